Source: an optimization exercise on an open RTL-to-GDS flow (aim: small area and a short achievable clock period). Production flows keep margins and buffers that such runs may drop. At most, simulation tests tie the RTL to the original design; equivalence was not proved. The runs stand in the order in which they began. Some may have run side by side, so a run need not build on the results above it, and the first need not be the original design. Some runs may be left out. An edit can pass the tests and still lose a function that they never use. Function not checked in runs 2 to 5: the RTL went through the layout flow alone. No driver is modelled on the clock port, so clocking that relies on it looks cheaper here than on a real chip. Power and IR drop assume default switching activity.

File: constraint.sdc
create_clock -name core_clock -period 8.5 [get_ports {clk}]
set_input_delay 1.7000 -clock core_clock [delete_from_list [all_inputs] [get_ports {clk}]]
set_output_delay 1.7000 -clock core_clock [all_outputs]
set_load 0.01 [all_outputs]
File: run.sh
#!/bin/bash
# synth_recipe.tcl (not shown) runs the flow's synth.tcl, then flattens the netlist and writes it again
# the make line also repeats each setting of config.mk as NAME=value (left out here)
make -C /OpenROAD-flow-scripts/flow DESIGN_CONFIG=/design/flow/config.mk WORK_HOME=/design/flow/orfs CLKGATE_MAP_FILE= SYNTH_SCRIPT=/design/flow/synth_recipe.tcl finish
File: config.mk
export PLATFORM = sky130hd
export DESIGN_NAME = booth_recoded_multiplier
export DESIGN_NICKNAME = booth_recoded_multiplier
export VERILOG_FILES = /design/flow/design.v
export SDC_FILE = /design/flow/constraint.sdc
export NUM_CORES = 4
export LEC_CHECK = 0
export CAP_MARGIN = 20
export CORE_MARGIN = 2
export CORE_UTILIZATION = 40
export SLEW_MARGIN = 20
File: design.v
module reg_N #(
	parameter NUMBER_OF_BITS = 12
)(
	reset, clk, D, Q
);
	input clk, reset;
	input [NUMBER_OF_BITS-1:0] D; 
	output [NUMBER_OF_BITS-1:0] Q;
	reg [NUMBER_OF_BITS-1:0] Q;
	always @ (posedge clk or posedge reset)
	if (reset==1)
	Q <= 0;
	else
	Q <= D;
endmodule 
module bin2comp #(
	parameter NUMBER_OF_BITS = 12
)(
	bin, inv_add
);
	input [NUMBER_OF_BITS-1:0]bin;
	output [NUMBER_OF_BITS-1:0]inv_add;
	assign	inv_add = bin[NUMBER_OF_BITS-1]?(~ bin +1'b1):bin;
endmodule
module boothEn (
    _y, _x, _2x, _neg
);
    input[2:0] _y;
    output _x, _2x, _neg;
    assign _x = _y[0] ^ _y[1];
    assign _2x = _y[2]?~(_y[1]|_y[0]):(_y[1]&_y[0]);
    assign _neg = _y[2];
endmodule
module boothEnNBits #(
    parameter NUMBER_OF_BITS = 12
)(
    _x, _y
);
    input [NUMBER_OF_BITS-1:0] _x;
    output [(NUMBER_OF_BITS/2)*3-1:0] _y;
    genvar i;
    generate 
        for(i=0;i<NUMBER_OF_BITS/2;i = i+1) begin
            if(i==0) 
                boothEn boothEncoder({_x[1:0],1'b0}, _y[2], _y[1], _y[0]);
            else 
                boothEn boothEncoder(_x[(i*2+1):(i*2-1)], _y[i*3+2], _y[i*3+1], _y[i*3]);
        end  
    endgenerate
endmodule
module ppGenNBits #(
    parameter NUMBER_OF_BITS = 12
)(
    _boothEn, _xin, _pp, _corBits
);
    input[(NUMBER_OF_BITS/2)*3-1:0] _boothEn;
    input[NUMBER_OF_BITS-1:0] _xin;
    output[(NUMBER_OF_BITS/2)*(NUMBER_OF_BITS+2):0] _pp;
    output[NUMBER_OF_BITS/2-1:0] _corBits;
    wire[(NUMBER_OF_BITS/2)*(NUMBER_OF_BITS+1)-1:0] _ppBuff;
    genvar i;
    generate
        for(i=0;i<NUMBER_OF_BITS/2;i=i+1) begin
            ppLineGenNBits #(NUMBER_OF_BITS) ppLine(_boothEn[(i+1)*3-1:i*3],_xin,_ppBuff[(i+1)*(NUMBER_OF_BITS+1)-1:i*(NUMBER_OF_BITS+1)]);
            if(i==0) begin
                assign _pp[NUMBER_OF_BITS+2:0] = {~_ppBuff[NUMBER_OF_BITS],_ppBuff[NUMBER_OF_BITS],_ppBuff[NUMBER_OF_BITS:0]};
            end
            else begin
                assign _pp[(i+1)*(NUMBER_OF_BITS+2):i*(NUMBER_OF_BITS+2)+1] = {1'b1,~_ppBuff[(i+1)*(NUMBER_OF_BITS+1)-1],_ppBuff[(i+1)*(NUMBER_OF_BITS+1)-2:i*(NUMBER_OF_BITS+1)]};
            end
            assign _corBits[i] = _boothEn[i*3];
        end
    endgenerate
endmodule
module ppLineGenNBits #(
    parameter NUMBER_OF_BITS = 12
)(
    _boothEn, _xin, _pp
);
    input[2:0] _boothEn;
    input[NUMBER_OF_BITS-1:0] _xin;
    output[NUMBER_OF_BITS:0] _pp;
    genvar i;
    generate
        for (i=0;i<=NUMBER_OF_BITS;i=i+1) begin
            if(i==NUMBER_OF_BITS)
                ppGenerator ppGen({2{_xin[i-1]}},_boothEn,_pp[i]);
            else begin
                if(i==0)
                    ppGenerator ppGen({_xin[i],1'b0},_boothEn,_pp[i]);
                else
                    ppGenerator ppGen(_xin[i:i-1],_boothEn,_pp[i]);
            end
        end
    endgenerate
endmodule
module ppGenerator(
    _xin, _be, _pp
);
    input[1:0] _xin;
    input[2:0] _be;
    output _pp;
    assign temp1 = _be[2] & _xin[1];
    assign temp2 = _be[1] & _xin[0];
    assign temp = temp1 | temp2;
    assign _pp = temp ^ _be[0];
endmodule
module full_adder(a, b, cin, cout, sum);
    input a, b, cin;
    output cout, sum;
    wire cout, sum;
    assign {cout, sum} = a + b + cin;
endmodule
module half_adder(a, b, c, s);
    input a, b;
    output c, s;
    wire c, s;
    assign {c, s} = a + b;
endmodule
module CSA_fa #(
    parameter bits = 4
)(
    a,b,cin,sum,cout
);
    input [bits-1:0] a, b, cin;
    output [bits-1:0] sum, cout;
    genvar i;
    generate
        for(i=0;i<bits;i=i+1) begin
            full_adder fa(a[i],b[i],cin[i],cout[i],sum[i]);
        end
    endgenerate
endmodule
module CSA_ha #(
    parameter bits = 4
)(
    a,b,sum,cout
);
    input [bits-1:0] a, b;
    output [bits-1:0] sum, cout;
    genvar i;
    generate
        for(i=0;i<bits;i=i+1) begin
            half_adder ha(a[i],b[i],cout[i],sum[i]);
        end
    endgenerate
endmodule
module ppCompressor_12(
    _PP, _Cor, _C, _S
);
    input[84:0] _PP;
    input[5:0] _Cor;
    output[23:0] _C, _S;
    wire[14:0] _pp0;
    wire[13:0] _pp1, _pp2, _pp3, _pp4, _pp5;
    assign _pp0 = _PP[14:0];
    assign _pp1 = _PP[28:15];
    assign _pp2 = _PP[42:29];
    assign _pp3 = _PP[56:43];
    assign _pp4 = _PP[70:57];
    assign _pp5 = _PP[84:71];
    wire[23:0] _r0, _r1, _r2, _r3, _r4, _r5, _rc;
    assign _r0 = {9'b0, _pp0};
    assign _r1 = {8'b0, _pp1, 2'b0};
    assign _r2 = {6'b0, _pp2, 4'b0};
    assign _r3 = {4'b0, _pp3, 6'b0};
    assign _r4 = {2'b0, _pp4, 8'b0};
    assign _r5 = {_pp5, 10'b0};
    assign _rc = {13'b0, _Cor[5], 1'b0, _Cor[4], 1'b0, _Cor[3], 1'b0, _Cor[2], 1'b0, _Cor[1], 1'b0, _Cor[0]};
    wire[23:0] _S11, _C11, _S12, _C12, _S21, _C21, _S31, _C31, _S41, _C41;
    CSA_fa #(24)   CSA_11(_r0, _r1, _r2, _S11, _C11);
    CSA_fa #(24)   CSA_12(_r3, _r4, _r5, _S12, _C12);
    CSA_fa #(24)   CSA_21(_S11, {_C11[22:0],1'b0}, _S12, _S21, _C21);
    CSA_fa #(24)   CSA_31(_S21, {_C21[22:0],1'b0}, {_C12[22:0],1'b0}, _S31, _C31);
    CSA_fa #(24)   CSA_41(_S31, {_C31[22:0],1'b0}, _rc, _S41, _C41);
    assign _C = {_C41[22:0],1'b0};
    assign _S = _S41;
endmodule
module cla_4bit(x, y , cin, sum, cout);
	input [3:0] x, y; 
	input cin;
	output [3:0] sum;
	output cout;
	wire [4:0] s;
	wire [3:0] p;   
	wire [3:0] g;   
	wire [4:0] c;   
	assign p[3:0] = x[3:0] ^ y[3:0];
	assign g[3:0] = x[3:0] & y[3:0];
	assign c[0] = cin;
	assign c[1] = g[0] | (p[0] & c[0]);
	assign c[2] = g[1] | (p[1] & g[0]) | (p[1] & p[0] & c[0]);
	assign c[3] = g[2] | (p[2] & g[1]) | (p[2] & p[1] & g[0])| (p[2] & p[1] & p[0] & c[0]);
	assign c[4] = g[3] | (p[3] & g[2]) | (p[3] & p[2] & g[1])| (p[3] & p[2] & p[1] & g[0])| (p[3] & p[2] & p[1] & p[0] & c[0]);
	assign s[4:0] = {1'b0, p[3:0]} ^ c[4:0];
	assign sum = s[3:0];
	assign cout = c[4];
endmodule
module cla_24bit(
    a, b , cin, sum, cout
);
    input[23:0] a,b;
    input cin;
    output[23:0] sum;
    output cout;
    wire [4:0] c;
    cla_4bit cla1(a[3:0],b[3:0],cin,sum[3:0],c[0]);
    cla_4bit cla2(a[7:4],b[7:4],c[0],sum[7:4],c[1]);
    cla_4bit cla3(a[11:8],b[11:8],c[1],sum[11:8],c[2]);
    cla_4bit cla4(a[15:12],b[15:12],c[2],sum[15:12],c[3]);
    cla_4bit cla5(a[19:16],b[19:16],c[3],sum[19:16],c[4]);
    cla_4bit cla6(a[23:20],b[23:20],c[4],sum[23:20],cout);
endmodule
module booth_recoded_multiplier(
    clk, reset, multiplicand, multiplier, prod
);
    input clk;       
    input reset;     
	input [11:0] multiplicand, multiplier;
	output [23:0] prod;
	wire [11:0] A, B, A_2comp, B_2comp;
	wire [17:0] enc_op;
	wire [5:0] cor_bit;
	wire [84:0] pp;
	wire [23:0] out_x, out_y, sum,sumBuf;
	wire sign;
	wire cout;
	reg_N #(12) reg12_00(reset, clk, multiplicand, A);
	reg_N #(12) reg12_01(reset, clk, multiplier, B);
	reg_N #(24) reg24_00(reset, clk, sum, prod);
	bin2comp #(12) bin00 (A, A_2comp);
	bin2comp #(12) bin01 (B, B_2comp);
	assign sign = A[11]^B[11]^A_2comp[11]^B_2comp[11];
	assign sum = sign ? (~sumBuf + 1'b1) : sumBuf;
    boothEnNBits #(12) booth_enc00(B_2comp, enc_op);
    ppGenNBits #(12) pp_gen00( enc_op, A_2comp, pp, cor_bit);
    ppCompressor_12 pp_comp( pp, cor_bit, out_x, out_y);
	cla_24bit cla00(out_x, out_y , 1'b0, sumBuf, cout);
endmodule
==> impl_metrics.env, run 1 <==
export IMPL_synth_top_cell_area_share=0.183
export IMPL_dieArea_mm2=0.0174
export IMPL_relSlewSlack=0.449
export IMPL_routed_via_density=5.60
export IMPL_fill_cells=1525
export IMPL_cp_end_kind="flop"
export IMPL_fmax_mhz=125
export IMPL_fp_dieH_um=132
export IMPL_tns_ps=0
export IMPL_routedWlPerCell_um=17.5
export IMPL_place_port_buffers=49
export IMPL_async_reset_ff_frac=1.00
export IMPL_cts_root_buf="clkbuf_16"
export IMPL_grt_usage=0.205
export IMPL_place_congestion=0.953
export IMPL_synth_top_area_cell="dfrtp_1"
export IMPL_syn_inst=733
export IMPL_clock_sinks=48
export IMPL_grt_max_degree=49
export IMPL_whs_path_depth=2
export IMPL_setup_viol_count_final=0
export IMPL_dp_hpwl_um=13900
export IMPL_maxCapViolations=0
export IMPL_hp_class="flop to flop"
export IMPL_cp_start_kind="flop"
export IMPL_grt_pass1_wl_um=28700
export IMPL_post_cts_resize_count=0
export IMPL_dp_cells=988
export IMPL_dr_first_iter_drc_count=459
export IMPL_ys_ff_latch=48
export IMPL_fin_util=0.480
export IMPL_rows=46
export IMPL_routed_wl_um=17400
export IMPL_rsz0062_at_grt="false"
export IMPL_required_ps=8690
export IMPL_synth_edff_count=0
export IMPL_outcome="no timing/DRC/antenna violations"
export IMPL_finalHoldViolations=0
export IMPL_grt_overflow=0
export IMPL_antenna_found_initial=0
export IMPL_synthToLayoutAreaGrowth_pct=16.6
export IMPL_postRouteAntennaNets=0
export IMPL_diodes=0
export IMPL_yosysSeqAreaShare=0.183
export IMPL_route_detailed_drc=0
export IMPL_r2r_cells=26
export IMPL_clk_path_buf_depth=2
export IMPL_final_cells=996
export IMPL_grt_pass1_vias=5555
export IMPL_core_mm2=0.0159
export IMPL_place_ws_ps=409
export IMPL_insertion_delay_ps=310
export IMPL_slew_viol_final=0
export IMPL_clk_pin_slew_ps=70
export IMPL_tritoncts="yes"
export IMPL_ys_top_cells_by_area="dfrtp_1 (18%), fa_1 (15%), xnor2_1 (13%)"
export IMPL_syn_area_per_cell_um2=8.95
export IMPL_tightest_slew_ps=825
export IMPL_htree_levels=2
export IMPL_setup_ws_ps=526
export IMPL_cts_buffers=5
export IMPL_post_cts_buffers=0
export IMPL_arrival_ps=8160
export IMPL_syn_area_mm2=0.00656
export IMPL_routed_via_count=5580
export IMPL_cp_max_fo=17
export IMPL_ys_flop_type="dfrtp_1"
export IMPL_fp_dieW_um=132
export IMPL_critPathKind="flop to flop"
export IMPL_skew_ps=12.3
export IMPL_synth_fp_nets=871
export IMPL_drive_above_1_share=0.0782
export IMPL_yosysWarnings=5
export IMPL_cts_hold_buffers=0
export IMPL_period_needed_ps=7970
export IMPL_ys_types=65
export IMPL_boundaryPins=50
export IMPL_drt_pass1_iterations=6
export IMPL_fin_crit_sh=0.938
export IMPL_start_util=0.412
export IMPL_nNetsFinal=917
-- logic make-up (layout without fill, tap and decap cells) --
group,after synthesis,count (layout),synth area share
and+or+nand+nor,150,150,0.115
DFF,48,48,0.183
xor gates and xnor gates,120,120,0.161
AOI/OAI and AO/OA,177,177,0.187
muxes,4,4,0.00629
adders and majority gates,118,118,0.279
buffers and inverters,116,163,0.0681
-- cells in the mapped netlist, drive strengths merged (6+ instances only) --
cell / number
fa: 49
nand2b: 10
inv: 72
a22oi: 50
o31ai: 12
maj3: 6
xor2: 21
o21ai: 33
or3: 6
buf: 8
a21oi: 28
or4: 6
nand2: 41
xnor2: 99
dfrtp: 48
nor3: 12
nor2: 39
clkbuf: 34
nand3: 11
ha: 63
o22ai: 8
-- metal layers --
metal / GRT usage / routed length (um) / vias up
met2: 0.337 / 8480 / 156
met5: 0 / 0 / -
met3: 0.0250 / 776 / 31
li1: - / - / 2641
met4: 0.0688 / 478 / 0
met1: 0.279 / 7650 / 2752
-- critical path: stages (launching register included) --
cell	delay (ps)
dfrtp_1	420
or4_1	580
or3_1	400
o21ai_1	250
xor2_2	210
buf_4	290
nand2_1	80
nand2_1	190
a22oi_1	120
xnor2_1	220
fa_1	480
fa_1	550
inv_1	50
fa_1	500
inv_1	50
fa_1	500
inv_1	40
ha_1	220
a21oi_1	230
nand2_1	100
o31a_1	280
fa_1	490
or4b_1	520
or4_4	460
nor4_4	320
a31oi_1	160
xnor2_1	160
-- per-stage QoR --
step	instance area (um2)	hold slack (ps)
after floorplan	6560	588
after global placement	7430	816
after detailed placement	7430	816
after CTS	7650	832
after global routing	7650	867
final	7650	850
-- layout by cell type (no fill, tap or decap), types with 5 or more instances in the layout --
master	n
or3_1	6
o31ai_1	9
clkdlybuf4s50_1	49
a21oi_1	28
nor3_1	12
a21o_1	5
ha_1	63
nand2b_1	10
or4_1	5
clkbuf_16	5
inv_1	70
and2_1	5
fa_1	49
nand2_1	41
xor2_1	20
a22oi_1	50
o22ai_1	8
nand3_1	11
dfrtp_1	48
nor2_1	39
buf_4	32
xnor2_1	95
o21ai_0	29
maj3_1	6
-- sequential cells by signal (all words and copies together) (netlist names) --
signal and cells:
reg12_01.Q 12, reg12_00.Q 12, reg24_00.Q 24
-- path summary, 6_finish.rpt --
kind	startpoint	slack, ps	to
min in group asynchronous	reset	1860	reg24_00.Q[23]
max	reg12_01.Q[3]	530	reg24_00.Q[23]
min reg2reg	reg12_01.Q[0]	850	reg24_00.Q[0]
max reg2reg	reg12_01.Q[3]	530	reg24_00.Q[23]
min	reg12_01.Q[0]	850	reg24_00.Q[0]
max in group asynchronous	reset	6150	reg12_01.Q[10]
-- layout make-up --
type / count / area [um2] / share of cell area
multi-input cells: 569 / 4960 / 0.648
clock buffers: 5 / 125 / 0.0163
repair buffers: 81 / 731 / 0.0955
inverters: 74 / 279 / 0.0365
flip-flops and latches: 48 / 1200 / 0.157
well taps: 216 / 270 / 0.0353
clock inverters: 3 / 90.1 / 0.0118
Power of run 1 is left out: the tool's default activity adds up to more than one toggle a clock period on the data nets, which glitch-free logic cannot reach.
==> inputs of run 2 (changes only) <==
==> design.v (replaced) <==
module booth_recoded_multiplier(clk, reset, multiplicand, multiplier, prod);
  input clk, reset;
  input [11:0] multiplicand, multiplier;
  output reg [23:0] prod;
  reg [11:0] A, B;
  wire [23:0] X, Y, P;
  wire hs1;
  wire hc2;
  wire fs3;
  wire fc4;
  wire hs5;
  wire hc6;
  wire fs7;
  wire fc8;
  wire fs9;
  wire fc10;
  wire hs11;
  wire hc12;
  wire fs13;
  wire fc14;
  wire fs15;
  wire fc16;
  wire fs17;
  wire fc18;
  wire hs19;
  wire hc20;
  wire fs21;
  wire fc22;
  wire fs23;
  wire fc24;
  wire fs25;
  wire fc26;
  wire fs27;
  wire fc28;
  wire hs29;
  wire hc30;
  wire fs31;
  wire fc32;
  wire fs33;
  wire fc34;
  wire fs35;
  wire fc36;
  wire fs37;
  wire fc38;
  wire fs39;
  wire fc40;
  wire fs41;
  wire fc42;
  wire fs43;
  wire fc44;
  wire fs45;
  wire fc46;
  wire fs47;
  wire fc48;
  wire fs49;
  wire fc50;
  wire hs51;
  wire hc52;
  wire fs53;
  wire fc54;
  wire fs55;
  wire fc56;
  wire fs57;
  wire fc58;
  wire fs59;
  wire fc60;
  wire fs61;
  wire fc62;
  wire fs63;
  wire fc64;
  wire hs65;
  wire hc66;
  wire fs67;
  wire fc68;
  wire fs69;
  wire fc70;
  wire fs71;
  wire fc72;
  wire fs73;
  wire fc74;
  wire fs75;
  wire fc76;
  wire fs77;
  wire fc78;
  wire fs79;
  wire fc80;
  wire hs81;
  wire hc82;
  wire fs83;
  wire fc84;
  wire fs85;
  wire fc86;
  wire fs87;
  wire fc88;
  wire fs89;
  wire fc90;
  wire fs91;
  wire fc92;
  wire fs93;
  wire fc94;
  wire fs95;
  wire fc96;
  wire fs97;
  wire fc98;
  wire hs99;
  wire hc100;
  wire fs101;
  wire fc102;
  wire fs103;
  wire fc104;
  wire fs105;
  wire fc106;
  wire fs107;
  wire fc108;
  wire fs109;
  wire fc110;
  wire fs111;
  wire fc112;
  wire fs113;
  wire fc114;
  wire fs115;
  wire fc116;
  wire fs117;
  wire fc118;
  wire hs119;
  wire hc120;
  wire fs121;
  wire fc122;
  wire fs123;
  wire fc124;
  wire fs125;
  wire fc126;
  wire fs127;
  wire fc128;
  wire fs129;
  wire fc130;
  wire fs131;
  wire fc132;
  wire fs133;
  wire fc134;
  wire fs135;
  wire fc136;
  wire fs137;
  wire fc138;
  wire fs139;
  wire fc140;
  wire fs141;
  wire fc142;
  wire fs143;
  wire fc144;
  wire fs145;
  wire fc146;
  wire fs147;
  wire fc148;
  wire fs149;
  wire fc150;
  wire fs151;
  wire fc152;
  wire fs153;
  wire fc154;
  wire fs155;
  wire fc156;
  wire fs157;
  wire fc158;
  wire fs159;
  wire fc160;
  wire fs161;
  wire fc162;
  wire fs163;
  wire fc164;
  wire fs165;
  wire fc166;
  wire fs167;
  wire fc168;
  wire fs169;
  wire fc170;
  wire fs171;
  wire fc172;
  wire fs173;
  wire fc174;
  wire fs175;
  wire fc176;
  wire fs177;
  wire fc178;
  wire fs179;
  wire fc180;
  wire fs181;
  wire fc182;
  wire fs183;
  wire fc184;
  wire fs185;
  wire fc186;
  wire fs187;
  wire fc188;
  wire fs189;
  wire fc190;
  wire fs191;
  wire fc192;
  wire fs193;
  wire fc194;
  wire fs195;
  wire fc196;
  wire fs197;
  wire fc198;
  wire fs199;
  wire fc200;
  wire fs201;
  wire fc202;
  wire fs203;
  wire fc204;
  wire fs205;
  wire fc206;
  wire fs207;
  wire fc208;
  wire fs209;
  wire fc210;
  wire fs211;
  wire fc212;
  wire fs213;
  wire fc214;
  wire fs215;
  wire fc216;
  wire fs217;
  wire fc218;
  wire fs219;
  wire fc220;
  wire fs221;
  wire fc222;
  wire fs223;
  wire fc224;
  wire fs225;
  wire fc226;
  wire fs227;
  wire fc228;
  wire fs229;
  wire fc230;
  ha uhs1 (.a((A[0] & B[1])), .b((A[1] & B[0])), .s(hs1), .c(hc2));
  fa ufs3 (.a((A[0] & B[2])), .b((A[1] & B[1])), .ci((A[2] & B[0])), .s(fs3), .co(fc4));
  ha uhs5 (.a(hc2), .b(fs3), .s(hs5), .c(hc6));
  fa ufs7 (.a((A[0] & B[3])), .b((A[1] & B[2])), .ci((A[2] & B[1])), .s(fs7), .co(fc8));
  fa ufs9 (.a((A[3] & B[0])), .b(fc4), .ci(fs7), .s(fs9), .co(fc10));
  ha uhs11 (.a(hc6), .b(fs9), .s(hs11), .c(hc12));
  fa ufs13 (.a((A[0] & B[4])), .b((A[1] & B[3])), .ci((A[2] & B[2])), .s(fs13), .co(fc14));
  fa ufs15 (.a((A[3] & B[1])), .b((A[4] & B[0])), .ci(fc8), .s(fs15), .co(fc16));
  fa ufs17 (.a(fs13), .b(fc10), .ci(fs15), .s(fs17), .co(fc18));
  ha uhs19 (.a(hc12), .b(fs17), .s(hs19), .c(hc20));
  fa ufs21 (.a((A[0] & B[5])), .b((A[1] & B[4])), .ci((A[2] & B[3])), .s(fs21), .co(fc22));
  fa ufs23 (.a((A[3] & B[2])), .b((A[4] & B[1])), .ci((A[5] & B[0])), .s(fs23), .co(fc24));
  fa ufs25 (.a(fc14), .b(fs21), .ci(fs23), .s(fs25), .co(fc26));
  fa ufs27 (.a(fc16), .b(fs25), .ci(fc18), .s(fs27), .co(fc28));
  ha uhs29 (.a(hc20), .b(fs27), .s(hs29), .c(hc30));
  fa ufs31 (.a((A[0] & B[6])), .b((A[1] & B[5])), .ci((A[2] & B[4])), .s(fs31), .co(fc32));
  fa ufs33 (.a((A[3] & B[3])), .b((A[4] & B[2])), .ci((A[5] & B[1])), .s(fs33), .co(fc34));
  fa ufs35 (.a((A[6] & B[0])), .b(fc22), .ci(fc24), .s(fs35), .co(fc36));
  fa ufs37 (.a(fs31), .b(fs33), .ci(fc26), .s(fs37), .co(fc38));
  fa ufs39 (.a(fs35), .b(fs37), .ci(fc28), .s(fs39), .co(fc40));
  fa ufs41 (.a((A[0] & B[7])), .b((A[1] & B[6])), .ci((A[2] & B[5])), .s(fs41), .co(fc42));
  fa ufs43 (.a((A[3] & B[4])), .b((A[4] & B[3])), .ci((A[5] & B[2])), .s(fs43), .co(fc44));
  fa ufs45 (.a((A[6] & B[1])), .b((A[7] & B[0])), .ci(fc32), .s(fs45), .co(fc46));
  fa ufs47 (.a(fc34), .b(fs41), .ci(fs43), .s(fs47), .co(fc48));
  fa ufs49 (.a(fc36), .b(fs45), .ci(fs47), .s(fs49), .co(fc50));
  ha uhs51 (.a(fc38), .b(fs49), .s(hs51), .c(hc52));
  fa ufs53 (.a((A[0] & B[8])), .b((A[1] & B[7])), .ci((A[2] & B[6])), .s(fs53), .co(fc54));
  fa ufs55 (.a((A[3] & B[5])), .b((A[4] & B[4])), .ci((A[5] & B[3])), .s(fs55), .co(fc56));
  fa ufs57 (.a((A[6] & B[2])), .b((A[7] & B[1])), .ci((A[8] & B[0])), .s(fs57), .co(fc58));
  fa ufs59 (.a(fc42), .b(fc44), .ci(fs53), .s(fs59), .co(fc60));
  fa ufs61 (.a(fs55), .b(fs57), .ci(fc46), .s(fs61), .co(fc62));
  fa ufs63 (.a(fc48), .b(fs59), .ci(fs61), .s(fs63), .co(fc64));
  ha uhs65 (.a(fc50), .b(hc52), .s(hs65), .c(hc66));
  fa ufs67 (.a((A[0] & B[9])), .b((A[1] & B[8])), .ci((A[2] & B[7])), .s(fs67), .co(fc68));
  fa ufs69 (.a((A[3] & B[6])), .b((A[4] & B[5])), .ci((A[5] & B[4])), .s(fs69), .co(fc70));
  fa ufs71 (.a((A[6] & B[3])), .b((A[7] & B[2])), .ci((A[8] & B[1])), .s(fs71), .co(fc72));
  fa ufs73 (.a((A[9] & B[0])), .b(fc54), .ci(fc56), .s(fs73), .co(fc74));
  fa ufs75 (.a(fc58), .b(fs67), .ci(fs69), .s(fs75), .co(fc76));
  fa ufs77 (.a(fs71), .b(fc60), .ci(fs73), .s(fs77), .co(fc78));
  fa ufs79 (.a(fs75), .b(fc62), .ci(fs77), .s(fs79), .co(fc80));
  ha uhs81 (.a(fc64), .b(fs79), .s(hs81), .c(hc82));
  fa ufs83 (.a((A[0] & B[10])), .b((A[1] & B[9])), .ci((A[2] & B[8])), .s(fs83), .co(fc84));
  fa ufs85 (.a((A[3] & B[7])), .b((A[4] & B[6])), .ci((A[5] & B[5])), .s(fs85), .co(fc86));
  fa ufs87 (.a((A[6] & B[4])), .b((A[7] & B[3])), .ci((A[8] & B[2])), .s(fs87), .co(fc88));
  fa ufs89 (.a((A[9] & B[1])), .b((A[10] & B[0])), .ci(fc68), .s(fs89), .co(fc90));
  fa ufs91 (.a(fc70), .b(fc72), .ci(fs83), .s(fs91), .co(fc92));
  fa ufs93 (.a(fs85), .b(fs87), .ci(fc74), .s(fs93), .co(fc94));
  fa ufs95 (.a(fc76), .b(fs89), .ci(fs91), .s(fs95), .co(fc96));
  fa ufs97 (.a(fs93), .b(fc78), .ci(fs95), .s(fs97), .co(fc98));
  ha uhs99 (.a(fc80), .b(fs97), .s(hs99), .c(hc100));
  fa ufs101 (.a(~(A[0] & B[11])), .b((A[1] & B[10])), .ci((A[2] & B[9])), .s(fs101), .co(fc102));
  fa ufs103 (.a((A[3] & B[8])), .b((A[4] & B[7])), .ci((A[5] & B[6])), .s(fs103), .co(fc104));
  fa ufs105 (.a((A[6] & B[5])), .b((A[7] & B[4])), .ci((A[8] & B[3])), .s(fs105), .co(fc106));
  fa ufs107 (.a((A[9] & B[2])), .b((A[10] & B[1])), .ci(~(A[11] & B[0])), .s(fs107), .co(fc108));
  fa ufs109 (.a(fc84), .b(fc86), .ci(fc88), .s(fs109), .co(fc110));
  fa ufs111 (.a(fs101), .b(fs103), .ci(fs105), .s(fs111), .co(fc112));
  fa ufs113 (.a(fs107), .b(fc90), .ci(fc92), .s(fs113), .co(fc114));
  fa ufs115 (.a(fs109), .b(fs111), .ci(fc94), .s(fs115), .co(fc116));
  fa ufs117 (.a(fs113), .b(fc96), .ci(fs115), .s(fs117), .co(fc118));
  ha uhs119 (.a(fc98), .b(hc100), .s(hs119), .c(hc120));
  fa ufs121 (.a(1'b1), .b(~(A[1] & B[11])), .ci((A[2] & B[10])), .s(fs121), .co(fc122));
  fa ufs123 (.a((A[3] & B[9])), .b((A[4] & B[8])), .ci((A[5] & B[7])), .s(fs123), .co(fc124));
  fa ufs125 (.a((A[6] & B[6])), .b((A[7] & B[5])), .ci((A[8] & B[4])), .s(fs125), .co(fc126));
  fa ufs127 (.a((A[9] & B[3])), .b((A[10] & B[2])), .ci(~(A[11] & B[1])), .s(fs127), .co(fc128));
  fa ufs129 (.a(fc102), .b(fc104), .ci(fc106), .s(fs129), .co(fc130));
  fa ufs131 (.a(fc108), .b(fs121), .ci(fs123), .s(fs131), .co(fc132));
  fa ufs133 (.a(fs125), .b(fs127), .ci(fc110), .s(fs133), .co(fc134));
  fa ufs135 (.a(fc112), .b(fs129), .ci(fs131), .s(fs135), .co(fc136));
  fa ufs137 (.a(fc114), .b(fs133), .ci(fs135), .s(fs137), .co(fc138));
  fa ufs139 (.a(fc116), .b(fs137), .ci(fc118), .s(fs139), .co(fc140));
  fa ufs141 (.a(~(A[2] & B[11])), .b((A[3] & B[10])), .ci((A[4] & B[9])), .s(fs141), .co(fc142));
  fa ufs143 (.a((A[5] & B[8])), .b((A[6] & B[7])), .ci((A[7] & B[6])), .s(fs143), .co(fc144));
  fa ufs145 (.a((A[8] & B[5])), .b((A[9] & B[4])), .ci((A[10] & B[3])), .s(fs145), .co(fc146));
  fa ufs147 (.a(~(A[11] & B[2])), .b(fc122), .ci(fc124), .s(fs147), .co(fc148));
  fa ufs149 (.a(fc126), .b(fc128), .ci(fs141), .s(fs149), .co(fc150));
  fa ufs151 (.a(fs143), .b(fs145), .ci(fc130), .s(fs151), .co(fc152));
  fa ufs153 (.a(fc132), .b(fs147), .ci(fs149), .s(fs153), .co(fc154));
  fa ufs155 (.a(fc134), .b(fs151), .ci(fc136), .s(fs155), .co(fc156));
  fa ufs157 (.a(fs153), .b(fc138), .ci(fs155), .s(fs157), .co(fc158));
  fa ufs159 (.a(~(A[3] & B[11])), .b((A[4] & B[10])), .ci((A[5] & B[9])), .s(fs159), .co(fc160));
  fa ufs161 (.a((A[6] & B[8])), .b((A[7] & B[7])), .ci((A[8] & B[6])), .s(fs161), .co(fc162));
  fa ufs163 (.a((A[9] & B[5])), .b((A[10] & B[4])), .ci(~(A[11] & B[3])), .s(fs163), .co(fc164));
  fa ufs165 (.a(fc142), .b(fc144), .ci(fc146), .s(fs165), .co(fc166));
  fa ufs167 (.a(fs159), .b(fs161), .ci(fs163), .s(fs167), .co(fc168));
  fa ufs169 (.a(fc148), .b(fc150), .ci(fs165), .s(fs169), .co(fc170));
  fa ufs171 (.a(fs167), .b(fc152), .ci(fc154), .s(fs171), .co(fc172));
  fa ufs173 (.a(fs169), .b(fc156), .ci(fs171), .s(fs173), .co(fc174));
  fa ufs175 (.a(~(A[4] & B[11])), .b((A[5] & B[10])), .ci((A[6] & B[9])), .s(fs175), .co(fc176));
  fa ufs177 (.a((A[7] & B[8])), .b((A[8] & B[7])), .ci((A[9] & B[6])), .s(fs177), .co(fc178));
  fa ufs179 (.a((A[10] & B[5])), .b(~(A[11] & B[4])), .ci(fc160), .s(fs179), .co(fc180));
  fa ufs181 (.a(fc162), .b(fc164), .ci(fs175), .s(fs181), .co(fc182));
  fa ufs183 (.a(fs177), .b(fc166), .ci(fc168), .s(fs183), .co(fc184));
  fa ufs185 (.a(fs179), .b(fs181), .ci(fc170), .s(fs185), .co(fc186));
  fa ufs187 (.a(fs183), .b(fc172), .ci(fs185), .s(fs187), .co(fc188));
  fa ufs189 (.a(~(A[5] & B[11])), .b((A[6] & B[10])), .ci((A[7] & B[9])), .s(fs189), .co(fc190));
  fa ufs191 (.a((A[8] & B[8])), .b((A[9] & B[7])), .ci((A[10] & B[6])), .s(fs191), .co(fc192));
  fa ufs193 (.a(~(A[11] & B[5])), .b(fc176), .ci(fc178), .s(fs193), .co(fc194));
  fa ufs195 (.a(fs189), .b(fs191), .ci(fc180), .s(fs195), .co(fc196));
  fa ufs197 (.a(fc182), .b(fs193), .ci(fc184), .s(fs197), .co(fc198));
  fa ufs199 (.a(fs195), .b(fc186), .ci(fs197), .s(fs199), .co(fc200));
  fa ufs201 (.a(~(A[6] & B[11])), .b((A[7] & B[10])), .ci((A[8] & B[9])), .s(fs201), .co(fc202));
  fa ufs203 (.a((A[9] & B[8])), .b((A[10] & B[7])), .ci(~(A[11] & B[6])), .s(fs203), .co(fc204));
  fa ufs205 (.a(fc190), .b(fc192), .ci(fs201), .s(fs205), .co(fc206));
  fa ufs207 (.a(fs203), .b(fc194), .ci(fs205), .s(fs207), .co(fc208));
  fa ufs209 (.a(fc196), .b(fs207), .ci(fc198), .s(fs209), .co(fc210));
  fa ufs211 (.a(~(A[7] & B[11])), .b((A[8] & B[10])), .ci((A[9] & B[9])), .s(fs211), .co(fc212));
  fa ufs213 (.a((A[10] & B[8])), .b(~(A[11] & B[7])), .ci(fc202), .s(fs213), .co(fc214));
  fa ufs215 (.a(fc204), .b(fs211), .ci(fc206), .s(fs215), .co(fc216));
  fa ufs217 (.a(fs213), .b(fs215), .ci(fc208), .s(fs217), .co(fc218));
  fa ufs219 (.a(~(A[8] & B[11])), .b((A[9] & B[10])), .ci((A[10] & B[9])), .s(fs219), .co(fc220));
  fa ufs221 (.a(~(A[11] & B[8])), .b(fc212), .ci(fs219), .s(fs221), .co(fc222));
  fa ufs223 (.a(fc214), .b(fs221), .ci(fc216), .s(fs223), .co(fc224));
  fa ufs225 (.a(~(A[9] & B[11])), .b((A[10] & B[10])), .ci(~(A[11] & B[9])), .s(fs225), .co(fc226));
  fa ufs227 (.a(fc220), .b(fs225), .ci(fc222), .s(fs227), .co(fc228));
  fa ufs229 (.a(~(A[10] & B[11])), .b(~(A[11] & B[10])), .ci(fc226), .s(fs229), .co(fc230));
  assign X = {1'b1, (A[11] & B[11]), fc228, fc224, fc218, fc210, fc200, fc188, fc174, fc158, fc140, hc120, fs117, hc82, hc66, fs63, fc40, hc30, hs29, hs19, hs11, hs5, hs1, (A[0] & B[0])};
  assign Y = {1'b0, fc230, fs229, fs227, fs223, fs217, fs209, fs199, fs187, fs173, fs157, fs139, hs119, hs99, hs81, hs65, hs51, fs39, 1'b0, 1'b0, 1'b0, 1'b0, 1'b0, 1'b0};
  assign P = X + Y;
  always @(posedge clk or posedge reset)
    if (reset) begin A <= 12'd0; B <= 12'd0; prod <= 24'd0; end
    else begin A <= multiplicand; B <= multiplier; prod <= P; end
endmodule
module fa(input a, input b, input ci, output s, output co);
  assign s = a ^ b ^ ci;
  assign co = (a & b) | (ci & (a ^ b));
endmodule
module ha(input a, input b, output s, output c);
  assign s = a ^ b;
  assign c = a & b;
endmodule
--- a/config.mk
+++ b/config.mk
@@ -11 +11,3 @@
 export SLEW_MARGIN = 20
+export SYNTH_HIERARCHICAL = 1
+export SYNTH_MINIMUM_KEEP_SIZE = 0
==> run 2 against run 1 <==
Against the previous run:
- critical endpoint is now prod[18]
- highest routed layer unchanged
- sequential share of layout area rose by 4.3 points
- routed wire length shrank 34%
- utilization is 0.76 points lower
- critical path depth is 12 lower
- clock skew shrank 3.0 ps
- hold slack worse by 81 ps
- via count down 39%
- critical path type unchanged
==> impl_metrics.env, run 2 <==
export IMPL_outcome="no timing/DRC/antenna violations"
export IMPL_fp_dieH_um=119
export IMPL_place_port_buffers=49
export IMPL_required_ps=8720
export IMPL_syn_area_per_cell_um2=11.5
export IMPL_worstHoldStart="A[0]"
export IMPL_fin_crit_sh=0.569
export IMPL_rows=41
export IMPL_cpPeakStageDelay_ps=530
export IMPL_timing_rr_start="B[3]"
export IMPL_fp_dieW_um=119
export IMPL_grt_overflow=0
export IMPL_yosysMostFrequentCell="and2_1"
export IMPL_drive_above_1_share=0.0287
export IMPL_finalHoldViolations=0
export IMPL_core_mm2=0.0127
export IMPL_syn_inst=456
export IMPL_tns_ps=0
export IMPL_start_util=0.413
export IMPL_synth_top_cell_area_share=0.404
export IMPL_post_cts_buffers=0
export IMPL_largest_reg_flops=24
export IMPL_routed_via_density=5.12
export IMPL_postRouteAntennaNets=0
export IMPL_ys_flop_type="dfrtp_1"
export IMPL_r2r_slack_ps=3660
export IMPL_path_delay_family="adder cells"
export IMPL_place_congestion=0.866
export IMPL_whs_path_depth=1
export IMPL_tightest_slew_ps=844
export IMPL_cts_root_buf="clkbuf_16"
export IMPL_syn_area_mm2=0.00525
export IMPL_yosysSeqAreaShare=0.229
export IMPL_r2r_cells=14
export IMPL_hp_class="flop to flop"
export IMPL_synthTopCellsByCount="and2_1 (126), fa_1 (106), dfrtp_1 (48)"
export IMPL_wl_met3_um=537
export IMPL_diodes=0
export IMPL_met1Wirelength_um=4750
export IMPL_slew_viol_final=0
export IMPL_fill_cells=1187
export IMPL_dp_hpwl_um=8930
export IMPL_top_register="prod"
export IMPL_power_density_mw_per_mm2=354
export IMPL_yosysWarnings=7
export IMPL_routed_via_count=3377
export IMPL_htree_levels=2
export IMPL_period_needed_ps=4840
export IMPL_synth_fp_nets=615
export IMPL_fmax_mhz=207
export IMPL_critPathKind="flop to flop"
export IMPL_worst_path_buf_inv=1
export IMPL_cts_buffers=5
export IMPL_reg2reg_to="prod[18]"
export IMPL_antenna_found_initial=0
export IMPL_nNetsFinal=646
export IMPL_ys_ff_latch=48
export IMPL_rsz0062_at_grt="false"
export IMPL_fin_hold_ws_ps=769
export IMPL_boundaryPins=50
export IMPL_synth_edff_count=0
export IMPL_grt_max_degree=49
export IMPL_top_regs="prod x24, A x12, B x12"
export IMPL_routedWlPerCell_um=17.5
export IMPL_final_common_cell="and2_1"
export IMPL_routed_wl_um=11500
export IMPL_whs_endpoint="prod[0]"
export IMPL_cp_start_kind="flop"
export IMPL_peakVddDrop_mv=0.249
export IMPL_dieArea_mm2=0.0141
export IMPL_insertion_delay_ps=300
export IMPL_cp_end_kind="flop"
export IMPL_ys_types=38
export IMPL_maxUsedRoutingLayer="met4"
export IMPL_skew_ps=9.31
export IMPL_arrival_ps=5060
export IMPL_route_detailed_drc=0
export IMPL_synthToLayoutAreaGrowth_pct=14.5
export IMPL_maxCapViolations=0
export IMPL_critical_path_slowest_cell="dfrtp_1"
export IMPL_synth_top_area_cell="fa_1"
export IMPL_post_cts_resize_count=0
export IMPL_grt_usage=0.176
export IMPL_relSlewSlack=0.437
export IMPL_ys_top_cells_by_area="fa_1 (40%), dfrtp_1 (23%), and2_1 (15%)"
export IMPL_grt_pass1_wl_um=19300
export IMPL_clk_pin_slew_ps=70
export IMPL_crit_chain="and2_1 > fa_1 > fa_1 > fa_1 > fa_1 > fa_1 > ha_1 > inv_1 > fa_1 > nand2b_1 > a21oi_2 > o2111ai_1 > a31oi_1 > xor2_1"
export IMPL_dr_first_iter_drc_count=201
export IMPL_p_leak_uw=0.00258
export IMPL_cpMostUsedCell="fa_1"
export IMPL_grt_pass1_vias=3750
export IMPL_clock_sinks=48
export IMPL_drt_pass1_iterations=4
export IMPL_clk_path_buf_depth=2
export IMPL_most_common_layout_cells="and2_1 (126), fa_1 (106), clkdlybuf4s50_1 (49)"
export IMPL_setup_viol_count_final=0
export IMPL_async_reset_ff_frac=1.00
export IMPL_tritoncts="yes"
export IMPL_cp_max_fo=12
export IMPL_wl_met2_um=6020
export IMPL_cts_hold_buffers=0
-- run 2: cell count changes after synthesis, sizes merged, moves of 28 or more --
| cell | before | now |
|---|---|---|
| fa | 49 | 106 |
| and2 | 5 | 126 |
| o21ai | 33 | 5 |
| a22oi | 50 | 1 |
| nor2 | 39 | 8 |
| inv | 72 | 7 |
| xnor2 | 99 | 7 |
| ha | 63 | 27 |
-- run 2: per-stage QoR --
step	setup WS, ps	cells	util	power, uW	area (um2)
final	3660	660	0.472	2130	6010
after global routing	3430	660	0.472	2340	6010
after CTS	3660	660	0.472	2150	6010
after detailed placement	3690	652	0.460	1930	5860
after global placement	3740	652	0.460	1920	5860
after floorplan	4080	456	-	1520	5250
-- run 2: how the worst max path moves through the flow --
stage               from       end  slack (ps)  depth (start not counted)
floorplan           B[8]  prod[23]        4080                         14
global placement    B[3]  prod[20]        3740                         14
detailed placement  B[3]  prod[18]        3690                         14
CTS                 B[3]  prod[18]        3660                         14
global route        B[3]  prod[18]        3430                         14
finish              B[3]  prod[18]        3660                         14
-- run 2: cell type report --
type / count / area [um2] / area share
multi-input combinational: 376 / 3920 / 0.653
sequential: 48 / 1200 / 0.200
inverter: 7 / 27.5 / 0.00458
clock inverter: 2 / 13.8 / 0.00229
timing repair buffer: 49 / 490 / 0.0816
tap: 172 / 215 / 0.0358
clock buffer: 6 / 139 / 0.0231
-- run 2: per-layer routing --
layer,vias to the layer above,GRT usage
met5,-,0
met4,0,0.0558
li1,1509,-
met1,1743,0.226
met2,107,0.301
met3,18,0.0323
-- run 2: per-module statistics from Yosys (local to each module, per instance) --
module	times used	area, um2
booth_recoded_multiplier	1	3020
fa	105	20.0
ha	10	12.5
-- run 2: cells by family after synthesis --
kind of cell,Yosys count,share of synthesized area
AOI/OAI and AO/OA,40,0.0520
adders and majority gates,133,0.469
muxes,1,0.00215
other,1,0.000714
DFF,48,0.229
buffers and inverters,32,0.0236
xor gates and xnor gates,13,0.0217
and+or+nand+nor,188,0.202
-- run 2: report_power, final --
part	leakage [uW]	total, uW	internal, uW	switching (uW)
logic	0.00194	1570	717	856
clock network	0.0000772	208	118	90.3
registers	0.000561	345	310	34.8
total	0.00258	2130	1140	981
==> inputs of run 3 (changes only) <==
==> design.v (replaced) <==
module booth_recoded_multiplier(clk, reset, multiplicand, multiplier, prod);
  input clk, reset;
  input [11:0] multiplicand, multiplier;
  output reg [23:0] prod;
  reg [11:0] A, B;
  wire [23:0] X, Y, P;
  wire p1;
  wire p2;
  wire p3;
  wire p4;
  wire p5;
  wire p6;
  wire p7;
  wire p8;
  wire p9;
  wire p10;
  wire p11;
  wire p12;
  wire p13;
  wire p14;
  wire p15;
  wire p16;
  wire p17;
  wire p18;
  wire p19;
  wire p20;
  wire p21;
  wire p22;
  wire p23;
  wire p24;
  wire p25;
  wire p26;
  wire p27;
  wire p28;
  wire p29;
  wire p30;
  wire p31;
  wire p32;
  wire p33;
  wire p34;
  wire p35;
  wire p36;
  wire p37;
  wire p38;
  wire p39;
  wire p40;
  wire p41;
  wire p42;
  wire p43;
  wire p44;
  wire p45;
  wire p46;
  wire p47;
  wire p48;
  wire p49;
  wire p50;
  wire p51;
  wire p52;
  wire p53;
  wire p54;
  wire p55;
  wire p56;
  wire p57;
  wire p58;
  wire p59;
  wire p60;
  wire p61;
  wire p62;
  wire p63;
  wire p64;
  wire p65;
  wire p66;
  wire p67;
  wire p68;
  wire p69;
  wire p70;
  wire p71;
  wire p72;
  wire p73;
  wire p74;
  wire p75;
  wire p76;
  wire p77;
  wire p78;
  wire p79;
  wire p80;
  wire p81;
  wire p82;
  wire p83;
  wire p84;
  wire p85;
  wire p86;
  wire p87;
  wire p88;
  wire p89;
  wire p90;
  wire p91;
  wire p92;
  wire p93;
  wire p94;
  wire p95;
  wire p96;
  wire p97;
  wire p98;
  wire p99;
  wire p100;
  wire p101;
  wire p102;
  wire p103;
  wire p104;
  wire p105;
  wire p106;
  wire p107;
  wire p108;
  wire p109;
  wire p110;
  wire p111;
  wire p112;
  wire p113;
  wire p114;
  wire p115;
  wire p116;
  wire p117;
  wire p118;
  wire p119;
  wire p120;
  wire p121;
  wire p122;
  wire p123;
  wire p124;
  wire p125;
  wire p126;
  wire p127;
  wire p128;
  wire p129;
  wire p130;
  wire p131;
  wire p132;
  wire p133;
  wire p134;
  wire p135;
  wire p136;
  wire p137;
  wire p138;
  wire p139;
  wire p140;
  wire p141;
  wire p142;
  wire p143;
  wire p144;
  wire hs145;
  wire hc146;
  wire fs147;
  wire fc148;
  wire hs149;
  wire hc150;
  wire fs151;
  wire fc152;
  wire fs153;
  wire fc154;
  wire hs155;
  wire hc156;
  wire fs157;
  wire fc158;
  wire fs159;
  wire fc160;
  wire fs161;
  wire fc162;
  wire hs163;
  wire hc164;
  wire fs165;
  wire fc166;
  wire fs167;
  wire fc168;
  wire fs169;
  wire fc170;
  wire fs171;
  wire fc172;
  wire hs173;
  wire hc174;
  wire fs175;
  wire fc176;
  wire fs177;
  wire fc178;
  wire fs179;
  wire fc180;
  wire fs181;
  wire fc182;
  wire fs183;
  wire fc184;
  wire fs185;
  wire fc186;
  wire fs187;
  wire fc188;
  wire fs189;
  wire fc190;
  wire fs191;
  wire fc192;
  wire fs193;
  wire fc194;
  wire hs195;
  wire hc196;
  wire fs197;
  wire fc198;
  wire fs199;
  wire fc200;
  wire fs201;
  wire fc202;
  wire fs203;
  wire fc204;
  wire fs205;
  wire fc206;
  wire fs207;
  wire fc208;
  wire hs209;
  wire hc210;
  wire fs211;
  wire fc212;
  wire fs213;
  wire fc214;
  wire fs215;
  wire fc216;
  wire fs217;
  wire fc218;
  wire fs219;
  wire fc220;
  wire fs221;
  wire fc222;
  wire fs223;
  wire fc224;
  wire hs225;
  wire hc226;
  wire fs227;
  wire fc228;
  wire fs229;
  wire fc230;
  wire fs231;
  wire fc232;
  wire fs233;
  wire fc234;
  wire fs235;
  wire fc236;
  wire fs237;
  wire fc238;
  wire fs239;
  wire fc240;
  wire fs241;
  wire fc242;
  wire hs243;
  wire hc244;
  wire fs245;
  wire fc246;
  wire fs247;
  wire fc248;
  wire fs249;
  wire fc250;
  wire fs251;
  wire fc252;
  wire fs253;
  wire fc254;
  wire fs255;
  wire fc256;
  wire fs257;
  wire fc258;
  wire fs259;
  wire fc260;
  wire fs261;
  wire fc262;
  wire hs263;
  wire hc264;
  wire ks265;
  wire kc266;
  wire fs267;
  wire fc268;
  wire fs269;
  wire fc270;
  wire fs271;
  wire fc272;
  wire fs273;
  wire fc274;
  wire fs275;
  wire fc276;
  wire fs277;
  wire fc278;
  wire fs279;
  wire fc280;
  wire fs281;
  wire fc282;
  wire fs283;
  wire fc284;
  wire fs285;
  wire fc286;
  wire fs287;
  wire fc288;
  wire fs289;
  wire fc290;
  wire fs291;
  wire fc292;
  wire fs293;
  wire fc294;
  wire fs295;
  wire fc296;
  wire fs297;
  wire fc298;
  wire fs299;
  wire fc300;
  wire fs301;
  wire fc302;
  wire fs303;
  wire fc304;
  wire fs305;
  wire fc306;
  wire fs307;
  wire fc308;
  wire fs309;
  wire fc310;
  wire fs311;
  wire fc312;
  wire fs313;
  wire fc314;
  wire fs315;
  wire fc316;
  wire fs317;
  wire fc318;
  wire fs319;
  wire fc320;
  wire fs321;
  wire fc322;
  wire fs323;
  wire fc324;
  wire fs325;
  wire fc326;
  wire fs327;
  wire fc328;
  wire fs329;
  wire fc330;
  wire fs331;
  wire fc332;
  wire fs333;
  wire fc334;
  wire fs335;
  wire fc336;
  wire fs337;
  wire fc338;
  wire fs339;
  wire fc340;
  wire fs341;
  wire fc342;
  wire fs343;
  wire fc344;
  wire fs345;
  wire fc346;
  wire fs347;
  wire fc348;
  wire fs349;
  wire fc350;
  wire fs351;
  wire fc352;
  wire fs353;
  wire fc354;
  wire fs355;
  wire fc356;
  wire fs357;
  wire fc358;
  wire fs359;
  wire fc360;
  wire fs361;
  wire fc362;
  wire fs363;
  wire fc364;
  wire fs365;
  wire fc366;
  wire fs367;
  wire fc368;
  wire fs369;
  wire fc370;
  wire fs371;
  wire fc372;
  wire fs373;
  wire fc374;
  assign p1 = ~(A[0] & B[0]);
  assign p2 = ~(A[0] & B[1]);
  assign p3 = ~(A[0] & B[2]);
  assign p4 = ~(A[0] & B[3]);
  assign p5 = ~(A[0] & B[4]);
  assign p6 = ~(A[0] & B[5]);
  assign p7 = ~(A[0] & B[6]);
  assign p8 = ~(A[0] & B[7]);
  assign p9 = ~(A[0] & B[8]);
  assign p10 = ~(A[0] & B[9]);
  assign p11 = ~(A[0] & B[10]);
  assign p12 = (A[0] & B[11]);
  assign p13 = ~(A[1] & B[0]);
  assign p14 = ~(A[1] & B[1]);
  assign p15 = ~(A[1] & B[2]);
  assign p16 = ~(A[1] & B[3]);
  assign p17 = ~(A[1] & B[4]);
  assign p18 = ~(A[1] & B[5]);
  assign p19 = ~(A[1] & B[6]);
  assign p20 = ~(A[1] & B[7]);
  assign p21 = ~(A[1] & B[8]);
  assign p22 = ~(A[1] & B[9]);
  assign p23 = ~(A[1] & B[10]);
  assign p24 = (A[1] & B[11]);
  assign p25 = ~(A[2] & B[0]);
  assign p26 = ~(A[2] & B[1]);
  assign p27 = ~(A[2] & B[2]);
  assign p28 = ~(A[2] & B[3]);
  assign p29 = ~(A[2] & B[4]);
  assign p30 = ~(A[2] & B[5]);
  assign p31 = ~(A[2] & B[6]);
  assign p32 = ~(A[2] & B[7]);
  assign p33 = ~(A[2] & B[8]);
  assign p34 = ~(A[2] & B[9]);
  assign p35 = ~(A[2] & B[10]);
  assign p36 = (A[2] & B[11]);
  assign p37 = ~(A[3] & B[0]);
  assign p38 = ~(A[3] & B[1]);
  assign p39 = ~(A[3] & B[2]);
  assign p40 = ~(A[3] & B[3]);
  assign p41 = ~(A[3] & B[4]);
  assign p42 = ~(A[3] & B[5]);
  assign p43 = ~(A[3] & B[6]);
  assign p44 = ~(A[3] & B[7]);
  assign p45 = ~(A[3] & B[8]);
  assign p46 = ~(A[3] & B[9]);
  assign p47 = ~(A[3] & B[10]);
  assign p48 = (A[3] & B[11]);
  assign p49 = ~(A[4] & B[0]);
  assign p50 = ~(A[4] & B[1]);
  assign p51 = ~(A[4] & B[2]);
  assign p52 = ~(A[4] & B[3]);
  assign p53 = ~(A[4] & B[4]);
  assign p54 = ~(A[4] & B[5]);
  assign p55 = ~(A[4] & B[6]);
  assign p56 = ~(A[4] & B[7]);
  assign p57 = ~(A[4] & B[8]);
  assign p58 = ~(A[4] & B[9]);
  assign p59 = ~(A[4] & B[10]);
  assign p60 = (A[4] & B[11]);
  assign p61 = ~(A[5] & B[0]);
  assign p62 = ~(A[5] & B[1]);
  assign p63 = ~(A[5] & B[2]);
  assign p64 = ~(A[5] & B[3]);
  assign p65 = ~(A[5] & B[4]);
  assign p66 = ~(A[5] & B[5]);
  assign p67 = ~(A[5] & B[6]);
  assign p68 = ~(A[5] & B[7]);
  assign p69 = ~(A[5] & B[8]);
  assign p70 = ~(A[5] & B[9]);
  assign p71 = ~(A[5] & B[10]);
  assign p72 = (A[5] & B[11]);
  assign p73 = ~(A[6] & B[0]);
  assign p74 = ~(A[6] & B[1]);
  assign p75 = ~(A[6] & B[2]);
  assign p76 = ~(A[6] & B[3]);
  assign p77 = ~(A[6] & B[4]);
  assign p78 = ~(A[6] & B[5]);
  assign p79 = ~(A[6] & B[6]);
  assign p80 = ~(A[6] & B[7]);
  assign p81 = ~(A[6] & B[8]);
  assign p82 = ~(A[6] & B[9]);
  assign p83 = ~(A[6] & B[10]);
  assign p84 = (A[6] & B[11]);
  assign p85 = ~(A[7] & B[0]);
  assign p86 = ~(A[7] & B[1]);
  assign p87 = ~(A[7] & B[2]);
  assign p88 = ~(A[7] & B[3]);
  assign p89 = ~(A[7] & B[4]);
  assign p90 = ~(A[7] & B[5]);
  assign p91 = ~(A[7] & B[6]);
  assign p92 = ~(A[7] & B[7]);
  assign p93 = ~(A[7] & B[8]);
  assign p94 = ~(A[7] & B[9]);
  assign p95 = ~(A[7] & B[10]);
  assign p96 = (A[7] & B[11]);
  assign p97 = ~(A[8] & B[0]);
  assign p98 = ~(A[8] & B[1]);
  assign p99 = ~(A[8] & B[2]);
  assign p100 = ~(A[8] & B[3]);
  assign p101 = ~(A[8] & B[4]);
  assign p102 = ~(A[8] & B[5]);
  assign p103 = ~(A[8] & B[6]);
  assign p104 = ~(A[8] & B[7]);
  assign p105 = ~(A[8] & B[8]);
  assign p106 = ~(A[8] & B[9]);
  assign p107 = ~(A[8] & B[10]);
  assign p108 = (A[8] & B[11]);
  assign p109 = ~(A[9] & B[0]);
  assign p110 = ~(A[9] & B[1]);
  assign p111 = ~(A[9] & B[2]);
  assign p112 = ~(A[9] & B[3]);
  assign p113 = ~(A[9] & B[4]);
  assign p114 = ~(A[9] & B[5]);
  assign p115 = ~(A[9] & B[6]);
  assign p116 = ~(A[9] & B[7]);
  assign p117 = ~(A[9] & B[8]);
  assign p118 = ~(A[9] & B[9]);
  assign p119 = ~(A[9] & B[10]);
  assign p120 = (A[9] & B[11]);
  assign p121 = ~(A[10] & B[0]);
  assign p122 = ~(A[10] & B[1]);
  assign p123 = ~(A[10] & B[2]);
  assign p124 = ~(A[10] & B[3]);
  assign p125 = ~(A[10] & B[4]);
  assign p126 = ~(A[10] & B[5]);
  assign p127 = ~(A[10] & B[6]);
  assign p128 = ~(A[10] & B[7]);
  assign p129 = ~(A[10] & B[8]);
  assign p130 = ~(A[10] & B[9]);
  assign p131 = ~(A[10] & B[10]);
  assign p132 = (A[10] & B[11]);
  assign p133 = (A[11] & B[0]);
  assign p134 = (A[11] & B[1]);
  assign p135 = (A[11] & B[2]);
  assign p136 = (A[11] & B[3]);
  assign p137 = (A[11] & B[4]);
  assign p138 = (A[11] & B[5]);
  assign p139 = (A[11] & B[6]);
  assign p140 = (A[11] & B[7]);
  assign p141 = (A[11] & B[8]);
  assign p142 = (A[11] & B[9]);
  assign p143 = (A[11] & B[10]);
  assign p144 = ~(A[11] & B[11]);
  assign hs145 = ~(p2 ^ p13);
  assign hc146 = p2 | p13;
  fa ufs147 (.a(p3), .b(p14), .ci(p25), .s(fs147), .co(fc148));
  assign hs149 = ~(hc146 ^ fs147);
  assign hc150 = hc146 | fs147;
  fa ufs151 (.a(p4), .b(p15), .ci(p26), .s(fs151), .co(fc152));
  fa ufs153 (.a(p37), .b(fc148), .ci(fs151), .s(fs153), .co(fc154));
  assign hs155 = ~(hc150 ^ fs153);
  assign hc156 = hc150 | fs153;
  fa ufs157 (.a(p5), .b(p16), .ci(p27), .s(fs157), .co(fc158));
  fa ufs159 (.a(p38), .b(p49), .ci(fc152), .s(fs159), .co(fc160));
  fa ufs161 (.a(fs157), .b(fc154), .ci(fs159), .s(fs161), .co(fc162));
  assign hs163 = ~(hc156 ^ fs161);
  assign hc164 = hc156 | fs161;
  fa ufs165 (.a(p6), .b(p17), .ci(p28), .s(fs165), .co(fc166));
  fa ufs167 (.a(p39), .b(p50), .ci(p61), .s(fs167), .co(fc168));
  fa ufs169 (.a(fc158), .b(fs165), .ci(fs167), .s(fs169), .co(fc170));
  fa ufs171 (.a(fc160), .b(fs169), .ci(fc162), .s(fs171), .co(fc172));
  assign hs173 = ~(hc164 ^ fs171);
  assign hc174 = hc164 | fs171;
  fa ufs175 (.a(p7), .b(p18), .ci(p29), .s(fs175), .co(fc176));
  fa ufs177 (.a(p40), .b(p51), .ci(p62), .s(fs177), .co(fc178));
  fa ufs179 (.a(p73), .b(fc166), .ci(fc168), .s(fs179), .co(fc180));
  fa ufs181 (.a(fs175), .b(fs177), .ci(fc170), .s(fs181), .co(fc182));
  fa ufs183 (.a(fs179), .b(fs181), .ci(fc172), .s(fs183), .co(fc184));
  fa ufs185 (.a(p8), .b(p19), .ci(p30), .s(fs185), .co(fc186));
  fa ufs187 (.a(p41), .b(p52), .ci(p63), .s(fs187), .co(fc188));
  fa ufs189 (.a(p74), .b(p85), .ci(fc176), .s(fs189), .co(fc190));
  fa ufs191 (.a(fc178), .b(fs185), .ci(fs187), .s(fs191), .co(fc192));
  fa ufs193 (.a(fc180), .b(fs189), .ci(fs191), .s(fs193), .co(fc194));
  assign hs195 = ~(fc182 ^ fs193);
  assign hc196 = fc182 | fs193;
  fa ufs197 (.a(p9), .b(p20), .ci(p31), .s(fs197), .co(fc198));
  fa ufs199 (.a(p42), .b(p53), .ci(p64), .s(fs199), .co(fc200));
  fa ufs201 (.a(p75), .b(p86), .ci(p97), .s(fs201), .co(fc202));
  fa ufs203 (.a(fc186), .b(fc188), .ci(fs197), .s(fs203), .co(fc204));
  fa ufs205 (.a(fs199), .b(fs201), .ci(fc190), .s(fs205), .co(fc206));
  fa ufs207 (.a(fc192), .b(fs203), .ci(fs205), .s(fs207), .co(fc208));
  assign hs209 = ~(fc194 ^ hc196);
  assign hc210 = fc194 | hc196;
  fa ufs211 (.a(p10), .b(p21), .ci(p32), .s(fs211), .co(fc212));
  fa ufs213 (.a(p43), .b(p54), .ci(p65), .s(fs213), .co(fc214));
  fa ufs215 (.a(p76), .b(p87), .ci(p98), .s(fs215), .co(fc216));
  fa ufs217 (.a(p109), .b(fc198), .ci(fc200), .s(fs217), .co(fc218));
  fa ufs219 (.a(fc202), .b(fs211), .ci(fs213), .s(fs219), .co(fc220));
  fa ufs221 (.a(fs215), .b(fc204), .ci(fs217), .s(fs221), .co(fc222));
  fa ufs223 (.a(fs219), .b(fc206), .ci(fs221), .s(fs223), .co(fc224));
  assign hs225 = ~(fc208 ^ fs223);
  assign hc226 = fc208 | fs223;
  fa ufs227 (.a(p11), .b(p22), .ci(p33), .s(fs227), .co(fc228));
  fa ufs229 (.a(p44), .b(p55), .ci(p66), .s(fs229), .co(fc230));
  fa ufs231 (.a(p77), .b(p88), .ci(p99), .s(fs231), .co(fc232));
  fa ufs233 (.a(p110), .b(p121), .ci(fc212), .s(fs233), .co(fc234));
  fa ufs235 (.a(fc214), .b(fc216), .ci(fs227), .s(fs235), .co(fc236));
  fa ufs237 (.a(fs229), .b(fs231), .ci(fc218), .s(fs237), .co(fc238));
  fa ufs239 (.a(fc220), .b(fs233), .ci(fs235), .s(fs239), .co(fc240));
  fa ufs241 (.a(fs237), .b(fc222), .ci(fs239), .s(fs241), .co(fc242));
  assign hs243 = ~(fc224 ^ fs241);
  assign hc244 = fc224 | fs241;
  fa ufs245 (.a(p12), .b(p23), .ci(p34), .s(fs245), .co(fc246));
  fa ufs247 (.a(p45), .b(p56), .ci(p67), .s(fs247), .co(fc248));
  fa ufs249 (.a(p78), .b(p89), .ci(p100), .s(fs249), .co(fc250));
  fa ufs251 (.a(p111), .b(p122), .ci(p133), .s(fs251), .co(fc252));
  fa ufs253 (.a(fc228), .b(fc230), .ci(fc232), .s(fs253), .co(fc254));
  fa ufs255 (.a(fs245), .b(fs247), .ci(fs249), .s(fs255), .co(fc256));
  fa ufs257 (.a(fs251), .b(fc234), .ci(fc236), .s(fs257), .co(fc258));
  fa ufs259 (.a(fs253), .b(fs255), .ci(fc238), .s(fs259), .co(fc260));
  fa ufs261 (.a(fs257), .b(fc240), .ci(fs259), .s(fs261), .co(fc262));
  assign hs263 = ~(fc242 ^ hc244);
  assign hc264 = fc242 | hc244;
  ha uks265 (.a(p24), .b(p35), .s(ks265), .c(kc266));
  fa ufs267 (.a(p46), .b(p57), .ci(p68), .s(fs267), .co(fc268));
  fa ufs269 (.a(p79), .b(p90), .ci(p101), .s(fs269), .co(fc270));
  fa ufs271 (.a(p112), .b(p123), .ci(p134), .s(fs271), .co(fc272));
  fa ufs273 (.a(ks265), .b(fc246), .ci(fc248), .s(fs273), .co(fc274));
  fa ufs275 (.a(fc250), .b(fc252), .ci(fs267), .s(fs275), .co(fc276));
  fa ufs277 (.a(fs269), .b(fs271), .ci(fc254), .s(fs277), .co(fc278));
  fa ufs279 (.a(fc256), .b(fs273), .ci(fs275), .s(fs279), .co(fc280));
  fa ufs281 (.a(fc258), .b(fs277), .ci(fs279), .s(fs281), .co(fc282));
  fa ufs283 (.a(fc260), .b(fs281), .ci(fc262), .s(fs283), .co(fc284));
  fa ufs285 (.a(p36), .b(p47), .ci(p58), .s(fs285), .co(fc286));
  fa ufs287 (.a(p69), .b(p80), .ci(p91), .s(fs287), .co(fc288));
  fa ufs289 (.a(p102), .b(p113), .ci(p124), .s(fs289), .co(fc290));
  fa ufs291 (.a(p135), .b(kc266), .ci(fc268), .s(fs291), .co(fc292));
  fa ufs293 (.a(fc270), .b(fc272), .ci(fs285), .s(fs293), .co(fc294));
  fa ufs295 (.a(fs287), .b(fs289), .ci(fc274), .s(fs295), .co(fc296));
  fa ufs297 (.a(fc276), .b(fs291), .ci(fs293), .s(fs297), .co(fc298));
  fa ufs299 (.a(fc278), .b(fs295), .ci(fc280), .s(fs299), .co(fc300));
  fa ufs301 (.a(fs297), .b(fc282), .ci(fs299), .s(fs301), .co(fc302));
  fa ufs303 (.a(p48), .b(p59), .ci(p70), .s(fs303), .co(fc304));
  fa ufs305 (.a(p81), .b(p92), .ci(p103), .s(fs305), .co(fc306));
  fa ufs307 (.a(p114), .b(p125), .ci(p136), .s(fs307), .co(fc308));
  fa ufs309 (.a(fc286), .b(fc288), .ci(fc290), .s(fs309), .co(fc310));
  fa ufs311 (.a(fs303), .b(fs305), .ci(fs307), .s(fs311), .co(fc312));
  fa ufs313 (.a(fc292), .b(fc294), .ci(fs309), .s(fs313), .co(fc314));
  fa ufs315 (.a(fs311), .b(fc296), .ci(fc298), .s(fs315), .co(fc316));
  fa ufs317 (.a(fs313), .b(fc300), .ci(fs315), .s(fs317), .co(fc318));
  fa ufs319 (.a(p60), .b(p71), .ci(p82), .s(fs319), .co(fc320));
  fa ufs321 (.a(p93), .b(p104), .ci(p115), .s(fs321), .co(fc322));
  fa ufs323 (.a(p126), .b(p137), .ci(fc304), .s(fs323), .co(fc324));
  fa ufs325 (.a(fc306), .b(fc308), .ci(fs319), .s(fs325), .co(fc326));
  fa ufs327 (.a(fs321), .b(fc310), .ci(fc312), .s(fs327), .co(fc328));
  fa ufs329 (.a(fs323), .b(fs325), .ci(fc314), .s(fs329), .co(fc330));
  fa ufs331 (.a(fs327), .b(fc316), .ci(fs329), .s(fs331), .co(fc332));
  fa ufs333 (.a(p72), .b(p83), .ci(p94), .s(fs333), .co(fc334));
  fa ufs335 (.a(p105), .b(p116), .ci(p127), .s(fs335), .co(fc336));
  fa ufs337 (.a(p138), .b(fc320), .ci(fc322), .s(fs337), .co(fc338));
  fa ufs339 (.a(fs333), .b(fs335), .ci(fc324), .s(fs339), .co(fc340));
  fa ufs341 (.a(fc326), .b(fs337), .ci(fc328), .s(fs341), .co(fc342));
  fa ufs343 (.a(fs339), .b(fc330), .ci(fs341), .s(fs343), .co(fc344));
  fa ufs345 (.a(p84), .b(p95), .ci(p106), .s(fs345), .co(fc346));
  fa ufs347 (.a(p117), .b(p128), .ci(p139), .s(fs347), .co(fc348));
  fa ufs349 (.a(fc334), .b(fc336), .ci(fs345), .s(fs349), .co(fc350));
  fa ufs351 (.a(fs347), .b(fc338), .ci(fs349), .s(fs351), .co(fc352));
  fa ufs353 (.a(fc340), .b(fs351), .ci(fc342), .s(fs353), .co(fc354));
  fa ufs355 (.a(p96), .b(p107), .ci(p118), .s(fs355), .co(fc356));
  fa ufs357 (.a(p129), .b(p140), .ci(fc346), .s(fs357), .co(fc358));
  fa ufs359 (.a(fc348), .b(fs355), .ci(fc350), .s(fs359), .co(fc360));
  fa ufs361 (.a(fs357), .b(fs359), .ci(fc352), .s(fs361), .co(fc362));
  fa ufs363 (.a(p108), .b(p119), .ci(p130), .s(fs363), .co(fc364));
  fa ufs365 (.a(p141), .b(fc356), .ci(fs363), .s(fs365), .co(fc366));
  fa ufs367 (.a(fc358), .b(fs365), .ci(fc360), .s(fs367), .co(fc368));
  fa ufs369 (.a(p120), .b(p131), .ci(p142), .s(fs369), .co(fc370));
  fa ufs371 (.a(fc364), .b(fs369), .ci(fc366), .s(fs371), .co(fc372));
  fa ufs373 (.a(p132), .b(p143), .ci(fc370), .s(fs373), .co(fc374));
  assign X = {1'b1, p144, fc372, fc368, fc362, fc354, fc344, fc332, fc318, fc302, fc284, hc264, fs261, hc226, hc210, fs207, fc184, hc174, hs173, hs163, hs155, hs149, hs145, p1};
  assign Y = {1'b1, fc374, fs373, fs371, fs367, fs361, fs353, fs343, fs331, fs317, fs301, fs283, hs263, hs243, hs225, hs209, hs195, fs183, 1'b1, 1'b1, 1'b1, 1'b1, 1'b1, 1'b1};
  assign P = (~(X + Y + 24'd1)) ^ 24'h800000;
  always @(posedge clk or posedge reset)
    if (reset) begin A <= 12'd0; B <= 12'd0; prod <= 24'd0; end
    else begin A <= multiplicand; B <= multiplier; prod <= P; end
endmodule
module fa(input a, input b, input ci, output s, output co);
  assign s = a ^ b ^ ci;
  assign co = (a & b) | (ci & (a ^ b));
endmodule
module ha(input a, input b, output s, output c);
  assign s = a ^ b;
  assign c = a & b;
endmodule
==> run 3 against run 2 <==
Against the previous run:
- still clean on timing, DRC and antenna
- critical path depth rose by 1
- worst setup slack improved by 15 ps
- sequential share of layout area rose by 0.71 points
- fmax rose by 0.32%
- synthesized cell count rose by 2.2%
- sequential cell count did not move
- clock-buffer cell count fell by 1
- clock skew fell by 3.5 ps
- cell count rose by 1.7%
- register-to-register slack improved by 20 ps
- cell area fell by 3.4%
- largest cell class unchanged
==> impl_metrics.env, run 3 <==
export IMPL_finalHoldViolations=0
export IMPL_critical_path_slowest_cell="dfrtp_1"
export IMPL_tns_ps=0
export IMPL_tightest_slew_ps=851
export IMPL_clk_pin_slew_ps=70
export IMPL_yosysWarnings=7
export IMPL_required_ps=8690
export IMPL_synth_xor_area_frac=0.0243
export IMPL_synth_simple_area_share=0.151
export IMPL_yosysSeqAreaShare=0.238
export IMPL_grt_usage=0.171
export IMPL_rsz0062_at_grt="false"
export IMPL_cpMostUsedCell="fa_1"
export IMPL_grt_pass1_wl_um=17300
export IMPL_most_common_layout_cells="nand2_1 (129), fa_1 (105), clkdlybuf4s50_1 (49)"
export IMPL_cp_start_kind="flop"
export IMPL_cpPeakStageDelay_ps=620
export IMPL_clk_path_buf_depth=2
export IMPL_crit_chain="nand2_1 > fa_1 > fa_1 > fa_1 > fa_1 > fa_1 > inv_1 > ha_1 > fa_1 > nand2b_1 > a21oi_2 > o211ai_1 > o31ai_1 > a21oi_1 > xor2_1"
export IMPL_critPathKind="flop to flop"
export IMPL_routed_wl_um=10600
export IMPL_slew_viol_final=0
export IMPL_cp_end_kind="flop"
export IMPL_place_port_buffers=49
export IMPL_grt_overflow=0
export IMPL_fin_crit_sh=0.568
export IMPL_synth_adder_area_share=0.486
export IMPL_drt_pass1_iterations=4
export IMPL_final_common_cell="nand2_1"
export IMPL_synth_fp_nets=625
export IMPL_yosysMostFrequentCell="nand2_1"
export IMPL_synthMuxAreaShare=0
export IMPL_synth_compound_area_frac=0.0640
export IMPL_ys_top_cells_by_area="fa_1 (42%), dfrtp_1 (24%), nand2_1 (9.6%)"
export IMPL_routedWlPerCell_um=15.9
export IMPL_postRouteAntennaNets=0
export IMPL_place_congestion=0.877
export IMPL_synth_top_cell_area_share=0.417
export IMPL_top_regs="prod x24, A x12, B x12"
export IMPL_relSlewSlack=0.432
export IMPL_cts_root_buf="clkbuf_16"
export IMPL_synthToLayoutAreaGrowth_pct=15.2
export IMPL_grt_max_degree=49
export IMPL_outcome="no timing/DRC/antenna violations"
export IMPL_cts_hold_buffers=0
export IMPL_ys_types=34
export IMPL_whs_path_depth=1
export IMPL_r2r_cells=15
export IMPL_top_register="prod"
export IMPL_async_reset_ff_frac=1.00
export IMPL_nNetsFinal=657
export IMPL_routed_via_count=3359
export IMPL_synth_edff_count=0
export IMPL_largest_reg_flops=24
export IMPL_period_needed_ps=4820
export IMPL_setup_viol_count_final=0
export IMPL_cts_buffers=5
export IMPL_maxCapViolations=0
export IMPL_ys_flop_type="dfrtp_1"
export IMPL_dp_hpwl_um=8250
export IMPL_arrival_ps=5010
export IMPL_insertion_delay_ps=310
export IMPL_syn_inst=466
export IMPL_post_cts_resize_count=0
export IMPL_skew_ps=5.77
export IMPL_core_mm2=0.0125
export IMPL_htree_levels=2
export IMPL_antenna_found_initial=0
export IMPL_grt_pass1_vias=3483
export IMPL_synth_top_family_by_area="adder cells"
export IMPL_syn_area_per_cell_um2=10.8
export IMPL_dieArea_mm2=0.0135
export IMPL_route_detailed_drc=0
export IMPL_drive_above_1_share=0.0401
export IMPL_routed_via_density=5.01
export IMPL_syn_area_mm2=0.00504
export IMPL_synthTopCellsByCount="nand2_1 (129), fa_1 (105), dfrtp_1 (48)"
export IMPL_hp_class="flop to flop"
export IMPL_post_cts_buffers=0
export IMPL_tritoncts="yes"
export IMPL_start_util=0.404
export IMPL_rows=41
export IMPL_diodes=0
export IMPL_cp_max_fo=12
export IMPL_synth_top_area_cell="fa_1"
export IMPL_fmax_mhz=207
export IMPL_boundaryPins=50
export IMPL_clock_sinks=48
export IMPL_ys_ff_latch=48
export IMPL_dr_first_iter_drc_count=105
export IMPL_fp_dieW_um=116
export IMPL_fp_dieH_um=116
==> run 3: changes by cell type after synthesis, sizes merged, moves of 3 or more <==
cell and change:
and2 -101, nand2 +94, inv +17, a21o +5, o21ai +5, a21oi +4
a31oi -3, xor2 +3
==> run 3: path summary, 6_finish.rpt <==
kind / end / slack, ps / start
setup / recovery: prod[20] / 3680 / B[2]
hold / removal: prod[0] / 740 / A[0]
setup reg to reg: prod[20] / 3680 / B[2]
hold reg to reg: prod[0] / 740 / A[0]
max in group asynchronous: A[4] / 6130 / reset
min in group asynchronous: prod[6] / 1870 / reset
==> run 3: critical path, delay by kind of cell, from the launching register on <==
family	cells	cell delay, ps
compound gates	4	700
fa+ha+maj	7	2880
simple gates	2	330
buf+inv	1	40
xor+xnor	1	150
flops	1	620
==> run 3: area by class of cell <==
type | instances | area (um2)
Clock buffer | 5 | 125
Clock inverter | 3 | 22.5
Fill cell | 1152 | 6660
Tap cell | 172 | 215
Multi-Input combinational cell | 370 | 3660
Inverter | 24 | 91.3
Timing Repair Buffer | 49 | 490
Sequential cell | 48 | 1200
==> run 3: metrics by stage <==
| step | cells | hold slack [ps] | utilization | area, um2 | setup slack, ps |
|---|---|---|---|---|---|
| finish | 671 | 743 | 0.466 | 5810 | 3680 |
| global route | 671 | 791 | 0.466 | 5810 | 3410 |
| CTS | 671 | 752 | 0.466 | 5800 | 3670 |
| detailed placement | 663 | 742 | 0.454 | 5660 | 3690 |
| global placement | 663 | 738 | 0.454 | 5660 | 3720 |
| floorplan | 466 | 471 | - | 5040 | 3980 |
==> run 3: cell families (layout without fill, tap and decap cells) <==
kind of cell | Yosys count | count (layout)
adder cells (fa/ha/maj) | 133 | 133
flip-flops | 48 | 48
XOR/XNOR | 14 | 14
AND/OR/NAND/NOR | 177 | 177
AO/OA/AOI/OAI | 46 | 46
buffers and inverters | 48 | 81
==> run 3: metal layers <==
| metal | wire length (um) | track usage | vias to the layer above |
|---|---|---|---|
| met3 | 547 | 0.0368 | 17 |
| met5 | 0 | 0 | - |
| met2 | 5580 | 0.293 | 92 |
| met1 | 4310 | 0.215 | 1736 |
| li1 | - | - | 1514 |
| met4 | 208 | 0.0627 | 0 |
==> run 3: per-module statistics from Yosys (local to each module, per instance) <==
module | copies in the design | cells
booth_recoded_multiplier | 1 | 361
ha | 1 | 1
fa | 104 | 1
Power of run 3 is not shown: the default activity estimate is doubtful for this run.
==> inputs of run 4 (changes only) <==
--- a/config.mk
+++ b/config.mk
@@ -9,3 +9,4 @@
 export CORE_MARGIN = 2
-export CORE_UTILIZATION = 40
+export CORE_UTILIZATION = 60
+export SETUP_SLACK_MARGIN = 4.0
 export SLEW_MARGIN = 20
==> run 4 against run 3 <==
Against the previous run:
- critical path depth fell by 2
- area after synthesis did not move
- die area fell by 32%
- via count rose by 17%
- sequential share of layout area fell by 2.1 points
- synthesized cell count did not move
- critical path type unchanged
==> impl_metrics.env, run 4 <==
export IMPL_slew_viol_final=0
export IMPL_synthToLayoutAreaGrowth_pct=31.7
export IMPL_grt_max_degree=49
export IMPL_dr_first_iter_drc_count=223
export IMPL_syn_area_mm2=0.00504
export IMPL_grt_usage=0.281
export IMPL_dieArea_mm2=0.00915
export IMPL_fmax_mhz=223
export IMPL_required_ps=8670
export IMPL_insertion_delay_ps=300
export IMPL_cp_end_kind="flop"
export IMPL_routed_via_count=3916
export IMPL_cts_root_buf="clkbuf_8"
export IMPL_r2r_slack_ps=4010
export IMPL_grt_overflow=0
export IMPL_place_port_buffers=49
export IMPL_yosysWarnings=7
export IMPL_fin_crit_sh=0.528
export IMPL_cp_max_fo=6
export IMPL_place_ws_ps=3620
export IMPL_clk_path_buf_depth=2
export IMPL_htree_levels=2
export IMPL_postRouteAntennaNets=0
export IMPL_skew_ps=5.20
export IMPL_async_reset_ff_frac=1.00
export IMPL_antenna_found_initial=0
export IMPL_path_delay_family="adder cells"
export IMPL_fin_hold_ws_ps=602
export IMPL_drt_pass1_iterations=5
export IMPL_syn_area_per_cell_um2=10.8
export IMPL_top_register="prod"
export IMPL_cp_start_kind="flop"
export IMPL_worst_path_buf_inv=0
export IMPL_routedWlPerCell_um=19.1
export IMPL_critical_path_slowest_cell="fa_1"
export IMPL_cts_buffers=5
export IMPL_final_cell_area_mm2=0.00664
export IMPL_synth_top_cell_area_share=0.417
export IMPL_start_util=0.617
export IMPL_tns_ps=0
export IMPL_grt_pass1_wl_um=18700
export IMPL_nNetsFinal=737
export IMPL_rows=33
export IMPL_largest_reg_flops=24
export IMPL_cts_hold_buffers=0
export IMPL_tightest_slew_ps=884
export IMPL_top_regs="prod x24, A x12, B x12"
export IMPL_core_mm2=0.00818
export IMPL_ys_top_cells_by_area="fa_1 (42%), dfrtp_1 (24%), nand2_1 (9.6%)"
export IMPL_crit_chain="nand2_2 > fa_1 > fa_1 > fa_1 > fa_1 > fa_1 > ha_4 > a21o_1 > a21oi_2 > nand3b_1 > o21ai_4 > or3_1 > nand4_1"
export IMPL_maxCapViolations=0
export IMPL_synth_edff_count=0
export IMPL_fp_dieW_um=95.7
export IMPL_arrival_ps=4660
export IMPL_synthTopCellsByCount="nand2_1 (129), fa_1 (105), dfrtp_1 (48)"
export IMPL_drive_above_1_share=0.304
export IMPL_most_common_layout_cells="nand2_1 (120), fa_1 (84), buf_4 (66)"
export IMPL_rsz0062_at_grt="true"
export IMPL_setup_ws_ps=4010
export IMPL_synth_fp_nets=625
export IMPL_finalHoldViolations=0
export IMPL_cpPeakStageDelay_ps=610
export IMPL_setup_viol_count_final=0
export IMPL_hp_class="flop to flop"
export IMPL_period_needed_ps=4490
export IMPL_critPathKind="flop to flop"
export IMPL_syn_inst=466
export IMPL_clk_pin_slew_ps=90
export IMPL_fp_dieH_um=95.7
export IMPL_dp_hpwl_um=8140
export IMPL_clock_sinks=48
export IMPL_cpMostUsedCell="fa_1"
export IMPL_final_common_cell="nand2_1"
export IMPL_routed_wl_um=13100
export IMPL_ys_ff_latch=48
export IMPL_routed_via_density=5.73
export IMPL_post_dp_cell_area_mm2=0.00557
export IMPL_grt_pass1_vias=3946
export IMPL_route_detailed_drc=0
export IMPL_tritoncts="yes"
export IMPL_place_congestion=0.896
export IMPL_yosysMostFrequentCell="nand2_1"
export IMPL_yosysSeqAreaShare=0.238
export IMPL_diodes=0
export IMPL_ys_types=34
export IMPL_relSlewSlack=0.410
export IMPL_ys_flop_type="dfrtp_1"
export IMPL_outcome="no timing/DRC/antenna violations"
export IMPL_boundaryPins=50
export IMPL_synth_top_area_cell="fa_1"
==> run 4: stage by stage <==
stage	instances	utilization
finish	684	0.812
floorplan	466	-
global placement	596	0.682
detailed placement	596	0.682
CTS	654	0.756
global route	684	0.812
==> run 4: final cells by class <==
| type | instances | area, um2 |
|---|---|---|
| multi-input combinational | 370 | 3920 |
| tap | 105 | 131 |
| sequential | 48 | 1230 |
| clock buffer | 8 | 90.1 |
| inverter | 24 | 91.3 |
| fill | 476 | 1540 |
| timing repair buffer | 129 | 1180 |
==> run 4: worst register-to-register path: stages (launching register included) <==
cell,delay [ps]
dfrtp_2,500
nand2_2,100
fa_1,560
fa_1,450
fa_1,610
fa_1,450
fa_1,570
ha_4,230
a21o_1,170
a21oi_2,160
nand3b_1,140
o21ai_4,210
or3_1,140
nand4_1,80
==> run 4: repair_timing <==
| item | CTS | global route |
|---|---|---|
| gates resized for setup | 41 | 54 |
| setup buffers | 50 | 30 |
| pin swaps | 18 | 29 |
| endpoints found under the setup margin | 10 | 10 |
==> run 4: kinds of logic (layout without fill, tap and decap cells) <==
family,count (synthesis),count (layout),share of synthesized area
fa+ha+maj,133,133,0.486
xor+xnor,14,14,0.0243
compound gates,46,46,0.0640
simple gates,177,177,0.151
flops,48,48,0.238
buf+inv,48,161,0.0357
==> run 4: worst paths after layout <==
kind	from	to	cells after the start
max	B[9]	prod[21]	13
min	A[0]	prod[0]	1
max reg2reg	B[9]	prod[21]	13
min reg2reg	A[0]	prod[0]	1
max in group asynchronous	reset	B[8]	2
min in group asynchronous	reset	prod[8]	2
==> run 4: Yosys stat by module (local to each module, per instance) <==
module / cells inside / times used / flops+latches
fa: 1 / 104 / 0
ha: 1 / 1 / 0
booth_recoded_multiplier: 361 / 1 / 48
==> run 4: per-layer routing <==
layer | vias to the layer above | global-route usage | part of all wire
met5 | - | 0 | 0
met4 | 0 | 0.0952 | 0.036
met3 | 49 | 0.0498 | 0.065
met2 | 196 | 0.492 | 0.53
met1 | 1992 | 0.352 | 0.37
li1 | 1679 | - | -
Power of run 4 is not shown: the default activity estimate is doubtful for this run.
==> inputs of run 5 (changes only) <==
==> flow/run.sh (new file) <==
#!/bin/bash
# Standard layout, with each port buffered by the smallest buffer instead of the default.
set -euo pipefail
export BUFFER_PORTS_ARGS="-buffer_cell sky130_fd_sc_hd__buf_1"
bash standard.sh > flow_make.log 2>&1
==> standard.sh (new file) <==
#!/bin/bash
# synth_recipe.tcl (not shown) runs the flow's synth.tcl, then flattens the netlist and writes it again
# the make line also repeats each setting of config.mk as NAME=value (left out here)
make -C /OpenROAD-flow-scripts/flow DESIGN_CONFIG=/design/flow/config.mk WORK_HOME=/design/flow/orfs CLKGATE_MAP_FILE= SYNTH_SCRIPT=/design/flow/synth_recipe.tcl "${@:-finish}"
--- a/config.mk
+++ b/config.mk
@@ -9,4 +9,3 @@
 export CORE_MARGIN = 2
-export CORE_UTILIZATION = 60
-export SETUP_SLACK_MARGIN = 4.0
+export CORE_UTILIZATION = 70
 export SLEW_MARGIN = 20
removed: run.sh
==> run 5 against run 4 <==
Against the previous run:
- highest routed layer unchanged
- routed wire length decreased by 20%
- still clean
- utilization decreased by 3.1 points
- sequential cell count unchanged
- cell area decreased by 19%
- via count decreased by 11%
==> impl_metrics.env, run 5 <==
export IMPL_drive_above_1_share=0.0381
export IMPL_fin_crit_sh=0.573
export IMPL_synth_edff_count=0
export IMPL_rows=30
export IMPL_most_common_layout_cells="nand2_1 (129), fa_1 (105), buf_1 (49)"
export IMPL_fp_dieH_um=88.9
export IMPL_final_cell_area_mm2=0.00536
export IMPL_cp_end_kind="flop"
export IMPL_clk_pin_slew_ps=90
export IMPL_critPathKind="flop to flop"
export IMPL_dp_cells=587
export IMPL_postRouteAntennaNets=0
export IMPL_routed_via_density=5.87
export IMPL_yosysWarnings=7
export IMPL_syn_area_per_cell_um2=10.8
export IMPL_period_needed_ps=4870
export IMPL_top_register="prod"
export IMPL_slew_viol_final=0
export IMPL_post_cts_buffers=0
export IMPL_relSlewSlack=0.447
export IMPL_required_ps=8680
export IMPL_cts_hold_buffers=0
export IMPL_clk_path_buf_depth=2
export IMPL_fmax_mhz=205
export IMPL_cts_buffers=5
export IMPL_tns_ps=0
export IMPL_maxCapViolations=0
export IMPL_fp_dieW_um=88.9
export IMPL_timing_rr_start="B[5]"
export IMPL_antenna_found_initial=0
export IMPL_final_common_cell="nand2_1"
export IMPL_post_cts_resize_count=0
export IMPL_boundaryPins=50
export IMPL_syn_inst=466
export IMPL_diodes=0
export IMPL_finalHoldViolations=0
export IMPL_route_detailed_drc=0
export IMPL_clock_sinks=48
export IMPL_place_port_buffers=49
export IMPL_arrival_ps=5050
export IMPL_ys_types=34
export IMPL_synth_top_area_cell="fa_1"
export IMPL_routedWlPerCell_um=17.7
export IMPL_yosysMostFrequentCell="nand2_1"
export IMPL_routed_wl_um=10500
export IMPL_grt_usage=0.288
export IMPL_insertion_delay_ps=300
export IMPL_grt_pass1_vias=3643
export IMPL_dr_first_iter_drc_count=273
export IMPL_cpMostUsedCell="fa_1"
export IMPL_final_cells=595
export IMPL_async_reset_ff_frac=1.00
export IMPL_tightest_slew_ps=829
export IMPL_largest_reg_flops=24
export IMPL_nNetsFinal=657
export IMPL_cp_start_kind="flop"
export IMPL_tritoncts="yes"
export IMPL_ys_ff_latch=48
export IMPL_dp_hpwl_um=8130
export IMPL_reg2reg_to="prod[19]"
export IMPL_grt_pass1_wl_um=16900
export IMPL_crit_path_end="prod[19]"
export IMPL_skew_ps=7.57
export IMPL_crit_chain="nand2_1 > fa_1 > fa_1 > fa_1 > fa_1 > fa_1 > fa_1 > ha_1 > a21o_1 > a21oi_1 > nand3b_1 > o21ai_2 > o21ai_1 > xnor2_1"
export IMPL_top_regs="prod x24, A x12, B x12"
export IMPL_synthToLayoutAreaGrowth_pct=6.40
export IMPL_ys_flop_type="dfrtp_1"
export IMPL_setup_viol_count_final=0
export IMPL_fill_cells=463
export IMPL_grt_overflow=0
export IMPL_core_mm2=0.00687
export IMPL_ys_top_cells_by_area="fa_1 (42%), dfrtp_1 (24%), nand2_1 (9.6%)"
export IMPL_r2r_slack_ps=3630
export IMPL_dieArea_mm2=0.00790
export IMPL_synth_fp_nets=625
export IMPL_hp_class="flop to flop"
export IMPL_cpPeakStageDelay_ps=680
export IMPL_post_dp_cell_area_mm2=0.00526
export IMPL_grt_max_degree=49
export IMPL_drt_pass1_iterations=6
export IMPL_htree_levels=2
export IMPL_place_congestion=0.881
export IMPL_crit_start="B[5]"
export IMPL_start_util=0.734
export IMPL_cp_max_fo=12
export IMPL_yosysSeqAreaShare=0.238
export IMPL_synth_top_cell_area_share=0.417
export IMPL_synthTopCellsByCount="nand2_1 (129), fa_1 (105), dfrtp_1 (48)"
export IMPL_cts_root_buf="clkbuf_8"
export IMPL_routed_via_count=3491
export IMPL_r2r_cells=14
export IMPL_outcome="no timing/DRC/antenna violations"
export IMPL_syn_area_mm2=0.00504
export IMPL_rsz0062_at_grt="false"
export IMPL_critical_path_slowest_cell="dfrtp_1"
==> run 5: cell counts after synthesis <==
No cell type changed its count.
==> run 5: per-module statistics from Yosys (local to each module, per instance) <==
module	flops+latches	cell area (um2)	cells
ha	0	12.5	1
booth_recoded_multiplier	48	2950	361
fa	0	20.0	1
==> run 5: routing by layer <==
layer,wire (um),GRT usage,part of all wire,vias to the layer above
met5,0,0,0,-
met4,230,0.0813,0.022,0
met3,707,0.0448,0.067,29
met2,5580,0.499,0.53,179
met1,4000,0.381,0.38,1768
li1,-,-,-,1515
==> run 5: cells by family after synthesis <==
kind of cell | count (synthesis) | share of synthesized area
AOI/OAI and AO/OA | 46 | 0.0640
buffers and inverters | 48 | 0.0357
adders and majority gates | 133 | 0.486
xor gates and xnor gates | 14 | 0.0243
DFF | 48 | 0.238
and+or+nand+nor | 177 | 0.151
==> run 5: how the worst min path moves through the flow <==
stage / from / end / slack, ps / cells after the start
final: A[0] / prod[0] / 780 / 1
after global routing: A[0] / prod[0] / 800 / 1
after CTS: A[0] / prod[0] / 780 / 1
after detailed placement: A[0] / prod[0] / 770 / 1
after global placement: A[0] / prod[0] / 770 / 1
after floorplan: B[0] / prod[0] / 470 / 1
==> run 5: layout make-up <==
| cell class | instances | area, um2 | area share |
|---|---|---|---|
| multi-input combinational | 370 | 3660 | 0.682 |
| clock buffer | 6 | 72.6 | 0.0135 |
| clock inverter | 2 | 35.0 | 0.00653 |
| sequential | 48 | 1200 | 0.224 |
| tap | 96 | 120 | 0.0224 |
| inverter | 24 | 91.3 | 0.0170 |
| timing repair buffer | 49 | 184 | 0.0343 |
==> run 5: worst max-delay path, delay by kind of cell, from the launching register on <==
kind                       cells  cell delay (ps)
adders and majority gates      7             2920
and+or+nand+nor                2              290
xor gates and xnor gates       1              140
DFF                            1              680
AOI/OAI and AO/OA              4              700
==> run 5: per-stage QoR <==
step                hold slack, ps  worst slack [ps]   util
floorplan                      471              3980      -
global placement               769              3770  0.765
detailed placement             771              3670  0.765
CTS                            784              3660  0.781
global route                   798              3370  0.781
finish                         781              3630  0.781
Power of run 5 is not shown: the default activity estimate is doubtful for this run.
==> inputs of run 6 (changes only) <==
--- a/design.v
+++ b/design.v
@@ -653,4 +653,6 @@
   always @(posedge clk or posedge reset)
-    if (reset) begin A <= 12'd0; B <= 12'd0; prod <= 24'd0; end
-    else begin A <= multiplicand; B <= multiplier; prod <= P; end
+    if (reset) begin A <= 12'd0; prod <= 24'd0; end
+    else begin A <= multiplicand; prod <= P; end
+  always @(posedge clk)
+    B <= multiplier;
 endmodule
==> flow/run.sh (replaced) <==
#!/bin/bash
# Standard layout, with each port buffered by the smallest buffer, and no dummy clock loads.
set -euo pipefail
export BUFFER_PORTS_ARGS="-buffer_cell sky130_fd_sc_hd__buf_1"
export CTS_ARGS="-sink_clustering_enable -repair_clock_nets -dont_use_dummy_load"
bash standard.sh > flow_make.log 2>&1
==> run 6 against run 5 <==
Against the previous run:
- clock skew up 3.0 ps
- global-route usage up 2.0 points
- area after synthesis down 1.2%
- critical endpoint is now prod[21]
==> impl_metrics.env, run 6 <==
export IMPL_outcome="no timing/DRC/antenna violations"
export IMPL_core_mm2=0.00683
export IMPL_syn_inst=466
export IMPL_period_needed_ps=4930
export IMPL_critPathKind="flop to flop"
export IMPL_ys_flop_type="dfrtp_1"
export IMPL_nNetsFinal=658
export IMPL_cp_end_kind="flop"
export IMPL_yosysSeqAreaShare=0.229
export IMPL_place_port_buffers=49
export IMPL_cpPeakStageDelay_ps=700
export IMPL_grt_pass1_wl_um=17700
export IMPL_synthTopCellsByCount="nand2_1 (129), fa_1 (105), dfrtp_1 (36)"
export IMPL_yosysMostFrequentCell="nand2_1"
export IMPL_start_util=0.729
export IMPL_fill_cells=495
export IMPL_cpMostUsedCell="fa_1"
export IMPL_fmax_mhz=203
export IMPL_fp_dieW_um=88.4
export IMPL_fin_crit_sh=0.580
export IMPL_ys_ff_latch=48
export IMPL_route_detailed_drc=0
export IMPL_required_ps=8670
export IMPL_ys_top_cells_by_area="fa_1 (42%), dfrtp_1 (18%), nand2_1 (9.7%)"
export IMPL_grt_overflow=0
export IMPL_final_common_cell="nand2_1"
export IMPL_routedWlPerCell_um=18.0
export IMPL_async_reset_ff_frac=0.750
export IMPL_maxCapViolations=0
export IMPL_dieArea_mm2=0.00781
export IMPL_most_common_layout_cells="nand2_1 (129), fa_1 (105), buf_1 (49)"
export IMPL_cp_max_fo=12
export IMPL_diodes=0
export IMPL_crit_chain="nand2_1 > fa_1 > fa_1 > fa_1 > fa_1 > fa_1 > ha_1 > a21o_1 > a21oi_1 > nand3b_1 > o21ai_2 > or3_1 > nand4_1"
export IMPL_grt_max_degree=37
export IMPL_routed_via_density=5.87
export IMPL_syn_area_per_cell_um2=10.7
export IMPL_tritoncts="yes"
export IMPL_antenna_found_initial=0
export IMPL_synth_edff_count=0
export IMPL_cts_buffers=5
export IMPL_clk_path_buf_depth=2
export IMPL_syn_area_mm2=0.00498
export IMPL_place_congestion=0.851
export IMPL_synth_top_cell_area_share=0.422
export IMPL_yosysWarnings=7
export IMPL_timing_rr_start="B[7]"
export IMPL_slew_viol_final=0
export IMPL_largest_reg_flops=24
export IMPL_rsz0062_at_grt="false"
export IMPL_dr_first_iter_drc_count=207
export IMPL_drive_above_1_share=0.0342
export IMPL_arrival_ps=5100
export IMPL_routed_via_count=3480
export IMPL_cp_start_kind="flop"
export IMPL_worstHoldStart="B[0]"
export IMPL_routed_wl_um=10700
export IMPL_relSlewSlack=0.602
export IMPL_ys_types=35
export IMPL_worst_path_buf_inv=0
export IMPL_synth_top_area_cell="fa_1"
export IMPL_postRouteAntennaNets=0
export IMPL_path_delay_family="adder cells"
export IMPL_critical_path_slowest_cell="dfxtp_1"
export IMPL_synthToLayoutAreaGrowth_pct=5.83
export IMPL_crit_start="B[7]"
export IMPL_grt_pass1_vias=3882
export IMPL_setup_viol_count_final=0
export IMPL_clock_sinks=48
export IMPL_synth_fp_nets=625
export IMPL_hp_class="flop to flop"
export IMPL_boundaryPins=50
export IMPL_clk_pin_slew_ps=80
export IMPL_post_cts_buffers=0
export IMPL_tns_ps=0
export IMPL_insertion_delay_ps=300
export IMPL_cts_hold_buffers=0
export IMPL_cts_root_buf="clkbuf_8"
export IMPL_rows=30
export IMPL_htree_levels=2
export IMPL_drt_pass1_iterations=5
export IMPL_top_register="prod"
export IMPL_skew_ps=10.6
export IMPL_fp_dieH_um=88.4
export IMPL_dp_hpwl_um=8040
export IMPL_tightest_slew_ps=596
export IMPL_post_cts_resize_count=0
export IMPL_grt_usage=0.308
export IMPL_finalHoldViolations=0
export IMPL_top_regs="prod x24, A x12, B x12"
[run 6: worst paths after layout]
kind                            slack (ps)  cells after the start  endpoint
worst min-delay path                   700                      1   prod[0]
min in group asynchronous             1460                      3   prod[8]
worst max-delay path                  3570                     13  prod[21]
worst max register to register        3570                     13  prod[21]
max in group asynchronous             6700                      3     A[10]
worst min register to register         700                      1   prod[0]
[run 6: final cells by class]
class	count	area (um2)	share of cell area
clock buffer	5	68.8	0.0131
inverter	24	90.1	0.0171
timing repair buffer	50	191	0.0363
tap	96	120	0.0228
multi-input combinational	370	3660	0.694
sequential	48	1140	0.216
[run 6: kinds of logic after synthesis]
kind of cell	share of synthesized area
AO/OA/AOI/OAI	0.0648
AND/OR/NAND/NOR	0.153
adder cells (fa/ha/maj)	0.492
buffers and inverters	0.0362
flip-flops	0.229
XOR/XNOR	0.0246
[run 6: per-module statistics from Yosys (local to each module, per instance)]
module | cell area [um2] | copies in the design | flops+latches | cells
ha | 12.5 | 1 | 0 | 1
booth_recoded_multiplier | 2890 | 1 | 48 | 361
fa | 20.0 | 104 | 0 | 1
[run 6: per-layer routing]
layer	wire (um)	part of all wire	vias up	global-route usage
met3	663	0.062	34	0.0513
met5	0	0	-	0
li1	-	-	1508	-
met2	5480	0.51	171	0.522
met4	386	0.036	0	0.153
met1	4160	0.39	1767	0.388
[run 6: per-stage QoR]
step	worst slack, ps	instances	cell area, um2	hold slack (ps)	utilization
CTS	3610	593	5270	692	0.772
detailed placement	3660	588	5200	680	0.762
global placement	3680	588	5200	689	0.762
global route	3310	593	5270	741	0.772
floorplan	3990	466	4980	454	-
finish	3570	593	5270	699	0.772
Power of run 6 is not shown: the default activity estimate is doubtful for this run.
==> inputs of run 7 (changes only) <==
--- a/config.mk
+++ b/config.mk
@@ -10,2 +10,3 @@
 export CORE_UTILIZATION = 70
+export SETUP_SLACK_MARGIN = 3.7
 export SLEW_MARGIN = 20
==> run 7 against run 6 <==
Against the previous run:
- still clean on timing, DRC and antenna
- clock skew fell by 0.97 ps
- register-to-register slack improved by 290 ps
- hold slack got worse by 88 ps
- utilization rose by 2.8 points
- non-clock buffer count rose by 17
- sequential share of layout area rose by 0.12 points
- cell area rose by 3.7%
- via count rose by 1.6%
- die area did not move
- synthesized cell count did not move
- worst setup slack improved by 290 ps
==> impl_metrics.env, run 7 <==
export IMPL_grt_pass1_vias=3885
export IMPL_final_cell_area_mm2=0.00547
export IMPL_setup_viol_count_final=0
export IMPL_slew_viol_final=0
export IMPL_cts_buffers=5
export IMPL_cp_end_kind="flop"
export IMPL_post_dp_cell_area_mm2=0.00520
export IMPL_critPathKind="flop to flop"
export IMPL_diodes=0
export IMPL_arrival_ps=4820
export IMPL_grt_usage=0.307
export IMPL_top_usage_layer="met2"
export IMPL_grt_overflow=0
export IMPL_core_mm2=0.00683
export IMPL_synth_top_area_cell="fa_1"
export IMPL_synth_top_cell_area_share=0.422
export IMPL_synth_simple_area_share=0.153
export IMPL_synth_xor_area_frac=0.0246
export IMPL_route_detailed_drc=0
export IMPL_cp_max_fo=7
export IMPL_nNetsFinal=675
export IMPL_tns_ps=0
export IMPL_rsz0062_at_grt="false"
export IMPL_regArea_mm2=0.00119
export IMPL_start_util=0.729
export IMPL_postRouteAntennaNets=0
export IMPL_antenna_found_initial=0
export IMPL_yosysWarnings=7
export IMPL_yosysSeqAreaShare=0.229
export IMPL_synth_top_family_by_area="adder cells"
export IMPL_tightest_slew_ps=480
export IMPL_boundaryPins=50
export IMPL_drt_pass1_iterations=4
export IMPL_synth_edff_count=0
export IMPL_place_congestion=0.851
export IMPL_relSlewSlack=0.680
export IMPL_syn_inst=466
export IMPL_routed_via_density=5.79
export IMPL_most_common_layout_cells="nand2_1 (129), fa_1 (102), buf_1 (49)"
export IMPL_synthMuxAreaShare=0
export IMPL_place_port_buffers=49
export IMPL_grt_max_degree=37
export IMPL_syn_area_mm2=0.00498
export IMPL_yosysMostFrequentCell="nand2_1"
export IMPL_grt_pass1_wl_um=17700
export IMPL_skew_ps=9.65
export IMPL_period_needed_ps=4640
export IMPL_ys_flop_type="dfrtp_1"
export IMPL_fp_dieH_um=88.4
export IMPL_largest_reg_flops=24
export IMPL_synth_adder_area_share=0.492
export IMPL_fin_crit_sh=0.545
export IMPL_fp_dieW_um=88.4
export IMPL_htree_levels=2
export IMPL_routedWlPerCell_um=18.6
export IMPL_synth_fp_nets=625
export IMPL_routed_wl_um=11400
export IMPL_insertion_delay_ps=310
export IMPL_clk_pin_slew_ps=80
export IMPL_syn_area_per_cell_um2=10.7
export IMPL_use_met1=0.387
export IMPL_cts_root_buf="clkbuf_8"
export IMPL_synthToLayoutAreaGrowth_pct=9.72
export IMPL_final_common_cell="nand2_1"
export IMPL_clk_path_buf_depth=2
export IMPL_top_regs="prod x24, A x12, B x12"
export IMPL_fmax_mhz=216
export IMPL_outcome="no timing/DRC/antenna violations"
export IMPL_groute_layer_met3_usage=0.0513
export IMPL_required_ps=8680
export IMPL_dieArea_mm2=0.00781
export IMPL_tritoncts="yes"
export IMPL_finalHoldViolations=0
export IMPL_ys_top_cells_by_area="fa_1 (42%), dfrtp_1 (18%), nand2_1 (9.7%)"
export IMPL_synthTopCellsByCount="nand2_1 (129), fa_1 (105), dfrtp_1 (36)"
export IMPL_top_register="prod"
export IMPL_fill_cells=453
export IMPL_routed_via_count=3534
export IMPL_ys_types=35
export IMPL_drive_above_1_share=0.126
export IMPL_async_reset_ff_frac=0.750
export IMPL_synth_compound_area_frac=0.0648
export IMPL_ys_ff_latch=48
export IMPL_dp_hpwl_um=8040
export IMPL_rows=30
export IMPL_clock_sinks=48
export IMPL_cp_start_kind="flop"
export IMPL_grt_use_met2=0.522
export IMPL_hp_class="flop to flop"
export IMPL_maxCapViolations=0
export IMPL_dr_first_iter_drc_count=344
export IMPL_multi_input_area_mm2=0.00368
[run 7: changes by cell type in the layout (fill, tap and decap cells not counted), moves of 3 or more]
cell     before  now
buf_4         1   14
dfxtp_1      12    0
dfrtp_1      36   25
dfrtp_2       0   11
dfxtp_4       0    8
dfxtp_2       0    4
buf_2         0    3
fa_1        105  102
fa_2          0    3
[run 7: worst max-delay path: stages (launching register included)]
cell and delay, ps:
dfrtp_2 470, buf_2 190, and2_1 180, ha_1 330, fa_1 530, fa_1 560, fa_1 440, fa_1 520
ha_2 310, a21o_1 190, a21oi_2 180, nand3b_1 110, o21ai_2 240, or3_1 150, nand4_1 90
[run 7: per-layer routing]
layer  routed length, um  up-vias
li1                    -     1543
met1                4160     1766
met2                5970      192
met3                 868       33
met4                 359        0
met5                   0        -
[run 7: per-module statistics from Yosys (local to each module, per instance)]
module,flip-flops and latches,times used
booth_recoded_multiplier,48,1
fa,0,104
ha,0,1
[run 7: cell families after synthesis]
kind of cell	Yosys count
compound gates	46
flops	48
buf+inv	48
fa+ha+maj	133
simple gates	177
xor+xnor	14
[run 7: worst paths after layout]
kind | cells after the start | from | slack [ps] | endpoint
worst max register to register | 14 | A[1] | 3860 | prod[21]
max in group asynchronous | 3 | reset | 6670 | A[10]
min in group asynchronous | 3 | reset | 1470 | prod[8]
worst max-delay path | 14 | A[1] | 3860 | prod[21]
worst min register to register | 1 | B[0] | 610 | prod[0]
worst min-delay path | 1 | B[0] | 610 | prod[0]
[run 7: area by class of cell]
| class | instances | share of cell area |
|---|---|---|
| multi-input cells | 370 | 0.674 |
| flip-flops and latches | 48 | 0.218 |
| repair buffers | 67 | 0.0570 |
| well taps | 96 | 0.0220 |
| inverters | 24 | 0.0165 |
| clock buffers | 5 | 0.0126 |
[run 7: metrics by stage]
step           utilization  worst slack [ps]  hold WS, ps  instances
3_5_place_dp         0.762              3660          680        588
5_1_grt              0.800              3690          637        610
3_3_place_gp         0.762              3680          689        588
2_1_floorplan            -              3990          454        466
6_report             0.800              3860          611        610
4_1_cts              0.774              3710          691        593
[run 7: repair_timing]
| item | 4_1_cts | 5_1_grt |
|---|---|---|
| pin swaps | 0 | 4 |
| endpoints found under the setup margin | 4 | 9 |
| hold buffers | 0 | 0 |
| gates resized for setup | 12 | 28 |
| setup buffers | 0 | 17 |
Power of run 7 is not shown: the default activity estimate is doubtful for this run.
==> inputs of run 8 (changes only) <==
==> flow/run.sh (replaced) <==
#!/bin/bash
set -euo pipefail
export BUFFER_PORTS_ARGS="-buffer_cell sky130_fd_sc_hd__buf_1"
export CTS_ARGS="-sink_clustering_enable -repair_clock_nets -dont_use_dummy_load"
bash standard.sh synth floorplan place cts > log_make_to_cts.txt 2>&1

R=orfs/results/${FLOW_PLATFORM}/booth_recoded_multiplier/base
mkdir -p skew
cp $R/4_cts.odb skew/4_cts_noskew.odb
export SKEW_IN=skew/4_cts_noskew.odb SKEW_SDC=$R/4_cts.sdc
export SKEW_LIB=$FLOW_HOME/platforms/${FLOW_PLATFORM}/lib/sky130_fd_sc_hd__tt_025C_1v80.lib
export SKEW_RC=$FLOW_HOME/platforms/${FLOW_PLATFORM}/setRC.tcl
chains=(
  "clkdlybuf4s50_1 clkbuf_16"
  "clkdlybuf4s50_1 clkdlybuf4s15_1 clkbuf_16"
  "clkdlybuf4s50_1 clkdlybuf4s25_1 clkbuf_16"
  "clkdlybuf4s50_1 clkdlybuf4s50_1 clkbuf_16"
  "clkdlybuf4s50_1 clkdlybuf4s50_1 clkbuf_2 clkbuf_16"
  "clkdlybuf4s50_1 clkdlybuf4s50_1 clkdlybuf4s15_1 clkbuf_16"
  "clkdlybuf4s50_1 clkdlybuf4s50_1 clkdlybuf4s18_1 clkbuf_16"
  "clkdlybuf4s50_1 clkdlybuf4s50_1 clkdlybuf4s25_1 clkbuf_16"
  "clkdlybuf4s50_1 clkdlybuf4s50_1 clkdlybuf4s50_1 clkbuf_16"
)
n=0
for up in 0 1; do
  for thr in 5.0 5.7; do
    for ch in "${chains[@]}"; do
      ( SKEW_UPAB=$up SKEW_THR=$thr SKEW_CHAIN="$ch" SKEW_OUT=skew/try_$n.odb \
          openroad -no_splash -exit flow/skew_apply.tcl > skew/try_$n.log 2>&1 || true ) &
      n=$((n + 1))
      while [ "$(jobs -rp | wc -l)" -ge "${NUM_CORES:-4}" ]; do sleep 0.5; done
    done
  done
done
wait
best=$(grep -H SKEW_RESULT skew/try_*.log | sed -E 's/^skew\/try_([0-9]+)\.log:.*setup_after=([^ ]+) hold_after=([^ ]+) clkslew=([^ ]+) area=([^ ]+).*/\1 \2 \3 \4 \5/' \
  | awk -v p=$FLOW_PERIOD_NS '$4 < 0.100 {printf "%s %.2f %.4f\n", $1, (p - $2*1e9) * $5, $3*1e9}' \
  | sort -k2,2g | awk 'NR==1{top=$2} $2<=top*1.002' | sort -k3,3gr | head -1 | cut -d' ' -f1)
grep -h SKEW_RESULT skew/try_*.log > skew/results.txt || true
if [ -n "$best" ] && [ -f skew/try_$best.odb ]; then
  echo "chosen: try_$best $(grep SKEW_RESULT skew/try_$best.log)" >> skew/results.txt
  cp skew/try_$best.odb $R/4_cts.odb
fi
rm -f skew/try_*.odb
bash standard.sh route finish > log_make_route_finish.txt 2>&1
==> flow/skew_apply.tcl (new file) <==
read_db $::env(SKEW_IN)
read_liberty $::env(SKEW_LIB)
read_sdc $::env(SKEW_SDC)
source $::env(SKEW_RC)
estimate_parasitics -placement

# optionally the operand flip-flops (fanout 12 each) get the next drive strength
if {[info exists ::env(SKEW_UPAB)] && $::env(SKEW_UPAB)} {
  foreach pin [get_pins -hierarchical {A*/CLK B*/CLK}] {
    set inst [$pin instance]
    set cell [get_name [$inst liberty_cell]]
    if {[regsub {_1$} $cell {_2} up]} {
      replace_cell $inst [get_lib_cells */$up]
    }
  }
  estimate_parasitics -placement
}
set s0 [sta::worst_slack_cmd max]
set block [ord::get_db_block]
set dbu [[ord::get_db_tech] getDbUnitsPerMicron]

set moved {}
set moved_sta {}
foreach pin [get_pins -hierarchical prod*/D] {
  if {[get_property $pin slack_max] < $::env(SKEW_THR)} {
    lappend moved [sta::sta_to_db_inst [$pin instance]]
    lappend moved_sta [$pin instance]
  }
}

# the clock root buffer (driven by the clk port) and its output net
set clknet [[$block findBTerm clk] getNet]
set rootinst ""
foreach it [$clknet getITerms] { if {[$it isInputSignal]} { set rootinst [$it getInst] } }
set rootnet ""
foreach it [$rootinst getITerms] { if {[$it isOutputSignal]} { set rootnet [[$it getNet] getName] } }
puts "SKEW: root [$rootinst getName] net $rootnet"

# centroid of the moved flip-flops
set x 0; set y 0
foreach i $moved {
  set bb [$i getBBox]
  set x [expr {$x + ([$bb xMin] + [$bb xMax]) / 2.0}]
  set y [expr {$y + ([$bb yMin] + [$bb yMax]) / 2.0}]
}
set n [llength $moved]
set cx [expr {$x / $n / $dbu}]; set cy [expr {$y / $n / $dbu}]

# move their clock pins onto the root net, then build the chain backwards from them
set oldnets {}
set rootdb [$block findNet $rootnet]
foreach i $moved {
  set it [$i findITerm CLK]
  lappend oldnets [[$it getNet] getName]
  $it disconnect
  $it connect $rootdb
}
# optionally the other flip-flops hang directly on the root net (no leaf buffers)
if {[info exists ::env(SKEW_FLAT)] && $::env(SKEW_FLAT)} {
  foreach inst [$block getInsts] {
    set it [$inst findITerm CLK]
    if {$it eq "NULL" || [lsearch -exact $moved $inst] >= 0} continue
    if {[[$inst getMaster] isSequential] == 0} continue
    set net [$it getNet]
    if {[$net getName] eq $rootnet} continue
    lappend oldnets [$net getName]
    $it disconnect
    $it connect $rootdb
  }
}
estimate_parasitics -placement
set loads {}
foreach i $moved_sta { lappend loads [$i find_pin CLK] }
set k 0
foreach cell [lreverse $::env(SKEW_CHAIN)] {
  set name "skew_buf_$k"
  set b [insert_buffer -buffer_cell sky130_fd_sc_hd__$cell -net $rootnet -load_pins $loads \
      -location [list $cx $cy] -buffer_name $name -net_name "skew_net_$k"]
  puts "SKEW: inserted $b [get_full_name $b]"
  set loads [get_pins [get_full_name $b]/A]
  lappend chain_insts [get_full_name $b]
  incr k
}
foreach b $chain_insts {
  set dbi [$block findInst $b]
  $dbi setPlacementStatus PLACED
  foreach it [$dbi getITerms] { if {[$it isOutputSignal]} { [$it getNet] setSigType CLOCK } }
}

# leaf buffers left without a load go
foreach nn [lsort -unique $oldnets] {
  set dbn [$block findNet $nn]
  if {$dbn eq "NULL"} continue
  set nload 0
  foreach it [$dbn getITerms] { if {[$it isInputSignal]} { incr nload } }
  if {$nload == 0} {
    foreach it [$dbn getITerms] {
      if {[$it isOutputSignal]} {
        set inst [$it getInst]
        puts "SKEW: removing unloaded clock buffer [$inst getName]"
        odb::dbInst_destroy $inst
      }
    }
    odb::dbNet_destroy $dbn
  }
}

detailed_placement
check_placement
estimate_parasitics -placement
set s1 [sta::worst_slack_cmd max]
set h1 [sta::worst_slack_cmd min]
set area 0.0
foreach inst [$block getInsts] {
  set m [$inst getMaster]
  set area [expr {$area + [$m getWidth] * [$m getHeight] / double($dbu * $dbu)}]
}
set maxslew 0.0
foreach i $moved_sta {
  set sl [get_property [$i find_pin CLK] slew_max]
  if {$sl > $maxslew} { set maxslew $sl }
}
puts "SKEW_RESULT upab=[expr {[info exists ::env(SKEW_UPAB)] ? $::env(SKEW_UPAB) : 0}] flat=[expr {[info exists ::env(SKEW_FLAT)] ? $::env(SKEW_FLAT) : 0}] thr=$::env(SKEW_THR) chain={$::env(SKEW_CHAIN)} moved=$n setup_before=$s0 setup_after=$s1 hold_after=$h1 clkslew=$maxslew area=$area"
report_clock_latency
if {[info exists ::env(SKEW_OUT)] && $::env(SKEW_OUT) ne ""} {
  write_db $::env(SKEW_OUT)
}
--- a/config.mk
+++ b/config.mk
@@ -10,3 +10,2 @@
 export CORE_UTILIZATION = 70
-export SETUP_SLACK_MARGIN = 3.7
 export SLEW_MARGIN = 20
==> run 8 against run 7 <==
Against the previous run:
- worst setup slack improved by 970 ps
- register-to-register slack improved by 970 ps
- critical path depth decreased by 1
- first-iteration DRC count increased by 1.2%
- sequential cell count unchanged
==> impl_metrics.env, run 8 <==
export IMPL_routedWlPerCell_um=18.2
export IMPL_post_cts_resize_count=0
export IMPL_groute_layer_met3_usage=0.0606
export IMPL_synthToLayoutAreaGrowth_pct=7.84
export IMPL_cp_end_kind="flop"
export IMPL_r2r_cells=13
export IMPL_fin_hold_ws_ps=9.48
export IMPL_synth_fp_nets=625
export IMPL_start_util=0.729
export IMPL_nNetsFinal=664
export IMPL_fin_crit_sh=0.431
export IMPL_grt_use_met2=0.535
export IMPL_rows=30
export IMPL_yosysWarnings=7
export IMPL_outcome="no timing/DRC/antenna violations"
export IMPL_fin_util=0.786
export IMPL_cts_root_buf="clkbuf_8"
export IMPL_grt_pass1_wl_um=18000
export IMPL_tns_ps=0
export IMPL_dr_first_iter_drc_count=348
export IMPL_yosysSeqAreaShare=0.229
export IMPL_period_needed_ps=3670
export IMPL_synthTopCellsByCount="nand2_1 (129), fa_1 (105), dfrtp_1 (36)"
export IMPL_ys_flop_type="dfrtp_1"
export IMPL_dieArea_mm2=0.00781
export IMPL_rsz0062_at_grt="false"
export IMPL_top_register="prod"
export IMPL_post_dp_cell_area_mm2=0.00520
export IMPL_cts_buffers=5
export IMPL_postRouteAntennaNets=0
export IMPL_worstHoldStart="B[11]"
export IMPL_drt_pass1_iterations=5
export IMPL_crit_chain="and2_1 > fa_1 > fa_1 > fa_1 > fa_1 > fa_1 > ha_1 > a21o_1 > a21oi_1 > nand3b_1 > o21ai_2 > or3_1 > nand4_1"
export IMPL_hp_class="flop to flop"
export IMPL_antenna_found_initial=0
export IMPL_synth_top_cell_area_share=0.422
export IMPL_critPathKind="flop to flop"
export IMPL_ys_types=35
export IMPL_reg2reg_to="prod[21]"
export IMPL_skew_ps=1130
export IMPL_slew_viol_final=0
export IMPL_whs_path_depth=5
export IMPL_core_mm2=0.00683
export IMPL_syn_area_mm2=0.00498
export IMPL_relSlewSlack=0.684
export IMPL_routed_via_count=3544
export IMPL_drive_above_1_share=0.0855
export IMPL_timing_rr_start="A[0]"
export IMPL_async_reset_ff_frac=0.750
export IMPL_fmax_mhz=273
export IMPL_cp_start_kind="flop"
export IMPL_top_regs="prod x24, A x12, B x12"
export IMPL_cpPeakStageDelay_ps=590
export IMPL_place_port_buffers=49
export IMPL_post_cts_buffers=0
export IMPL_ys_top_cells_by_area="fa_1 (42%), dfrtp_1 (18%), nand2_1 (9.7%)"
export IMPL_synth_top_area_cell="fa_1"
export IMPL_clk_path_buf_depth=2
export IMPL_syn_area_per_cell_um2=10.7
export IMPL_routed_wl_um=10900
export IMPL_syn_inst=466
export IMPL_critical_path_slowest_cell="fa_1"
export IMPL_routed_via_density=5.92
export IMPL_route_detailed_drc=0
export IMPL_diodes=0
export IMPL_place_congestion=0.851
export IMPL_fp_dieH_um=88.4
export IMPL_fill_cells=473
export IMPL_setup_viol_count_final=0
export IMPL_grt_overflow=0
export IMPL_top_usage_layer="met2"
export IMPL_grt_usage=0.324
export IMPL_insertion_delay_ps=1390
export IMPL_yosysMostFrequentCell="nand2_1"
export IMPL_arrival_ps=4940
export IMPL_synth_edff_count=0
export IMPL_grt_pass1_vias=3968
export IMPL_final_cell_area_mm2=0.00537
export IMPL_final_common_cell="nand2_1"
export IMPL_tightest_slew_ps=474
export IMPL_whs_endpoint="prod[23]"
export IMPL_cp_max_fo=12
export IMPL_boundaryPins=50
export IMPL_maxCapViolations=0
export IMPL_most_common_layout_cells="nand2_1 (129), fa_1 (105), buf_1 (49)"
export IMPL_finalHoldViolations=0
export IMPL_fp_dieW_um=88.4
export IMPL_clk_pin_slew_ps=90
export IMPL_use_met1=0.413
export IMPL_ys_ff_latch=48
export IMPL_clock_sinks=48
export IMPL_largest_reg_flops=24
export IMPL_grt_max_degree=37
export IMPL_tritoncts="yes"
export IMPL_cpMostUsedCell="fa_1"
export IMPL_dp_hpwl_um=8040
export IMPL_r2r_slack_ps=4830
export IMPL_required_ps=9770
export IMPL_htree_levels=2
-- run 8: metrics by stage --
step,setup WS (ps),cells
3_5_place_dp,3660,588
4_1_cts,3610,593
2_1_floorplan,3990,466
5_1_grt,4630,599
3_3_place_gp,3680,588
6_report,4830,599
-- run 8: logic make-up (layout without fill, tap and decap cells) --
logic type / after synthesis / count (layout) / share of synthesized area
DFF: 48 / 48 / 0.229
adders and majority gates: 133 / 133 / 0.492
xor gates and xnor gates: 14 / 14 / 0.0246
AOI/OAI and AO/OA: 46 / 46 / 0.0648
and+or+nand+nor: 177 / 177 / 0.153
buffers and inverters: 48 / 85 / 0.0362
-- run 8: metal layers --
layer | wire [um] | part of all wire | vias up
met5 | 0 | 0 | -
met4 | 424 | 0.039 | 0
met3 | 848 | 0.078 | 43
met2 | 5530 | 0.51 | 200
met1 | 4100 | 0.38 | 1779
li1 | - | - | 1522
-- run 8: repair_timing --
item,in CTS,in global routing
hold buffers,0,2
hold endpoints to repair,0,2
setup endpoints to repair,0,0
-- run 8: how the worst max path moves through the flow --
stage                     start       end  slack [ps]  cells after the start
final                      A[0]  prod[21]        4830                     13
after global routing       B[8]  prod[20]        4630                     14
after CTS                  B[3]  prod[20]        3610                     15
after detailed placement   B[3]  prod[20]        3660                     15
after global placement     B[5]  prod[21]        3680                     14
after floorplan            B[8]  prod[19]        3990                     15
-- run 8: layout make-up --
class / instances / area, um2 / area share
clock buffers: 9 / 119 / 0.0221
inverters: 24 / 90.1 / 0.0168
multi-input cells: 370 / 3660 / 0.681
flip-flops and latches: 48 / 1170 / 0.218
well taps: 96 / 120 / 0.0224
repair buffers: 52 / 211 / 0.0394
-- run 8: per-module statistics from Yosys, one instance, submodules excluded --
module | cells inside | cell area, um2 | copies in the design
ha | 1 | 12.5 | 1
fa | 1 | 20.0 | 104
booth_recoded_multiplier | 361 | 2890 | 1
-- run 8: critical path, delay by kind of cell (launching register included) --
kind,cells,cell delay (ps)
adders and majority gates,6,2880
and+or+nand+nor,4,590
DFF,1,510
AOI/OAI and AO/OA,3,640
Power of run 8 is not shown: the default activity estimate is doubtful for this run.
==> inputs of run 9 (changes only) <==
--- a/flow/run.sh
+++ b/flow/run.sh
@@ -14,6 +14,7 @@
   "clkdlybuf4s50_1 clkbuf_16"
-  "clkdlybuf4s50_1 clkdlybuf4s15_1 clkbuf_16"
   "clkdlybuf4s50_1 clkdlybuf4s25_1 clkbuf_16"
   "clkdlybuf4s50_1 clkdlybuf4s50_1 clkbuf_16"
+  "clkdlybuf4s50_1 clkdlybuf4s50_1 clkbuf_1 clkbuf_16"
   "clkdlybuf4s50_1 clkdlybuf4s50_1 clkbuf_2 clkbuf_16"
+  "clkdlybuf4s50_1 clkdlybuf4s50_1 clkbuf_2 clkbuf_2 clkbuf_16"
   "clkdlybuf4s50_1 clkdlybuf4s50_1 clkdlybuf4s15_1 clkbuf_16"
@@ -23,10 +24,13 @@
 )
+# flat=1: the other flip-flops hang on the root net, whose buffer becomes a clkbuf_16
 n=0
 for up in 0 1; do
-  for thr in 5.0 5.7; do
-    for ch in "${chains[@]}"; do
-      ( SKEW_UPAB=$up SKEW_THR=$thr SKEW_CHAIN="$ch" SKEW_OUT=skew/try_$n.odb \
-          openroad -no_splash -exit flow/skew_apply.tcl > skew/try_$n.log 2>&1 || true ) &
-      n=$((n + 1))
-      while [ "$(jobs -rp | wc -l)" -ge "${NUM_CORES:-4}" ]; do sleep 0.5; done
+  for flat in 0 1; do
+    for thr in 5.0 5.7; do
+      for ch in "${chains[@]}"; do
+        ( SKEW_UPAB=$up SKEW_FLAT=$flat SKEW_ROOTCELL=clkbuf_16 SKEW_THR=$thr SKEW_CHAIN="$ch" \
+            SKEW_OUT=skew/try_$n.odb openroad -no_splash -exit flow/skew_apply.tcl > skew/try_$n.log 2>&1 || true ) &
+        n=$((n + 1))
+        while [ "$(jobs -rp | wc -l)" -ge "${NUM_CORES:-4}" ]; do sleep 0.5; done
+      done
     done
--- a/flow/skew_apply.tcl
+++ b/flow/skew_apply.tcl
@@ -69,2 +69,5 @@
   }
+  if {[info exists ::env(SKEW_ROOTCELL)] && $::env(SKEW_ROOTCELL) ne ""} {
+    replace_cell [get_cells [$rootinst getName]] [get_lib_cells */sky130_fd_sc_hd__$::env(SKEW_ROOTCELL)]
+  }
 }
@@ -117,7 +120,15 @@
 }
+# largest clock-pin slew over all flip-flops, and a rough area for the hold fixes to come
+# (one ~10 um2 delay buffer per 0.35 ns of negative hold slack at each endpoint)
 set maxslew 0.0
-foreach i $moved_sta {
-  set sl [get_property [$i find_pin CLK] slew_max]
+set holdfix 0
+foreach pin [get_pins -hierarchical */CLK] {
+  set sl [get_property $pin slew_max]
   if {$sl > $maxslew} { set maxslew $sl }
 }
+foreach pin [get_pins -hierarchical */D] {
+  set hs [get_property $pin slack_min]
+  if {$hs < 0} { incr holdfix [expr {int(ceil(-$hs / 0.35))}] }
+}
+set area [expr {$area + 10.0 * $holdfix}]
 puts "SKEW_RESULT upab=[expr {[info exists ::env(SKEW_UPAB)] ? $::env(SKEW_UPAB) : 0}] flat=[expr {[info exists ::env(SKEW_FLAT)] ? $::env(SKEW_FLAT) : 0}] thr=$::env(SKEW_THR) chain={$::env(SKEW_CHAIN)} moved=$n setup_before=$s0 setup_after=$s1 hold_after=$h1 clkslew=$maxslew area=$area"
==> run 9 against run 8 <==
Against the previous run:
- now fails the layout checks on hold timing
- routed wire length is 0.28% lower
- critical path type is now flop to output pin
- clock skew up 36 ps
- utilization about the same
- critical path depth down 12
- sequential cell count did not move
- clock-buffer cell count stayed put
- cell count unchanged
- cell area about the same
- die area is the same
- hold slack got worse by 48 ps
- synthesized cell count is the same
- register-to-register slack gained 50 ps
==> impl_metrics.env, run 9 <==
export IMPL_yosysMostFrequentCell="nand2_1"
export IMPL_groute_layer_met3_usage=0.0606
export IMPL_clk_pin_slew_ps=70
export IMPL_largest_reg_flops=24
export IMPL_grt_usage=0.324
export IMPL_synth_top_cell_area_share=0.422
export IMPL_cp_end_kind="output pin"
export IMPL_crit_chain="buf_1"
export IMPL_syn_area_mm2=0.00498
export IMPL_nNetsFinal=664
export IMPL_fill_cells=473
export IMPL_grt_max_degree=37
export IMPL_relSlewSlack=0.685
export IMPL_synthTopCellsByCount="nand2_1 (129), fa_1 (105), dfrtp_1 (36)"
export IMPL_ys_flop_type="dfrtp_1"
export IMPL_synth_edff_count=0
export IMPL_place_congestion=0.851
export IMPL_routed_wl_um=10900
export IMPL_dp_hpwl_um=8040
export IMPL_fin_util=0.786
export IMPL_insertion_delay_ps=1430
export IMPL_most_common_layout_cells="nand2_1 (129), fa_1 (105), buf_1 (49)"
export IMPL_period_needed_ps=3650
export IMPL_synth_top_area_cell="fa_1"
export IMPL_outcome="complete, but fails checks"
export IMPL_maxCapViolations=0
export IMPL_postRouteAntennaNets=0
export IMPL_cpPeakStageDelay_ps=390
export IMPL_critical_path_slowest_cell="dfrtp_1"
export IMPL_yosysSeqAreaShare=0.229
export IMPL_routed_via_count=3535
export IMPL_worstHoldStart="B[11]"
export IMPL_drive_above_1_share=0.0835
export IMPL_use_met1=0.413
export IMPL_arrival_ps=1950
export IMPL_diodes=0
export IMPL_top_register="prod"
export IMPL_path_delay_family="flip-flops"
export IMPL_dr_first_iter_drc_count=343
export IMPL_clk_path_buf_depth=2
export IMPL_required_ps=6800
export IMPL_top_usage_layer="met2"
export IMPL_hp_class="flop to flop"
export IMPL_fin_crit_sh=0.429
export IMPL_cts_buffers=5
export IMPL_top_regs="prod x24, A x12, B x12"
export IMPL_crit_start="prod[18]"
export IMPL_skew_ps=1160
export IMPL_syn_inst=466
export IMPL_slew_viol_final=0
export IMPL_grt_overflow=0
export IMPL_timing_rr_start="A[0]"
export IMPL_syn_area_per_cell_um2=10.7
export IMPL_rows=30
export IMPL_fin_hold_ws_ps=-38.7
export IMPL_clock_sinks=48
export IMPL_ys_top_cells_by_area="fa_1 (42%), dfrtp_1 (18%), nand2_1 (9.7%)"
export IMPL_worst_path_buf_inv=1
export IMPL_boundaryPins=50
export IMPL_cp_max_fo=1
export IMPL_rsz0062_at_grt="false"
export IMPL_grt_pass1_vias=3968
export IMPL_start_util=0.729
export IMPL_place_port_buffers=49
export IMPL_route_detailed_drc=0
export IMPL_cp_start_kind="flop"
export IMPL_final_cells=599
export IMPL_tightest_slew_ps=473
export IMPL_htree_levels=2
export IMPL_tns_ps=0
export IMPL_drt_pass1_iterations=6
export IMPL_routedWlPerCell_um=18.2
export IMPL_antenna_found_initial=0
export IMPL_finalHoldViolations=2
export IMPL_fp_dieW_um=88.4
export IMPL_grt_pass1_wl_um=18000
export IMPL_fmax_mhz=274
export IMPL_routed_via_density=5.90
export IMPL_async_reset_ff_frac=0.750
export IMPL_violations="hold timing"
export IMPL_grt_use_met2=0.535
export IMPL_fp_dieH_um=88.4
export IMPL_dp_cells=588
export IMPL_core_mm2=0.00683
export IMPL_dieArea_mm2=0.00781
export IMPL_setup_viol_count_final=0
export IMPL_post_cts_buffers=0
export IMPL_yosysWarnings=7
export IMPL_final_common_cell="nand2_1"
export IMPL_ys_types=35
export IMPL_synthToLayoutAreaGrowth_pct=7.81
export IMPL_synth_fp_nets=625
export IMPL_tritoncts="yes"
export IMPL_cts_root_buf="clkbuf_8"
export IMPL_critPathKind="flop to output pin"
export IMPL_ys_ff_latch=48
-- run 9: kinds of logic (layout without fill, tap and decap cells) --
kind of cell	count (synthesis)	after routing	share of synthesized area
buf+inv	48	85	0.0362
compound gates	46	46	0.0648
simple gates	177	177	0.153
flops	48	48	0.229
fa+ha+maj	133	133	0.492
xor+xnor	14	14	0.0246
-- run 9: routing by layer --
metal / share of wire / up-vias
met5: 0 / -
met1: 0.37 / 1770
met3: 0.082 / 39
met4: 0.037 / 0
li1: - / 1523
met2: 0.51 / 203
-- run 9: final cells by class --
class / instances / area [um2] / share of cell area
repair buffers: 52 / 211 / 0.0394
inverters: 24 / 90.1 / 0.0168
clock buffers: 9 / 118 / 0.0219
multi-input cells: 370 / 3660 / 0.682
flip-flops and latches: 48 / 1170 / 0.218
well taps: 96 / 120 / 0.0224
-- run 9: path summary, 6_finish.rpt --
check / to / cells past startpoint / slack [ps]
max: prod[18] / 1 / 4850
min: prod[23] / 5 / -40
max reg2reg: prod[20] / 15 / 4880
min reg2reg: prod[23] / 5 / -40
max in group asynchronous: A[9] / 3 / 6630
min in group asynchronous: prod[8] / 3 / 350
-- run 9: repair_timing --
| item | in CTS | in global routing |
|---|---|---|
| hold buffers | 0 | 2 |
| hold endpoints to repair | 0 | 2 |
| resized for setup | 0 | 0 |
-- run 9: modules after synthesis, one instance, submodules excluded --
module | area [um2] | times used | cells | flip-flops and latches
booth_recoded_multiplier | 2890 | 1 | 361 | 48
fa | 20.0 | 104 | 1 | 0
ha | 12.5 | 1 | 1 | 0
-- run 9: metrics by stage --
step                instance area [um2]  worst slack (ps)
finish                             5370              4850
global route                       5370              4680
CTS                                5270              3610
detailed placement                 5200              3660
global placement                   5200              3680
floorplan                          4980              3990
Power of run 9 is not shown: the default activity estimate is doubtful for this run.
==> inputs of run 10 (changes only) <==
--- a/flow/run.sh
+++ b/flow/run.sh
@@ -9,3 +9,3 @@
 cp $R/4_cts.odb skew/4_cts_noskew.odb
-export SKEW_IN=skew/4_cts_noskew.odb SKEW_SDC=$R/4_cts.sdc
+export SKEW_SDC=$R/4_cts.sdc
 export SKEW_LIB=$FLOW_HOME/platforms/${FLOW_PLATFORM}/lib/sky130_fd_sc_hd__tt_025C_1v80.lib
@@ -24,13 +24,19 @@
 )
-# flat=1: the other flip-flops hang on the root net, whose buffer becomes a clkbuf_16
+# bases: the placed design as CTS left it, and after setup repair towards tighter targets
+cp skew/4_cts_noskew.odb skew/base_0.odb
+for m in 3.8 3.95; do
+  ( REPAIR_IN=skew/4_cts_noskew.odb REPAIR_OUT=skew/base_$m.odb REPAIR_MARGIN=$m \
+      openroad -no_splash -exit flow/repair.tcl > skew/repair_$m.log 2>&1 || true ) &
+done
+wait
 n=0
-for up in 0 1; do
-  for flat in 0 1; do
-    for thr in 5.0 5.7; do
-      for ch in "${chains[@]}"; do
-        ( SKEW_UPAB=$up SKEW_FLAT=$flat SKEW_ROOTCELL=clkbuf_16 SKEW_THR=$thr SKEW_CHAIN="$ch" \
-            SKEW_OUT=skew/try_$n.odb openroad -no_splash -exit flow/skew_apply.tcl > skew/try_$n.log 2>&1 || true ) &
-        n=$((n + 1))
-        while [ "$(jobs -rp | wc -l)" -ge "${NUM_CORES:-4}" ]; do sleep 0.5; done
-      done
+for base in 0 3.8 3.95; do
+  [ -f skew/base_$base.odb ] || continue
+  for up in 0 1; do
+    for ch in "${chains[@]}"; do
+      ( SKEW_IN=skew/base_$base.odb SKEW_UPAB=$up SKEW_THR=1.4 SKEW_CHAIN="$ch" \
+          SKEW_OUT=skew/try_$n.odb openroad -no_splash -exit flow/skew_apply.tcl > skew/try_$n.log 2>&1 || true ) &
+      echo "try_$n base=$base" >> skew/trials.txt
+      n=$((n + 1))
+      while [ "$(jobs -rp | wc -l)" -ge "${NUM_CORES:-4}" ]; do sleep 0.5; done
     done
@@ -47,3 +53,3 @@
 fi
-rm -f skew/try_*.odb
+rm -f skew/try_*.odb skew/base_*.odb
 bash standard.sh route finish > log_make_route_finish.txt 2>&1
==> flow/repair.tcl (new file) <==
read_db $::env(REPAIR_IN)
read_liberty $::env(SKEW_LIB)
read_sdc $::env(SKEW_SDC)
source $::env(SKEW_RC)
estimate_parasitics -placement
repair_timing -setup -setup_margin $::env(REPAIR_MARGIN) -verbose
detailed_placement
check_placement
estimate_parasitics -placement
puts "REPAIR_RESULT margin=$::env(REPAIR_MARGIN) setup=[sta::worst_slack_cmd max]"
write_db $::env(REPAIR_OUT)
--- a/flow/skew_apply.tcl
+++ b/flow/skew_apply.tcl
@@ -24,3 +24,3 @@
 foreach pin [get_pins -hierarchical prod*/D] {
-  if {[get_property $pin slack_max] < $::env(SKEW_THR)} {
+  if {[get_property $pin slack_max] < $s0 * 1e9 + $::env(SKEW_THR)} {
     lappend moved [sta::sta_to_db_inst [$pin instance]]
@@ -133,3 +133,3 @@
 set area [expr {$area + 10.0 * $holdfix}]
-puts "SKEW_RESULT upab=[expr {[info exists ::env(SKEW_UPAB)] ? $::env(SKEW_UPAB) : 0}] flat=[expr {[info exists ::env(SKEW_FLAT)] ? $::env(SKEW_FLAT) : 0}] thr=$::env(SKEW_THR) chain={$::env(SKEW_CHAIN)} moved=$n setup_before=$s0 setup_after=$s1 hold_after=$h1 clkslew=$maxslew area=$area"
+puts "SKEW_RESULT in=[file tail $::env(SKEW_IN)] upab=[expr {[info exists ::env(SKEW_UPAB)] ? $::env(SKEW_UPAB) : 0}] flat=[expr {[info exists ::env(SKEW_FLAT)] ? $::env(SKEW_FLAT) : 0}] thr=$::env(SKEW_THR) chain={$::env(SKEW_CHAIN)} moved=$n setup_before=$s0 setup_after=$s1 hold_after=$h1 clkslew=$maxslew area=$area"
 report_clock_latency
==> run 10 against run 9 <==
Against the previous run:
- the layout still fails its checks (hold timing)
- worst setup slack unchanged
- clock-buffer cell count unchanged
- highest routed layer unchanged
- sequential cell count unchanged
- utilization is the same
- cell count unchanged
- cell area did not move
- global-route usage unchanged
- die area stayed put
==> impl_metrics.env, run 10 <==
export IMPL_reg2reg_to="prod[20]"
export IMPL_critical_path_slowest_cell="dfrtp_1"
export IMPL_place_port_buffers=49
export IMPL_final_common_cell="nand2_1"
export IMPL_dr_first_iter_drc_count=343
export IMPL_synthTopCellsByCount="nand2_1 (129), fa_1 (105), dfrtp_1 (36)"
export IMPL_cts_root_buf="clkbuf_8"
export IMPL_ys_ff_latch=48
export IMPL_hp_class="flop to flop"
export IMPL_outcome="complete, but fails checks"
export IMPL_most_common_layout_cells="nand2_1 (129), fa_1 (105), buf_1 (49)"
export IMPL_whs_path_depth=5
export IMPL_synth_top_cell_area_share=0.422
export IMPL_required_ps=6800
export IMPL_cp_start_kind="flop"
export IMPL_grt_usage=0.324
export IMPL_dieArea_mm2=0.00781
export IMPL_routed_via_density=5.90
export IMPL_wl_met3_um=894
export IMPL_maxCapViolations=0
export IMPL_fin_util=0.786
export IMPL_path_delay_family="flip-flops"
export IMPL_synth_simple_area_share=0.153
export IMPL_grt_overflow=0
export IMPL_clk_path_buf_depth=2
export IMPL_nNetsFinal=664
export IMPL_worst_path_buf_inv=1
export IMPL_synth_xor_area_frac=0.0246
export IMPL_synth_adder_area_share=0.492
export IMPL_cp_end_kind="output pin"
export IMPL_fill_cells=473
export IMPL_start_util=0.729
export IMPL_antenna_found_initial=0
export IMPL_boundaryPins=50
export IMPL_fin_hold_ws_ps=-38.7
export IMPL_clk_pin_slew_ps=70
export IMPL_yosysMostFrequentCell="nand2_1"
export IMPL_top_regs="prod x24, A x12, B x12"
export IMPL_ys_flop_type="dfrtp_1"
export IMPL_timing_rr_start="A[0]"
export IMPL_rows=30
export IMPL_yosysWarnings=7
export IMPL_relSlewSlack=0.685
export IMPL_crit_chain="buf_1"
export IMPL_diodes=0
export IMPL_setup_ws_ps=4850
export IMPL_drive_above_1_share=0.0835
export IMPL_core_mm2=0.00683
export IMPL_rsz0062_at_grt="false"
export IMPL_r2r_slack_ps=4880
export IMPL_maxUsedRoutingLayer="met4"
export IMPL_dp_hpwl_um=8040
export IMPL_synth_top_family_by_area="adder cells"
export IMPL_syn_area_mm2=0.00498
export IMPL_regArea_mm2=0.00117
export IMPL_async_reset_ff_frac=0.750
export IMPL_whs_endpoint="prod[23]"
export IMPL_drt_pass1_iterations=6
export IMPL_synthMuxAreaShare=0
export IMPL_arrival_ps=1950
export IMPL_cp_max_fo=1
export IMPL_routed_wl_um=10900
export IMPL_routed_via_count=3535
export IMPL_grt_pass1_vias=3968
export IMPL_grt_max_degree=37
export IMPL_worstHoldStart="B[11]"
export IMPL_top_register="prod"
export IMPL_htree_levels=2
export IMPL_syn_area_per_cell_um2=10.7
export IMPL_slew_viol_final=0
export IMPL_ys_types=35
export IMPL_multi_input_area_mm2=0.00366
export IMPL_period_needed_ps=3650
export IMPL_setup_viol_count_final=0
export IMPL_synth_compound_area_frac=0.0648
export IMPL_ys_top_cells_by_area="fa_1 (42%), dfrtp_1 (18%), nand2_1 (9.7%)"
export IMPL_fmax_mhz=274
export IMPL_route_detailed_drc=0
export IMPL_tritoncts="yes"
export IMPL_skew_ps=1160
export IMPL_grt_pass1_wl_um=18000
export IMPL_routedWlPerCell_um=18.2
export IMPL_post_dp_cell_area_mm2=0.00520
export IMPL_fp_dieH_um=88.4
export IMPL_synth_fp_nets=625
export IMPL_yosysSeqAreaShare=0.229
export IMPL_final_cell_area_mm2=0.00537
export IMPL_fin_crit_sh=0.429
export IMPL_postRouteAntennaNets=0
export IMPL_r2r_cells=15
export IMPL_place_ws_ps=3660
export IMPL_fp_dieW_um=88.4
export IMPL_syn_inst=466
export IMPL_synth_edff_count=0
export IMPL_critPathKind="flop to output pin"
export IMPL_tightest_slew_ps=473
export IMPL_violations="hold timing"
export IMPL_wl_met2_um=5520
export IMPL_place_congestion=0.851
export IMPL_cts_buffers=5
export IMPL_largest_reg_flops=24
export IMPL_synthToLayoutAreaGrowth_pct=7.81
export IMPL_insertion_delay_ps=1430
export IMPL_tns_ps=0
export IMPL_clock_sinks=48
export IMPL_synth_top_area_cell="fa_1"
export IMPL_finalHoldViolations=2
export IMPL_cpPeakStageDelay_ps=390
export IMPL_met1Wirelength_um=4060
## run 10: cell type report
type                            count  share of cell area
Sequential cell                    48               0.218
Multi-Input combinational cell    370               0.682
Timing Repair Buffer               52              0.0394
Tap cell                           96              0.0224
Clock buffer                        9              0.0219
Inverter                           24              0.0168
## run 10: logic make-up after synthesis
logic type | Yosys count
fa+ha+maj | 133
simple gates | 177
compound gates | 46
xor+xnor | 14
buf+inv | 48
flops | 48
## run 10: worst max-delay path by stage
stage / startpoint / endpoint / slack (ps) / cells past startpoint
floorplan: B[8] / prod[19] / 3990 / 15
detailed placement: B[3] / prod[20] / 3660 / 15
finish: prod[18] / prod[18] / 4850 / 1
global placement: B[5] / prod[21] / 3680 / 14
CTS: B[3] / prod[20] / 3610 / 15
global route: B[8] / prod[20] / 4680 / 14
## run 10: modules after synthesis, one instance, submodules excluded
module	cells	flops+latches	copies in the design	cell area (um2)
ha	1	0	1	12.5
booth_recoded_multiplier	361	48	1	2890
fa	1	0	104	20.0
## run 10: per-stage QoR
stage | hold slack (ps) | instances
after floorplan | 454 | 466
after global placement | 689 | 588
after detailed placement | 680 | 588
after CTS | 692 | 593
after global routing | 65.2 | 599
final | -38.7 | 599
## run 10: routing by layer
layer,track usage,vias up
met5,0,-
met4,0.164,0
met3,0.0606,39
met2,0.535,203
met1,0.413,1770
li1,-,1523
## run 10: timing repair
item	in CTS	in global routing
resized for setup	0	0
buffers inserted	0	0
hold buffers	0	2
endpoints found under the hold margin	0	2
Power of run 10 is not shown: the default activity estimate is doubtful for this run.
==> inputs of run 11 (changes only) <==
--- a/config.mk
+++ b/config.mk
@@ -9,3 +9,4 @@
 export CORE_MARGIN = 2
-export CORE_UTILIZATION = 70
+export CORE_UTILIZATION = 80
+export HOLD_SLACK_MARGIN = 0.1
 export SLEW_MARGIN = 20
==> run 11 against run 10 <==
Against the previous run:
- now clean on timing, DRC and antenna
- routed wire length up 12%
- critical path type is now flop to flop
- sequential share of layout area about the same
- largest cell class unchanged
- critical path depth up 15
- fmax down 1.8%
==> impl_metrics.env, run 11 <==
export IMPL_outcome="no timing/DRC/antenna violations"
export IMPL_synth_top_area_cell="fa_1"
export IMPL_async_reset_ff_frac=0.750
export IMPL_htree_levels=2
export IMPL_antenna_found_initial=0
export IMPL_syn_inst=466
export IMPL_cpMostUsedCell="fa_1"
export IMPL_route_detailed_drc=0
export IMPL_ys_top_cells_by_area="fa_1 (42%), dfrtp_1 (18%), nand2_1 (9.7%)"
export IMPL_rows=28
export IMPL_synthTopCellsByCount="nand2_1 (129), fa_1 (105), dfrtp_1 (36)"
export IMPL_top_regs="prod x24, A x12, B x12"
export IMPL_post_cts_buffers=0
export IMPL_dp_hpwl_um=9000
export IMPL_slew_viol_final=0
export IMPL_tritoncts="yes"
export IMPL_arrival_ps=4980
export IMPL_cts_root_buf="clkbuf_8"
export IMPL_period_needed_ps=3710
export IMPL_fp_dieH_um=82.9
export IMPL_grt_pass1_vias=4017
export IMPL_synth_fp_nets=625
export IMPL_setup_viol_count_final=0
export IMPL_nNetsFinal=665
export IMPL_yosysSeqAreaShare=0.229
export IMPL_cp_start_kind="flop"
export IMPL_routed_via_count=3766
export IMPL_syn_area_per_cell_um2=10.7
export IMPL_r2r_cells=16
export IMPL_multi_input_area_mm2=0.00366
export IMPL_boundaryPins=50
export IMPL_post_cts_resize_count=0
export IMPL_cp_end_kind="flop"
export IMPL_drive_above_1_share=0.0754
export IMPL_core_mm2=0.00596
export IMPL_r2r_slack_ps=4790
export IMPL_most_common_layout_cells="nand2_1 (129), fa_1 (105), buf_1 (49)"
export IMPL_place_port_buffers=49
export IMPL_grt_pass1_wl_um=19800
export IMPL_largest_reg_flops=24
export IMPL_cts_hold_buffers=0
export IMPL_grt_max_degree=37
export IMPL_cts_buffers=5
export IMPL_top_register="prod"
export IMPL_clk_pin_slew_ps=90
export IMPL_synth_edff_count=0
export IMPL_tightest_slew_ps=489
export IMPL_tns_ps=0
export IMPL_post_dp_cell_area_mm2=0.00518
export IMPL_maxCapViolations=0
export IMPL_drt_pass1_iterations=10
export IMPL_final_cell_area_mm2=0.00534
export IMPL_ys_flop_type="dfrtp_1"
export IMPL_yosysWarnings=7
export IMPL_routed_via_density=6.50
export IMPL_hp_class="flop to flop"
export IMPL_cpPeakStageDelay_ps=600
export IMPL_clock_sinks=48
export IMPL_routedWlPerCell_um=21.0
export IMPL_dr_first_iter_drc_count=483
export IMPL_fp_dieW_um=82.9
export IMPL_synthToLayoutAreaGrowth_pct=7.23
export IMPL_ys_types=35
export IMPL_clk_path_buf_depth=2
export IMPL_required_ps=9770
export IMPL_fill_cells=270
export IMPL_start_util=0.836
export IMPL_fin_crit_sh=0.437
export IMPL_ys_ff_latch=48
export IMPL_grt_overflow=0
export IMPL_whs_path_depth=5
export IMPL_finalHoldViolations=0
export IMPL_crit_chain="nand2_1 > fa_1 > fa_1 > fa_1 > fa_1 > inv_1 > ha_1 > ha_1 > inv_1 > ha_1 > o211ai_2 > a21oi_2 > o211ai_1 > o31ai_1 > a21oi_1 > xor2_1"
export IMPL_critPathKind="flop to flop"
export IMPL_postRouteAntennaNets=0
export IMPL_diodes=0
export IMPL_dieArea_mm2=0.00687
export IMPL_grt_usage=0.391
export IMPL_rsz0062_at_grt="false"
export IMPL_fmax_mhz=269
export IMPL_cp_max_fo=12
export IMPL_yosysMostFrequentCell="nand2_1"
export IMPL_relSlewSlack=0.674
export IMPL_insertion_delay_ps=1380
export IMPL_syn_area_mm2=0.00498
export IMPL_skew_ps=1100
export IMPL_synth_top_cell_area_share=0.422
export IMPL_routed_wl_um=12200
export IMPL_critical_path_slowest_cell="dfxtp_1"
export IMPL_regArea_mm2=0.00117
export IMPL_place_congestion=0.926
export IMPL_final_common_cell="nand2_1"
## run 11: cell type report
cell class                 instances  share of cell area
multi-input combinational        370               0.685
sequential                        48               0.218
timing repair buffer              54              0.0424
clock buffer                       8              0.0197
tap                               75              0.0176
inverter                          24              0.0169
## run 11: cell families after synthesis
family                     Yosys count  synth area share
and+or+nand+nor                    177             0.153
adders and majority gates          133             0.492
buffers and inverters               48            0.0362
DFF                                 48             0.229
AOI/OAI and AO/OA                   46            0.0648
xor gates and xnor gates            14            0.0246
## run 11: worst paths after layout
check	startpoint	end
setup / recovery	B[9]	prod[20]
hold / removal	B[10]	prod[23]
setup reg to reg	B[9]	prod[20]
hold reg to reg	B[10]	prod[23]
max in group asynchronous	reset	A[10]
min in group asynchronous	reset	prod[9]
## run 11: critical path, delay by kind of cell, from the launching register on
family | cells | cell delay (ps)
flops | 1 | 600
simple gates | 1 | 150
fa+ha+maj | 7 | 2800
xor+xnor | 1 | 140
compound gates | 5 | 900
buf+inv | 2 | 70
## run 11: modules after synthesis (local to each module, per instance)
module / flops+latches / cell area, um2
ha: 0 / 12.5
fa: 0 / 20.0
booth_recoded_multiplier: 48 / 2890
## run 11: stage by stage
stage               hold slack, ps  utilization  setup WS, ps  instances
floorplan                      454            -          3990        466
global placement               713        0.869          3780        567
detailed placement             740        0.869          3640        567
CTS                            753        0.881          3620        572
global route                   119        0.897          4650        579
finish                        43.2        0.897          4790        579
## run 11: per-layer routing
metal / up-vias / global-route usage / wire length [um]
li1: 1533 / - / -
met1: 1808 / 0.480 / 3880
met2: 326 / 0.657 / 6150
met3: 99 / 0.0696 / 1250
met4: 0 / 0.224 / 883
met5: - / 0 / 0
Power of run 11 is not shown: the default activity estimate is doubtful for this run.
==> inputs of run 12 (changes only) <==
--- a/config.mk
+++ b/config.mk
@@ -9,3 +9,3 @@
 export CORE_MARGIN = 2
-export CORE_UTILIZATION = 80
+export CORE_UTILIZATION = 70
 export HOLD_SLACK_MARGIN = 0.1
==> run 12 against run 11 <==
Against the previous run:
- fmax grew 2.3%
- hold slack gained 39 ps
- clock skew grew 54 ps
- area after synthesis is the same
- still clean
- global-route usage shrank 6.7 points
- synthesized cell count is the same
- highest routed layer unchanged
- non-clock buffer count grew 1
- worst setup slack gained 83 ps
- first-iteration DRC count shrank 36%
==> impl_metrics.env, run 12 <==
export IMPL_diodes=0
export IMPL_crit_start="prod[18]"
export IMPL_post_cts_buffers=0
export IMPL_path_delay_family="flip-flops"
export IMPL_tritoncts="yes"
export IMPL_relSlewSlack=0.682
export IMPL_cp_max_fo=1
export IMPL_rows=30
export IMPL_cts_root_buf="clkbuf_8"
export IMPL_grt_usage=0.324
export IMPL_critPathKind="flop to output pin"
export IMPL_outcome="no timing/DRC/antenna violations"
export IMPL_syn_area_per_cell_um2=10.7
export IMPL_tns_ps=0
export IMPL_largest_reg_flops=24
export IMPL_ys_top_cells_by_area="fa_1 (42%), dfrtp_1 (18%), nand2_1 (9.7%)"
export IMPL_postRouteAntennaNets=0
export IMPL_dp_cells=588
export IMPL_fin_crit_sh=0.427
export IMPL_synth_top_area_cell="fa_1"
export IMPL_grt_pass1_wl_um=18000
export IMPL_synth_top_cell_area_share=0.422
export IMPL_grt_max_degree=37
export IMPL_nNetsFinal=667
export IMPL_ys_ff_latch=48
export IMPL_ys_flop_type="dfrtp_1"
export IMPL_fill_cells=471
export IMPL_routed_via_count=3569
export IMPL_clk_path_buf_depth=2
export IMPL_hp_class="flop to flop"
export IMPL_clk_pin_slew_ps=80
export IMPL_synth_fp_nets=625
export IMPL_synthToLayoutAreaGrowth_pct=8.41
export IMPL_groute_layer_met3_usage=0.0606
export IMPL_core_mm2=0.00683
export IMPL_synth_edff_count=0
export IMPL_fp_dieW_um=88.4
export IMPL_fmax_mhz=276
export IMPL_start_util=0.729
export IMPL_regArea_mm2=0.00117
export IMPL_routed_via_density=5.93
export IMPL_required_ps=6800
export IMPL_multi_input_area_mm2=0.00366
export IMPL_use_met1=0.413
export IMPL_cts_hold_buffers=0
export IMPL_top_regs="prod x24, A x12, B x12"
export IMPL_period_needed_ps=3630
export IMPL_grt_use_met2=0.535
export IMPL_final_cells=602
export IMPL_insertion_delay_ps=1420
export IMPL_ys_types=35
export IMPL_maxCapViolations=0
export IMPL_place_port_buffers=49
export IMPL_boundaryPins=50
export IMPL_cp_end_kind="output pin"
export IMPL_critical_path_slowest_cell="dfrtp_1"
export IMPL_fin_util=0.790
export IMPL_routedWlPerCell_um=18.4
export IMPL_yosysWarnings=7
export IMPL_cp_start_kind="flop"
export IMPL_antenna_found_initial=0
export IMPL_fp_dieH_um=88.4
export IMPL_place_congestion=0.851
export IMPL_finalHoldViolations=0
export IMPL_dr_first_iter_drc_count=307
export IMPL_drive_above_1_share=0.0830
export IMPL_worst_path_buf_inv=1
export IMPL_top_register="prod"
export IMPL_crit_chain="buf_1"
export IMPL_yosysMostFrequentCell="nand2_1"
export IMPL_dieArea_mm2=0.00781
export IMPL_route_detailed_drc=0
export IMPL_top_usage_layer="met2"
export IMPL_skew_ps=1160
export IMPL_post_cts_resize_count=0
export IMPL_cpPeakStageDelay_ps=380
export IMPL_final_common_cell="nand2_1"
export IMPL_setup_viol_count_final=0
export IMPL_yosysSeqAreaShare=0.229
export IMPL_routed_wl_um=11100
export IMPL_rsz0062_at_grt="false"
export IMPL_dp_hpwl_um=8040
export IMPL_grt_pass1_vias=3968
export IMPL_most_common_layout_cells="nand2_1 (129), fa_1 (105), buf_1 (49)"
export IMPL_arrival_ps=1930
export IMPL_tightest_slew_ps=477
export IMPL_drt_pass1_iterations=5
export IMPL_grt_overflow=0
export IMPL_synthTopCellsByCount="nand2_1 (129), fa_1 (105), dfrtp_1 (36)"
export IMPL_cts_buffers=5
export IMPL_syn_inst=466
export IMPL_worstHoldStart="A[10]"
export IMPL_clock_sinks=48
export IMPL_htree_levels=2
export IMPL_timing_rr_start="B[3]"
export IMPL_async_reset_ff_frac=0.750
export IMPL_slew_viol_final=0
export IMPL_syn_area_mm2=0.00498
==> run 12: path summary, 6_finish.rpt <==
path / to / slack [ps] / cells after the start
setup / recovery: prod[18] / 4870 / 1
hold / removal: prod[23] / 80 / 5
setup reg to reg: prod[20] / 4880 / 15
hold reg to reg: prod[23] / 80 / 5
max in group asynchronous: A[9] / 6620 / 3
min in group asynchronous: prod[9] / 360 / 3
==> run 12: per-module statistics from Yosys (local to each module, per instance) <==
module | cell area, um2 | cells inside | copies in the design | flops+latches
booth_recoded_multiplier | 2890 | 361 | 1 | 48
ha | 12.5 | 1 | 1 | 0
fa | 20.0 | 1 | 104 | 0
==> run 12: layout make-up <==
class                   count  share of cell area
clock buffers               9              0.0218
inverters                  24              0.0167
multi-input cells         370               0.678
flip-flops and latches     48               0.217
well taps                  96              0.0222
repair buffers             55              0.0447
==> run 12: logic make-up (layout without fill, tap and decap cells) <==
group,after synthesis,in the layout,synth area share
flip-flops,48,48,0.229
adder cells (fa/ha/maj),133,133,0.492
buffers and inverters,48,88,0.0362
AND/OR/NAND/NOR,177,177,0.153
AO/OA/AOI/OAI,46,46,0.0648
XOR/XNOR,14,14,0.0246
==> run 12: per-layer routing <==
metal / routed length (um) / share of wire
met1: 4190 / 0.38
met2: 5690 / 0.51
met3: 804 / 0.072
met4: 423 / 0.038
met5: 0 / 0
==> run 12: through the flow <==
stage          hold slack (ps)  cell area [um2]  setup WS, ps
3_3_place_gp               689             5200          3680
4_1_cts                    692             5270          3610
2_1_floorplan              454             4980          3990
6_report                  82.6             5400          4870
3_5_place_dp               680             5200          3660
5_1_grt                    163             5400          4680
Power of run 12 is not shown: the default activity estimate is doubtful for this run.
==> inputs of run 13 (changes only) <==
--- a/flow/run.sh
+++ b/flow/run.sh
@@ -26,3 +26,3 @@
 cp skew/4_cts_noskew.odb skew/base_0.odb
-for m in 3.8 3.95; do
+for m in 3.8; do
   ( REPAIR_IN=skew/4_cts_noskew.odb REPAIR_OUT=skew/base_$m.odb REPAIR_MARGIN=$m \
@@ -32,9 +32,9 @@
 n=0
-for base in 0 3.8 3.95; do
+for base in 0 3.8; do
   [ -f skew/base_$base.odb ] || continue
   for up in 0 1; do
+   for split in 0 2 3; do
     for ch in "${chains[@]}"; do
-      ( SKEW_IN=skew/base_$base.odb SKEW_UPAB=$up SKEW_THR=1.4 SKEW_CHAIN="$ch" \
+      ( SKEW_IN=skew/base_$base.odb SKEW_UPAB=$up SKEW_SPLIT=$split SKEW_SPLITCELL=clkbuf_8 SKEW_THR=1.4 SKEW_CHAIN="$ch" \
           SKEW_OUT=skew/try_$n.odb openroad -no_splash -exit flow/skew_apply.tcl > skew/try_$n.log 2>&1 || true ) &
-      echo "try_$n base=$base" >> skew/trials.txt
       n=$((n + 1))
@@ -42,2 +42,3 @@
     done
+   done
   done
--- a/flow/skew_apply.tcl
+++ b/flow/skew_apply.tcl
@@ -92,2 +92,43 @@
 
+# optionally the other flip-flops leave the clock tree and get their clock from the port
+# through SKEW_SPLIT buffers (clkbuf_8, one per group of nearby flip-flops); the
+# original root buffer is then only the head of the delay chain
+if {[info exists ::env(SKEW_SPLIT)] && $::env(SKEW_SPLIT) > 0} {
+  set rest {}
+  foreach inst [$block getInsts] {
+    set it [$inst findITerm CLK]
+    if {$it eq "NULL" || [lsearch -exact $moved $inst] >= 0} continue
+    if {[[$inst getMaster] isSequential] == 0} continue
+    set bb [$inst getBBox]
+    lappend rest [list $inst [expr {([$bb xMin] + [$bb xMax]) / 2.0}] [expr {([$bb yMin] + [$bb yMax]) / 2.0}]]
+  }
+  set rest [lsort -real -index 1 $rest]
+  set ng $::env(SKEW_SPLIT)
+  set per [expr {int(ceil([llength $rest] / double($ng)))}]
+  set clkname [$clknet getName]
+  for {set g 0} {$g < $ng} {incr g} {
+    set grp [lrange $rest [expr {$g * $per}] [expr {($g + 1) * $per - 1}]]
+    if {[llength $grp] == 0} continue
+    set gx 0; set gy 0
+    foreach e $grp {
+      set inst [lindex $e 0]
+      set it [$inst findITerm CLK]
+      lappend oldnets [[$it getNet] getName]
+      $it disconnect
+      $it connect $clknet
+      set gx [expr {$gx + [lindex $e 1]}]; set gy [expr {$gy + [lindex $e 2]}]
+    }
+    set gx [expr {$gx / [llength $grp] / $dbu}]; set gy [expr {$gy / [llength $grp] / $dbu}]
+    estimate_parasitics -placement
+    set gl {}
+    foreach e $grp { lappend gl [get_pins -of_objects [get_cells [[lindex $e 0] getName]] -filter "name==CLK"] }
+    set b [insert_buffer -buffer_cell sky130_fd_sc_hd__$::env(SKEW_SPLITCELL) -net $clkname -load_pins $gl \
+        -location [list $gx $gy] -buffer_name "clksplit_$g" -net_name "clksplit_net_$g"]
+    set dbi [$block findInst [get_full_name $b]]
+    $dbi setPlacementStatus PLACED
+    foreach it [$dbi getITerms] { if {[$it isOutputSignal]} { [$it getNet] setSigType CLOCK } }
+    puts "SKEW: split group $g: [llength $grp] flip-flops on [get_full_name $b]"
+  }
+}
+
 # leaf buffers left without a load go
@@ -110,2 +151,13 @@
 
+# with the split, the old root buffer only feeds the delay chain: the chain then starts
+# at the port and the root buffer goes
+if {[info exists ::env(SKEW_SPLIT)] && $::env(SKEW_SPLIT) > 0} {
+  set rdb [$block findNet $rootnet]
+  set loads_left {}
+  foreach it [$rdb getITerms] { if {[$it isInputSignal]} { lappend loads_left $it } }
+  foreach it $loads_left { $it disconnect; $it connect $clknet }
+  puts "SKEW: root buffer [$rootinst getName] removed; chain starts at the port"
+  odb::dbInst_destroy $rootinst
+  odb::dbNet_destroy $rdb
+}
 detailed_placement
@@ -133,3 +185,3 @@
 set area [expr {$area + 10.0 * $holdfix}]
-puts "SKEW_RESULT in=[file tail $::env(SKEW_IN)] upab=[expr {[info exists ::env(SKEW_UPAB)] ? $::env(SKEW_UPAB) : 0}] flat=[expr {[info exists ::env(SKEW_FLAT)] ? $::env(SKEW_FLAT) : 0}] thr=$::env(SKEW_THR) chain={$::env(SKEW_CHAIN)} moved=$n setup_before=$s0 setup_after=$s1 hold_after=$h1 clkslew=$maxslew area=$area"
+puts "SKEW_RESULT in=[file tail $::env(SKEW_IN)] split=[expr {[info exists ::env(SKEW_SPLIT)] ? $::env(SKEW_SPLIT) : 0}] upab=[expr {[info exists ::env(SKEW_UPAB)] ? $::env(SKEW_UPAB) : 0}] flat=[expr {[info exists ::env(SKEW_FLAT)] ? $::env(SKEW_FLAT) : 0}] thr=$::env(SKEW_THR) chain={$::env(SKEW_CHAIN)} moved=$n setup_before=$s0 setup_after=$s1 hold_after=$h1 clkslew=$maxslew area=$area"
 report_clock_latency
==> run 13 against run 12 <==
Against the previous run:
- sequential share of layout area shrank 0.085 points
- still clean
- first-iteration DRC count grew 4.9%
- clock-buffer cell count shrank 1
- hold slack gained 0.78 ps
- cell count grew 0.66%
- non-clock buffer count grew 5
==> impl_metrics.env, run 13 <==
export IMPL_yosysSeqAreaShare=0.229
export IMPL_ys_flop_type="dfrtp_1"
export IMPL_drive_above_1_share=0.0882
export IMPL_cts_root_buf="clkbuf_8"
export IMPL_synth_edff_count=0
export IMPL_synth_fp_nets=625
export IMPL_top_register="prod"
export IMPL_fp_dieW_um=88.4
export IMPL_outcome="no timing/DRC/antenna violations"
export IMPL_tritoncts="yes"
export IMPL_dr_first_iter_drc_count=322
export IMPL_final_common_cell="nand2_1"
export IMPL_whs_endpoint="prod[18]"
export IMPL_yosysWarnings=7
export IMPL_most_common_layout_cells="nand2_1 (129), fa_1 (105), buf_1 (49)"
export IMPL_grt_pass1_vias=3927
export IMPL_syn_area_mm2=0.00498
export IMPL_slew_viol_final=0
export IMPL_cp_start_kind="flop"
export IMPL_boundaryPins=50
export IMPL_maxCapViolations=0
export IMPL_tightest_slew_ps=476
export IMPL_place_congestion=0.851
export IMPL_worstHoldStart="B[8]"
export IMPL_drt_pass1_iterations=7
export IMPL_finalHoldViolations=0
export IMPL_routed_wl_um=11300
export IMPL_largest_reg_flops=24
export IMPL_cts_buffers=5
export IMPL_post_cts_resize_count=0
export IMPL_insertion_delay_ps=1300
export IMPL_synthToLayoutAreaGrowth_pct=8.84
export IMPL_skew_ps=1170
export IMPL_critical_path_slowest_cell="dlygate4sd3_1"
export IMPL_relSlewSlack=0.683
export IMPL_grt_overflow=0
export IMPL_ys_types=35
export IMPL_fin_crit_sh=0.475
export IMPL_place_port_buffers=49
export IMPL_period_needed_ps=4040
export IMPL_antenna_found_initial=0
export IMPL_nNetsFinal=671
export IMPL_setup_viol_count_final=0
export IMPL_grt_pass1_wl_um=18100
export IMPL_cp_end_kind="flop"
export IMPL_routedWlPerCell_um=18.6
export IMPL_clock_sinks=48
export IMPL_rows=30
export IMPL_r2r_cells=16
export IMPL_worst_path_buf_inv=2
export IMPL_post_cts_buffers=0
export IMPL_routed_via_count=3615
export IMPL_hp_class="flop to flop"
export IMPL_required_ps=9680
export IMPL_crit_chain="nand2_1 > fa_1 > fa_1 > fa_1 > fa_1 > fa_1 > inv_1 > ha_1 > fa_1 > nand2b_1 > a21oi_2 > o21bai_2 > nand2_1 > a311oi_2 > xor2_1 > dlygate4sd3_1"
export IMPL_cts_hold_buffers=0
export IMPL_diodes=0
export IMPL_cp_max_fo=12
export IMPL_start_util=0.729
export IMPL_tns_ps=0
export IMPL_ys_ff_latch=48
export IMPL_routed_via_density=5.97
export IMPL_cpPeakStageDelay_ps=580
export IMPL_rsz0062_at_grt="false"
export IMPL_fmax_mhz=248
export IMPL_grt_max_degree=37
export IMPL_top_regs="prod x24, A x12, B x12"
export IMPL_yosysMostFrequentCell="nand2_1"
export IMPL_critPathKind="flop to flop"
export IMPL_fill_cells=468
export IMPL_grt_usage=0.343
export IMPL_syn_area_per_cell_um2=10.7
export IMPL_route_detailed_drc=0
export IMPL_async_reset_ff_frac=0.750
export IMPL_arrival_ps=5220
export IMPL_dieArea_mm2=0.00781
export IMPL_ys_top_cells_by_area="fa_1 (42%), dfrtp_1 (18%), nand2_1 (9.7%)"
export IMPL_fp_dieH_um=88.4
export IMPL_whs_path_depth=5
export IMPL_synth_top_area_cell="fa_1"
export IMPL_multi_input_area_mm2=0.00366
export IMPL_core_mm2=0.00683
export IMPL_postRouteAntennaNets=0
export IMPL_synthTopCellsByCount="nand2_1 (129), fa_1 (105), dfrtp_1 (36)"
export IMPL_clk_path_buf_depth=2
export IMPL_dp_hpwl_um=8040
export IMPL_reg2reg_to="prod[22]"
export IMPL_r2r_slack_ps=4460
export IMPL_regArea_mm2=0.00117
export IMPL_cpMostUsedCell="fa_1"
export IMPL_syn_inst=466
export IMPL_clk_pin_slew_ps=80
export IMPL_fin_hold_ws_ps=83.3
export IMPL_path_delay_family="adder cells"
export IMPL_htree_levels=2
export IMPL_synth_top_cell_area_share=0.422
export IMPL_timing_rr_start="B[3]"
run 13: cell count changes in the layout (fill, tap and decap cells not counted):
cell / before / now
buf_4: 1 / 4
clkbuf_1: 1 / 0
clkbuf_2: 0 / 2
clkbuf_8: 5 / 3
dlygate4sd3_1: 5 / 7
run 13: worst max path at each step:
stage	start	end	slack [ps]	cells after the start
after floorplan	B[8]	prod[19]	3990	15
after global placement	B[5]	prod[21]	3680	14
after detailed placement	B[3]	prod[20]	3660	15
after CTS	B[3]	prod[20]	3610	15
after global routing	B[8]	prod[22]	4320	13
final	B[3]	prod[22]	4460	16
run 13: Yosys stat by module (local to each module, per instance):
| module | cells | area [um2] | copies in the design |
|---|---|---|---|
| booth_recoded_multiplier | 361 | 2890 | 1 |
| fa | 1 | 20.0 | 104 |
| ha | 1 | 12.5 | 1 |
run 13: per-stage QoR:
step	utilization	instances	setup WS (ps)	instance area, um2
3_5_place_dp	0.762	588	3660	5200
5_1_grt	0.794	606	4320	5420
2_1_floorplan	-	466	3990	4980
6_report	0.794	606	4460	5420
4_1_cts	0.772	593	3610	5270
3_3_place_gp	0.762	588	3680	5200
run 13: layer usage:
layer	vias to the layer above	wire length (um)	global-route usage
met1	1833	4330	0.446
met2	205	5820	0.590
met4	0	351	0.147
met3	37	802	0.0420
li1	1540	-	-
met5	-	0	0
run 13: cell families after synthesis:
kind of cell	share of synthesized area
adder cells (fa/ha/maj)	0.492
XOR/XNOR	0.0246
AND/OR/NAND/NOR	0.153
flip-flops	0.229
AO/OA/AOI/OAI	0.0648
buffers and inverters	0.0362
run 13: worst register-to-register path: cells and delay by family (launching register included):
| family | cells | cell delay (ps) |
|---|---|---|
| flip-flops | 1 | 510 |
| XOR/XNOR | 1 | 160 |
| buffers and inverters | 2 | 620 |
| adder cells (fa/ha/maj) | 7 | 2860 |
| AND/OR/NAND/NOR | 3 | 470 |
| AO/OA/AOI/OAI | 3 | 450 |
run 13: final cells by class:
| type | count | area share |
|---|---|---|
| multi-input combinational | 370 | 0.675 |
| sequential | 48 | 0.216 |
| timing repair buffer | 60 | 0.0524 |
| tap | 96 | 0.0222 |
| clock buffer | 8 | 0.0178 |
| inverter | 24 | 0.0166 |
Power of run 13 is not shown: the default activity estimate is doubtful for this run.
==> inputs of run 14 (changes only) <==
--- a/flow/run.sh
+++ b/flow/run.sh
@@ -37,3 +37,3 @@
     for ch in "${chains[@]}"; do
-      ( SKEW_IN=skew/base_$base.odb SKEW_UPAB=$up SKEW_SPLIT=$split SKEW_SPLITCELL=clkbuf_8 SKEW_THR=1.4 SKEW_CHAIN="$ch" \
+      ( SKEW_IN=skew/base_$base.odb SKEW_HOLDFIX=0.1 SKEW_UPAB=$up SKEW_SPLIT=$split SKEW_SPLITCELL=clkbuf_8 SKEW_THR=1.4 SKEW_CHAIN="$ch" \
           SKEW_OUT=skew/try_$n.odb openroad -no_splash -exit flow/skew_apply.tcl > skew/try_$n.log 2>&1 || true ) &
--- a/flow/skew_apply.tcl
+++ b/flow/skew_apply.tcl
@@ -165,2 +165,9 @@
 estimate_parasitics -placement
+# hold repair here, where it may not eat into the setup slack the skew has won
+if {[info exists ::env(SKEW_HOLDFIX)] && $::env(SKEW_HOLDFIX)} {
+  set sm [expr {[sta::worst_slack_cmd max] * 1e9 - 0.02}]
+  repair_timing -hold -setup_margin $sm -hold_margin $::env(SKEW_HOLDFIX)
+  detailed_placement
+  estimate_parasitics -placement
+}
 set s1 [sta::worst_slack_cmd max]
==> run 14 against run 13 <==
Against the previous run:
- routed wire length fell by 1.3%
- area after synthesis unchanged
- utilization down 0.20 points
- synthesized cell count stayed put
- global-route usage is 0.64 points higher
- register-to-register slack improved by 460 ps
- clock skew decreased by 4.2 ps
- cell area shrank 0.25%
- die area did not move
- non-clock buffer count down 1
==> impl_metrics.env, run 14 <==
export IMPL_fp_dieW_um=88.4
export IMPL_tightest_slew_ps=534
export IMPL_required_ps=9670
export IMPL_grt_overflow=0
export IMPL_post_cts_resize_count=0
export IMPL_syn_inst=466
export IMPL_yosysMostFrequentCell="nand2_1"
export IMPL_drive_above_1_share=0.0825
export IMPL_clk_path_buf_depth=2
export IMPL_whs_endpoint="prod[20]"
export IMPL_tritoncts="yes"
export IMPL_cp_max_fo=12
export IMPL_ys_flop_type="dfrtp_1"
export IMPL_timing_rr_start="A[8]"
export IMPL_boundaryPins=50
export IMPL_post_cts_buffers=0
export IMPL_fill_cells=468
export IMPL_most_common_layout_cells="nand2_1 (129), fa_1 (105), buf_1 (49)"
export IMPL_whs_path_depth=5
export IMPL_post_dp_cell_area_mm2=0.00520
export IMPL_dp_cells=588
export IMPL_rows=30
export IMPL_place_port_buffers=49
export IMPL_grt_pass1_wl_um=18400
export IMPL_routedWlPerCell_um=18.4
export IMPL_cts_buffers=5
export IMPL_yosysWarnings=7
export IMPL_route_detailed_drc=0
export IMPL_grt_pass1_vias=3940
export IMPL_ys_types=35
export IMPL_core_mm2=0.00683
export IMPL_synth_top_area_cell="fa_1"
export IMPL_dieArea_mm2=0.00781
export IMPL_start_util=0.729
export IMPL_top_register="prod"
export IMPL_fin_crit_sh=0.421
export IMPL_fin_hold_ws_ps=121
export IMPL_syn_area_per_cell_um2=10.7
export IMPL_ys_ff_latch=48
export IMPL_period_needed_ps=3580
export IMPL_finalHoldViolations=0
export IMPL_final_cell_area_mm2=0.00541
export IMPL_diodes=0
export IMPL_dp_hpwl_um=8040
export IMPL_cp_start_kind="flop"
export IMPL_cts_hold_buffers=0
export IMPL_setup_viol_count_final=0
export IMPL_fmax_mhz=279
export IMPL_htree_levels=2
export IMPL_r2r_cells=13
export IMPL_clock_sinks=48
export IMPL_ys_top_cells_by_area="fa_1 (42%), dfrtp_1 (18%), nand2_1 (9.7%)"
export IMPL_slew_viol_final=0
export IMPL_r2r_slack_ps=4920
export IMPL_clk_pin_slew_ps=80
export IMPL_cp_end_kind="flop"
export IMPL_place_congestion=0.851
export IMPL_routed_wl_um=11200
export IMPL_drt_pass1_iterations=6
export IMPL_arrival_ps=4750
export IMPL_hp_class="flop to flop"
export IMPL_worstHoldStart="B[10]"
export IMPL_synth_fp_nets=625
export IMPL_grt_usage=0.350
export IMPL_routed_via_density=5.95
export IMPL_routed_via_count=3600
export IMPL_synth_edff_count=0
export IMPL_grt_max_degree=37
export IMPL_synth_top_cell_area_share=0.422
export IMPL_postRouteAntennaNets=0
export IMPL_final_common_cell="nand2_1"
export IMPL_nNetsFinal=670
export IMPL_cts_root_buf="clkbuf_8"
export IMPL_synthTopCellsByCount="nand2_1 (129), fa_1 (105), dfrtp_1 (36)"
export IMPL_skew_ps=1160
export IMPL_fp_dieH_um=88.4
export IMPL_insertion_delay_ps=1290
export IMPL_syn_area_mm2=0.00498
export IMPL_maxCapViolations=0
export IMPL_relSlewSlack=0.644
export IMPL_yosysSeqAreaShare=0.229
export IMPL_top_regs="prod x24, A x12, B x12"
export IMPL_critPathKind="flop to flop"
export IMPL_async_reset_ff_frac=0.750
export IMPL_tns_ps=0
export IMPL_outcome="no timing/DRC/antenna violations"
export IMPL_dr_first_iter_drc_count=322
export IMPL_final_cells=605
export IMPL_rsz0062_at_grt="false"
export IMPL_antenna_found_initial=0
export IMPL_synthToLayoutAreaGrowth_pct=8.57
export IMPL_largest_reg_flops=24
export IMPL_reg2reg_to="prod[21]"
-- run 14: cell counts after synthesis --
Identical to the previous run, type by type.
-- run 14: critical path: stages, from the launching register on --
cell	delay, ps
dfrtp_1	680
nand2_1	130
fa_1	420
fa_1	590
fa_1	450
fa_1	520
fa_1	420
ha_1	390
a21o_1	180
a21oi_1	230
nand3b_1	140
o21ai_2	220
or3_1	150
nand4_1	90
-- run 14: how the worst max path moves through the flow --
stage / endpoint / from / slack [ps] / depth (start not counted)
final: prod[21] / A[8] / 4920 / 13
after global routing: prod[20] / B[8] / 4760 / 14
after CTS: prod[20] / B[3] / 3610 / 15
after detailed placement: prod[20] / B[3] / 3660 / 15
after global placement: prod[21] / B[5] / 3680 / 14
after floorplan: prod[19] / B[8] / 3990 / 15
-- run 14: routing by layer --
| metal | vias to the layer above | GRT usage | part of all wire |
|---|---|---|---|
| met5 | - | 0 | 0 |
| met3 | 34 | 0.0662 | 0.078 |
| met1 | 1828 | 0.449 | 0.37 |
| li1 | 1533 | - | - |
| met4 | 0 | 0.136 | 0.033 |
| met2 | 205 | 0.596 | 0.52 |
-- run 14: final cells by class --
class,count,area [um2],share of cell area
tap,96,120,0.0222
clock buffer,8,96.3,0.0178
sequential,48,1170,0.216
multi-input combinational,370,3660,0.677
inverter,24,90.1,0.0167
timing repair buffer,59,274,0.0507
-- run 14: logic make-up (layout without fill, tap and decap cells) --
| group | count (synthesis) | after routing | share of synthesized area |
|---|---|---|---|
| adders and majority gates | 133 | 133 | 0.492 |
| xor gates and xnor gates | 14 | 14 | 0.0246 |
| DFF | 48 | 48 | 0.229 |
| AOI/OAI and AO/OA | 46 | 46 | 0.0648 |
| and+or+nand+nor | 177 | 177 | 0.153 |
| buffers and inverters | 48 | 91 | 0.0362 |
-- run 14: per-module statistics from Yosys (local to each module, per instance) --
module | cells | flip-flops and latches
fa | 1 | 0
ha | 1 | 0
booth_recoded_multiplier | 361 | 48
-- run 14: stage by stage --
step	util	worst slack (ps)
after floorplan	-	3990
after global placement	0.762	3680
after detailed placement	0.762	3660
after CTS	0.772	3610
after global routing	0.792	4760
final	0.792	4920
Power of run 14 is not shown: the default activity estimate is doubtful for this run.
==> inputs of run 15 (changes only) <==
--- a/flow/run.sh
+++ b/flow/run.sh
@@ -18,5 +18,6 @@
   "clkdlybuf4s50_1 clkdlybuf4s50_1 clkbuf_2 clkbuf_16"
+  "clkdlybuf4s50_1 clkdlybuf4s50_1 clkbuf_1 clkbuf_1 clkbuf_16"
   "clkdlybuf4s50_1 clkdlybuf4s50_1 clkbuf_2 clkbuf_2 clkbuf_16"
+  "clkdlybuf4s50_1 clkdlybuf4s50_1 clkbuf_2 clkbuf_2 clkbuf_2 clkbuf_16"
   "clkdlybuf4s50_1 clkdlybuf4s50_1 clkdlybuf4s15_1 clkbuf_16"
-  "clkdlybuf4s50_1 clkdlybuf4s50_1 clkdlybuf4s18_1 clkbuf_16"
   "clkdlybuf4s50_1 clkdlybuf4s50_1 clkdlybuf4s25_1 clkbuf_16"
@@ -35,3 +36,3 @@
   for up in 0 1; do
-   for split in 0 2 3; do
+   for split in 0 3; do
     for ch in "${chains[@]}"; do
@@ -46,4 +47,5 @@
 wait
-best=$(grep -H SKEW_RESULT skew/try_*.log | sed -E 's/^skew\/try_([0-9]+)\.log:.*setup_after=([^ ]+) hold_after=([^ ]+) clkslew=([^ ]+) area=([^ ]+).*/\1 \2 \3 \4 \5/' \
-  | awk -v p=$FLOW_PERIOD_NS '$4 < 0.100 {printf "%s %.2f %.4f\n", $1, (p - $2*1e9) * $5, $3*1e9}' \
+best=$(grep -H SKEW_RESULT skew/try_*.log | sed -E 's/^skew\/try_([0-9]+)\.log:.*setup_after=([^ ]+) hold_after=([^ ]+) clkslew=([^ ]+) area=([^ ]+) sr2r=([^ ]+) sout=([^ ]+).*/\1 \2 \3 \4 \5 \6 \7/' \
+  | awk -v p=$FLOW_PERIOD_NS '$4 < 0.100 { s = $2*1e9; r = $6 - 0.12; if (r < s) s = r; if ($7 < s) s = $7;
+        printf "%s %.2f %.4f\n", $1, (p - s) * $5, $3*1e9 }' \
   | sort -k2,2g | awk 'NR==1{top=$2} $2<=top*1.002' | sort -k3,3gr | head -1 | cut -d' ' -f1)
--- a/flow/skew_apply.tcl
+++ b/flow/skew_apply.tcl
@@ -174,2 +174,6 @@
 set h1 [sta::worst_slack_cmd min]
+set sr2r 1e9
+foreach p [get_pins -hierarchical prod*/D] { set v [get_property $p slack_max]; if {$v < $sr2r} { set sr2r $v } }
+set sout 1e9
+foreach p [get_ports prod*] { set v [get_property $p slack_max]; if {$v < $sout} { set sout $v } }
 set area 0.0
@@ -192,3 +196,3 @@
 set area [expr {$area + 10.0 * $holdfix}]
-puts "SKEW_RESULT in=[file tail $::env(SKEW_IN)] split=[expr {[info exists ::env(SKEW_SPLIT)] ? $::env(SKEW_SPLIT) : 0}] upab=[expr {[info exists ::env(SKEW_UPAB)] ? $::env(SKEW_UPAB) : 0}] flat=[expr {[info exists ::env(SKEW_FLAT)] ? $::env(SKEW_FLAT) : 0}] thr=$::env(SKEW_THR) chain={$::env(SKEW_CHAIN)} moved=$n setup_before=$s0 setup_after=$s1 hold_after=$h1 clkslew=$maxslew area=$area"
+puts "SKEW_RESULT in=[file tail $::env(SKEW_IN)] split=[expr {[info exists ::env(SKEW_SPLIT)] ? $::env(SKEW_SPLIT) : 0}] upab=[expr {[info exists ::env(SKEW_UPAB)] ? $::env(SKEW_UPAB) : 0}] flat=[expr {[info exists ::env(SKEW_FLAT)] ? $::env(SKEW_FLAT) : 0}] thr=$::env(SKEW_THR) chain={$::env(SKEW_CHAIN)} moved=$n setup_before=$s0 setup_after=$s1 hold_after=$h1 clkslew=$maxslew area=$area sr2r=$sr2r sout=$sout"
 report_clock_latency
--- a/config.mk
+++ b/config.mk
@@ -11,2 +11,3 @@
 export HOLD_SLACK_MARGIN = 0.1
+export PLACE_DENSITY = 0.8
 export SLEW_MARGIN = 20
==> run 15 against run 14 <==
Against the previous run:
- still clean
- critical path depth decreased by 12
- cell area grew 0.99%
- area after synthesis did not move
- die area unchanged
- non-clock buffer count rose by 5
- register-to-register slack better by 40 ps
- global-route usage rose by 1.9 points
- fmax about the same
- utilization up 0.79 points
- hold slack barely moved
- critical path type is now flop to output pin
- critical endpoint is now prod[20]
- largest cell class unchanged
- highest routed layer unchanged
==> impl_metrics.env, run 15 <==
export IMPL_outcome="no timing/DRC/antenna violations"
export IMPL_skew_ps=1230
export IMPL_clk_pin_slew_ps=80
export IMPL_worst_path_buf_inv=1
export IMPL_r2r_slack_ps=4960
export IMPL_top_regs="prod x24, A x12, B x12"
export IMPL_fill_cells=466
export IMPL_arrival_ps=1880
export IMPL_whs_path_depth=5
export IMPL_most_common_layout_cells="nand2_1 (129), fa_1 (105), buf_1 (49)"
export IMPL_fp_dieH_um=88.4
export IMPL_cts_root_buf="clkbuf_8"
export IMPL_syn_inst=466
export IMPL_async_reset_ff_frac=0.750
export IMPL_top_register="prod"
export IMPL_start_util=0.729
export IMPL_grt_overflow=0
export IMPL_ys_types=35
export IMPL_drt_pass1_iterations=6
export IMPL_syn_area_mm2=0.00498
export IMPL_diodes=0
export IMPL_period_needed_ps=3580
export IMPL_nNetsFinal=675
export IMPL_cp_end_kind="output pin"
export IMPL_synth_fp_nets=625
export IMPL_synthTopCellsByCount="nand2_1 (129), fa_1 (105), dfrtp_1 (36)"
export IMPL_place_port_buffers=49
export IMPL_maxCapViolations=0
export IMPL_grt_pass1_wl_um=19200
export IMPL_htree_levels=2
export IMPL_hp_class="flop to flop"
export IMPL_yosysSeqAreaShare=0.229
export IMPL_ys_ff_latch=48
export IMPL_rsz0062_at_grt="false"
export IMPL_grt_max_degree=37
export IMPL_tightest_slew_ps=505
export IMPL_core_mm2=0.00683
export IMPL_yosysWarnings=7
export IMPL_relSlewSlack=0.663
export IMPL_path_delay_family="flip-flops"
export IMPL_dr_first_iter_drc_count=432
export IMPL_cp_start_kind="flop"
export IMPL_tns_ps=0
export IMPL_dp_hpwl_um=8500
export IMPL_r2r_cells=15
export IMPL_critical_path_slowest_cell="dfrtp_1"
export IMPL_final_common_cell="nand2_1"
export IMPL_syn_area_per_cell_um2=10.7
export IMPL_crit_chain="buf_1"
export IMPL_grt_pass1_vias=4073
export IMPL_yosysMostFrequentCell="nand2_1"
export IMPL_synth_edff_count=0
export IMPL_antenna_found_initial=0
export IMPL_postRouteAntennaNets=0
export IMPL_place_congestion=0.926
export IMPL_synth_top_cell_area_share=0.422
export IMPL_cts_buffers=5
export IMPL_finalHoldViolations=0
export IMPL_slew_viol_final=0
export IMPL_largest_reg_flops=24
export IMPL_fmax_mhz=279
export IMPL_critPathKind="flop to output pin"
export IMPL_required_ps=6800
export IMPL_fin_crit_sh=0.421
export IMPL_cts_hold_buffers=0
export IMPL_ys_flop_type="dfrtp_1"
export IMPL_cp_max_fo=1
export IMPL_routedWlPerCell_um=19.3
export IMPL_post_cts_buffers=0
export IMPL_route_detailed_drc=0
export IMPL_clock_sinks=48
export IMPL_setup_viol_count_final=0
export IMPL_fp_dieW_um=88.4
export IMPL_ys_top_cells_by_area="fa_1 (42%), dfrtp_1 (18%), nand2_1 (9.7%)"
export IMPL_routed_via_density=6.11
export IMPL_synth_top_area_cell="fa_1"
export IMPL_tritoncts="yes"
export IMPL_cpPeakStageDelay_ps=390
export IMPL_routed_via_count=3727
export IMPL_routed_wl_um=11800
export IMPL_boundaryPins=50
export IMPL_rows=30
export IMPL_dieArea_mm2=0.00781
export IMPL_crit_cells=1
export IMPL_grt_usage=0.368
export IMPL_synthToLayoutAreaGrowth_pct=9.65
export IMPL_post_cts_resize_count=0
export IMPL_drive_above_1_share=0.0895
export IMPL_insertion_delay_ps=1360
export IMPL_clk_path_buf_depth=2
[run 15: cell counts after synthesis]
Identical to the previous run, type by type.
[run 15: layer usage]
metal / share of wire / GRT usage / vias up
met5: 0 / 0 / -
met3: 0.087 / 0.0662 / 63
li1: - / - / 1544
met1: 0.34 / 0.459 / 1878
met2: 0.52 / 0.617 / 242
met4: 0.051 / 0.198 / 0
[run 15: kinds of logic (layout without fill, tap and decap cells)]
logic type / count (synthesis) / after routing / synth area share
AO/OA/AOI/OAI: 46 / 46 / 0.0648
XOR/XNOR: 14 / 14 / 0.0246
adder cells (fa/ha/maj): 133 / 133 / 0.492
buffers and inverters: 48 / 96 / 0.0362
flip-flops: 48 / 48 / 0.229
AND/OR/NAND/NOR: 177 / 177 / 0.153
[run 15: worst reg2reg max path, cell delays in order, from the launching register on]
cell and delay, ps:
dfrtp_2 530, nand2_1 140, fa_1 480, fa_1 410
fa_1 420, fa_1 380, fa_1 510, inv_1 50
ha_1 230, fa_1 410, nand2b_1 190, a21oi_2 220
o211ai_1 150, o31ai_1 250, a21oi_1 120, xor2_1 150
[run 15: path summary, 6_finish.rpt]
kind | from | to
max | prod[20] | prod[20]
min reg2reg | A[10] | prod[18]
max reg2reg | A[2] | prod[20]
min in group asynchronous | reset | prod[13]
min | A[10] | prod[18]
max in group asynchronous | reset | A[4]
[run 15: stage by stage]
stage,std cells,area [um2],setup WS [ps],hold WS [ps],utilization
detailed placement,588,5200,3610,725,0.762
global placement,588,5200,3750,693,0.762
finish,610,5460,4920,121,0.799
floorplan,466,4980,3990,454,-
CTS,593,5270,3570,720,0.772
global route,610,5460,4790,174,0.799
[run 15: cell type report]
| class | count | area, um2 | area share |
|---|---|---|---|
| multi-input cells | 370 | 3660 | 0.671 |
| flip-flops and latches | 48 | 1170 | 0.215 |
| repair buffers | 64 | 319 | 0.0584 |
| well taps | 96 | 120 | 0.0220 |
| clock buffers | 8 | 96.3 | 0.0176 |
| inverters | 24 | 90.1 | 0.0165 |
[run 15: modules after synthesis (local to each module, per instance)]
module / times used / flops+latches / cells
booth_recoded_multiplier: 1 / 48 / 361
ha: 1 / 0 / 1
fa: 104 / 0 / 1
Power of run 15 is not shown: the default activity estimate is doubtful for this run.
==> inputs of run 16 (changes only) <==
--- a/config.mk
+++ b/config.mk
@@ -11,3 +11,2 @@
 export HOLD_SLACK_MARGIN = 0.1
-export PLACE_DENSITY = 0.8
 export SLEW_MARGIN = 20
==> run 16 against run 15 <==
Against the previous run:
- sequential cell count stayed put
- sequential share of layout area increased by 0.058 points
- register-to-register slack about the same
- first-iteration DRC count down 21%
- die area stayed put
- area after synthesis stayed put
- cell area fell by 0.80%
- fmax grew 1.2%
- still clean on timing, DRC and antenna
- critical path type is now flop to flop
==> impl_metrics.env, run 16 <==
export IMPL_syn_inst=466
export IMPL_tritoncts="yes"
export IMPL_ys_types=35
export IMPL_start_util=0.729
export IMPL_place_port_buffers=49
export IMPL_worstHoldStart="B[11]"
export IMPL_hp_class="flop to flop"
export IMPL_cp_start_kind="flop"
export IMPL_most_common_layout_cells="nand2_1 (129), fa_1 (105), buf_1 (49)"
export IMPL_drive_above_1_share=0.0786
export IMPL_routed_via_count=3607
export IMPL_cts_root_buf="clkbuf_8"
export IMPL_postRouteAntennaNets=0
export IMPL_yosysWarnings=7
export IMPL_routed_via_density=5.96
export IMPL_rows=30
export IMPL_syn_area_per_cell_um2=10.7
export IMPL_cts_buffers=5
export IMPL_top_regs="prod x24, A x12, B x12"
export IMPL_grt_usage=0.351
export IMPL_finalHoldViolations=0
export IMPL_multi_input_area_mm2=0.00366
export IMPL_core_mm2=0.00683
export IMPL_synth_top_area_cell="fa_1"
export IMPL_dieArea_mm2=0.00781
export IMPL_top_register="prod"
export IMPL_dp_hpwl_um=8040
export IMPL_final_common_cell="nand2_1"
export IMPL_critPathKind="flop to flop"
export IMPL_timing_rr_start="B[3]"
export IMPL_diodes=0
export IMPL_routed_wl_um=11100
export IMPL_clk_pin_slew_ps=80
export IMPL_clock_sinks=48
export IMPL_route_detailed_drc=0
export IMPL_period_needed_ps=3540
export IMPL_synthTopCellsByCount="nand2_1 (129), fa_1 (105), dfrtp_1 (36)"
export IMPL_boundaryPins=50
export IMPL_syn_area_mm2=0.00498
export IMPL_antenna_found_initial=0
export IMPL_insertion_delay_ps=1320
export IMPL_crit_start="B[3]"
export IMPL_ys_top_cells_by_area="fa_1 (42%), dfrtp_1 (18%), nand2_1 (9.7%)"
export IMPL_rsz0062_at_grt="false"
export IMPL_outcome="no timing/DRC/antenna violations"
export IMPL_async_reset_ff_frac=0.750
export IMPL_fill_cells=469
export IMPL_ys_ff_latch=48
export IMPL_htree_levels=2
export IMPL_grt_max_degree=37
export IMPL_clk_path_buf_depth=2
export IMPL_nNetsFinal=670
export IMPL_yosysMostFrequentCell="nand2_1"
export IMPL_maxCapViolations=0
export IMPL_relSlewSlack=0.651
export IMPL_grt_overflow=0
export IMPL_synthToLayoutAreaGrowth_pct=8.77
export IMPL_grt_pass1_wl_um=18500
export IMPL_place_congestion=0.851
export IMPL_grt_pass1_vias=3961
export IMPL_routedWlPerCell_um=18.4
export IMPL_regArea_mm2=0.00117
export IMPL_post_cts_buffers=0
export IMPL_skew_ps=1190
export IMPL_synth_top_cell_area_share=0.422
export IMPL_cts_hold_buffers=0
export IMPL_cp_max_fo=12
export IMPL_ys_flop_type="dfrtp_1"
export IMPL_cp_end_kind="flop"
export IMPL_post_cts_resize_count=0
export IMPL_synth_edff_count=0
export IMPL_fin_util=0.793
export IMPL_fmax_mhz=283
export IMPL_setup_viol_count_final=0
export IMPL_tightest_slew_ps=524
export IMPL_yosysSeqAreaShare=0.229
export IMPL_dr_first_iter_drc_count=341
export IMPL_post_dp_cell_area_mm2=0.00520
export IMPL_tns_ps=0
export IMPL_drt_pass1_iterations=6
export IMPL_largest_reg_flops=24
export IMPL_arrival_ps=4740
export IMPL_fp_dieH_um=88.4
export IMPL_slew_viol_final=0
export IMPL_fin_crit_sh=0.416
export IMPL_required_ps=9710
export IMPL_fp_dieW_um=88.4
export IMPL_final_cell_area_mm2=0.00542
export IMPL_synth_fp_nets=625
run 16: cell counts after synthesis:
No cell type changed its count.
run 16: path summary, 6_finish.rpt:
| kind | endpoint | slack, ps | cells after the start |
|---|---|---|---|
| min in group asynchronous | prod[9] | 450 | 3 |
| worst min-delay path | prod[22] | 150 | 5 |
| worst min register to register | prod[22] | 150 | 5 |
| worst max register to register | prod[20] | 4960 | 15 |
| worst max-delay path | prod[20] | 4960 | 15 |
| max in group asynchronous | A[5] | 6490 | 3 |
run 16: through the flow:
step / hold WS (ps) / cells / setup WS, ps
floorplan: 454 / 466 / 3990
global placement: 689 / 588 / 3680
detailed placement: 680 / 588 / 3660
CTS: 692 / 593 / 3610
global route: 184 / 605 / 4800
finish: 155 / 605 / 4960
run 16: layout make-up:
| class | instances | area share |
|---|---|---|
| multi-input combinational | 370 | 0.676 |
| sequential | 48 | 0.215 |
| timing repair buffer | 60 | 0.0524 |
| tap | 96 | 0.0222 |
| clock buffer | 7 | 0.0178 |
| inverter | 24 | 0.0166 |
run 16: kinds of logic (layout without fill, tap and decap cells):
logic type,count (synthesis),count (layout),synth area share
simple gates,177,177,0.153
fa+ha+maj,133,133,0.492
xor+xnor,14,14,0.0246
compound gates,46,46,0.0648
flops,48,48,0.229
buf+inv,48,91,0.0362
run 16: layer usage:
metal / part of all wire / GRT usage / vias to the layer above / wire length [um]
met5: 0 / 0 / - / 0
met4: 0.035 / 0.136 / 0 / 388
met3: 0.084 / 0.0644 / 39 / 932
met2: 0.52 / 0.601 / 210 / 5780
met1: 0.36 / 0.450 / 1823 / 4040
li1: - / - / 1535 / -
run 16: worst max-delay path, stage by stage (launching register included):
cell,delay [ps]
dfxtp_2,500
nand2_1,130
fa_1,500
fa_1,400
fa_1,420
fa_1,400
fa_1,500
inv_1,40
ha_1,230
fa_1,410
nand2b_1,190
a21oi_2,210
o211ai_1,160
o31ai_1,240
a21oi_1,110
xor2_1,150
run 16: per-module statistics from Yosys (local to each module, per instance):
module / cells inside / area, um2 / copies in the design
booth_recoded_multiplier: 361 / 2890 / 1
fa: 1 / 20.0 / 104
ha: 1 / 12.5 / 1
Power of run 16 is not shown: the default activity estimate is doubtful for this run.
==> inputs of run 17 (changes only) <==
--- a/flow/run.sh
+++ b/flow/run.sh
@@ -38,3 +38,3 @@
     for ch in "${chains[@]}"; do
-      ( SKEW_IN=skew/base_$base.odb SKEW_HOLDFIX=0.1 SKEW_UPAB=$up SKEW_SPLIT=$split SKEW_SPLITCELL=clkbuf_8 SKEW_THR=1.4 SKEW_CHAIN="$ch" \
+      ( SKEW_IN=skew/base_$base.odb SKEW_HOLDFIX=0.05 SKEW_UPAB=$up SKEW_SPLIT=$split SKEW_SPLITCELL=clkbuf_8 SKEW_THR=1.4 SKEW_CHAIN="$ch" \
           SKEW_OUT=skew/try_$n.odb openroad -no_splash -exit flow/skew_apply.tcl > skew/try_$n.log 2>&1 || true ) &
--- a/flow/skew_apply.tcl
+++ b/flow/skew_apply.tcl
@@ -196,2 +196,10 @@
 set area [expr {$area + 10.0 * $holdfix}]
+if {[info exists ::env(SKEW_DUMP)] && $::env(SKEW_DUMP)} {
+  foreach p [get_pins -hierarchical prod*/D] {
+    set f [get_full_name [$p instance]]
+    regexp {prod\[([0-9]+)\]} $f -> bit
+    set q [get_ports "prod\[$bit\]"]
+    puts [format "DUMP %-24s setup %.3f hold %.3f out %.3f" $f [get_property $p slack_max] [get_property $p slack_min] [get_property $q slack_max]]
+  }
+}
 puts "SKEW_RESULT in=[file tail $::env(SKEW_IN)] split=[expr {[info exists ::env(SKEW_SPLIT)] ? $::env(SKEW_SPLIT) : 0}] upab=[expr {[info exists ::env(SKEW_UPAB)] ? $::env(SKEW_UPAB) : 0}] flat=[expr {[info exists ::env(SKEW_FLAT)] ? $::env(SKEW_FLAT) : 0}] thr=$::env(SKEW_THR) chain={$::env(SKEW_CHAIN)} moved=$n setup_before=$s0 setup_after=$s1 hold_after=$h1 clkslew=$maxslew area=$area sr2r=$sr2r sout=$sout"
--- a/config.mk
+++ b/config.mk
@@ -10,3 +10,3 @@
 export CORE_UTILIZATION = 70
-export HOLD_SLACK_MARGIN = 0.1
+export HOLD_SLACK_MARGIN = 0.05
 export SLEW_MARGIN = 20
==> run 17 against run 16 <==
Against the previous run:
- still clean on timing, DRC and antenna
- cell count shrank 0.33%
- non-clock buffer count fell by 2
- cell area shrank 0.37%
- worst setup slack got worse by 13 ps
- clock skew about the same
- sequential cell count unchanged
- utilization fell by 0.29 points
- area after synthesis stayed put
- global-route usage is 0.14 points lower
- hold slack lost 75 ps
- critical path depth unchanged
- register-to-register slack about the same
- largest cell class unchanged
- highest routed layer unchanged
==> impl_metrics.env, run 17 <==
export IMPL_synth_xor_area_frac=0.0246
export IMPL_place_port_buffers=49
export IMPL_dieArea_mm2=0.00781
export IMPL_clk_pin_slew_ps=80
export IMPL_most_common_layout_cells="nand2_1 (129), fa_1 (105), buf_1 (49)"
export IMPL_arrival_ps=4760
export IMPL_drive_above_1_share=0.0789
export IMPL_r2r_cells=15
export IMPL_ys_ff_latch=48
export IMPL_grt_overflow=0
export IMPL_slew_viol_final=0
export IMPL_whs_endpoint="prod[20]"
export IMPL_async_reset_ff_frac=0.750
export IMPL_syn_area_per_cell_um2=10.7
export IMPL_final_common_cell="nand2_1"
export IMPL_clock_sinks=48
export IMPL_dr_first_iter_drc_count=291
export IMPL_r2r_slack_ps=4950
export IMPL_cts_root_buf="clkbuf_8"
export IMPL_whs_path_depth=5
export IMPL_ys_types=35
export IMPL_maxCapViolations=0
export IMPL_top_register="prod"
export IMPL_synth_simple_area_share=0.153
export IMPL_wl_met3_um=916
export IMPL_yosysMostFrequentCell="nand2_1"
export IMPL_post_cts_resize_count=0
export IMPL_dp_hpwl_um=8040
export IMPL_cp_max_fo=12
export IMPL_fin_crit_sh=0.418
export IMPL_skew_ps=1190
export IMPL_finalHoldViolations=0
export IMPL_routed_via_count=3595
export IMPL_required_ps=9710
export IMPL_syn_area_mm2=0.00498
export IMPL_post_cts_buffers=0
export IMPL_synthMuxAreaShare=0
export IMPL_rows=30
export IMPL_route_detailed_drc=0
export IMPL_critical_path_slowest_cell="dfxtp_2"
export IMPL_clk_path_buf_depth=2
export IMPL_rsz0062_at_grt="false"
export IMPL_relSlewSlack=0.647
export IMPL_critPathKind="flop to flop"
export IMPL_largest_reg_flops=24
export IMPL_yosysWarnings=7
export IMPL_syn_inst=466
export IMPL_reg2reg_to="prod[20]"
export IMPL_grt_max_degree=37
export IMPL_cts_hold_buffers=0
export IMPL_cp_end_kind="flop"
export IMPL_met1Wirelength_um=4160
export IMPL_period_needed_ps=3550
export IMPL_grt_usage=0.350
export IMPL_cp_start_kind="flop"
export IMPL_synth_top_family_by_area="adder cells"
export IMPL_synthTopCellsByCount="nand2_1 (129), fa_1 (105), dfrtp_1 (36)"
export IMPL_routedWlPerCell_um=18.5
export IMPL_timing_rr_start="B[3]"
export IMPL_grt_pass1_wl_um=18400
export IMPL_synth_top_area_cell="fa_1"
export IMPL_htree_levels=2
export IMPL_fmax_mhz=282
export IMPL_cts_buffers=5
export IMPL_maxUsedRoutingLayer="met4"
export IMPL_boundaryPins=50
export IMPL_tightest_slew_ps=530
export IMPL_antenna_found_initial=0
export IMPL_grt_pass1_vias=3941
export IMPL_ys_top_cells_by_area="fa_1 (42%), dfrtp_1 (18%), nand2_1 (9.7%)"
export IMPL_postRouteAntennaNets=0
export IMPL_fp_dieH_um=88.4
export IMPL_setup_viol_count_final=0
export IMPL_core_mm2=0.00683
export IMPL_synth_compound_area_frac=0.0648
export IMPL_outcome="no timing/DRC/antenna violations"
export IMPL_synthToLayoutAreaGrowth_pct=8.36
export IMPL_fp_dieW_um=88.4
export IMPL_synth_edff_count=0
export IMPL_synth_adder_area_share=0.492
export IMPL_start_util=0.729
export IMPL_cpPeakStageDelay_ps=500
export IMPL_tritoncts="yes"
export IMPL_worstHoldStart="B[9]"
export IMPL_routed_wl_um=11200
export IMPL_hp_class="flop to flop"
export IMPL_drt_pass1_iterations=5
export IMPL_ys_flop_type="dfrtp_1"
export IMPL_routed_via_density=5.96
export IMPL_synth_fp_nets=625
export IMPL_crit_chain="nand2_1 > fa_1 > fa_1 > fa_1 > fa_1 > fa_1 > inv_1 > ha_1 > fa_1 > nand2b_1 > a21oi_2 > o211ai_1 > o31ai_1 > a21oi_1 > xor2_1"
export IMPL_nNetsFinal=668
export IMPL_yosysSeqAreaShare=0.229
export IMPL_top_regs="prod x24, A x12, B x12"
export IMPL_place_congestion=0.851
export IMPL_diodes=0
export IMPL_synth_top_cell_area_share=0.422
export IMPL_tns_ps=0
export IMPL_insertion_delay_ps=1320
export IMPL_wl_met2_um=5700
export IMPL_cpMostUsedCell="fa_1"
-- run 17: worst max path at each step --
stage	start	slack, ps	end
floorplan	B[8]	3990	prod[19]
global placement	B[5]	3680	prod[21]
detailed placement	B[3]	3660	prod[20]
CTS	B[3]	3610	prod[20]
global route	B[8]	4800	prod[20]
finish	B[3]	4950	prod[20]
-- run 17: worst max-delay path: cells and delay by family (launching register included) --
| family | cells | cell delay, ps |
|---|---|---|
| adder cells (fa/ha/maj) | 7 | 2860 |
| AO/OA/AOI/OAI | 4 | 730 |
| flip-flops | 1 | 500 |
| AND/OR/NAND/NOR | 2 | 320 |
| XOR/XNOR | 1 | 150 |
| buffers and inverters | 1 | 40 |
-- run 17: cell families (layout without fill, tap and decap cells) --
kind of cell             after synthesis  count (layout)
AO/OA/AOI/OAI                         46              46
buffers and inverters                 48              89
flip-flops                            48              48
XOR/XNOR                              14              14
adder cells (fa/ha/maj)              133             133
AND/OR/NAND/NOR                      177             177
-- run 17: cell type report --
cell class / count / area [um2]
clock buffer: 7 / 96.3
tap: 96 / 120
inverter: 24 / 90.1
sequential: 48 / 1170
multi-input combinational: 370 / 3660
timing repair buffer: 58 / 264
fill: 470 / 1430
-- run 17: metal layers --
metal  GRT usage  vias to the layer above
met5           0                        -
met3      0.0662                       40
met4       0.136                        0
met1       0.449                     1805
li1            -                     1531
met2       0.596                      219
-- run 17: modules after synthesis, one instance, submodules excluded --
| module | area, um2 | times used |
|---|---|---|
| ha | 12.5 | 1 |
| fa | 20.0 | 104 |
| booth_recoded_multiplier | 2890 | 1 |
-- run 17: stage by stage --
step                      cells  hold WS (ps)  utilization  area, um2  setup WS, ps
after detailed placement    588           680        0.762       5200          3660
after global placement      588           689        0.762       5200          3680
after CTS                   593           692        0.772       5270          3610
after floorplan             466           454            -       4980          3990
final                       603          79.3        0.790       5400          4950
after global routing        603           120        0.790       5400          4800
Power of run 17 is not shown: the default activity estimate is doubtful for this run.
==> inputs of run 18 (changes only) <==
--- a/flow/run.sh
+++ b/flow/run.sh
@@ -27,3 +27,3 @@
 cp skew/4_cts_noskew.odb skew/base_0.odb
-for m in 3.8; do
+for m in 3.7 3.8; do
   ( REPAIR_IN=skew/4_cts_noskew.odb REPAIR_OUT=skew/base_$m.odb REPAIR_MARGIN=$m \
@@ -33,3 +33,3 @@
 n=0
-for base in 0 3.8; do
+for base in 0 3.7 3.8; do
   [ -f skew/base_$base.odb ] || continue
==> run 18 against run 17 <==
Against the previous run:
- still clean on timing, DRC and antenna
- sequential share of layout area decreased by 0.074 points
- routed wire length decreased by 1.0%
- clock skew increased by 77 ps
- worst setup slack got worse by 56 ps
- fmax decreased by 1.6%
- sequential cell count unchanged
- critical endpoint is now prod[20]
- largest cell class unchanged
- highest routed layer unchanged
==> impl_metrics.env, run 18 <==
export IMPL_synthTopCellsByCount="nand2_1 (129), fa_1 (105), dfrtp_1 (36)"
export IMPL_grt_pass1_wl_um=18200
export IMPL_worst_path_buf_inv=1
export IMPL_syn_area_mm2=0.00498
export IMPL_crit_start="prod[20]"
export IMPL_critPathKind="flop to output pin"
export IMPL_syn_area_per_cell_um2=10.7
export IMPL_cp_start_kind="flop"
export IMPL_place_port_buffers=49
export IMPL_whs_path_depth=5
export IMPL_path_delay_family="flip-flops"
export IMPL_post_cts_buffers=0
export IMPL_synth_fp_nets=625
export IMPL_drt_pass1_iterations=7
export IMPL_fmax_mhz=277
export IMPL_timing_rr_start="A[2]"
export IMPL_tns_ps=0
export IMPL_cts_hold_buffers=0
export IMPL_final_common_cell="nand2_1"
export IMPL_grt_usage=0.347
export IMPL_setup_ws_ps=4890
export IMPL_tritoncts="yes"
export IMPL_grt_max_degree=37
export IMPL_skew_ps=1270
export IMPL_dp_hpwl_um=8040
export IMPL_cp_end_kind="output pin"
export IMPL_tightest_slew_ps=522
export IMPL_finalHoldViolations=0
export IMPL_diodes=0
export IMPL_cts_buffers=5
export IMPL_final_cells=600
export IMPL_worstHoldStart="B[10]"
export IMPL_critical_path_slowest_cell="dfrtp_1"
export IMPL_insertion_delay_ps=1400
export IMPL_period_needed_ps=3610
export IMPL_maxCapViolations=0
export IMPL_routedWlPerCell_um=18.4
export IMPL_synth_top_cell_area_share=0.422
export IMPL_dp_cells=588
export IMPL_top_regs="prod x24, A x12, B x12"
export IMPL_postRouteAntennaNets=0
export IMPL_grt_use_met2=0.596
export IMPL_required_ps=6800
export IMPL_cpPeakStageDelay_ps=380
export IMPL_top_usage_layer="met2"
export IMPL_fp_dieH_um=88.4
export IMPL_yosysWarnings=7
export IMPL_ys_ff_latch=48
export IMPL_hp_class="flop to flop"
export IMPL_outcome="no timing/DRC/antenna violations"
export IMPL_htree_levels=2
export IMPL_drive_above_1_share=0.0556
export IMPL_routed_wl_um=11100
export IMPL_async_reset_ff_frac=0.750
export IMPL_nNetsFinal=665
export IMPL_yosysMostFrequentCell="nand2_1"
export IMPL_place_ws_ps=3660
export IMPL_syn_inst=466
export IMPL_fin_util=0.785
export IMPL_fin_crit_sh=0.424
export IMPL_fp_dieW_um=88.4
export IMPL_clk_pin_slew_ps=80
export IMPL_rows=30
export IMPL_use_met1=0.449
export IMPL_ys_flop_type="dfrtp_1"
export IMPL_cts_root_buf="clkbuf_8"
export IMPL_most_common_layout_cells="nand2_1 (129), fa_1 (105), buf_1 (49)"
export IMPL_top_register="prod"
export IMPL_crit_chain="buf_1"
export IMPL_synth_edff_count=0
export IMPL_synth_top_area_cell="fa_1"
export IMPL_synthToLayoutAreaGrowth_pct=7.69
export IMPL_yosysSeqAreaShare=0.229
export IMPL_clock_sinks=48
export IMPL_boundaryPins=50
export IMPL_slew_viol_final=0
export IMPL_place_congestion=0.851
export IMPL_ys_types=35
export IMPL_r2r_cells=15
export IMPL_groute_layer_met3_usage=0.0438
export IMPL_core_mm2=0.00683
export IMPL_post_cts_resize_count=0
export IMPL_routed_via_density=5.92
export IMPL_grt_overflow=0
export IMPL_dieArea_mm2=0.00781
export IMPL_route_detailed_drc=0
export IMPL_largest_reg_flops=24
export IMPL_rsz0062_at_grt="false"
export IMPL_grt_pass1_vias=3905
export IMPL_routed_via_count=3553
export IMPL_arrival_ps=1910
export IMPL_clk_path_buf_depth=2
export IMPL_antenna_found_initial=0
export IMPL_start_util=0.729
export IMPL_ys_top_cells_by_area="fa_1 (42%), dfrtp_1 (18%), nand2_1 (9.7%)"
export IMPL_setup_viol_count_final=0
export IMPL_crit_cells=1
export IMPL_dr_first_iter_drc_count=319
export IMPL_relSlewSlack=0.652
export IMPL_cp_max_fo=1
[run 18: cell count changes in the layout (fill, tap and decap cells not counted), sizes merged]
cell           change
clkdlybuf4s15      -1
clkdlybuf4s25      +1
buf                -3
[run 18: worst paths after layout]
kind,endpoint,slack (ps)
max in group asynchronous,A[3],6500
worst max register to register,prod[20],4920
worst min register to register,prod[22],70
min in group asynchronous,prod[9],370
worst max-delay path,prod[20],4890
worst min-delay path,prod[22],70
[run 18: final cells by class]
class	instances	area (um2)
Timing Repair Buffer	55	241
Fill cell	469	1470
Clock buffer	7	96.3
Inverter	24	90.1
Sequential cell	48	1160
Tap cell	96	120
Multi-Input combinational cell	370	3660
[run 18: through the flow]
stage | cell area [um2] | hold WS (ps)
3_3_place_gp | 5200 | 689
4_1_cts | 5270 | 692
3_5_place_dp | 5200 | 680
5_1_grt | 5360 | 115
2_1_floorplan | 4980 | 454
6_report | 5360 | 66.5
[run 18: logic make-up after synthesis]
| group | Yosys count | share of synthesized area |
|---|---|---|
| AND/OR/NAND/NOR | 177 | 0.153 |
| buffers and inverters | 48 | 0.0362 |
| adder cells (fa/ha/maj) | 133 | 0.492 |
| XOR/XNOR | 14 | 0.0246 |
| AO/OA/AOI/OAI | 46 | 0.0648 |
| flip-flops | 48 | 0.229 |
[run 18: per-layer routing]
| metal | wire length, um | up-vias |
|---|---|---|
| met2 | 5630 | 223 |
| met1 | 4150 | 1767 |
| met4 | 391 | 0 |
| met3 | 878 | 39 |
| met5 | 0 | - |
| li1 | - | 1524 |
[run 18: per-module statistics from Yosys, one instance, submodules excluded]
module                    times used  flip-flops and latches  cell area (um2)
fa                               104                       0             20.0
booth_recoded_multiplier           1                      48             2890
ha                                 1                       0             12.5
Power of run 18 is not shown: the default activity estimate is doubtful for this run.
==> inputs of run 19 (changes only) <==
--- a/flow/run.sh
+++ b/flow/run.sh
@@ -22,2 +22,4 @@
   "clkdlybuf4s50_1 clkdlybuf4s50_1 clkdlybuf4s15_1 clkbuf_16"
+  "clkdlybuf4s50_1 clkdlybuf4s50_1 clkdlybuf4s15_1 clkbuf_1 clkbuf_16"
+  "clkdlybuf4s50_1 clkdlybuf4s50_1 clkdlybuf4s18_1 clkbuf_1 clkbuf_16"
   "clkdlybuf4s50_1 clkdlybuf4s50_1 clkdlybuf4s25_1 clkbuf_16"
@@ -27,3 +29,3 @@
 cp skew/4_cts_noskew.odb skew/base_0.odb
-for m in 3.7 3.8; do
+for m in 3.8; do
   ( REPAIR_IN=skew/4_cts_noskew.odb REPAIR_OUT=skew/base_$m.odb REPAIR_MARGIN=$m \
@@ -33,3 +35,3 @@
 n=0
-for base in 0 3.7 3.8; do
+for base in 0 3.8; do
   [ -f skew/base_$base.odb ] || continue
@@ -48,3 +50,3 @@
 best=$(grep -H SKEW_RESULT skew/try_*.log | sed -E 's/^skew\/try_([0-9]+)\.log:.*setup_after=([^ ]+) hold_after=([^ ]+) clkslew=([^ ]+) area=([^ ]+) sr2r=([^ ]+) sout=([^ ]+).*/\1 \2 \3 \4 \5 \6 \7/' \
-  | awk -v p=$FLOW_PERIOD_NS '$4 < 0.100 { s = $2*1e9; r = $6 - 0.12; if (r < s) s = r; if ($7 < s) s = $7;
+  | awk -v p=$FLOW_PERIOD_NS '$4 < 0.100 { s = $2*1e9; r = $6 - 0.16; if (r < s) s = r; if ($7 < s) s = $7;
         printf "%s %.2f %.4f\n", $1, (p - s) * $5, $3*1e9 }' \
==> run 19 against run 18 <==
Against the previous run:
- highest routed layer unchanged
- register-to-register slack gained 30 ps
- clock-buffer cell count is the same
- via count grew 1.2%
- largest cell class unchanged
- first-iteration DRC count shrank 8.8%
- utilization grew 0.49 points
- still clean on timing, DRC and antenna
- area after synthesis is the same
==> impl_metrics.env, run 19 <==
export IMPL_outcome="no timing/DRC/antenna violations"
export IMPL_cpPeakStageDelay_ps=500
export IMPL_clk_pin_slew_ps=80
export IMPL_dp_hpwl_um=8040
export IMPL_clk_path_buf_depth=2
export IMPL_rows=30
export IMPL_post_cts_buffers=0
export IMPL_cts_hold_buffers=0
export IMPL_ys_ff_latch=48
export IMPL_fin_crit_sh=0.418
export IMPL_dp_cells=588
export IMPL_cpMostUsedCell="fa_1"
export IMPL_critPathKind="flop to flop"
export IMPL_period_needed_ps=3550
export IMPL_setup_viol_count_final=0
export IMPL_synth_simple_area_share=0.153
export IMPL_finalHoldViolations=0
export IMPL_synthTopCellsByCount="nand2_1 (129), fa_1 (105), dfrtp_1 (36)"
export IMPL_synth_fp_nets=625
export IMPL_timing_rr_start="B[3]"
export IMPL_arrival_ps=4760
export IMPL_hp_class="flop to flop"
export IMPL_path_delay_family="adder cells"
export IMPL_dieArea_mm2=0.00781
export IMPL_maxCapViolations=0
export IMPL_yosysSeqAreaShare=0.229
export IMPL_cp_max_fo=12
export IMPL_worst_path_buf_inv=1
export IMPL_regArea_mm2=0.00117
export IMPL_ys_flop_type="dfrtp_1"
export IMPL_grt_pass1_vias=3941
export IMPL_cp_end_kind="flop"
export IMPL_post_cts_resize_count=0
export IMPL_top_regs="prod x24, A x12, B x12"
export IMPL_synth_adder_area_share=0.492
export IMPL_synth_compound_area_frac=0.0648
export IMPL_synthToLayoutAreaGrowth_pct=8.36
export IMPL_fp_dieW_um=88.4
export IMPL_postRouteAntennaNets=0
export IMPL_routed_wl_um=11200
export IMPL_route_detailed_drc=0
export IMPL_drive_above_1_share=0.0789
export IMPL_synth_xor_area_frac=0.0246
export IMPL_htree_levels=2
export IMPL_synthMuxAreaShare=0
export IMPL_synth_edff_count=0
export IMPL_nNetsFinal=668
export IMPL_dr_first_iter_drc_count=291
export IMPL_async_reset_ff_frac=0.750
export IMPL_most_common_layout_cells="nand2_1 (129), fa_1 (105), buf_1 (49)"
export IMPL_rsz0062_at_grt="false"
export IMPL_drt_pass1_iterations=5
export IMPL_diodes=0
export IMPL_routedWlPerCell_um=18.5
export IMPL_required_ps=9710
export IMPL_syn_area_per_cell_um2=10.7
export IMPL_crit_chain="nand2_1 > fa_1 > fa_1 > fa_1 > fa_1 > fa_1 > inv_1 > ha_1 > fa_1 > nand2b_1 > a21oi_2 > o211ai_1 > o31ai_1 > a21oi_1 > xor2_1"
export IMPL_multi_input_area_mm2=0.00366
export IMPL_cts_root_buf="clkbuf_8"
export IMPL_place_ws_ps=3660
export IMPL_syn_inst=466
export IMPL_crit_start="B[3]"
export IMPL_grt_pass1_wl_um=18400
export IMPL_slew_viol_final=0
export IMPL_routed_via_density=5.96
export IMPL_clock_sinks=48
export IMPL_final_common_cell="nand2_1"
export IMPL_antenna_found_initial=0
export IMPL_synth_top_area_cell="fa_1"
export IMPL_relSlewSlack=0.647
export IMPL_cp_start_kind="flop"
export IMPL_grt_overflow=0
export IMPL_tns_ps=0
export IMPL_start_util=0.729
export IMPL_routed_via_count=3595
export IMPL_synth_top_cell_area_share=0.422
export IMPL_grt_usage=0.350
export IMPL_place_congestion=0.851
export IMPL_cts_buffers=5
export IMPL_worstHoldStart="B[9]"
export IMPL_synth_top_family_by_area="adder cells"
export IMPL_tritoncts="yes"
export IMPL_skew_ps=1190
export IMPL_setup_ws_ps=4950
export IMPL_final_cells=603
export IMPL_fmax_mhz=282
export IMPL_ys_top_cells_by_area="fa_1 (42%), dfrtp_1 (18%), nand2_1 (9.7%)"
export IMPL_boundaryPins=50
export IMPL_grt_max_degree=37
export IMPL_yosysWarnings=7
export IMPL_tightest_slew_ps=530
export IMPL_core_mm2=0.00683
export IMPL_place_port_buffers=49
export IMPL_yosysMostFrequentCell="nand2_1"
export IMPL_fill_cells=470
export IMPL_critical_path_slowest_cell="dfxtp_2"
export IMPL_syn_area_mm2=0.00498
export IMPL_ys_types=35
export IMPL_insertion_delay_ps=1320
export IMPL_largest_reg_flops=24
export IMPL_top_register="prod"
export IMPL_fp_dieH_um=88.4
==> run 19: cell counts after synthesis <==
Identical to the previous run, type by type.
==> run 19: cell type report <==
type,count,area share
well taps,96,0.0223
inverters,24,0.0167
clock buffers,7,0.0178
multi-input cells,370,0.678
flip-flops and latches,48,0.216
repair buffers,58,0.0489
==> run 19: through the flow <==
step / utilization / hold WS [ps] / instance area, um2
finish: 0.790 / 79.3 / 5400
detailed placement: 0.762 / 680 / 5200
global placement: 0.762 / 689 / 5200
global route: 0.790 / 120 / 5400
CTS: 0.772 / 692 / 5270
floorplan: - / 454 / 4980
==> run 19: worst paths after layout <==
path                       slack [ps]  cells after the start       end
hold / removal                     80                      5  prod[20]
setup / recovery                 4950                     15  prod[20]
min in group asynchronous         450                      3   prod[9]
setup reg to reg                 4950                     15  prod[20]
max in group asynchronous        6500                      3      A[6]
hold reg to reg                    80                      5  prod[20]
==> run 19: metal layers <==
metal,vias up,global-route usage,share of wire
met1,1805,0.449,0.37
met3,40,0.0662,0.082
met5,-,0,0
li1,1531,-,-
met2,219,0.596,0.51
met4,0,0.136,0.035
==> run 19: per-module statistics from Yosys (local to each module, per instance) <==
module / flops+latches / cells / area (um2) / copies in the design
booth_recoded_multiplier: 48 / 361 / 2890 / 1
ha: 0 / 1 / 12.5 / 1
fa: 0 / 1 / 20.0 / 104
==> run 19: cell families (layout without fill, tap and decap cells) <==
group,after synthesis,after routing
xor gates and xnor gates,14,14
adders and majority gates,133,133
DFF,48,48
AOI/OAI and AO/OA,46,46
buffers and inverters,48,89
and+or+nand+nor,177,177
==> run 19: tightest hold or removal path, delay by kind of cell (launching register included) <==
kind | cells | cell delay (ps)
xor+xnor | 1 | 90
fa+ha+maj | 3 | 600
flops | 1 | 410
simple gates | 1 | 110
Power of run 19 is not shown: the default activity estimate is doubtful for this run.
==> inputs of run 20 (changes only) <==
--- a/flow/run.sh
+++ b/flow/run.sh
@@ -22,4 +22,2 @@
   "clkdlybuf4s50_1 clkdlybuf4s50_1 clkdlybuf4s15_1 clkbuf_16"
-  "clkdlybuf4s50_1 clkdlybuf4s50_1 clkdlybuf4s15_1 clkbuf_1 clkbuf_16"
-  "clkdlybuf4s50_1 clkdlybuf4s50_1 clkdlybuf4s18_1 clkbuf_1 clkbuf_16"
   "clkdlybuf4s50_1 clkdlybuf4s50_1 clkdlybuf4s25_1 clkbuf_16"
@@ -50,3 +48,3 @@
 best=$(grep -H SKEW_RESULT skew/try_*.log | sed -E 's/^skew\/try_([0-9]+)\.log:.*setup_after=([^ ]+) hold_after=([^ ]+) clkslew=([^ ]+) area=([^ ]+) sr2r=([^ ]+) sout=([^ ]+).*/\1 \2 \3 \4 \5 \6 \7/' \
-  | awk -v p=$FLOW_PERIOD_NS '$4 < 0.100 { s = $2*1e9; r = $6 - 0.16; if (r < s) s = r; if ($7 < s) s = $7;
+  | awk -v p=$FLOW_PERIOD_NS '$4 < 0.100 { s = $2*1e9; r = $6 - 0.12; if (r < s) s = r; if ($7 < s) s = $7;
         printf "%s %.2f %.4f\n", $1, (p - s) * $5, $3*1e9 }' \
--- a/config.mk
+++ b/config.mk
@@ -9,3 +9,3 @@
 export CORE_MARGIN = 2
-export CORE_UTILIZATION = 70
+export CORE_UTILIZATION = 75
 export HOLD_SLACK_MARGIN = 0.05
==> run 20 against run 19 <==
Against the previous run:
- still clean on timing, DRC and antenna
- hold slack got worse by 1.6 ps
- first-iteration DRC count up 43%
- fmax grew 0.26%
- via count grew 3.2%
- worst setup slack improved by 9.2 ps
- area after synthesis stayed put
- die area fell by 6.4%
==> impl_metrics.env, run 20 <==
export IMPL_outcome="no timing/DRC/antenna violations"
export IMPL_timing_rr_start="A[3]"
export IMPL_async_reset_ff_frac=0.750
export IMPL_whs_endpoint="prod[18]"
export IMPL_hp_class="flop to flop"
export IMPL_final_common_cell="nand2_1"
export IMPL_cts_root_buf="clkbuf_8"
export IMPL_routed_via_density=6.35
export IMPL_synth_fp_nets=625
export IMPL_dr_first_iter_drc_count=417
export IMPL_r2r_cells=14
export IMPL_relSlewSlack=0.673
export IMPL_routed_wl_um=11300
export IMPL_top_register="prod"
export IMPL_start_util=0.780
export IMPL_cp_start_kind="flop"
export IMPL_grt_overflow=0
export IMPL_tritoncts="yes"
export IMPL_ys_ff_latch=48
export IMPL_clock_sinks=48
export IMPL_r2r_slack_ps=4960
export IMPL_post_cts_resize_count=0
export IMPL_nNetsFinal=668
export IMPL_boundaryPins=50
export IMPL_maxCapViolations=0
export IMPL_clk_path_buf_depth=2
export IMPL_fin_hold_ws_ps=77.8
export IMPL_rsz0062_at_grt="false"
export IMPL_synth_top_cell_area_share=0.422
export IMPL_dp_hpwl_um=8190
export IMPL_finalHoldViolations=0
export IMPL_arrival_ps=4720
export IMPL_routedWlPerCell_um=19.4
export IMPL_insertion_delay_ps=1300
export IMPL_fill_cells=362
export IMPL_synthToLayoutAreaGrowth_pct=8.19
export IMPL_antenna_found_initial=0
export IMPL_core_mm2=0.00639
export IMPL_ys_types=35
export IMPL_synthTopCellsByCount="nand2_1 (129), fa_1 (105), dfrtp_1 (36)"
export IMPL_clk_pin_slew_ps=90
export IMPL_final_cells=584
export IMPL_grt_usage=0.372
export IMPL_setup_viol_count_final=0
export IMPL_ys_top_cells_by_area="fa_1 (42%), dfrtp_1 (18%), nand2_1 (9.7%)"
export IMPL_largest_reg_flops=24
export IMPL_diodes=0
export IMPL_skew_ps=1170
export IMPL_yosysSeqAreaShare=0.229
export IMPL_final_cell_area_mm2=0.00539
export IMPL_critPathKind="flop to flop"
export IMPL_period_needed_ps=3540
export IMPL_slew_viol_final=0
export IMPL_syn_area_mm2=0.00498
export IMPL_syn_area_per_cell_um2=10.7
export IMPL_fp_dieW_um=85.5
export IMPL_whs_path_depth=5
export IMPL_tns_ps=0
export IMPL_drive_above_1_share=0.0828
export IMPL_dp_cells=569
export IMPL_routed_via_count=3710
export IMPL_fmax_mhz=282
export IMPL_fin_crit_sh=0.417
export IMPL_drt_pass1_iterations=8
export IMPL_synth_edff_count=0
export IMPL_postRouteAntennaNets=0
export IMPL_most_common_layout_cells="nand2_1 (129), fa_1 (105), buf_1 (49)"
export IMPL_cp_max_fo=12
export IMPL_top_regs="prod x24, A x12, B x12"
export IMPL_dieArea_mm2=0.00731
export IMPL_place_port_buffers=49
export IMPL_rows=29
export IMPL_ys_flop_type="dfrtp_1"
export IMPL_post_dp_cell_area_mm2=0.00518
export IMPL_route_detailed_drc=0
export IMPL_place_congestion=0.891
export IMPL_cts_hold_buffers=0
export IMPL_tightest_slew_ps=491
export IMPL_yosysWarnings=7
export IMPL_required_ps=9680
export IMPL_grt_pass1_vias=3978
export IMPL_post_cts_buffers=0
export IMPL_cp_end_kind="flop"
export IMPL_cts_buffers=5
export IMPL_grt_max_degree=37
export IMPL_grt_pass1_wl_um=18700
export IMPL_fp_dieH_um=85.5
export IMPL_reg2reg_to="prod[21]"
export IMPL_worstHoldStart="B[8]"
export IMPL_yosysMostFrequentCell="nand2_1"
export IMPL_syn_inst=466
export IMPL_synth_top_area_cell="fa_1"
export IMPL_htree_levels=2
## run 20: layout make-up
| type | count | area (um2) | area share |
|---|---|---|---|
| Multi-Input combinational cell | 370 | 3670 | 0.681 |
| Sequential cell | 48 | 1170 | 0.217 |
| Timing Repair Buffer | 58 | 269 | 0.0499 |
| Inverter | 24 | 90.1 | 0.0167 |
| Tap cell | 77 | 96.3 | 0.0179 |
| Clock buffer | 7 | 90.1 | 0.0167 |
## run 20: kinds of logic (layout without fill, tap and decap cells)
kind of cell | Yosys count | after routing | share of synthesized area
fa+ha+maj | 133 | 133 | 0.492
buf+inv | 48 | 89 | 0.0362
simple gates | 177 | 177 | 0.153
xor+xnor | 14 | 14 | 0.0246
compound gates | 46 | 46 | 0.0648
flops | 48 | 48 | 0.229
## run 20: modules after synthesis (local to each module, per instance)
| module | cells | flops+latches |
|---|---|---|
| fa | 1 | 0 |
| ha | 1 | 0 |
| booth_recoded_multiplier | 361 | 48 |
## run 20: worst max-delay path, stage by stage (launching register included)
cell	delay (ps)
dfrtp_2	520
nand2_1	120
fa_1	460
fa_1	400
fa_1	400
fa_1	470
fa_1	410
fa_1	570
ha_4	240
a21o_1	160
a21oi_1	200
nand3b_1	130
o21ai_2	260
or3_1	150
nand4_1	90
## run 20: worst max-delay path by stage
| stage | start | to | slack (ps) | depth (start not counted) |
|---|---|---|---|---|
| after floorplan | B[8] | prod[19] | 3990 | 15 |
| after global routing | B[8] | prod[19] | 4850 | 14 |
| final | A[3] | prod[21] | 4960 | 14 |
| after detailed placement | B[8] | prod[21] | 3670 | 14 |
| after global placement | B[3] | prod[20] | 3770 | 15 |
| after CTS | B[8] | prod[21] | 3650 | 14 |
## run 20: stage by stage
step	setup slack, ps	utilization
after floorplan	3990	-
after global placement	3770	0.811
after detailed placement	3670	0.811
after CTS	3650	0.822
after global routing	4850	0.844
final	4960	0.844
## run 20: per-layer routing
metal	part of all wire	up-vias	track usage
li1	-	1532	-
met1	0.35	1824	0.482
met2	0.49	274	0.619
met3	0.096	80	0.0664
met4	0.063	0	0.177
met5	0	-	0
Power of run 20 is not shown: the default activity estimate is doubtful for this run.
==> inputs of run 21 (changes only) <==
--- a/config.mk
+++ b/config.mk
@@ -9,3 +9,3 @@
 export CORE_MARGIN = 2
-export CORE_UTILIZATION = 75
+export CORE_UTILIZATION = 65
 export HOLD_SLACK_MARGIN = 0.05
==> run 21 against run 20 <==
Against the previous run:
- still clean
- register-to-register slack better by 20 ps
- global-route usage fell by 4.9 points
- first-iteration DRC count down 20%
- critical path depth is 13 lower
- cell area rose by 1.2%
- hold slack improved by 21 ps
==> impl_metrics.env, run 21 <==
export IMPL_routed_via_density=6.00
export IMPL_fmax_mhz=282
export IMPL_relSlewSlack=0.668
export IMPL_yosysWarnings=7
export IMPL_skew_ps=1200
export IMPL_synthTopCellsByCount="nand2_1 (129), fa_1 (105), dfrtp_1 (36)"
export IMPL_tightest_slew_ps=498
export IMPL_clk_pin_slew_ps=90
export IMPL_cts_hold_buffers=0
export IMPL_post_cts_resize_count=0
export IMPL_r2r_cells=13
export IMPL_rsz0062_at_grt="false"
export IMPL_grt_pass1_vias=3898
export IMPL_final_common_cell="nand2_1"
export IMPL_synth_fp_nets=625
export IMPL_worst_path_buf_inv=1
export IMPL_slew_viol_final=0
export IMPL_cp_max_fo=1
export IMPL_route_detailed_drc=0
export IMPL_routedWlPerCell_um=18.8
export IMPL_syn_area_mm2=0.00498
export IMPL_cpPeakStageDelay_ps=390
export IMPL_critical_path_slowest_cell="dfrtp_1"
export IMPL_ys_ff_latch=48
export IMPL_ys_top_cells_by_area="fa_1 (42%), dfrtp_1 (18%), nand2_1 (9.7%)"
export IMPL_synth_top_cell_area_share=0.422
export IMPL_routed_wl_um=11500
export IMPL_required_ps=6800
export IMPL_largest_reg_flops=24
export IMPL_rows=31
export IMPL_ys_types=35
export IMPL_crit_path_end="prod[20]"
export IMPL_fp_dieH_um=91.5
export IMPL_grt_pass1_wl_um=18900
export IMPL_post_cts_buffers=0
export IMPL_hp_class="flop to flop"
export IMPL_drive_above_1_share=0.0877
export IMPL_grt_usage=0.323
export IMPL_routed_via_count=3670
export IMPL_cts_buffers=5
export IMPL_period_needed_ps=3550
export IMPL_htree_levels=2
export IMPL_top_register="prod"
export IMPL_diodes=0
export IMPL_outcome="no timing/DRC/antenna violations"
export IMPL_syn_inst=466
export IMPL_syn_area_per_cell_um2=10.7
export IMPL_fin_util=0.744
export IMPL_path_delay_family="flip-flops"
export IMPL_nNetsFinal=674
export IMPL_core_mm2=0.00733
export IMPL_yosysSeqAreaShare=0.229
export IMPL_start_util=0.679
export IMPL_most_common_layout_cells="nand2_1 (129), fa_1 (105), buf_1 (49)"
export IMPL_crit_start="prod[20]"
export IMPL_place_congestion=0.869
export IMPL_grt_max_degree=37
export IMPL_dp_hpwl_um=8440
export IMPL_maxCapViolations=0
export IMPL_top_regs="prod x24, A x12, B x12"
export IMPL_ys_flop_type="dfrtp_1"
export IMPL_clk_path_buf_depth=2
export IMPL_tritoncts="yes"
export IMPL_grt_overflow=0
export IMPL_fp_dieW_um=91.5
export IMPL_cts_root_buf="clkbuf_8"
export IMPL_synth_edff_count=0
export IMPL_finalHoldViolations=0
export IMPL_tns_ps=0
export IMPL_postRouteAntennaNets=0
export IMPL_post_dp_cell_area_mm2=0.00521
export IMPL_arrival_ps=1850
export IMPL_critPathKind="flop to output pin"
export IMPL_boundaryPins=50
export IMPL_r2r_slack_ps=4980
export IMPL_crit_cells=1
export IMPL_synthToLayoutAreaGrowth_pct=9.50
export IMPL_fin_crit_sh=0.418
export IMPL_timing_rr_start="A[8]"
export IMPL_dr_first_iter_drc_count=332
export IMPL_setup_viol_count_final=0
export IMPL_insertion_delay_ps=1320
export IMPL_drt_pass1_iterations=6
export IMPL_async_reset_ff_frac=0.750
export IMPL_crit_chain="buf_1"
export IMPL_cp_start_kind="flop"
export IMPL_yosysMostFrequentCell="nand2_1"
export IMPL_synth_top_area_cell="fa_1"
export IMPL_reg2reg_to="prod[19]"
export IMPL_antenna_found_initial=0
export IMPL_cp_end_kind="output pin"
export IMPL_place_port_buffers=49
export IMPL_dieArea_mm2=0.00838
export IMPL_clock_sinks=48
export IMPL_final_cell_area_mm2=0.00545
[run 21: metrics by stage]
stage                     std cells  hold slack [ps]  setup WS [ps]
after global routing            612              119           4790
after detailed placement        591              702           3590
final                           612             98.5           4950
after CTS                       596              713           3550
after floorplan                 466              454           3990
after global placement          591              693           3640
[run 21: layout make-up]
| cell class | instances | area [um2] |
|---|---|---|
| Multi-Input combinational cell | 370 | 3660 |
| Fill cell | 517 | 1880 |
| Sequential cell | 48 | 1180 |
| Timing Repair Buffer | 63 | 307 |
| Tap cell | 99 | 124 |
| Clock buffer | 8 | 96.3 |
| Inverter | 24 | 90.1 |
[run 21: routing by layer]
layer,wire length [um],part of all wire,vias up,track usage
met5,0,0,-,0
met4,388,0.034,0,0.121
met3,936,0.081,53,0.0631
met2,5980,0.52,226,0.553
met1,4210,0.37,1851,0.409
li1,-,-,1540,-
[run 21: worst min path at each step]
| stage | startpoint | cells after the start | endpoint |
|---|---|---|---|
| CTS | B[0] | 1 | prod[0] |
| global route | A[10] | 4 | prod[22] |
| finish | B[10] | 5 | prod[20] |
| floorplan | B[0] | 1 | prod[0] |
| detailed placement | B[0] | 1 | prod[0] |
| global placement | B[0] | 1 | prod[0] |
[run 21: cell families after synthesis]
group / synth area share
buffers and inverters: 0.0362
DFF: 0.229
xor gates and xnor gates: 0.0246
and+or+nand+nor: 0.153
AOI/OAI and AO/OA: 0.0648
adders and majority gates: 0.492
[run 21: Yosys stat by module, one instance, submodules excluded]
module | copies in the design | flops+latches | area [um2] | cells inside
booth_recoded_multiplier | 1 | 48 | 2890 | 361
fa | 104 | 0 | 20.0 | 1
ha | 1 | 0 | 12.5 | 1
Power of run 21 is not shown: the default activity estimate is doubtful for this run.

==> static timing again, ports no longer ideal <==
Ports are ideal in the flow. The routed layouts listed here were re-timed in OpenROAD.
Step 1 (the two cells are an assumption about what drives the block):
set clk [get_ports {clk}]
set_driving_cell -lib_cell sky130_fd_sc_hd__clkbuf_16 $clk
set_driving_cell -lib_cell sky130_fd_sc_hd__buf_2 [delete_from_list [all_inputs] $clk]
Step 2, shift: input delay + t, output delay - t, t = (earliest + latest rising clock arrival at the registers) / 2. This alone moves slack from input paths to output paths.
a / b / c = ideal ports / drivers / drivers and shift; a / b = the first two.
run	shift t [ns]	setup slack, ns	hold slack, ns	worst setup path at the end	latest minus earliest clock arrival (ns)
run 1	0.342	0.526 / 0.526 / 0.526	0.850 / 0.850 / 0.850	register to register	0.012 / 0.012
run 2	0.335	3.660 / 3.660 / 3.660	0.769 / 0.769 / 0.769	register to register	0.010 / 0.010
run 3	0.342	3.676 / 3.676 / 3.676	0.743 / 0.743 / 0.743	register to register	0.007 / 0.006
run 4	0.335	4.014 / 4.014 / 4.014	0.602 / 0.602 / 0.602	register to register	0.006 / 0.005
run 5	0.329	3.632 / 3.632 / 3.632	0.781 / 0.781 / 0.781	register to register	0.009 / 0.009
run 6	0.332	3.570 / 3.570 / 3.570	0.699 / 0.699 / 0.699	register to register	0.012 / 0.012
run 7	0.341	3.865 / 3.865 / 3.865	0.611 / 0.611 / 0.611	register to register	0.010 / 0.009
run 8	0.860	4.832 / 4.832 / 4.832	0.009 / 0.009 / 0.009	register to register	1.126 / 1.127
run 9	0.878	4.855 / 4.822 / 4.882	-0.039 / -0.039 / -0.039	register to register	1.163 / 1.163
run 10	0.878	4.855 / 4.822 / 4.882	-0.039 / -0.039 / -0.039	register to register	1.163 / 1.163
run 11	0.855	4.789 / 4.789 / 4.789	0.043 / 0.043 / 0.043	register to register	1.104 / 1.105
run 12	0.874	4.871 / 4.838 / 4.877	0.083 / 0.083 / 0.083	register to register	1.159 / 1.159
run 13	0.777	4.463 / 4.462 / 4.462	0.083 / 0.085 / 0.085	register to register	1.169 / 1.167
run 14	0.775	4.920 / 4.919 / 4.919	0.121 / 0.123 / 0.123	register to register	1.165 / 1.163
run 15	0.804	4.920 / 4.860 / 4.961	0.121 / 0.122 / 0.122	register to register	1.226 / 1.225
run 16	0.789	4.963 / 4.907 / 4.962	0.155 / 0.156 / 0.156	register to register	1.194 / 1.192
run 17	0.788	4.950 / 4.909 / 4.948	0.079 / 0.081 / 0.081	register to register	1.194 / 1.192
run 18	0.830	4.893 / 4.829 / 4.916	0.067 / 0.068 / 0.068	register to register	1.270 / 1.269
run 19	0.788	4.950 / 4.909 / 4.948	0.079 / 0.081 / 0.081	register to register	1.194 / 1.192
run 20	0.774	4.959 / 4.913 / 4.957	0.078 / 0.079 / 0.079	register to register	1.172 / 1.170
run 21	0.782	4.948 / 4.891 / 4.976	0.099 / 0.100 / 0.100	register to register	1.197 / 1.196
In 14 of these runs the clock reaches the registers at very different times; t lies between them, and the last value is a rough guide only.
